Source: an optimization exercise on an open RTL-to-GDS flow (aim: small area, a short achievable clock period and few clock cycles per item). Production flows keep margins and buffers that such runs may drop.
Where RTL was checked, it was by simulation tests only, not by an equivalence proof against the original.
Order is by start time. A run may have started before the one above it ended, and the first run may already hold edits.
Not every run is shown, and edits may drop behaviour that the tests do not exercise.
The RTL of runs 2 to 14, 24, 32, 33 and 37 was laid out without a check of its function.

### run.sh
#!/bin/bash
# synth_recipe.tcl (not shown) runs the flow's synth.tcl, then flattens the netlist and writes it again
# the make line also repeats each setting of config.mk as NAME=value (left out here)
make -C /OpenROAD-flow-scripts/flow DESIGN_CONFIG=/design/flow/config.mk WORK_HOME=/design/flow/orfs CLKGATE_MAP_FILE= SYNTH_SCRIPT=/design/flow/synth_recipe.tcl finish
### config.mk
export PLATFORM = sky130hd
export DESIGN_NAME = gcd_coprocessor
export DESIGN_NICKNAME = gcd_coprocessor
export VERILOG_FILES = /design/flow/design.v
export SDC_FILE = /design/flow/constraint.sdc
export NUM_CORES = 4
export LEC_CHECK = 0
export CAP_MARGIN = 20
export CELL_PAD_IN_SITES_DETAIL_PLACEMENT = 1
export CELL_PAD_IN_SITES_GLOBAL_PLACEMENT = 2
export CORE_AREA = 10 10 170 170
export DIE_AREA = 0 0 180 180
export PLACE_DENSITY = 0.5
export SLEW_MARGIN = 20
### constraint.sdc
create_clock -name core_clock -period 5.0 [get_ports {clk}]
set_input_delay 1.0000 -clock core_clock [delete_from_list [all_inputs] [get_ports {clk}]]
set_output_delay 1.0000 -clock core_clock [all_outputs]
set_load 0.01 [all_outputs]
### design.v
module fifo #(parameter WIDTH = 8, parameter LOGDEPTH = 3) (
    input clk,
    input reset,
    input enq_val,
    input [WIDTH-1:0] enq_data,
    output enq_rdy,
    output deq_val,
    output [WIDTH-1:0] deq_data,
    input deq_rdy
);
localparam DEPTH = (1 << LOGDEPTH);
reg [WIDTH-1:0] buffer [0:DEPTH-1];
reg [LOGDEPTH-1:0] rptr, wptr;
reg full;
wire enq_fire;
wire deq_fire;
assign enq_fire = enq_val & enq_rdy;
assign deq_fire = deq_val & deq_rdy;
assign enq_rdy  = !full;
assign deq_val  = (rptr != wptr) || full;
assign deq_data = buffer[rptr];
always @(posedge clk or posedge reset) begin
  if (reset) begin
    rptr <= 0;
    wptr <= 0;
    full <= 1'b0;
  end else begin
    if (enq_fire) begin
      buffer[wptr] <= enq_data;
      wptr <= wptr + 1'b1;
    end
    if (deq_fire) begin
      rptr <= rptr + 1'b1;
    end
    if (enq_fire && !deq_fire) begin
      full <= ((wptr + 1'b1) == rptr);
    end else if (deq_fire && !enq_fire) begin
      full <= 1'b0;
    end
  end
end
endmodule
module gcd_datapath #( parameter W = 16 )
( 
	input [W-1:0] operands_bits_A,
	input [W-1:0] operands_bits_B,
	output [W-1:0] result_bits_data,
	input clk, reset,
	input B_mux_sel, A_en, B_en,
	input [1:0] A_mux_sel,
	output B_zero,
	output A_lt_B
);
reg [W-1:0] A_reg;
reg [W-1:0] B_reg;
wire [W-1:0] A_next;
wire [W-1:0] B_next;
wire [W-1:0] sub_out;
assign A_next
	= A_mux_sel == 0 ? operands_bits_A
	: A_mux_sel == 1 ? B_reg
	: A_mux_sel == 2 ? sub_out
	: {W{1'bx}};
assign B_next
	= B_mux_sel == 0 ? operands_bits_B
	: B_mux_sel == 1 ? A_reg
	: {W{1'bx}};
assign sub_out = A_reg - B_reg;
assign B_zero = (B_reg == 0) ? 1'b1 : 1'b0;
assign A_lt_B = (A_reg < B_reg) ? 1'b1 : 1'b0;
assign result_bits_data = A_reg;
always @ (posedge clk or posedge reset) begin
	if(reset) begin
		A_reg <= 0;
		B_reg <= 0;
	end else begin
		if (A_en) A_reg <= A_next;
		if (B_en) B_reg <= B_next;
	end
end
endmodule
module gcd_control
( 
	input clk, reset, operands_val, result_rdy,
	input B_zero, A_lt_B,
	output reg result_val, operands_rdy,
	output reg [1:0] A_mux_sel,
	output reg B_mux_sel, A_en, B_en
);
parameter CALC = 2'b00;
parameter IDLE = 2'b10;
parameter DONE = 2'b11;
reg [1:0] state;
reg [1:0] nextstate;
always @* begin
	nextstate = state; 
	A_en = 0;
	B_en = 0;
	result_val = 0;
	operands_rdy = 0;
	B_mux_sel = 0;
	A_mux_sel = 0;
	case (state)
		IDLE : begin
			operands_rdy = 1;
			if(operands_val == 1'b1) begin
				nextstate = CALC;
				A_en = 1;
				B_en = 1;
			end else begin
				nextstate = IDLE;
			end
		end
		CALC : begin
			if(A_lt_B == 1'b1) begin
				B_mux_sel = 1;
				A_mux_sel = 1;
				A_en = 1;
				B_en = 1;
				nextstate = CALC;
			end else if (B_zero == 1'b0) begin
				A_mux_sel = 2;
				A_en = 1;
				nextstate = CALC;
			end else begin
				nextstate = DONE;
			end
		end
		DONE : begin
      result_val = 1;
			if (result_rdy == 1'b1) begin
				nextstate = IDLE;
			end else begin
				nextstate = DONE;
			end
		end
	endcase
end
always @(posedge clk) begin
	if(reset)
		state <= IDLE;
	else
		state <= nextstate;
end
endmodule
module gcd_coprocessor #( parameter W = 16 ) (
  input clk,
  input reset,
  input operands_val,
  input [W-1:0] operands_bits_A,
  input [W-1:0] operands_bits_B,
  output operands_rdy,
  output result_val,
  output [W-1:0] result_bits,
  input result_rdy
);
  wire             req_deq_val, req_deq_rdy;
  wire [2*W-1:0]   req_deq_bits;
  wire             resp_deq_val;
  wire [W-1:0]     resp_deq_bits;
  wire [W-1:0] gcd_A, gcd_B;
  wire [W-1:0] gcd_result_bits;
  wire         B_zero, A_lt_B;
  wire [1:0]   A_mux_sel;
  wire         B_mux_sel, A_en, B_en;
  wire         gcd_result_val, gcd_result_rdy;
  fifo #( .WIDTH(2*W), .LOGDEPTH(2) ) req_fifo (
    .clk(clk),
    .reset(reset),
    .enq_val(operands_val),
    .enq_data({operands_bits_A, operands_bits_B}),
    .enq_rdy(operands_rdy),
    .deq_val(req_deq_val),
    .deq_data(req_deq_bits),
    .deq_rdy(req_deq_rdy)
  );
  assign gcd_A = req_deq_bits[2*W-1:W];
  assign gcd_B = req_deq_bits[W-1:0];
  gcd_datapath #( .W(W) ) datapath (
    .operands_bits_A(gcd_A),
    .operands_bits_B(gcd_B),
    .result_bits_data(gcd_result_bits),
    .clk(clk),
    .reset(reset),
    .B_mux_sel(B_mux_sel),
    .A_en(A_en),
    .B_en(B_en),
    .A_mux_sel(A_mux_sel),
    .B_zero(B_zero),
    .A_lt_B(A_lt_B)
  );
  gcd_control control (
    .clk(clk),
    .reset(reset),
    .operands_val(req_deq_val),
    .result_rdy(gcd_result_rdy),
    .B_zero(B_zero),
    .A_lt_B(A_lt_B),
    .result_val(gcd_result_val),
    .operands_rdy(req_deq_rdy),
    .A_mux_sel(A_mux_sel),
    .B_mux_sel(B_mux_sel),
    .A_en(A_en),
    .B_en(B_en)
  );
  fifo #( .WIDTH(W), .LOGDEPTH(2) ) resp_fifo (
    .clk(clk),
    .reset(reset),
    .enq_val(gcd_result_val),
    .enq_data(gcd_result_bits),
    .enq_rdy(gcd_result_rdy),
    .deq_val(result_val),
    .deq_data(result_bits),
    .deq_rdy(result_rdy)
  );
endmodule
==> flow_metrics.tcl, run 1 <==
set metrics [dict create \
    fin_ws_ns 1.161 \
    rows 58 \
    globalplace.congestion 0.8192 \
    initial_utilization 0.4095 \
    fillers 2503 \
    worst_clock_skew_ns 0.01253 \
    grt_use_total 0.1514 \
    critPathLaunchType "register" \
    reg2reg_slack_ns 1.97 \
    die_x_um 180 \
    gr-usage-met3 0.02570 \
    fin_crit_ns 3.839 \
    path_max_fanout 16 \
    largest_reg_flops 128 \
    synth_area_leader_cell "edfxtp_1" \
    cts-root-buf "clkbuf_16" \
    syn-instance-count 761 \
    drc 0 \
    fin_setup_tns_ns 0 \
    largest_registers "req_fifo.buffer (128), resp_fifo.buffer (64)" \
    max_freq_mhz 260.5 \
    dr.pass1.iters 6 \
    regMostFlops "req_fifo.buffer" \
    clk_latency_ns 0.53 \
    syn2layout_area_growth_pct 15.94 \
    antenna_cells 0 \
    worst_ep_arrival_time_ns 2.84 \
    tightest_slew_ns 1.016 \
    worstHoldPathType "reg -> reg" \
    critical_path_class "reg -> out" \
    rsz0062_at_grt "false" \
    mappedNetlistNets 836 \
    synthTopCellsByArea "edfxtp_1, dfrtp_1, a222oi_1" \
    synth_cell_types 63 \
    grt_pass1_vias 6894 \
    dpl.hpwl_mm 16.78 \
    hold_viol_final 0 \
    slew_headroom 0.3227 \
    synthArstFlopShare 0.1780 \
    grtUsageMet1 0.1958 \
    cts_sinks 236 \
    h-tree-depth 1 \
    placed_cells 1117 \
    drv_cap 0 \
    final_cells 1162 \
    yosys-top-cells-count "edfxtp_1, nor2_1, a21oi_1" \
    drt-initial-drc-count 601 \
    yosys_warnings 6 \
    synth_area_um2 10310 \
    cts_resized 0 \
    postCtsHoldBufs 0 \
    grt_max_degree 43 \
    setup_viol 0 \
    drive_gt1_frac 0.07572 \
    drt_wl_total_mm 25.31 \
    syn_area_per_cell_um2 13.55 \
    post-route-period-util 0.7678 \
    io_pins 54 \
    vias 6396 \
    antenna_found_initial 0 \
    die_y_um 180 \
    die_area_um2 32400 \
    synth.yosys.seq_area_share 0.6649 \
    viasPerCell 5.504 \
    clkTransAtPathRegs_ns 0.06 \
    cts_buffer_depth 3 \
    cts_buffers 26 \
    met2_usage 0.2612 \
    coreArea_um2 25180 \
    place_ws_ns 1.621 \
    port-buffer-count 53 \
    grt_pass1_wl_mm 39.99 \
    status "finished clean" \
    routedWlPerCell_um 21.78 \
    synth_edf_count 192 \
    cts_tree "built" \
    worstPathRequired_ns 4.00 \
    layout.nets 890 \
    crit_path_end_kind "output pin" \
    slew_violations 0 \
    grt_overflow 0 \
    post_cts_buffers 0 \
    ys_ff_latch 236 \
    grt_busiest_layer "met2" \
    synth_most_common_cell "edfxtp_1" \
    drt.antenna.violating_nets 0 \
    synth_top_area_share 0.5591 \
    synth-main-ff-cell "edfxtp_1" \
]
==> kinds of logic after synthesis <==
| logic type | share of synthesized area |
|---|---|
| muxes | 0.02960 |
| and+or+nand+nor | 0.06625 |
| xor gates and xnor gates | 0.01784 |
| buffers and inverters | 0.03434 |
| AOI/OAI and AO/OA | 0.1390 |
| adders and majority gates | 0.04805 |
| DFF | 0.6649 |
==> per-layer routing <==
metal	wire length (um)	up-vias
met5	0	-
met4	314	0
met3	1063	23
met2	12450	129
met1	11480	3202
li1	-	3042
==> placed cells by master, fill, tap and decap left out, types with 4 or more instances in the layout <==
cell / instances
o21a_1: 4
nand3_1: 8
xnor2_1: 14
nor2b_1: 4
a31oi_1: 4
clkbuf_16: 27
clkinv_1: 5
inv_1: 47
mux2_2: 4
a21oi_1: 72
clkdlybuf4s50_1: 53
buf_4: 12
a211oi_1: 6
and3_1: 11
nand2_1: 27
clkbuf_1: 6
nor4_1: 5
o21ai_0: 25
edfxtp_1: 192
clkinv_2: 5
mux2i_1: 26
a221o_1: 5
dfrtp_1: 42
a222oi_1: 48
xor2_1: 7
o22ai_1: 6
nor2_1: 76
ha_1: 37
nand2b_1: 5
==> through the flow <==
stage / hold WS (ns) / utilization / area [um^2]
CTS: 0.5435 / 0.4748 / 11960
detailed placement: 0.5288 / 0.4439 / 11180
global placement: 0.4982 / 0.4439 / 11180
floorplan: 0.4793 / - / 10310
finish: 0.5294 / 0.4748 / 11960
global route: 0.5705 / 0.4748 / 11960
==> cell type report <==
type / instances / area [um^2] / share of cell area
flip-flops and latches: 236 / 6857 / 0.5735
multi-input cells: 438 / 3107 / 0.2598
clock buffers: 33 / 698.2 / 0.05839
repair buffers: 65 / 620.6 / 0.05190
well taps: 330 / 412.9 / 0.03453
inverters: 48 / 180.2 / 0.01507
clock inverters: 12 / 81.33 / 0.006802
==> final timing paths <==
kind                                            to              start  cells after the start
worst max-delay path                result_bits[0]  resp_fifo.rptr[0]                      4
worst min register to register       req_fifo.full      req_fifo.full                      2
worst min-delay path                 req_fifo.full      req_fifo.full                      2
min in group asynchronous            req_fifo.full              reset                      2
max in group asynchronous       datapath.B_reg[12]              reset                      3
worst max register to register  datapath.A_reg[15]  datapath.A_reg[0]                      9
==> worst max-delay path: stages, from the launching register on <==
cell,delay [ns]
dfrtp_1,0.46
inv_1,0.11
ha_1,0.83
mux2i_1,0.32
clkdlybuf4s50_1,0.59
Testbench counts, summed over its fixed seeds: cycles 62,215, items 512.
Power of run 1 is not shown: the default activity estimate is doubtful for this run.
==> run 2, diff against run 1 <==
==> design.v (replaced) <==
module gcd_coprocessor #( parameter W = 16, parameter S = 2 ) (
  input clk,
  input reset,
  input operands_val,
  input [W-1:0] operands_bits_A,
  input [W-1:0] operands_bits_B,
  output operands_rdy,
  output result_val,
  output [W-1:0] result_bits,
  input result_rdy
);
  reg [W-1:0] A, B;
  reg [3:0]   k;       
  reg         busy;
  wire eq   = (A == B);
  wire kz   = (k == 4'd0);
  wire bz   = (B == {W{1'b0}});
  wire done = busy & eq & kz;
  assign result_val   = done;
  assign result_bits  = A;
  assign operands_rdy = ~busy | (done & result_rdy);
  wire load = operands_val & operands_rdy;
  wire [W:0] d1 = {1'b0, A} - {1'b0, B};
  wire [W:0] d2 = {1'b0, B} - {1'b0, A};
  wire agtb = ~d1[W];
  wire [W-1:0] dabs = agtb ? d1[W-1:0] : d2[W-1:0];
  function [W-1:0] shr_tz(input [W-1:0] x);
    integer i;
    reg stop;
    begin
      shr_tz = x;
      stop = 1'b0;
      for (i = 0; i < S; i = i + 1) begin
        if (!stop && !shr_tz[0]) shr_tz = shr_tz >> 1;
        else stop = 1'b1;
      end
    end
  endfunction
  wire both_even = ~A[0] & ~B[0];
  wire sub_step  = B[0] | bz;
  wire swap      = agtb | ~A[0];
  always @(posedge clk or posedge reset) begin
    if (reset) begin
      busy <= 1'b0;
    end else if (load) begin
      busy <= 1'b1;
    end else if (done & result_rdy) begin
      busy <= 1'b0;
    end
  end
  always @(posedge clk) begin
    if (load) begin
      A <= operands_bits_A;
      B <= operands_bits_B;
      k <= 4'd0;
    end else if (busy) begin
      if (eq) begin
        if (!kz) begin
          A <= A << 1;
          B <= B << 1;
          k <= k - 4'd1;
        end
      end else if (both_even) begin
        A <= A >> 1;
        B <= B >> 1;
        k <= k + 4'd1;
      end else if (sub_step) begin
        if (swap) A <= B;
        B <= shr_tz(dabs);
      end else begin
        B <= shr_tz(B);
      end
    end
  end
endmodule
--- a/config.mk
+++ b/config.mk
@@ -8,7 +8,7 @@
 export CAP_MARGIN = 20
 export CELL_PAD_IN_SITES_DETAIL_PLACEMENT = 1
 export CELL_PAD_IN_SITES_GLOBAL_PLACEMENT = 2
-export CORE_AREA = 10 10 170 170
-export DIE_AREA = 0 0 180 180
-export PLACE_DENSITY = 0.5
+export CORE_AREA = 5 5 65 65
+export DIE_AREA = 0 0 70 70
+export PLACE_DENSITY = 0.6
 export SLEW_MARGIN = 20
==> run 2 against run 1 <==
Net effect: the run now fails in global placement without I/O (3_1_place_gp_skip_io); synthesized cell count is 27% lower; area after synthesis shrank 57%.
==> flow_metrics.tcl, run 2 <==
set metrics [dict create \
    status "aborted with a tool error" \
    haltStage "global placement without I/O (3_1_place_gp_skip_io)" \
    tool.error "[ERROR GPL-0301] Utilization 240.917 % exceeds 100%." \
    synth_area_leader_cell "edfxtp_1" \
    initial_utilization 1.286 \
    yosys_warnings 1 \
    die_y_um 70 \
    synthTopCellsByArea "edfxtp_1, ha_1, nand2_1" \
    yosys-top-cells-count "nand2_1, a21oi_1, inv_1" \
    synthArstFlopShare 0.02703 \
    syn-instance-count 558 \
    mappedNetlistNets 631 \
    die_x_um 70 \
    synth-main-ff-cell "edfxtp_1" \
    synth_edf_count 32 \
    synth_most_common_cell "nand2_1" \
    synth_top_area_share 0.2187 \
    synth_cell_types 64 \
    synth_area_um2 4394 \
    ys_ff_latch 37 \
    rows 21 \
    synth.yosys.seq_area_share 0.2426 \
    syn_area_per_cell_um2 7.875 \
]
==> run 2: changes by cell type after synthesis, moves of 21 or more <==
cell	before	now
a222oi_1	48	0
nor2_1	76	26
o21ai_1	1	34
dfrtp_1	42	1
o211ai_1	3	24
a21oi_1	72	45
nand2_1	28	72
edfxtp_1	192	32
==> run 2: kinds of logic after synthesis <==
| kind of cell | share of synthesized area |
|---|---|
| muxes | 0.05125 |
| buffers and inverters | 0.08229 |
| DFF | 0.2426 |
| adders and majority gates | 0.1105 |
| xor gates and xnor gates | 0.03388 |
| AOI/OAI and AO/OA | 0.2981 |
| and+or+nand+nor | 0.1814 |
==> run 3, diff against run 2 <==
==> config.mk (replaced) <==
export PLATFORM = sky130hd
export DESIGN_NAME = gcd_coprocessor
export DESIGN_NICKNAME = gcd_coprocessor
export VERILOG_FILES = /design/flow/design.v
export SDC_FILE = /design/flow/constraint.sdc
export NUM_CORES = 4
export LEC_CHECK = 0
export CAP_MARGIN = 20
export CELL_PAD_IN_SITES_DETAIL_PLACEMENT = 0
export CELL_PAD_IN_SITES_GLOBAL_PLACEMENT = 0
export CORE_AREA = 5 5 95 95
export DIE_AREA = 0 0 100 100
export PLACE_DENSITY = 0.6
export SLEW_MARGIN = 20
==> run 3 against run 2 <==
Net effect: the run now finishes clean; area after synthesis is the same; synthesized cell count unchanged.
==> flow_metrics.tcl, run 3 <==
set metrics [dict create \
    clkTransAtPathRegs_ns 0.07 \
    die_x_um 100 \
    hold_viol_final 0 \
    cts_sinks 37 \
    syn2layout_area_growth_pct 14.12 \
    worst_ep_arrival_time_ns 3.17 \
    synthTopCellsByArea "edfxtp_1, ha_1, nand2_1" \
    grt_busiest_layer "met2" \
    slew_violations 0 \
    endpoint "operands_rdy" \
    h-tree-depth 2 \
    synth_area_um2 4394 \
    synth_most_common_cell "nand2_1" \
    cts_tree "built" \
    synth-main-ff-cell "edfxtp_1" \
    grt_overflow 0 \
    synth_area_leader_cell "edfxtp_1" \
    status "finished clean" \
    final_cell_mix "nand2_1, clkdlybuf4s50_1, a21oi_1" \
    drt.antenna.violating_nets 0 \
    met2_usage 0.4423 \
    synth_edf_count 32 \
    dpl.hpwl_mm 11.34 \
    r2r_cells 11 \
    critPathLaunchType "register" \
    tightest_slew_ns 0.7737 \
    coreArea_um2 7807 \
    mappedNetlistNets 631 \
    crit_path_end_kind "output pin" \
    r2r_start "B[0]" \
    drc 0 \
    clk_latency_ns 0.28 \
    final_cells 688 \
    synth_cell_types 64 \
    gr-usage-met3 0.03753 \
    path_max_fanout 15 \
    routedWlPerCell_um 21.09 \
    cts_resized 0 \
    syn_area_per_cell_um2 7.875 \
    yosys-top-cells-count "nand2_1, a21oi_1, inv_1" \
    postCtsHoldBufs 0 \
    critPathLaunch "B[0]" \
    worst_clock_skew_ns 0.005987 \
    drt-initial-drc-count 640 \
    rows 32 \
    fin_setup_tns_ns 0 \
    antenna_found_initial 0 \
    grtUsageMet1 0.4317 \
    post_cts_buffers 0 \
    synth.yosys.seq_area_share 0.2426 \
    viasPerCell 6.528 \
    drv_cap 0 \
    layout_commonest_cell "nand2_1" \
    antenna_cells 0 \
    synthArstFlopShare 0.02703 \
    setup_viol 0 \
    port-buffer-count 53 \
    slew_headroom 0.4823 \
    synth_top_area_share 0.2187 \
    cts_buffer_depth 2 \
    reg2reg_slack_ns 1.13 \
    rsz0062_at_grt "false" \
    rr_endpoint "A[10]" \
    io_pins 54 \
    die_area_um2 10000 \
    worstHoldPathType "reg -> reg" \
    ys_ff_latch 37 \
    grt_max_degree 44 \
    largest_registers "A (16), B (16), k (4)" \
    critical_path_class "reg -> out" \
    fin_crit_ns 4.168 \
    layout.nets 658 \
    cts_buffers 5 \
    vias 4491 \
    dr.pass1.iters 7 \
    grt_pass1_wl_mm 22.76 \
    yosys_warnings 1 \
    drive_gt1_frac 0.05802 \
    grt_pass1_vias 4084 \
    post-route-period-util 0.8335 \
    worstPathRequired_ns 4.00 \
    fillers 684 \
    max_freq_mhz 240.0 \
    syn-instance-count 558 \
    grt_use_total 0.2872 \
    initial_utilization 0.5628 \
    globalplace.congestion 0.9827 \
    cts-root-buf "clkbuf_8" \
    drt_wl_total_mm 14.51 \
    placed_cells 680 \
    die_y_um 100 \
]
==> run 3: cell counts after synthesis <==
Identical to the previous run, type by type.
==> run 3: worst min-delay path by stage <==
stage | startpoint | to | depth (start not counted)
2_1_floorplan | k[3] | k[3] | 2
3_3_place_gp | k[3] | k[3] | 2
3_5_place_dp | k[3] | k[3] | 2
4_1_cts | k[3] | k[3] | 2
5_1_grt | k[3] | k[3] | 2
6_report | k[3] | k[3] | 2
==> run 3: critical path, cell delays in order, from the launching register on <==
cell	delay, ns
edfxtp_1	0.55
inv_1	0.19
ha_1	0.53
inv_2	0.15
nand2_1	0.18
nor4_4	0.30
buf_4	0.22
a31o_2	0.21
clkdlybuf4s50_1	0.54
==> run 3: routing by layer <==
metal / share of wire / vias to the layer above
li1: - / 2105
met1: 0.44 / 2090
met2: 0.44 / 266
met3: 0.10 / 30
met4: 0.015 / 0
met5: 0 / -
==> run 3: final cells by class <==
| class | instances | area, um^2 | area share |
|---|---|---|---|
| inverter | 41 | 153.9 | 0.03069 |
| multi-input combinational | 438 | 2968 | 0.5918 |
| clock buffer | 7 | 96.34 | 0.01921 |
| timing repair buffer | 62 | 598.1 | 0.1193 |
| sequential | 37 | 1066 | 0.2126 |
| clock inverter | 1 | 5.005 | 0.0009980 |
| tap | 102 | 127.6 | 0.02545 |
==> run 3: stage by stage <==
stage | worst slack (ns) | utilization | cell area, um^2 | hold WS, ns
2_1_floorplan | 1.221 | - | 4394 | 0.4583
3_3_place_gp | 1.177 | 0.6293 | 4913 | 0.4824
3_5_place_dp | 1.169 | 0.6293 | 4913 | 0.5024
4_1_cts | 0.8549 | 0.6423 | 5015 | 0.5164
5_1_grt | 0.6327 | 0.6423 | 5015 | 0.5797
6_report | 0.8325 | 0.6423 | 5015 | 0.5267
==> run 3: logic make-up (layout without fill, tap and decap cells) <==
group                      after synthesis  in the layout  share of synthesized area
AOI/OAI and AO/OA                      199            199                     0.2981
xor gates and xnor gates                17             17                    0.03388
adders and majority gates               37             37                     0.1105
buffers and inverters                   83            111                    0.08229
DFF                                     37             37                     0.2426
muxes                                   22             22                    0.05125
and+or+nand+nor                        163            163                     0.1814
Power of run 3 is not shown: default switching activity piles up to over one toggle a cycle in this logic, so the estimate is an artifact.
==> run 4, diff against run 3 <==
--- a/config.mk
+++ b/config.mk
@@ -5,6 +5,7 @@
 export SDC_FILE = /design/flow/constraint.sdc
 export NUM_CORES = 4
 export LEC_CHECK = 0
+export ABC_AREA = 1
 export CAP_MARGIN = 20
 export CELL_PAD_IN_SITES_DETAIL_PLACEMENT = 0
 export CELL_PAD_IN_SITES_GLOBAL_PLACEMENT = 0
==> run 4 against run 3 <==
Net effect: core utilization is 8.4 points higher; synthesized cell count increased by 49%; design area grew 13%; via count is 32% higher; still clean on timing, DRC and antenna; sequential share of layout area decreased by 2.5 points.
==> flow_metrics.tcl, run 4 <==
set metrics [dict create \
    status "finished clean" \
    yosys-top-cells-count "nand2_1, inv_1, nand3_1" \
    crit_buf_inv 2 \
    mappedNetlistNets 902 \
    met2_usage 0.5962 \
    io_pins 54 \
    globalplace.congestion 1.025 \
    die_x_um 100 \
    critPathLaunchType "register" \
    worstPathRequired_ns 4.00 \
    syn2layout_area_growth_pct 12.48 \
    tightest_slew_ns 0.8355 \
    coreArea_um2 7807 \
    rr_endpoint "A[12]" \
    clkTransAtPathRegs_ns 0.09 \
    worst_clock_skew_ns 0.01106 \
    synth_area_um2 5045 \
    yosys_warnings 1 \
    synth.yosys.seq_area_share 0.2113 \
    grt_overflow 0 \
    post_cts_buffers 0 \
    antenna_found_initial 0 \
    rows 32 \
    vias 5930 \
    whs_ns 0.5480 \
    setup_viol 0 \
    final_cell_mix "nand2_1, inv_1, nand3_1" \
    critPathTopFamily "buffers and inverters" \
    layout.nets 932 \
    grtUsageMet1 0.4832 \
    synth_edf_count 32 \
    synth_top_area_share 0.2031 \
    drt-initial-drc-count 686 \
    syn_area_per_cell_um2 6.085 \
    syn-instance-count 829 \
    drc 0 \
    slew_violations 0 \
    worstHoldPathType "reg -> reg" \
    synth_area_leader_cell "nand2_1" \
    max_stage_delay_ns 0.60 \
    drv_cap 0 \
    cts_sinks 37 \
    dr.pass1.iters 6 \
    cts_resized 0 \
    drive_gt1_frac 0.04651 \
    drt.antenna.violating_nets 0 \
    cts_buffers 5 \
    cpMostUsedCell "nand3_2" \
    grt_busiest_layer "met2" \
    initial_utilization 0.6462 \
    ys_ff_latch 37 \
    postCtsHoldBufs 0 \
    endpoint "operands_rdy" \
    cts-root-buf "clkbuf_8" \
    port-buffer-count 53 \
    critPathLaunch "B[0]" \
    crit_path_end_kind "output pin" \
    die_y_um 100 \
    worst_ep_arrival_time_ns 3.31 \
    fin_setup_tns_ns 0 \
    slew_headroom 0.4409 \
    routedWlPerCell_um 18.88 \
    final_cells 962 \
    largest_registers "A (16), B (16), k (4)" \
    grt_use_total 0.3633 \
    critical_path_class "reg -> out" \
    grt_max_degree 40 \
    hold_viol_final 0 \
    grt_pass1_vias 5607 \
    crit_chain "inv_1, ha_1, nor2_2, nand3_2, nor2_4, nand3_2, o21ai_4, clkdlybuf4s50_1" \
    synth_most_common_cell "nand2_1" \
    gr-usage-met3 0.06185 \
    fillers 658 \
    synth_cell_types 42 \
    post-route-period-util 0.8622 \
    synth-main-ff-cell "edfxtp_1" \
    r2r_start "B[0]" \
    path_max_fanout 16 \
    worstHoldStart "k[0]" \
    dpl.hpwl_mm 14.33 \
    die_area_um2 10000 \
    synthTopCellsByArea "nand2_1, edfxtp_1, nand3_1" \
    layout_commonest_cell "nand2_1" \
    placed_cells 954 \
    critical_path_depth 8 \
    antenna_cells 0 \
    fin_crit_ns 4.311 \
    cts_buffer_depth 2 \
    clk_latency_ns 0.30 \
    grt_pass1_wl_mm 28.77 \
    h-tree-depth 2 \
    viasPerCell 6.164 \
    drt_wl_total_mm 18.16 \
    reg2reg_slack_ns 1.20 \
    cts_tree "built" \
    synthArstFlopShare 0.02703 \
    r2r_cells 9 \
    crit_slowest_cell "ha_1" \
    rsz0062_at_grt "false" \
    max_freq_mhz 232.0 \
]
==> run 4: cell count changes after synthesis, sizes merged, moves of 10 or more <==
cell / change
a21o: -12
a31oi: +10
inv: +85
mux2i: -21
nand2: +206
nand3: +82
nor2: +19
o21ai: -31
==> run 4: how the worst min path moves through the flow <==
stage	slack (ns)	cells past startpoint	endpoint
CTS	0.55	1	k[0]
global route	0.59	2	k[3]
floorplan	0.48	1	k[0]
global placement	0.50	1	k[0]
detailed placement	0.53	1	k[0]
finish	0.55	1	k[0]
==> run 4: layer usage <==
metal  wire, um  up-vias
met5          0        -
met4        783        0
met3       2219       78
met2       8182      413
met1       6973     2672
li1           -     2767
==> run 4: per-stage QoR <==
stage | instance area (um^2) | utilization | setup WS [ns]
after floorplan | 5045 | - | 1.567
after global placement | 5567 | 0.7130 | 1.205
after detailed placement | 5567 | 0.7130 | 1.108
after CTS | 5674 | 0.7268 | 0.7663
after global routing | 5674 | 0.7268 | 0.5138
final | 5674 | 0.7268 | 0.6892
==> run 4: final cells by class <==
cell class / instances / area (um^2) / share of cell area
clock buffers: 6 / 93.84 / 0.01654
multi-input cells: 628 / 3312 / 0.5837
inverters: 128 / 485.5 / 0.08556
repair buffers: 59 / 575.6 / 0.1014
well taps: 102 / 127.6 / 0.02249
flip-flops and latches: 37 / 1066 / 0.1879
clock inverters: 2 / 13.76 / 0.002426
==> run 4: kinds of logic after synthesis <==
group,after synthesis,synth area share
and+or+nand+nor,455,0.3899
buffers and inverters,164,0.1322
AOI/OAI and AO/OA,120,0.1426
DFF,37,0.2113
adders and majority gates,37,0.09623
xor gates and xnor gates,16,0.02778
Power of run 4 is left out for the same reason.
==> run 5, diff against run 4 <==
--- a/config.mk
+++ b/config.mk
@@ -5,11 +5,12 @@
 export SDC_FILE = /design/flow/constraint.sdc
 export NUM_CORES = 4
 export LEC_CHECK = 0
-export ABC_AREA = 1
+export ABC_CLOCK_PERIOD_IN_PS = 2500
 export CAP_MARGIN = 20
 export CELL_PAD_IN_SITES_DETAIL_PLACEMENT = 0
 export CELL_PAD_IN_SITES_GLOBAL_PLACEMENT = 0
 export CORE_AREA = 5 5 95 95
 export DIE_AREA = 0 0 100 100
 export PLACE_DENSITY = 0.6
+export SETUP_SLACK_MARGIN = 2.5
 export SLEW_MARGIN = 20
==> run 5 against run 4 <==
Net effect: design area is 18% higher; die area stayed put; cell count is 18% lower; area after synthesis is 13% lower; register-to-register slack better by 0.31 ns; sequential cell count stayed put; clock-buffer cell count is 1 higher; critical path type is now reg -> reg.
==> flow_metrics.tcl, run 5 <==
set metrics [dict create \
    cts_tree "built" \
    dpl.hpwl_mm 10.80 \
    max_stage_delay_ns 0.78 \
    critPathTopFamily "compound AO/OA/AOI/OAI gates" \
    crit_chain "inv_2, ha_4, buf_4, a21oi_1, o21ai_2, a221oi_4, buf_12, nand2_4, o211ai_1, o31ai_2, xnor2_1, a221oi_2, a22oi_1" \
    largest_registers "A (16), B (16), k (4)" \
    layout.nets 761 \
    coreArea_um2 7807 \
    cts_buffer_depth 2 \
    die_area_um2 10000 \
    hold_depth 2 \
    viasPerCell 7.268 \
    drive_gt1_frac 0.3367 \
    synth-main-ff-cell "edfxtp_1" \
    status "finished clean" \
    hold_viol_final 0 \
    critPathLaunchType "register" \
    worst_clock_skew_ns 0.01019 \
    drt.antenna.violating_nets 0 \
    die_y_um 100 \
    port-buffer-count 53 \
    synth.yosys.seq_area_share 0.2426 \
    grt_max_degree 44 \
    synth_area_leader_cell "edfxtp_1" \
    syn_area_per_cell_um2 7.875 \
    mappedNetlistNets 631 \
    post-route-period-util 0.6979 \
    drt_wl_total_mm 21.47 \
    reg2reg_slack_ns 1.51 \
    grt_pass1_vias 4987 \
    drt-initial-drc-count 1004 \
    synthArstFlopShare 0.02703 \
    worstHoldPathType "reg -> reg" \
    die_x_um 100 \
    syn2layout_area_growth_pct 52.93 \
    dr.pass1.iters 12 \
    path_max_fanout 8 \
    yosys-top-cells-count "nand2_1, a21oi_1, inv_1" \
    slew_violations 0 \
    final_cell_mix "buf_4, nand2_1, clkdlybuf4s50_1" \
    cts-root-buf "clkbuf_8" \
    synth_cell_types 64 \
    h-tree-depth 2 \
    worstPathRequired_ns 5.15 \
    antenna_cells 0 \
    grt_use_total 0.3589 \
    critical_path_class "reg -> reg" \
    rows 32 \
    crit_slowest_cell "xnor2_1" \
    slew_headroom 0.3410 \
    globalplace.congestion 1.061 \
    rsz0062_at_grt "true" \
    clk_latency_ns 0.31 \
    crit_buf_inv 3 \
    max_freq_mhz 286.6 \
    fin_setup_tns_ns 0 \
    worst_ep_arrival_time_ns 3.64 \
    synthTopCellsByArea "edfxtp_1, ha_1, nand2_1" \
    clkTransAtPathRegs_ns 0.09 \
    synth_area_um2 4394 \
    fin_area_um2 6720 \
    setup_viol 0 \
    antenna_found_initial 0 \
    io_pins 54 \
    vias 5749 \
    grt_overflow 0 \
    initial_utilization 0.5628 \
    drc 0 \
    r2r_cells 13 \
    ys_ff_latch 37 \
    yosys_warnings 1 \
    drv_cap 0 \
    synth_edf_count 32 \
    tightest_slew_ns 0.9815 \
    dpl_cell_area_um2 4927 \
    critical_path_depth 13 \
    fin_crit_ns 3.490 \
    crit_path_end_kind "register" \
    layout_commonest_cell "buf_4" \
    routedWlPerCell_um 27.15 \
    synth_top_area_share 0.2187 \
    cts_sinks 37 \
    grt_pass1_wl_mm 27.75 \
    syn-instance-count 558 \
    synth_most_common_cell "nand2_1" \
    fillers 407 \
    cts_buffers 5 \
]
[run 5: per-layer routing]
metal / share of wire / global-route usage / vias up
met1: 0.34 / 0.4734 / 2554
met2: 0.42 / 0.5541 / 626
met3: 0.14 / 0.06880 / 245
met5: 0 / 0 / -
li1: - / - / 2324
met4: 0.099 / 0.1948 / 0
[run 5: worst min-delay path, stage by stage (launching register included)]
cell,delay [ns]
dfxtp_1,0.33
o21ai_0,0.07
a21oi_1,0.06
[run 5: area by class of cell]
cell class,instances,area (um^2),area share
clock buffer,7,96.34,0.01434
clock inverter,1,8.758,0.001303
inverter,41,163.9,0.02439
multi-input combinational,442,3665,0.5453
sequential,37,1066,0.1586
tap,102,127.6,0.01899
timing repair buffer,161,1593,0.2370
[run 5: final timing paths]
check,from,to
worst min register to register,k[3],k[3]
worst min-delay path,k[3],k[3]
worst max-delay path,B[9],B[8]
max in group asynchronous,reset,busy
worst max register to register,B[9],B[8]
min in group asynchronous,reset,busy
[run 5: stage by stage]
step	hold slack (ns)	util	instances	setup WS, ns
2_1_floorplan	0.4557	-	558	2.007
3_3_place_gp	0.4779	0.6311	677	1.216
3_5_place_dp	0.4883	0.6311	677	1.125
4_1_cts	0.4974	0.7936	757	1.898
5_1_grt	0.5285	0.8607	791	1.560
6_report	0.4942	0.8607	791	1.511
[run 5: cell families after synthesis]
| logic type | after synthesis | share of synthesized area |
|---|---|---|
| simple gates | 163 | 0.1814 |
| fa+ha+maj | 37 | 0.1105 |
| buf+inv | 83 | 0.08229 |
| compound gates | 199 | 0.2981 |
| flops | 37 | 0.2426 |
| mux | 22 | 0.05125 |
| xor+xnor | 17 | 0.03388 |
[run 5: repair_timing]
action,4_1_cts,5_1_grt
gates cloned,7,1
gates resized for setup,112,54
endpoints found under the setup margin,71,72
buffers inserted,65,33
pin swaps,36,40
hold buffers,0,0
Power of run 5 is left out for the same reason.
==> run 6, diff against run 5 <==
--- a/config.mk
+++ b/config.mk
@@ -5,12 +5,12 @@
 export SDC_FILE = /design/flow/constraint.sdc
 export NUM_CORES = 4
 export LEC_CHECK = 0
-export ABC_CLOCK_PERIOD_IN_PS = 2500
+export ABC_CLOCK_PERIOD_IN_PS = 3500
 export CAP_MARGIN = 20
 export CELL_PAD_IN_SITES_DETAIL_PLACEMENT = 0
 export CELL_PAD_IN_SITES_GLOBAL_PLACEMENT = 0
 export CORE_AREA = 5 5 95 95
 export DIE_AREA = 0 0 100 100
 export PLACE_DENSITY = 0.6
-export SETUP_SLACK_MARGIN = 2.5
+export SETUP_SLACK_MARGIN = 1.5
 export SLEW_MARGIN = 20
==> run 6 against run 5 <==
Net effect: first-iteration DRC count decreased by 34%; critical path depth decreased by 1; sequential cell count is the same; via count shrank 18%; clock-buffer cell count down 2.
==> flow_metrics.tcl, run 6 <==
set metrics [dict create \
    critPathLaunchType "register" \
    synth-main-ff-cell "edfxtp_1" \
    fillers 609 \
    drt-initial-drc-count 661 \
    synth.yosys.seq_area_share 0.2426 \
    grt_pass1_vias 4427 \
    grt_overflow 0 \
    drc 0 \
    syn-instance-count 558 \
    mappedNetlistNets 631 \
    grt_max_degree 36 \
    vias 4727 \
    die_x_um 100 \
    grt_use_total 0.3083 \
    dr.pass1.iters 6 \
    placed_cells 679 \
    tightest_slew_ns 0.8845 \
    drv_cap 0 \
    worst_ep_arrival_time_ns 3.47 \
    h-tree-depth 2 \
    worstHoldPathType "reg -> reg" \
    routedWlPerCell_um 21.76 \
    layout_commonest_cell "nand2_1" \
    crit_slowest_cell "edfxtp_1" \
    cts_buffer_depth 2 \
    port-buffer-count 53 \
    cts_sinks 37 \
    synth_area_leader_cell "edfxtp_1" \
    clkTransAtPathRegs_ns 0.08 \
    globalplace.congestion 0.9394 \
    largest_registers "A (16), B (16), k (4)" \
    crit_path_end_kind "register" \
    slew_headroom 0.4103 \
    grt_pass1_wl_mm 24.07 \
    clk_latency_ns 0.29 \
    synth_area_um2 4394 \
    status "finished clean" \
    initial_utilization 0.5628 \
    post-route-period-util 0.6906 \
    worstPathRequired_ns 5.01 \
    path_max_fanout 18 \
    slew_violations 0 \
    cts_tree "built" \
    cts-root-buf "clkbuf_8" \
    coreArea_um2 7807 \
    synthTopCellsByArea "edfxtp_1, ha_1, nand2_1" \
    fin_crit_ns 3.453 \
    max_freq_mhz 289.6 \
    syn_area_per_cell_um2 7.875 \
    drive_gt1_frac 0.1853 \
    rsz0062_at_grt "true" \
    postCtsHoldBufs 0 \
    synth_most_common_cell "nand2_1" \
    drt_wl_total_mm 15.84 \
    drt.antenna.violating_nets 0 \
    io_pins 54 \
    worst_clock_skew_ns 0.004316 \
    viasPerCell 6.493 \
    yosys_warnings 1 \
    setup_viol 0 \
    hold_viol_final 0 \
    critical_path_class "reg -> reg" \
    synth_cell_types 64 \
    crit_chain "buf_4, ha_1, fa_1, nand3b_1, a21oi_4, o21bai_4, nand2_8, mux2i_1, xor2_2, o22ai_1, o221ai_1, o311ai_1" \
    die_area_um2 10000 \
    final_cell_mix "nand2_1, clkdlybuf4s50_1, buf_4" \
    layout.nets 698 \
    antenna_cells 0 \
    post-route-util 0.7215 \
    synth_edf_count 32 \
    dpl.hpwl_mm 11.31 \
    ys_ff_latch 37 \
    cts_buffers 5 \
    final_cells 728 \
    max_stage_delay_ns 0.44 \
    die_y_um 100 \
    antenna_found_initial 0 \
    synthArstFlopShare 0.02703 \
    yosys-top-cells-count "nand2_1, a21oi_1, inv_1" \
    synth_top_area_share 0.2187 \
    fin_setup_tns_ns 0 \
    rows 32 \
    syn2layout_area_growth_pct 28.19 \
]
## run 6: path summary, 6_finish.rpt
path / slack [ns] / to / start / depth (start not counted)
setup / recovery: 1.55 / B[2] / B[0] / 12
hold / removal: 0.51 / k[3] / k[3] / 2
setup reg to reg: 1.55 / B[2] / B[0] / 12
hold reg to reg: 0.51 / k[3] / k[3] / 2
max in group asynchronous: 4.07 / busy / reset / 2
min in group asynchronous: 0.84 / busy / reset / 2
## run 6: timing repair
action,in CTS,in global routing
setup endpoints to repair,45,29
cloned,0,0
pin swaps,4,5
gates resized for setup,32,30
buffers inserted,25,16
## run 6: through the flow
step                setup slack [ns]  cell area, um^2  hold WS [ns]
global route                   1.419             5633        0.5598
CTS                            1.357             5348        0.5129
floorplan                      1.546             4398        0.4583
detailed placement             1.133             4910        0.5012
global placement               1.237             4910        0.4797
finish                         1.547             5633        0.5145
## run 6: kinds of logic (layout without fill, tap and decap cells)
family	count (synthesis)	count (layout)	share of synthesized area
DFF	37	37	0.2426
and+or+nand+nor	163	163	0.1814
buffers and inverters	83	151	0.08229
xor gates and xnor gates	17	17	0.03388
adders and majority gates	37	37	0.1105
muxes	22	22	0.05125
AOI/OAI and AO/OA	199	199	0.2981
## run 6: routing by layer
layer / global-route usage / vias to the layer above / routed length, um
li1: - / 2179 / -
met1: 0.4578 / 2218 / 6972
met2: 0.4767 / 298 / 7048
met3: 0.04448 / 32 / 1530
met4: 0.06632 / 0 / 293
met5: 0 / - / 0
## run 6: worst max-delay path: cells and delay by family (launching register included)
kind / cells / cell delay (ns)
buffers and inverters: 1 / 0.20
muxes: 1 / 0.30
and+or+nand+nor: 2 / 0.46
xor gates and xnor gates: 1 / 0.28
AOI/OAI and AO/OA: 5 / 0.79
adders and majority gates: 2 / 0.68
DFF: 1 / 0.44
## run 6: layout make-up
cell class                 instances  area [um^2]  area share
clock buffer                       5        68.82     0.01222
sequential                        37         1066      0.1892
clock inverter                     3        17.52    0.003110
timing repair buffer             102        903.4      0.1604
tap                              102        127.6     0.02266
multi-input combinational        438         3296      0.5851
inverter                          41        153.9     0.02732
Power of run 6 is left out for the same reason.
==> run 7, diff against run 6 <==
==> design.v (replaced) <==
module gcd_coprocessor #( parameter W = 16 ) (
  input clk,
  input reset,
  input operands_val,
  input [W-1:0] operands_bits_A,
  input [W-1:0] operands_bits_B,
  output operands_rdy,
  output result_val,
  output [W-1:0] result_bits,
  input result_rdy
);
  reg [W-1:0] A, B;
  reg [3:0]   k;       
  reg         busy;
  wire [W-1:0] xab = A ^ B;
  wire eq   = ~|xab;
  wire kz   = (k == 4'd0);
  wire done = busy & eq & kz;
  assign result_val   = done;
  assign result_bits  = A;
  assign operands_rdy = ~busy | (done & result_rdy);
  wire load = operands_val & operands_rdy;
  wire both_even = ~A[0] & ~B[0];
  wire [W-1:0] X = B[0] ? A : {W{1'b0}};
  wire [W-1:0] y = B[0] ? xab : B;        
  wire [W:0]   d = {1'b0, X} - {1'b0, B};
  wire         neg = d[W];
  function [3:0] ctz(input [W-1:0] v);
    integer i;
    begin
      ctz = 4'd0;
      for (i = W - 1; i >= 0; i = i - 1)
        if (v[i]) ctz = i;
    end
  endfunction
  wire [3:0]   s = ctz(y);
  wire [W-1:0] f = d[W-1:0] ^ {W{neg}};   
  wire [W-1:0] bodd = (f >> s) | {{(W-1){1'b0}}, 1'b1};
  wire swap = B[0] & (~A[0] | ~neg);
  always @(posedge clk or posedge reset) begin
    if (reset) begin
      busy <= 1'b0;
    end else if (load) begin
      busy <= 1'b1;
    end else if (done & result_rdy) begin
      busy <= 1'b0;
    end
  end
  always @(posedge clk) begin
    if (load) begin
      A <= operands_bits_A;
      B <= (operands_bits_B == {W{1'b0}}) ? operands_bits_A : operands_bits_B;
      k <= 4'd0;
    end else if (busy) begin
      if (eq) begin
        if (!kz) begin
          A <= A << 1;
          B <= B << 1;
          k <= k - 4'd1;
        end
      end else if (both_even) begin
        A <= A >> 1;
        B <= B >> 1;
        k <= k + 4'd1;
      end else begin
        if (swap) A <= B;
        B <= bodd;
      end
    end
  end
endmodule
==> config.mk (replaced) <==
export PLATFORM = sky130hd
export DESIGN_NAME = gcd_coprocessor
export DESIGN_NICKNAME = gcd_coprocessor
export VERILOG_FILES = /design/flow/design.v
export SDC_FILE = /design/flow/constraint.sdc
export NUM_CORES = 4
export LEC_CHECK = 0
export CAP_MARGIN = 20
export CELL_PAD_IN_SITES_DETAIL_PLACEMENT = 1
export CELL_PAD_IN_SITES_GLOBAL_PLACEMENT = 2
export CORE_AREA = 5 5 95 95
export DIE_AREA = 0 0 100 100
export PLACE_DENSITY = 0.5
export SETUP_SLACK_MARGIN = 1.5
export SLEW_MARGIN = 20
==> run 7 against run 6 <==
Net effect: the flow now stops in global placement without I/O (3_1_place_gp_skip_io); area after synthesis grew 15%; synthesized cell count rose by 14%.
==> flow_metrics.tcl, run 7 <==
set metrics [dict create \
    die_x_um 100 \
    rows 32 \
    tool.error "[ERROR GPL-0301] Utilization 121.619 % exceeds 100%." \
    yosys_warnings 1 \
    synth_edf_count 32 \
    die_y_um 100 \
    synth_top_area_share 0.1903 \
    synth_most_common_cell "nand2_1" \
    synthTopCellsByArea "edfxtp_1, xnor2_1, mux2i_1" \
    yosys-top-cells-count "nand2_1, nor2_1, o21ai_0" \
    synth_area_leader_cell "edfxtp_1" \
    initial_utilization 0.6466 \
    synth.yosys.seq_area_share 0.2112 \
    synth_area_um2 5049 \
    synth-main-ff-cell "edfxtp_1" \
    status "aborted with a tool error" \
    mappedNetlistNets 694 \
    syn_area_per_cell_um2 7.926 \
    haltStage "global placement without I/O (3_1_place_gp_skip_io)" \
    syn-instance-count 637 \
    synthArstFlopShare 0.02703 \
    synth_cell_types 78 \
    ys_ff_latch 37 \
]
## run 7: cells by family after synthesis
kind of cell / Yosys count / synth area share
fa+ha+maj: 21 / 0.05502
flops: 37 / 0.2112
mux: 37 / 0.08005
xor+xnor: 52 / 0.09021
buf+inv: 84 / 0.07608
simple gates: 205 / 0.2047
compound gates: 201 / 0.2828
==> run 8, diff against run 7 <==
--- a/design.v
+++ b/design.v
@@ -21,10 +21,9 @@
   assign operands_rdy = ~busy | (done & result_rdy);
   wire load = operands_val & operands_rdy;
   wire both_even = ~A[0] & ~B[0];
-  wire [W-1:0] X = B[0] ? A : {W{1'b0}};
+  wire [W:0]   d = {1'b0, A} - {1'b0, B};
+  wire         neg = d[W];
   wire [W-1:0] y = B[0] ? xab : B;        
-  wire [W:0]   d = {1'b0, X} - {1'b0, B};
-  wire         neg = d[W];
   function [3:0] ctz(input [W-1:0] v);
     integer i;
     begin
@@ -35,7 +34,8 @@
   endfunction
   wire [3:0]   s = ctz(y);
   wire [W-1:0] f = d[W-1:0] ^ {W{neg}};   
-  wire [W-1:0] bodd = (f >> s) | {{(W-1){1'b0}}, 1'b1};
+  wire [W-1:0] g = B[0] ? f : B;
+  wire [W-1:0] bodd = (g >> s) | {{(W-1){1'b0}}, 1'b1};
   wire swap = B[0] & (~A[0] | ~neg);
   always @(posedge clk or posedge reset) begin
     if (reset) begin
==> config.mk (replaced) <==
export PLATFORM = sky130hd
export DESIGN_NAME = gcd_coprocessor
export DESIGN_NICKNAME = gcd_coprocessor
export VERILOG_FILES = /design/flow/design.v
export SDC_FILE = /design/flow/constraint.sdc
export NUM_CORES = 4
export LEC_CHECK = 0
export CAP_MARGIN = 20
export CELL_PAD_IN_SITES_DETAIL_PLACEMENT = 0
export CELL_PAD_IN_SITES_GLOBAL_PLACEMENT = 1
export CORE_AREA = 5 5 115 115
export DIE_AREA = 0 0 120 120
export PLACE_DENSITY = 0.5
export SETUP_SLACK_MARGIN = 1.5
export SLEW_MARGIN = 20
==> run 8 against run 7 <==
Net effect: the run now finishes clean; area after synthesis is 4.4% lower; synthesized cell count up 0.63%.
==> flow_metrics.tcl, run 8 <==
set metrics [dict create \
    clk_latency_ns 0.29 \
    syn_area_per_cell_um2 7.527 \
    cts_tree "built" \
    synth_top_area_share 0.1992 \
    setup_viol 0 \
    globalplace.congestion 0.9136 \
    grt_use_total 0.2704 \
    grt_busiest_layer "met2" \
    layout.nets 798 \
    regMostFlops "A" \
    syn2layout_area_growth_pct 40.92 \
    critical_path_class "reg -> reg" \
    drt.antenna.violating_nets 0 \
    vias 5592 \
    grt_pass1_vias 5225 \
    synth_area_um2 4825 \
    r2r_cells 11 \
    grt_max_degree 54 \
    met2_usage 0.4268 \
    rr_endpoint "B[6]" \
    crit_path_end_kind "register" \
    synth_edf_count 32 \
    min_to "k[3]" \
    fin_setup_tns_ns 0 \
    drt_wl_total_mm 20.37 \
    crit_slowest_cell "mux4_2" \
    coreArea_um2 11960 \
    grtUsageMet1 0.3667 \
    reg2reg_slack_ns 1.48 \
    hold_viol_final 0 \
    critPathTopFamily "compound AO/OA/AOI/OAI gates" \
    worstHoldPathType "reg -> reg" \
    fin_crit_ns 3.524 \
    grt_overflow 0 \
    drv_cap 0 \
    rows 40 \
    drt-initial-drc-count 547 \
    io_pins 54 \
    synthXorXnorAreaFrac 0.04305 \
    max_stage_delay_ns 0.57 \
    synthArstFlopShare 0.02703 \
    r2r_start "A[8]" \
    synth_area_leader_cell "edfxtp_1" \
    critPathLaunchType "register" \
    crit_chain "ha_4, buf_4, o2111ai_1, a31o_2, a211oi_4, or2_4, mux4_2, nand3_1, o2111ai_1, a221oi_1, a21oi_1" \
    viasPerCell 6.290 \
    yosys_warnings 1 \
    port-buffer-count 53 \
    largest_reg_flops 16 \
    h-tree-depth 2 \
    synthAdderAreaFrac 0.05757 \
    multi_input_area_um2 4056 \
    routedWlPerCell_um 22.91 \
    fillers 1122 \
    synth.yosys.seq_area_share 0.2210 \
    die_y_um 120 \
    initial_utilization 0.4033 \
    post-route-period-util 0.7048 \
    critical_path_depth 11 \
    cts_buffers 5 \
    synth_most_common_cell "a21oi_1" \
    cts_buffer_depth 2 \
    yosys-top-cells-count "a21oi_1, nor2_1, nand2_1" \
    final_cell_mix "a21oi_1, buf_4, nor2_1" \
    grt_pass1_wl_mm 30.25 \
    largest_registers "A (16), B (15), k (4)" \
    slew_headroom 0.5471 \
    gr-usage-met3 0.04383 \
    syn-instance-count 641 \
    cts-root-buf "clkbuf_16" \
    antenna_found_initial 0 \
    cpMostUsedCell "o2111ai_1" \
    worst_clock_skew_ns 0.006387 \
    worstHoldStart "k[3]" \
    worst_ep_arrival_time_ns 3.53 \
    ys_ff_latch 37 \
    seqCellArea_um2 1066 \
    worstPathRequired_ns 5.01 \
    synth_cell_types 79 \
    synth_top_family_by_area "compound AO/OA/AOI/OAI gates" \
    tightest_slew_ns 0.6722 \
    rsz0062_at_grt "true" \
    mappedNetlistNets 698 \
    antenna_cells 0 \
    synthMuxAreaShare 0.07287 \
    dr.pass1.iters 5 \
    die_x_um 120 \
    die_area_um2 14400 \
    slew_violations 0 \
    synth_compound_area_frac 0.3278 \
    drc 0 \
    path_max_fanout 6 \
    dpl.hpwl_mm 14.41 \
    hold_depth 2 \
    synth-main-ff-cell "edfxtp_1" \
    drive_gt1_frac 0.2668 \
    crit_buf_inv 1 \
    synth_simple_gate_area_frac 0.2160 \
    max_freq_mhz 283.8 \
    cts_sinks 37 \
    clkTransAtPathRegs_ns 0.06 \
    status "finished clean" \
    synthTopCellsByArea "edfxtp_1, a21oi_1, mux2i_1" \
]
==> run 8: cell types whose count changed after synthesis, moves of 7 or more <==
cell | before | now
xnor2_1 | 40 | 11
and2_1 | 16 | 5
a21oi_1 | 36 | 79
o22ai_1 | 10 | 3
clkbuf_1 | 38 | 29
nor2_1 | 47 | 61
==> run 8: cell type report <==
class | count | area share
clock buffer | 6 | 0.01895
clock inverter | 2 | 0.004969
inverter | 30 | 0.01711
multi-input combinational | 531 | 0.5966
sequential | 37 | 0.1568
tap | 147 | 0.02705
timing repair buffer | 136 | 0.1785
==> run 8: metal layers <==
layer / wire (um) / vias up
li1: - / 2613
met1: 8932 / 2704
met2: 9289 / 232
met3: 1407 / 43
met4: 740 / 0
met5: 0 / -
==> run 8: how the worst max path moves through the flow <==
stage,endpoint,start,slack [ns]
2_1_floorplan,A[0],B[13],1.51
6_report,B[6],A[8],1.48
3_3_place_gp,B[12],B[12],0.83
4_1_cts,register,A[8],1.38
3_5_place_dp,B[12],B[12],0.79
5_1_grt,B[6],B[0],1.40
==> run 8: metrics by stage <==
step | hold slack [ns] | util | area [um^2] | setup WS (ns) | instances
2_1_floorplan | 0.4578 | - | 4853 | 1.507 | 641
3_3_place_gp | 0.4822 | 0.4581 | 5479 | 0.8346 | 810
3_5_place_dp | 0.4871 | 0.4581 | 5479 | 0.7913 | 810
4_1_cts | 0.4957 | 0.5280 | 6316 | 1.378 | 861
5_1_grt | 0.5183 | 0.5684 | 6799 | 1.399 | 889
6_report | 0.4908 | 0.5684 | 6799 | 1.476 | 889
==> run 8: repair_timing <==
action | 4_1_cts | 5_1_grt
gates cloned | 0 | 1
hold buffers | 0 | 0
endpoints found under the setup margin | 50 | 48
hold endpoints to repair | 0 | 0
pin swaps | 12 | 47
gates resized for setup | 75 | 70
buffers inserted | 43 | 27
==> run 8: tightest hold or removal path: stages (launching register included) <==
cell	delay (ns)
dfxtp_1	0.32
o21ai_0	0.07
a21oi_1	0.06
==> run 8: kinds of logic after synthesis <==
kind of cell               Yosys count
AOI/OAI and AO/OA                  240
xor gates and xnor gates            22
adders and majority gates           21
buffers and inverters               74
DFF                                 37
muxes                               30
and+or+nand+nor                    217
Power of run 8 is left out for the same reason.
==> run 9, diff against run 8 <==
--- a/config.mk
+++ b/config.mk
@@ -11,5 +11,6 @@
 export CORE_AREA = 5 5 115 115
 export DIE_AREA = 0 0 120 120
 export PLACE_DENSITY = 0.5
-export SETUP_SLACK_MARGIN = 1.5
+export SETUP_SLACK_MARGIN = 1.0
 export SLEW_MARGIN = 20
+export TNS_END_PERCENT = 5
==> run 9 against run 8 <==
Net effect: still clean on timing, DRC and antenna; clock skew shrank 0.0026 ns; worst hold slack lost 0.0013 ns; area after synthesis is the same; synthesized cell count is the same; cell count shrank 6.2%; first-iteration DRC count grew 15%; critical path depth shrank 2; clock-buffer cell count is the same; critical endpoint is now operands_rdy; highest routed layer unchanged.
==> flow_metrics.tcl, run 9 <==
set metrics [dict create \
    status "finished clean" \
    slew_headroom 0.5066 \
    final_cell_mix "a21oi_1, nor2_1, nand2_1" \
    r2r_start "A[0]" \
    regMostFlops "A" \
    grt_pass1_vias 4970 \
    drt.antenna.violating_nets 0 \
    viasPerCell 6.312 \
    slew_violations 0 \
    synth_cell_types 79 \
    grt_overflow 0 \
    rows 40 \
    layout_commonest_cell "a21oi_1" \
    worst_ep_arrival_time_ns 2.88 \
    yosys_warnings 1 \
    synth_area_um2 4825 \
    vias 5264 \
    die_area_um2 14400 \
    die_x_um 120 \
    cpMostUsedCell "nand3_1" \
    rsz0062_at_grt "true" \
    worst_clock_skew_ns 0.003790 \
    coreArea_um2 11960 \
    synth-main-ff-cell "edfxtp_1" \
    dr.pass1.iters 5 \
    path_max_fanout 15 \
    synth_area_leader_cell "edfxtp_1" \
    layout.nets 743 \
    crit_buf_inv 3 \
    initial_utilization 0.4033 \
    max_stage_delay_ns 0.55 \
    largest_registers "A (16), B (15), k (4)" \
    cts_tree "built" \
    clkTransAtPathRegs_ns 0.06 \
    drive_gt1_frac 0.1194 \
    worstPathRequired_ns 4.00 \
    synth_most_common_cell "a21oi_1" \
    post-route-period-util 0.7754 \
    critPathLaunchType "register" \
    antenna_cells 0 \
    drv_cap 0 \
    drc 0 \
    synth_top_area_share 0.1992 \
    yosys-top-cells-count "a21oi_1, nor2_1, nand2_1" \
    ys_ff_latch 37 \
    grt_pass1_wl_mm 28.62 \
    fin_setup_tns_ns 0 \
    cts_buffers 5 \
    synthArstFlopShare 0.02703 \
    syn_area_per_cell_um2 7.527 \
    largest_reg_flops 16 \
    critPathTopFamily "buffers and inverters" \
    fin_crit_ns 3.877 \
    antenna_found_initial 0 \
    die_y_um 120 \
    syn2layout_area_growth_pct 21.86 \
    synthTopCellsByArea "edfxtp_1, a21oi_1, mux2i_1" \
    hold_viol_final 0 \
    syn-instance-count 641 \
    grt_max_degree 54 \
    h-tree-depth 2 \
    synth_edf_count 32 \
    crit_slowest_cell "clkdlybuf4s50_1" \
    cts_sinks 37 \
    routedWlPerCell_um 22.83 \
    clk_latency_ns 0.28 \
    cts_buffer_depth 2 \
    cts-root-buf "clkbuf_16" \
    synth.yosys.seq_area_share 0.2210 \
    io_pins 54 \
    dpl.hpwl_mm 14.64 \
    crit_path_end_kind "output pin" \
    drt_wl_total_mm 19.04 \
    worstHoldPathType "reg -> reg" \
    max_freq_mhz 257.9 \
    globalplace.congestion 0.8796 \
    mappedNetlistNets 698 \
    grt_use_total 0.2550 \
    port-buffer-count 53 \
    drt-initial-drc-count 631 \
    tightest_slew_ns 0.7401 \
    setup_viol 0 \
    worstHoldStart "k[3]" \
    postCtsHoldBufs 0 \
    critPathLaunch "A[9]" \
    critical_path_class "reg -> out" \
    crit_chain "ha_2, nand4_1, nor2_2, nand3_1, buf_4, inv_2, nand3_1, nand2_1, clkdlybuf4s50_1" \
]
## run 9: cell counts after synthesis
No cell type changed its count.
## run 9: logic make-up (layout without fill, tap and decap cells)
kind of cell,Yosys count,after routing,share of synthesized area
adder cells (fa/ha/maj),21,21,0.05757
AND/OR/NAND/NOR,217,217,0.2160
multiplexers,30,30,0.07287
XOR/XNOR,22,22,0.04305
buffers and inverters,74,120,0.06172
flip-flops,37,37,0.2210
AO/OA/AOI/OAI,240,240,0.3278
## run 9: repair_timing
action / CTS / global route
pin swaps: 2 / 2
setup endpoints to repair: 14 / 25
gates cloned: 0 / 0
setup buffers: 5 / 9
gates resized for setup: 11 / 26
## run 9: final cells by class
| class | instances | area (um^2) |
|---|---|---|
| timing repair buffer | 82 | 764.5 |
| inverter | 30 | 112.6 |
| clock inverter | 2 | 10.01 |
| fill | 1206 | 6082 |
| sequential | 37 | 1066 |
| tap | 147 | 183.9 |
| multi-input combinational | 530 | 3613 |
| clock buffer | 6 | 128.9 |
## run 9: final timing paths
kind / to / depth (start not counted) / slack, ns
max: operands_rdy / 9 / 1.12
min: k[3] / 2 / 0.49
min in group asynchronous: busy / 2 / 0.86
max in group asynchronous: busy / 2 / 4.05
min reg2reg: k[3] / 2 / 0.49
max reg2reg: register / 12 / 1.15
## run 9: worst min-delay path: cells and delay by family (launching register included)
| kind | cells | cell delay [ns] |
|---|---|---|
| DFF | 1 | 0.31 |
| AOI/OAI and AO/OA | 2 | 0.13 |
## run 9: per-stage QoR
stage	setup WS [ns]	instance area (um^2)	hold slack (ns)	utilization	std cells
floorplan	1.005	4825	0.4578	-	641
global route	0.9693	5879	0.5280	0.4915	834
CTS	0.9641	5688	0.4910	0.4755	825
global placement	0.7793	5466	0.4754	0.4570	812
finish	1.123	5879	0.4895	0.4915	834
detailed placement	0.6536	5466	0.4830	0.4570	812
## run 9: routing by layer
metal / up-vias / track usage / share of wire
met2: 214 / 0.4067 / 0.45
li1: 2506 / - / -
met1: 2503 / 0.3424 / 0.44
met3: 41 / 0.03817 / 0.068
met4: 0 / 0.1095 / 0.039
met5: - / 0 / 0
Power of run 9 is left out for the same reason.
==> run 10, diff against run 9 <==
--- a/config.mk
+++ b/config.mk
@@ -11,6 +11,6 @@
 export CORE_AREA = 5 5 115 115
 export DIE_AREA = 0 0 120 120
 export PLACE_DENSITY = 0.5
-export SETUP_SLACK_MARGIN = 1.0
+export SETUP_SLACK_MARGIN = 1.5
 export SLEW_MARGIN = 20
 export TNS_END_PERCENT = 5
==> run 10 against run 9 <==
Net effect: still clean; cell count up 3.8%; critical path depth is 3 higher; wire length up 4.3%; via count up 5.0%; global-route usage up 1.5 points; register-to-register slack gained 0.26 ns; critical path type is now reg -> reg; critical endpoint is now B[3]; highest routed layer unchanged.
==> flow_metrics.tcl, run 10 <==
set metrics [dict create \
    status "finished clean" \
    grt_pass1_vias 5303 \
    clkTransAtPathRegs_ns 0.05 \
    max_freq_mhz 278.4 \
    fin_setup_tns_ns 0 \
    h-tree-depth 2 \
    regMostFlops "A" \
    layout.nets 775 \
    cts_buffers 5 \
    fillers 1155 \
    hold_viol_final 0 \
    yosys-top-cells-count "a21oi_1, nor2_1, nand2_1" \
    cts-root-buf "clkbuf_16" \
    cts_buffer_depth 2 \
    synth.yosys.seq_area_share 0.2210 \
    syn2layout_area_growth_pct 32.96 \
    worstPathRequired_ns 5.01 \
    drt_wl_total_mm 19.85 \
    coreArea_um2 11960 \
    die_area_um2 14400 \
    drc 0 \
    synth_top_area_share 0.1992 \
    routedWlPerCell_um 22.93 \
    synth_area_um2 4825 \
    die_x_um 120 \
    tightest_slew_ns 0.6716 \
    synth_most_common_cell "a21oi_1" \
    grt_max_degree 54 \
    crit_path_end_kind "register" \
    viasPerCell 6.381 \
    clk_latency_ns 0.29 \
    critical_path_class "reg -> reg" \
    largest_reg_flops 16 \
    mappedNetlistNets 698 \
    dr.pass1.iters 5 \
    drt-initial-drc-count 529 \
    antenna_found_initial 0 \
    ys_ff_latch 37 \
    dpl.hpwl_mm 14.36 \
    grt_overflow 0 \
    synthTopCellsByArea "edfxtp_1, a21oi_1, mux2i_1" \
    yosys_warnings 1 \
    layout_commonest_cell "a21oi_1" \
    drv_cap 0 \
    slew_headroom 0.5518 \
    post-route-period-util 0.7184 \
    path_max_fanout 4 \
    globalplace.congestion 0.9044 \
    vias 5526 \
    antenna_cells 0 \
    initial_utilization 0.4033 \
    worst_clock_skew_ns 0.008658 \
    drt.antenna.violating_nets 0 \
    synthArstFlopShare 0.02703 \
    cts_tree "built" \
    largest_registers "A (16), B (15), k (4)" \
    worstHoldPathType "reg -> reg" \
    port-buffer-count 53 \
    setup_viol 0 \
    synth_area_leader_cell "edfxtp_1" \
    syn-instance-count 641 \
    synth-main-ff-cell "edfxtp_1" \
    grt_pass1_wl_mm 30.23 \
    rows 40 \
    critPathLaunchType "register" \
    slew_violations 0 \
    synth_edf_count 32 \
    io_pins 54 \
    die_y_um 120 \
    synth_cell_types 79 \
    cts_sinks 37 \
    grt_use_total 0.2702 \
    final_cell_mix "a21oi_1, nor2_1, buf_4" \
    rsz0062_at_grt "true" \
    worst_ep_arrival_time_ns 3.60 \
    drive_gt1_frac 0.1975 \
    fin_crit_ns 3.592 \
    syn_area_per_cell_um2 7.527 \
]
[run 10: cell count changes in the layout (fill, tap and decap cells not counted), sizes merged]
cell	delta
bufbuf	+1
clkinvlp	+1
buf	+31
dlygate4sd2	+2
inv	-1
clkdlybuf4s50	-2
[run 10: final cells by class]
| cell class | count | area, um^2 | area share |
|---|---|---|---|
| clock inverters | 2 | 8.758 | 0.001365 |
| inverters | 30 | 116.4 | 0.01814 |
| well taps | 147 | 183.9 | 0.02867 |
| clock buffers | 6 | 138.9 | 0.02165 |
| repair buffers | 114 | 1047 | 0.1633 |
| multi-input cells | 530 | 3854 | 0.6007 |
| flip-flops and latches | 37 | 1066 | 0.1662 |
[run 10: cells by family (layout without fill, tap and decap cells)]
logic type / after synthesis / after routing / share of synthesized area
and+or+nand+nor: 217 / 217 / 0.2160
muxes: 30 / 30 / 0.07287
AOI/OAI and AO/OA: 240 / 240 / 0.3278
DFF: 37 / 37 / 0.2210
adders and majority gates: 21 / 21 / 0.05757
buffers and inverters: 74 / 152 / 0.06172
xor gates and xnor gates: 22 / 22 / 0.04305
[run 10: layer usage]
metal / global-route usage / wire [um] / up-vias
li1: - / - / 2573
met1: 0.3556 / 8391 / 2643
met2: 0.4373 / 9052 / 254
met3: 0.04901 / 1561 / 56
met4: 0.1081 / 849 / 0
met5: 0 / 0 / -
[run 10: worst max-delay path, cell delays in order, from the launching register on]
cell and delay [ns]:
edfxtp_1 0.46, ha_2 0.27, fa_2 0.36, nand2b_4 0.17, a21oi_4 0.22, o221ai_1 0.23
nand3_1 0.20, xor2_2 0.27, mux4_2 0.30, nor2_1 0.05, nor4_1 0.46, or2_2 0.23
a32oi_1 0.10
[run 10: path summary, 6_finish.rpt]
path,slack (ns),cells after the start,to,start
max,1.41,12,B[3],B[0]
max reg2reg,1.41,12,B[3],B[0]
max in group asynchronous,4.06,2,busy,reset
min,0.50,2,k[3],k[3]
min reg2reg,0.50,2,k[3],k[3]
min in group asynchronous,0.85,2,busy,reset
[run 10: repair_timing]
action                                  4_1_cts  5_1_grt
pin swaps                                     8        8
endpoints found under the setup margin       50       49
resized for setup                            61       26
hold buffers                                  0        0
hold endpoints to repair                      0        0
cloned                                        1        0
setup buffers                                33       16
[run 10: per-stage QoR]
step	area (um^2)	hold WS (ns)	setup slack, ns	utilization	cells
final	6415	0.5040	1.408	0.5363	866
after global routing	6415	0.5399	1.273	0.5363	866
after CTS	6162	0.5032	1.403	0.5152	850
after detailed placement	5451	0.4918	0.7349	0.4558	808
after global placement	5451	0.4724	0.7921	0.4558	808
after floorplan	4840	0.4578	1.344	-	641
Power of run 10 is left out for the same reason.
==> run 11, diff against run 10 <==
--- a/config.mk
+++ b/config.mk
@@ -11,6 +11,6 @@
 export CORE_AREA = 5 5 115 115
 export DIE_AREA = 0 0 120 120
 export PLACE_DENSITY = 0.5
-export SETUP_SLACK_MARGIN = 1.5
+export SETUP_SLACK_MARGIN = 0.5
 export SLEW_MARGIN = 20
 export TNS_END_PERCENT = 5
==> run 11 against run 10 <==
Net effect: core utilization is 6.7 points lower; first-iteration DRC count increased by 9.3%; setup slack got worse by 0.64 ns; area after synthesis did not move; highest routed layer unchanged.
==> flow_metrics.tcl, run 11 <==
set metrics [dict create \
    hold_viol_final 0 \
    dr.pass1.iters 5 \
    rsz0062_at_grt "false" \
    drc 0 \
    cts_resized 0 \
    cts-root-buf "clkbuf_16" \
    synthArstFlopShare 0.02703 \
    largest_reg_flops 16 \
    mappedNetlistNets 698 \
    worst_ep_arrival_time_ns 4.37 \
    layout_commonest_cell "a21oi_1" \
    synthMuxAreaShare 0.07287 \
    status "finished clean" \
    synth-main-ff-cell "edfxtp_1" \
    slew_violations 0 \
    antenna_cells 0 \
    clkTransAtPathRegs_ns 0.06 \
    drt_wl_total_mm 18.81 \
    worst_clock_skew_ns 0.003404 \
    cts_tree "built" \
    coreArea_um2 11960 \
    syn2layout_area_growth_pct 16.36 \
    post_cts_buffers 0 \
    viasPerCell 6.368 \
    yosys-top-cells-count "a21oi_1, nor2_1, nand2_1" \
    cts_sinks 37 \
    setup_viol 0 \
    die_y_um 120 \
    synth_cell_types 79 \
    synth_simple_gate_area_frac 0.2160 \
    synthXorXnorAreaFrac 0.04305 \
    grt_overflow 0 \
    reg2reg_slack_ns 0.76 \
    synth_area_leader_cell "edfxtp_1" \
    die_area_um2 14400 \
    worstPathRequired_ns 5.13 \
    drt-initial-drc-count 578 \
    grt_max_degree 54 \
    final_cell_mix "a21oi_1, nor2_1, nand2_1" \
    rows 40 \
    grt_pass1_wl_mm 28.44 \
    post-route-period-util 0.8473 \
    antenna_found_initial 0 \
    path_max_fanout 10 \
    clk_latency_ns 0.28 \
    crit_path_end_kind "register" \
    syn-instance-count 641 \
    drv_cap 0 \
    grt_pass1_vias 4929 \
    slew_headroom 0.4950 \
    ys_ff_latch 37 \
    postCtsHoldBufs 0 \
    synthAdderAreaFrac 0.05757 \
    max_freq_mhz 236.0 \
    routedWlPerCell_um 22.94 \
    drive_gt1_frac 0.07132 \
    critPathLaunchType "register" \
    drt.antenna.violating_nets 0 \
    synthTopCellsByArea "edfxtp_1, a21oi_1, mux2i_1" \
    syn_area_per_cell_um2 7.527 \
    cts_buffers 5 \
    largest_registers "A (16), B (15), k (4)" \
    io_pins 54 \
    tightest_slew_ns 0.7557 \
    initial_utilization 0.4033 \
    synth_area_um2 4825 \
    die_x_um 120 \
    synth_most_common_cell "a21oi_1" \
    regMostFlops "A" \
    fin_crit_ns 4.237 \
    synth_top_family_by_area "compound AO/OA/AOI/OAI gates" \
    layout.nets 729 \
    whs_ns 0.4896 \
    globalplace.congestion 0.8796 \
    yosys_warnings 1 \
    fin_setup_tns_ns 0 \
    critical_path_class "reg -> reg" \
    worstHoldPathType "reg -> reg" \
    cts_buffer_depth 2 \
    synth_compound_area_frac 0.3278 \
    synth_top_area_share 0.1992 \
    synth.yosys.seq_area_share 0.2210 \
    grt_use_total 0.2531 \
    dpl.hpwl_mm 14.64 \
    synth_edf_count 32 \
    vias 5222 \
    port-buffer-count 53 \
    h-tree-depth 2 \
]
==> run 11: cell counts after synthesis <==
Identical to the previous run, type by type.
==> run 11: per-stage QoR <==
step / util / setup WS (ns) / cell area (um^2) / cells
after detailed placement: 0.4570 / 0.6536 / 5466 / 812
after global routing: 0.4694 / 0.5567 / 5614 / 820
final: 0.4694 / 0.7635 / 5614 / 820
after global placement: 0.4570 / 0.7793 / 5466 / 812
after CTS: 0.4686 / 0.6254 / 5605 / 820
after floorplan: - / 1.005 / 4825 / 641
==> run 11: layer usage <==
| layer | share of wire | wire length [um] | GRT usage | vias to the layer above |
|---|---|---|---|---|
| li1 | - | - | - | 2473 |
| met1 | 0.45 | 8439 | 0.3427 | 2496 |
| met2 | 0.45 | 8472 | 0.4057 | 208 |
| met3 | 0.059 | 1102 | 0.03063 | 45 |
| met4 | 0.042 | 792 | 0.1088 | 0 |
| met5 | 0 | 0 | 0 | - |
==> run 11: critical path, cell delays in order (launching register included) <==
cell	delay, ns
edfxtp_1	0.57
inv_1	0.11
ha_1	0.48
nand4_1	0.33
a21oi_1	0.32
o21ai_4	0.16
a31oi_4	0.41
xor3_1	0.43
mux4_2	0.54
a221o_1	0.37
o211a_1	0.25
o22ai_2	0.10
==> run 11: final timing paths <==
kind	from	end	depth (start not counted)
max in group asynchronous	reset	busy	2
worst min-delay path	k[3]	k[3]	2
worst max-delay path	B[10]	register	11
worst max register to register	B[10]	register	11
min in group asynchronous	reset	busy	2
worst min register to register	k[3]	k[3]	2
==> run 11: final cells by class <==
class,count,area [um^2]
fillers,1230,6347
flip-flops and latches,37,1066
multi-input cells,530,3470
inverters,30,112.6
well taps,147,183.9
clock buffers,6,128.9
repair buffers,68,643.1
clock inverters,2,10.01
==> run 11: cells by family after synthesis <==
group / count (synthesis)
adders and majority gates: 21
DFF: 37
AOI/OAI and AO/OA: 240
xor gates and xnor gates: 22
buffers and inverters: 74
and+or+nand+nor: 217
muxes: 30
Power of run 11 is left out for the same reason.
==> run 12, diff against run 11 <==
--- a/design.v
+++ b/design.v
@@ -32,11 +32,14 @@
         if (v[i]) ctz = i;
     end
   endfunction
-  wire [3:0]   s = ctz(y);
+  wire [3:0]   tz = ctz(y);
+  wire         big = tz[3];
+  wire [2:0]   s = big ? 3'd7 : tz[2:0];
   wire [W-1:0] f = d[W-1:0] ^ {W{neg}};   
   wire [W-1:0] g = B[0] ? f : B;
-  wire [W-1:0] bodd = (g >> s) | {{(W-1){1'b0}}, 1'b1};
-  wire swap = B[0] & (~A[0] | ~neg);
+  wire [W-1:0] bodd = (g >> s) | {{(W-1){1'b0}}, B[0] & neg};
+  wire         flip = B[0] & A[0] & neg & big;
+  wire swap = B[0] & (~A[0] | ~neg | big);
   always @(posedge clk or posedge reset) begin
     if (reset) begin
       busy <= 1'b0;
@@ -64,7 +67,7 @@
         k <= k + 4'd1;
       end else begin
         if (swap) A <= B;
-        B <= bodd;
+        B <= flip ? A : bodd;
       end
     end
   end
--- a/config.mk
+++ b/config.mk
@@ -11,6 +11,6 @@
 export CORE_AREA = 5 5 115 115
 export DIE_AREA = 0 0 120 120
 export PLACE_DENSITY = 0.5
-export SETUP_SLACK_MARGIN = 0.5
+export SETUP_SLACK_MARGIN = 1.0
 export SLEW_MARGIN = 20
 export TNS_END_PERCENT = 5
==> run 12 against run 11 <==
Net effect: still clean; sequential cell count is the same; sequential share of layout area decreased by 0.90 points; critical path depth decreased by 4; largest cell class unchanged.
==> flow_metrics.tcl, run 12 <==
set metrics [dict create \
    viasPerCell 6.747 \
    worst_ep_arrival_time_ns 2.94 \
    die_area_um2 14400 \
    crit_path_end_kind "output pin" \
    yosys_warnings 1 \
    post-route-util 0.4927 \
    critical_path_class "reg -> out" \
    dr.pass1.iters 5 \
    critPathLaunchType "register" \
    drt-initial-drc-count 740 \
    cts_sinks 37 \
    synth_most_common_cell "nand2_1" \
    slew_headroom 0.4554 \
    grt_use_total 0.2877 \
    grt_max_degree 32 \
    final_cell_mix "nand2_1, clkdlybuf4s50_1, nor2_1" \
    tightest_slew_ns 0.8169 \
    hold_viol_final 0 \
    vias 5627 \
    port-buffer-count 53 \
    cts-root-buf "clkbuf_16" \
    coreArea_um2 11960 \
    r2r_cells 14 \
    synth_edf_count 32 \
    synth_cell_types 79 \
    fin_setup_tns_ns 0 \
    slew_violations 0 \
    h-tree-depth 2 \
    synthArstFlopShare 0.02703 \
    hold_depth 2 \
    synth-main-ff-cell "edfxtp_1" \
    crit_slowest_cell "clkdlybuf4s50_1" \
    grt_overflow 0 \
    post-route-period-util 0.7871 \
    worstPathRequired_ns 4.00 \
    routedWlPerCell_um 25.19 \
    largest_registers "A (16), B (16), k (4)" \
    rr_endpoint "B[6]" \
    clkTransAtPathRegs_ns 0.06 \
    dpl_cell_area_um2 5590 \
    dpl.hpwl_mm 16.04 \
    syn_area_per_cell_um2 7.596 \
    layout_commonest_cell "nand2_1" \
    cpMostUsedCell "and3_1" \
    synthTopCellsByArea "edfxtp_1, ha_1, nand2_1" \
    synth.yosys.seq_area_share 0.2162 \
    r2r_start "A[0]" \
    critPathLaunch "B[8]" \
    drc 0 \
    antenna_found_initial 0 \
    postCtsHoldBufs 0 \
    reg2reg_slack_ns 1.07 \
    syn2layout_area_growth_pct 19.54 \
    die_x_um 120 \
    cts_tree "built" \
    die_y_um 120 \
    worst_clock_skew_ns 0.008332 \
    clk_latency_ns 0.30 \
    crit_chain "inv_1, ha_1, and4_1, and2_1, and3_1, and3_1, clkdlybuf4s50_1" \
    drv_cap 0 \
    grt_pass1_wl_mm 31.77 \
    setup_viol 0 \
    synth_top_area_share 0.1949 \
    ys_ff_latch 37 \
    io_pins 54 \
    fin_ws_ns 1.064 \
    cts_buffer_depth 2 \
    fin_crit_ns 3.936 \
    drive_gt1_frac 0.09753 \
    drt_wl_total_mm 21.01 \
    drt.antenna.violating_nets 0 \
    synth_area_um2 4930 \
    max_freq_mhz 254.1 \
    mappedNetlistNets 708 \
    endpoint "result_val" \
    layout.nets 745 \
    path_max_fanout 10 \
    syn-instance-count 649 \
    grt_pass1_vias 5276 \
    fin_area_um2 5893 \
    worstHoldPathType "reg -> reg" \
    max_stage_delay_ns 0.53 \
    rsz0062_at_grt "true" \
    rows 40 \
    yosys-top-cells-count "nand2_1, nor2_1, a21oi_1" \
    globalplace.congestion 0.9760 \
    cts_buffers 5 \
    antenna_cells 0 \
    status "finished clean" \
    place_ws_ns 0.8966 \
    synth_area_leader_cell "edfxtp_1" \
    initial_utilization 0.4121 \
]
run 12: cell count changes after synthesis, sizes merged, moves of 7 or more:
cell and delta:
a21o -9, nand3 +12, nand2 +13, a221o +11, clkbuf +7, or2 -8
mux2i -13, nand2b -7, o211ai +10, a21oi -33, nor2 -14, a211oi +7
run 12: cell type report:
class / instances / area, um^2
flip-flops and latches: 37 / 1066
clock buffers: 5 / 125.1
multi-input cells: 528 / 3617
fillers: 1187 / 6068
repair buffers: 79 / 725.7
inverters: 35 / 131.4
well taps: 147 / 183.9
clock inverters: 3 / 43.79
run 12: stage by stage:
| step | hold slack [ns] | cells |
|---|---|---|
| 2_1_floorplan | 0.4804 | 649 |
| 3_3_place_gp | 0.4997 | 817 |
| 5_1_grt | 0.5601 | 834 |
| 4_1_cts | 0.5368 | 825 |
| 3_5_place_dp | 0.5177 | 817 |
| 6_report | 0.5358 | 834 |
run 12: logic make-up after synthesis:
logic type / after synthesis / synth area share
compound gates: 244 / 0.3556
simple gates: 224 / 0.2236
mux: 17 / 0.04036
xor+xnor: 20 / 0.03553
fa+ha+maj: 23 / 0.06142
buf+inv: 84 / 0.06726
flops: 37 / 0.2162
run 12: per-layer routing:
layer	share of wire	track usage	routed length [um]	vias up
li1	-	-	-	2576
met1	0.43	0.3990	9073	2676
met2	0.44	0.4338	9314	327
met3	0.094	0.06362	1985	48
met4	0.030	0.1110	632	0
met5	0	0	0	-
run 12: worst max-delay path, delay by kind of cell (launching register included):
family / cells / cell delay, ns
simple gates: 4 / 1.00
buf+inv: 2 / 0.65
fa+ha+maj: 1 / 0.52
flops: 1 / 0.47
run 12: timing repair:
item | CTS | global route
gates resized for setup | 3 | 12
setup endpoints to repair | 9 | 33
setup buffers | 0 | 9
pin swaps | 0 | 2
hold endpoints to repair | 0 | 0
run 12: how the worst min path moves through the flow:
stage,end,startpoint,slack [ns]
4_1_cts,k[3],k[3],0.54
5_1_grt,k[1],k[1],0.56
3_5_place_dp,k[3],k[3],0.52
2_1_floorplan,k[3],k[3],0.48
3_3_place_gp,k[3],k[3],0.50
6_report,k[3],k[3],0.54
Power of run 12 is left out for the same reason.
==> run 13, diff against run 12 <==
==> design.v (replaced) <==
module gcd_coprocessor #( parameter W = 16 ) (
  input clk,
  input reset,
  input operands_val,
  input [W-1:0] operands_bits_A,
  input [W-1:0] operands_bits_B,
  output operands_rdy,
  output result_val,
  output [W-1:0] result_bits,
  input result_rdy
);
  function [3:0] ctz(input [W-1:0] v);
    integer i;
    begin
      ctz = 4'd0;
      for (i = W - 1; i >= 0; i = i - 1)
        if (v[i]) ctz = i;
    end
  endfunction
  reg [W-1:0] A, B;
  reg [3:0]   k;       
  reg         fin;     
  reg         busy;
  wire [W-1:0] xab = A ^ B;
  wire eq   = ~|xab;
  wire bz   = ~|B;
  wire kz   = (k == 4'd0);
  wire stop = eq | fin;
  wire done = busy & stop & kz;
  assign result_val   = done;
  assign result_bits  = A;
  assign operands_rdy = ~busy | (done & result_rdy);
  wire load = operands_val & operands_rdy;
  wire both_even = ~A[0] & ~B[0];
  wire         sub = B[0] | bz;
  wire [W:0]   d = {1'b0, A} - {1'b0, B};
  wire         neg = d[W];
  wire [W-1:0] y = sub ? xab : B;         
  wire [3:0]   s = both_even ? 4'd1 : ctz(y);
  wire [W-1:0] f = d[W-1:0] ^ {W{neg}};   
  wire [W-1:0] g = sub ? f : B;
  wire [W-1:0] bnext = (g >> s) | {{(W-1){1'b0}}, sub & neg};
  wire swap = B[0] & (~A[0] | ~neg);
  always @(posedge clk or posedge reset) begin
    if (reset) begin
      busy <= 1'b0;
    end else if (load) begin
      busy <= 1'b1;
    end else if (done & result_rdy) begin
      busy <= 1'b0;
    end
  end
  always @(posedge clk) begin
    if (load) begin
      A   <= operands_bits_A;
      B   <= operands_bits_B;
      k   <= 4'd0;
      fin <= 1'b0;
    end else if (busy) begin
      if (stop) begin
        if (!kz) begin
          A   <= A << 1;
          k   <= k - 4'd1;
          fin <= 1'b1;
        end
      end else begin
        if (both_even) begin
          A <= A >> 1;
          k <= k + 4'd1;
        end else if (swap) begin
          A <= B;
        end
        B <= bnext;
      end
    end
  end
endmodule
==> run 13 against run 12 <==
Net effect: critical endpoint is now B[3]; area after synthesis is 6.1% lower; setup slack worse by 0.00097 ns; worst hold slack worse by 0.015 ns; still clean on timing, DRC and antenna; via count down 13%; design area is 2.7% lower; maximum frequency hardly changed; global-route usage shrank 5.6 points; cell count shrank 3.8%; core utilization decreased by 1.3 points; non-clock buffer count is 11 higher; clock-buffer cell count increased by 3; largest cell class unchanged.
==> flow_metrics.tcl, run 13 <==
set metrics [dict create \
    status "finished clean" \
    hold_viol_final 0 \
    cts-root-buf "clkbuf_16" \
    synth_top_area_share 0.2075 \
    drc 0 \
    viasPerCell 6.136 \
    fin_setup_tns_ns 0 \
    worstHoldPathType "reg -> reg" \
    yosys_warnings 1 \
    slew_violations 0 \
    critPathLaunchType "register" \
    synth_cell_types 86 \
    crit_chain "ha_1, fa_1, nor2b_2, o31a_1, buf_4, o211a_1, nor2_4, buf_4, xnor2_1, a211oi_1, nor3_1, a311oi_1, a21o_1, o311a_1" \
    clkTransAtPathRegs_ns 0.06 \
    synth.yosys.seq_area_share 0.2345 \
    fillers 1230 \
    worst_ep_arrival_time_ns 4.07 \
    cts_buffers 5 \
    crit_path_end_kind "register" \
    largest_registers "A (16), B (16), k (4)" \
    critPathTopFamily "compound AO/OA/AOI/OAI gates" \
    vias 4921 \
    fin_crit_ns 3.936 \
    synth_area_leader_cell "edfxtp_1" \
    drt.antenna.violating_nets 0 \
    synthArstFlopShare 0.02632 \
    final_cell_mix "nand2_1, nor2_1, o21ai_0" \
    postCtsHoldBufs 0 \
    io_pins 54 \
    cts_sinks 38 \
    drv_cap 0 \
    layout_commonest_cell "nand2_1" \
    yosys-top-cells-count "nand2_1, nor2_1, o21ai_0" \
    worst_clock_skew_ns 0.006502 \
    max_stage_delay_ns 0.50 \
    synth_most_common_cell "nand2_1" \
    mappedNetlistNets 653 \
    cpMostUsedCell "buf_4" \
    globalplace.congestion 0.9317 \
    die_area_um2 14400 \
    layout.nets 711 \
    ys_ff_latch 38 \
    syn_area_per_cell_um2 7.770 \
    syn2layout_area_growth_pct 23.86 \
    drt-initial-drc-count 414 \
    slew_headroom 0.6117 \
    rows 40 \
    coreArea_um2 11960 \
    dr_wl_met2_mm 7.805 \
    clk_latency_ns 0.29 \
    setup_viol 0 \
    rsz0062_at_grt "true" \
    crit_buf_inv 2 \
    grt_overflow 0 \
    wl_met1_mm 7.771 \
    dpl.hpwl_mm 12.99 \
    cts_tree "built" \
    initial_utilization 0.3871 \
    die_x_um 120 \
    routedWlPerCell_um 21.33 \
    grt_pass1_vias 4713 \
    synth_edf_count 32 \
    antenna_cells 0 \
    syn-instance-count 596 \
    port-buffer-count 53 \
    drive_gt1_frac 0.1466 \
    met3WireLength_mm 1.089 \
    path_max_fanout 6 \
    cts_buffer_depth 2 \
    synth_area_um2 4631 \
    h-tree-depth 2 \
    worstPathRequired_ns 5.13 \
    grt_max_degree 38 \
    post-route-period-util 0.7873 \
    critical_path_class "reg -> reg" \
    crit_slowest_cell "edfxtp_1" \
    routed.top_layer "met4" \
    max_freq_mhz 254.0 \
    dr.pass1.iters 5 \
    tightest_slew_ns 0.5774 \
    synth-main-ff-cell "edfxtp_1" \
    synthTopCellsByArea "edfxtp_1, o21ai_0, nand2_1" \
    drt_wl_total_mm 17.11 \
    antenna_found_initial 0 \
    grt_pass1_wl_mm 26.41 \
    die_y_um 120 \
    grt_use_total 0.2320 \
]
run 13: through the flow:
stage	std cells	instance area, um^2	util	hold slack [ns]	setup WS, ns
detailed placement	764	5218	0.4362	0.5084	0.5454
finish	802	5736	0.4795	0.5206	1.064
CTS	774	5416	0.4528	0.5268	0.9602
global route	802	5736	0.4795	0.5763	0.9295
global placement	764	5218	0.4362	0.5022	0.4567
floorplan	596	4631	-	0.4707	1.484
run 13: per-layer routing:
metal / track usage / vias to the layer above
met1: 0.3195 / 2340
met5: 0 / -
li1: - / 2359
met2: 0.3656 / 189
met4: 0.07516 / 0
met3: 0.04383 / 33
run 13: area by class of cell:
cell class / instances / area [um^2] / area share
multi-input combinational: 487 / 3369 / 0.5875
inverter: 32 / 120.1 / 0.02094
clock buffer: 8 / 167.7 / 0.02923
timing repair buffer: 90 / 808.3 / 0.1409
sequential: 38 / 1086 / 0.1894
tap: 147 / 183.9 / 0.03207
run 13: final timing paths:
path / startpoint / end / slack, ns / depth (start not counted)
worst min-delay path: k[3] / k[3] / 0.52 / 2
max in group asynchronous: reset / busy / 4.07 / 2
min in group asynchronous: reset / busy / 0.84 / 2
worst min register to register: k[3] / k[3] / 0.52 / 2
worst max-delay path: B[0] / B[3] / 1.06 / 14
worst max register to register: B[0] / B[3] / 1.06 / 14
run 13: worst min-delay path: stages (launching register included):
cell     delay (ns)
dfxtp_1        0.34
xor2_1         0.07
nor2_1         0.07
run 13: cell families after synthesis:
group,synth area share
simple gates,0.2245
xor+xnor,0.03972
compound gates,0.3350
fa+ha+maj,0.05998
flops,0.2345
buf+inv,0.06836
mux,0.03783
run 13: what timing repair did:
item,CTS,global route
hold endpoints to repair,0,0
gates cloned,0,1
resized for setup,6,23
endpoints found under the setup margin,18,16
setup buffers,2,27
pin swaps,0,5
Power of run 13 is left out for the same reason.
==> run 14, diff against run 13 <==
==> flow/run.sh (new file) <==
#!/bin/bash
# The standard layout (standard.sh on all ORFS steps), with the port
# buffers that global placement inserts made the smallest buffer cell
# (sky130_fd_sc_hd__buf_1) instead of the delay buffer buffer_ports picks by
# itself. Every input and output port still gets its own buffer.
set -euo pipefail
export BUFFER_PORTS_ARGS="-buffer_cell sky130_fd_sc_hd__buf_1"
bash standard.sh > run_standard.log 2>&1
==> standard.sh (new file) <==
#!/bin/bash
# synth_recipe.tcl (not shown) runs the flow's synth.tcl, then flattens the netlist and writes it again
# the make line also repeats each setting of config.mk as NAME=value (left out here)
make -C /OpenROAD-flow-scripts/flow DESIGN_CONFIG=/design/flow/config.mk WORK_HOME=/design/flow/orfs CLKGATE_MAP_FILE= SYNTH_SCRIPT=/design/flow/synth_recipe.tcl "${@:-finish}"
removed: run.sh
==> run 14 against run 13 <==
Net effect: clock-buffer cell count decreased by 1; global-route usage decreased by 0.37 points; register-to-register slack improved by 0.04 ns; clock skew increased by 0.0056 ns; non-clock buffer count decreased by 19; critical endpoint is now B[6]; largest cell class unchanged.
==> flow_metrics.tcl, run 14 <==
set metrics [dict create \
    routedWlPerCell_um 21.42 \
    syn-instance-count 596 \
    synth_most_common_cell "nand2_1" \
    syn_area_per_cell_um2 7.770 \
    synth-main-ff-cell "edfxtp_1" \
    drv_cap 0 \
    port-buffer-count 53 \
    vias 4798 \
    r2r_start "B[14]" \
    initial_utilization 0.3871 \
    reg2reg_slack_ns 1.11 \
    viasPerCell 6.136 \
    clkTransAtPathRegs_ns 0.06 \
    h-tree-depth 2 \
    fin_setup_tns_ns 0 \
    grt_max_degree 52 \
    die_y_um 120 \
    largest_registers "A (16), B (16), k (4)" \
    drt.antenna.violating_nets 0 \
    grt_pass1_wl_mm 25.65 \
    synth_edf_count 32 \
    dpl_cell_area_um2 4893 \
    max_freq_mhz 256.9 \
    yosys-top-cells-count "nand2_1, nor2_1, o21ai_0" \
    slew_violations 0 \
    worstPathRequired_ns 5.13 \
    die_x_um 120 \
    critPathLaunchType "register" \
    post-route-period-util 0.7785 \
    placed_cells 765 \
    io_pins 54 \
    place_ws_ns 0.4806 \
    layout_commonest_cell "nand2_1" \
    cts_tree "built" \
    worstHoldPathType "in -> async" \
    synth_top_area_share 0.2075 \
    clk_latency_ns 0.30 \
    critPathLaunch "B[14]" \
    die_area_um2 14400 \
    worst_clock_skew_ns 0.01209 \
    worst_ep_arrival_time_ns 4.02 \
    rr_endpoint "B[6]" \
    synth.yosys.seq_area_share 0.2345 \
    syn2layout_area_growth_pct 11.32 \
    globalplace.congestion 0.9254 \
    crit_chain "inv_1, ha_1, nand2b_1, a311oi_1, o221ai_1, a211oi_2, nand2b_4, nand2_1, o221a_2, o21ai_0, a221oi_1, o31ai_1" \
    antenna_cells 0 \
    cts-root-buf "clkbuf_16" \
    mappedNetlistNets 653 \
    rows 40 \
    grt_use_total 0.2283 \
    critical_path_class "reg -> reg" \
    antenna_found_initial 0 \
    crit_path_end_kind "register" \
    rsz0062_at_grt "true" \
    path_max_fanout 19 \
    fin_area_um2 5155 \
    drive_gt1_frac 0.1008 \
    synth_cell_types 86 \
    drt_wl_total_mm 16.75 \
    drc 0 \
    final_cell_mix "nand2_1, nor2_1, o21ai_0" \
    status "finished clean" \
    r2r_cells 12 \
    crit_slowest_cell "ha_1" \
    synthTopCellsByArea "edfxtp_1, o21ai_0, nand2_1" \
    drt-initial-drc-count 508 \
    cts_buffer_depth 2 \
    coreArea_um2 11960 \
    cts_sinks 38 \
    cts_buffers 5 \
    tightest_slew_ns 0.8776 \
    postCtsHoldBufs 0 \
    yosys_warnings 1 \
    fin_crit_ns 3.893 \
    layout.nets 691 \
    hold_viol_final 0 \
    ys_ff_latch 38 \
    dr.pass1.iters 5 \
    slew_headroom 0.4149 \
    final_cells 782 \
    synth_area_um2 4631 \
    max_stage_delay_ns 0.52 \
    synth_area_leader_cell "edfxtp_1" \
    grt_overflow 0 \
    grt_pass1_vias 4419 \
    synthArstFlopShare 0.02632 \
    dpl.hpwl_mm 12.87 \
    fin_ws_ns 1.107 \
    setup_viol 0 \
]
[run 14: cell count changes in the layout (fill, tap and decap cells not counted), moves of 2 or more]
| cell | previous run | this run |
|---|---|---|
| o31a_1 | 3 | 1 |
| mux2i_2 | 2 | 0 |
| nor3_1 | 17 | 19 |
| mux2i_1 | 11 | 13 |
| buf_1 | 0 | 53 |
| ha_2 | 4 | 1 |
| buf_4 | 37 | 18 |
| and4_1 | 1 | 3 |
| ha_1 | 11 | 17 |
| nor3_2 | 2 | 0 |
| ha_4 | 4 | 1 |
| and4_2 | 2 | 0 |
| clkdlybuf4s50_1 | 53 | 0 |
[run 14: area by class of cell]
class	instances	area, um^2
Fill cell	1259	6807
Multi-Input combinational cell	486	3283
Sequential cell	38	1086
Timing Repair Buffer	71	334.1
Tap cell	147	183.9
Clock buffer	7	142.6
Inverter	32	120.1
Clock inverter	1	5.005
[run 14: kinds of logic (layout without fill, tap and decap cells)]
family	Yosys count	in the layout	share of synthesized area
compound gates	217	217	0.3350
simple gates	211	211	0.2245
buf+inv	72	111	0.06836
flops	38	38	0.2345
fa+ha+maj	21	21	0.05998
xor+xnor	21	21	0.03972
mux	16	16	0.03783
[run 14: worst max-delay path by stage]
stage | cells past startpoint | slack [ns] | to
2_1_floorplan | 9 | 1.48 | A[0]
3_3_place_gp | 12 | 0.36 | B[5]
3_5_place_dp | 12 | 0.48 | B[5]
4_1_cts | 12 | 1.04 | B[0]
5_1_grt | 12 | 0.94 | B[8]
6_report | 12 | 1.11 | B[6]
[run 14: what timing repair did]
item	4_1_cts	5_1_grt
resized for setup	4	8
cloned	0	0
setup buffers	0	9
pin swaps	0	2
endpoints found under the setup margin	16	10
[run 14: stage by stage]
stage                     utilization  hold WS [ns]
after floorplan                     -        0.4707
after global placement         0.4091        0.5022
after detailed placement       0.4091        0.5115
after CTS                      0.4230        0.4879
after global routing           0.4310        0.4953
final                          0.4310        0.4940
[run 14: metal layers]
metal | global-route usage | share of wire | vias to the layer above | wire, um
li1 | - | - | 2319 | -
met1 | 0.3144 | 0.46 | 2254 | 7658
met2 | 0.3678 | 0.46 | 200 | 7658
met3 | 0.03582 | 0.060 | 25 | 1012
met4 | 0.06872 | 0.025 | 0 | 422
met5 | 0 | 0 | - | 0
[run 14: worst max-delay path: cells and delay by family (launching register included)]
family                   cells  cell delay (ns)
flip-flops                   1             0.44
AO/OA/AOI/OAI                7             2.01
buffers and inverters        1             0.15
AND/OR/NAND/NOR              3             0.60
adder cells (fa/ha/maj)      1             0.52
Power of run 14 is left out for the same reason.
==> run 15, diff against run 14 <==
--- a/design.v
+++ b/design.v
@@ -50,27 +50,30 @@
       busy <= 1'b0;
     end
   end
+  wire a_load = load;
+  wire a_shl  = ~load & busy & stop & ~kz;
+  wire a_shr  = ~load & busy & ~stop & both_even;
+  wire a_swp  = ~load & busy & ~stop & ~both_even & swap;
+  wire a_hold = ~(a_load | a_shl | a_shr | a_swp);
+  wire b_new  = ~load & busy & ~stop;
+  wire b_hold = ~(load | b_new);
+  wire [W-1:0] anext = ({W{a_load}} & operands_bits_A) | ({W{a_shl}} & (A << 1))
+                     | ({W{a_shr}} & (A >> 1)) | ({W{a_swp}} & B) | ({W{a_hold}} & A);
+  wire [W-1:0] bnext2 = ({W{load}} & operands_bits_B) | ({W{b_new}} & bnext) | ({W{b_hold}} & B);
   always @(posedge clk) begin
+    A <= anext;
+    B <= bnext2;
     if (load) begin
-      A   <= operands_bits_A;
-      B   <= operands_bits_B;
       k   <= 4'd0;
       fin <= 1'b0;
     end else if (busy) begin
       if (stop) begin
         if (!kz) begin
-          A   <= A << 1;
           k   <= k - 4'd1;
           fin <= 1'b1;
         end
-      end else begin
-        if (both_even) begin
-          A <= A >> 1;
-          k <= k + 4'd1;
-        end else if (swap) begin
-          A <= B;
-        end
-        B <= bnext;
+      end else if (both_even) begin
+        k <= k + 4'd1;
       end
     end
   end
==> run.sh (new file) <==
#!/bin/bash
# synth_recipe.tcl (not shown) runs the flow's synth.tcl, then flattens the netlist and writes it again
# the make line also repeats each setting of config.mk as NAME=value (left out here)
make -C /OpenROAD-flow-scripts/flow DESIGN_CONFIG=/design/flow/config.mk WORK_HOME=/design/flow/orfs CLKGATE_MAP_FILE= SYNTH_SCRIPT=/design/flow/synth_recipe.tcl finish
removed: flow/run.sh
removed: standard.sh
==> run 15 against run 14 <==
Net effect: maximum frequency barely moved; clock-buffer cell count fell by 1; synthesized cell count fell by 5.4%; non-clock buffer count rose by 5; clock skew fell by 0.0091 ns; critical path depth fell by 4; design area rose by 0.63%.
==> flow_metrics.tcl, run 15 <==
set metrics [dict create \
    mappedNetlistNets 621 \
    die_x_um 120 \
    synth_area_um2 4285 \
    largest_registers "A (16), B (16), k (4)" \
    grt_use_total 0.2381 \
    synth_area_leader_cell "dfxtp_1" \
    drt_wl_total_mm 16.90 \
    io_pins 54 \
    drive_gt1_frac 0.1080 \
    slew_violations 0 \
    fin_crit_ns 3.895 \
    synthTopCellsByArea "dfxtp_1, nand2_1, mux2i_1" \
    layout.nets 667 \
    placed_cells 747 \
    antenna_found_initial 0 \
    hold_viol_final 0 \
    synth_most_common_cell "nand2_1" \
    h-tree-depth 2 \
    ys_ff_latch 38 \
    rows 40 \
    drc 0 \
    drv_cap 0 \
    worstPathRequired_ns 4.00 \
    dpl.hpwl_mm 13.32 \
    max_freq_mhz 256.8 \
    postCtsHoldBufs 0 \
    vias 4691 \
    grt_pass1_vias 4581 \
    clk_latency_ns 0.30 \
    synth_cell_types 79 \
    crit_path_end_kind "output pin" \
    final_cell_mix "nand2_1, clkdlybuf4s50_1, dfxtp_1" \
    post-route-period-util 0.7789 \
    grt_pass1_wl_mm 26.79 \
    critical_path_class "reg -> out" \
    syn_area_per_cell_um2 7.598 \
    synthArstFlopShare 0.02632 \
    synth-main-ff-cell "dfxtp_1" \
    grt_overflow 0 \
    port-buffer-count 53 \
    setup_viol 0 \
    routedWlPerCell_um 22.29 \
    coreArea_um2 11960 \
    synth_top_area_share 0.1728 \
    die_y_um 120 \
    grt_max_degree 26 \
    clkTransAtPathRegs_ns 0.06 \
    fillers 1247 \
    yosys-top-cells-count "nand2_1, dfxtp_1, a21oi_1" \
    status "finished clean" \
    synth.yosys.seq_area_share 0.1787 \
    initial_utilization 0.3583 \
    die_area_um2 14400 \
    drt-initial-drc-count 454 \
    slew_headroom 0.3656 \
    worstHoldPathType "reg -> reg" \
    tightest_slew_ns 0.9444 \
    synth_edf_count 0 \
    cts_buffers 5 \
    fin_setup_tns_ns 0 \
    worst_clock_skew_ns 0.003026 \
    dr.pass1.iters 5 \
    critPathLaunchType "register" \
    yosys_warnings 1 \
    cts_tree "built" \
    path_max_fanout 8 \
    worst_ep_arrival_time_ns 2.89 \
    globalplace.congestion 0.9021 \
    syn-instance-count 564 \
    final_cells 758 \
    rsz0062_at_grt "true" \
    syn2layout_area_growth_pct 21.05 \
    cts_sinks 38 \
    cts-root-buf "clkbuf_16" \
    viasPerCell 6.189 \
    cts_buffer_depth 2 \
    drt.antenna.violating_nets 0 \
    antenna_cells 0 \
    layout_commonest_cell "nand2_1" \
]
## run 15: cell count changes in the layout (fill, tap and decap cells not counted), moves of 13 or more
| cell | previous run | this run |
|---|---|---|
| a222oi_1 | 0 | 15 |
| and3_1 | 1 | 16 |
| buf_1 | 53 | 0 |
| clkdlybuf4s50_1 | 0 | 53 |
| dfxtp_1 | 5 | 32 |
| edfxtp_1 | 32 | 0 |
| nand3_1 | 9 | 25 |
| nor2_1 | 59 | 29 |
| o211ai_1 | 21 | 8 |
| o21ai_0 | 58 | 24 |
## run 15: cell type report
cell class / instances / area, um^2 / share of cell area
multi-input cells: 460 / 3262 / 0.6288
flip-flops and latches: 38 / 774.5 / 0.1493
repair buffers: 76 / 703.2 / 0.1356
well taps: 147 / 183.9 / 0.03546
clock buffers: 6 / 138.9 / 0.02677
inverters: 29 / 112.6 / 0.02171
clock inverters: 2 / 12.51 / 0.002412
## run 15: per-stage QoR
| step | hold slack [ns] | setup slack (ns) | cell area, um^2 | utilization |
|---|---|---|---|---|
| floorplan | 0.4578 | 1.712 | 4285 | - |
| global placement | 0.4756 | 0.8600 | 4972 | 0.4157 |
| detailed placement | 0.4847 | 0.7537 | 4972 | 0.4157 |
| CTS | 0.4934 | 1.001 | 5161 | 0.4315 |
| global route | 0.5169 | 0.9393 | 5187 | 0.4337 |
| finish | 0.4886 | 1.105 | 5187 | 0.4337 |
## run 15: what timing repair did
item | 4_1_cts | 5_1_grt
pin swaps | 3 | 2
endpoints found under the setup margin | 4 | 31
setup buffers | 3 | 0
resized for setup | 3 | 11
## run 15: worst paths after layout
kind,from,endpoint,slack (ns),depth (start not counted)
max,B[8],operands_rdy,1.11,8
min,k[3],k[3],0.49,2
max reg2reg,B[15],B[8],1.17,12
min reg2reg,k[3],k[3],0.49,2
max in group asynchronous,reset,busy,4.07,2
min in group asynchronous,reset,busy,0.84,2
## run 15: worst max-delay path: stages, from the launching register on
cell and delay [ns]:
dfxtp_1 0.59, inv_1 0.09, ha_1 0.45, nand4_1 0.13, buf_4 0.18, o41ai_4 0.38, nand3_1 0.12, nand2_1 0.11
clkdlybuf4s50_1 0.54
## run 15: kinds of logic (layout without fill, tap and decap cells)
group / count (synthesis) / after routing / share of synthesized area
AO/OA/AOI/OAI: 174 / 174 / 0.3092
buffers and inverters: 66 / 113 / 0.07241
adder cells (fa/ha/maj): 21 / 21 / 0.06482
XOR/XNOR: 22 / 22 / 0.04496
multiplexers: 31 / 31 / 0.07533
flip-flops: 38 / 38 / 0.1787
AND/OR/NAND/NOR: 212 / 212 / 0.2546
## run 15: metal layers
metal | share of wire | wire length [um] | up-vias | GRT usage
met5 | 0 | 0 | - | 0
met1 | 0.46 | 7772 | 2231 | 0.3305
met2 | 0.45 | 7655 | 177 | 0.3692
li1 | - | - | 2257 | -
met3 | 0.055 | 935 | 26 | 0.04100
met4 | 0.032 | 533 | 0 | 0.08518
Testbench counts for the RTL of run 15, summed over its fixed seeds: cycles 6,282, items 512.
Power of run 15 is not shown: the default activity estimate is doubtful for this run.
==> run 16, diff against run 15 <==
==> flow/run.sh (new file) <==
#!/bin/bash
# The standard layout (standard.sh on all ORFS steps), with the port
# buffers that global placement inserts made the smallest buffer cell
# (sky130_fd_sc_hd__buf_1) instead of the delay buffer buffer_ports picks by
# itself. Every input and output port still gets its own buffer.
set -euo pipefail
export BUFFER_PORTS_ARGS="-buffer_cell sky130_fd_sc_hd__buf_1"
export RECOVER_POWER=100
bash standard.sh > run_standard.log 2>&1
==> standard.sh (new file) <==
#!/bin/bash
# synth_recipe.tcl (not shown) runs the flow's synth.tcl, then flattens the netlist and writes it again
# the make line also repeats each setting of config.mk as NAME=value (left out here)
make -C /OpenROAD-flow-scripts/flow DESIGN_CONFIG=/design/flow/config.mk WORK_HOME=/design/flow/orfs CLKGATE_MAP_FILE= SYNTH_SCRIPT=/design/flow/synth_recipe.tcl "${@:-finish}"
removed: run.sh
==> run 16 against run 15 <==
Net effect: core utilization shrank 2.5 points; clock-buffer cell count rose by 1; global-route usage fell by 0.96 points; clock skew grew 0.0081 ns; worst hold slack about the same; first-iteration DRC count is 14% higher; largest cell class unchanged; highest routed layer unchanged.
==> flow_metrics.tcl, run 16 <==
set metrics [dict create \
    largest_registers "A (16), B (16), k (4)" \
    grt_pass1_vias 4510 \
    drt.antenna.violating_nets 0 \
    r2r_cells 12 \
    whs_ns 0.4884 \
    synth_cell_types 79 \
    critPathLaunchType "register" \
    synth_edf_count 0 \
    fin_ws_ns 0.6445 \
    grt_max_degree 26 \
    coreArea_um2 11960 \
    drv_cap 0 \
    cts_buffers 5 \
    tightest_slew_ns 0.8533 \
    h-tree-depth 2 \
    layout_commonest_cell "nand2_1" \
    synthArstFlopShare 0.02632 \
    path_max_fanout 15 \
    ys_ff_latch 38 \
    port-buffer-count 53 \
    cts-root-buf "clkbuf_16" \
    grt_pass1_wl_mm 25.94 \
    critical_path_class "reg -> out" \
    max_stage_delay_ns 0.71 \
    syn-instance-count 564 \
    synth_most_common_cell "nand2_1" \
    yosys-top-cells-count "nand2_1, dfxtp_1, a21oi_1" \
    synthMuxAreaShare 0.07533 \
    die_area_um2 14400 \
    crit_chain "clkinv_1, ha_1, nand4b_1, o41ai_1, nand3_1, nand2_1, buf_1" \
    placed_cells 747 \
    setup_viol 0 \
    grt_use_total 0.2284 \
    drive_gt1_frac 0.09724 \
    synthAdderAreaFrac 0.06482 \
    endpoint "operands_rdy" \
    r2r_start "B[0]" \
    rows 40 \
    status "finished clean" \
    clkTransAtPathRegs_ns 0.06 \
    drt_wl_total_mm 16.73 \
    clk_latency_ns 0.30 \
    globalplace.congestion 0.9009 \
    drt-initial-drc-count 518 \
    place_ws_ns 0.7118 \
    antenna_cells 0 \
    fillers 1285 \
    rsz0062_at_grt "true" \
    synth.yosys.seq_area_share 0.1787 \
    die_x_um 120 \
    synth_compound_area_frac 0.3092 \
    viasPerCell 6.187 \
    final_cell_mix "nand2_1, buf_1, dfxtp_1" \
    worstPathRequired_ns 4.00 \
    fin_crit_ns 4.356 \
    synth_top_family_by_area "compound AO/OA/AOI/OAI gates" \
    fin_setup_tns_ns 0 \
    synth_area_um2 4285 \
    final_cells 764 \
    synth-main-ff-cell "dfxtp_1" \
    crit_slowest_cell "dfxtp_1" \
    antenna_found_initial 0 \
    yosys_warnings 1 \
    critPathLaunch "B[0]" \
    vias 4727 \
    synth_area_leader_cell "dfxtp_1" \
    io_pins 54 \
    grt_overflow 0 \
    mappedNetlistNets 621 \
    post-route-period-util 0.8711 \
    syn_area_per_cell_um2 7.598 \
    dr.pass1.iters 7 \
    synth_top_area_share 0.1728 \
    cts_buffer_depth 2 \
    layout.nets 673 \
    die_y_um 120 \
    synthXorXnorAreaFrac 0.04496 \
    synthTopCellsByArea "dfxtp_1, nand2_1, mux2i_1" \
    dpl.hpwl_mm 13.04 \
    hold_viol_final 0 \
    worst_ep_arrival_time_ns 3.36 \
    routedWlPerCell_um 21.89 \
    initial_utilization 0.3583 \
    synth_simple_gate_area_frac 0.2546 \
    drc 0 \
    worstHoldPathType "reg -> reg" \
    worst_clock_skew_ns 0.01112 \
    syn2layout_area_growth_pct 14.19 \
    cts_tree "built" \
    cts_sinks 38 \
    slew_headroom 0.4312 \
    slew_violations 0 \
    rr_endpoint "B[3]" \
    crit_path_end_kind "output pin" \
    reg2reg_slack_ns 0.79 \
    max_freq_mhz 229.6 \
]
[run 16: area by class of cell]
cell class | instances | area, um^2 | area share
Sequential cell | 38 | 765.7 | 0.1565
Clock inverter | 1 | 30.03 | 0.006137
Tap cell | 147 | 183.9 | 0.03759
Inverter | 29 | 108.9 | 0.02224
Multi-Input combinational cell | 461 | 3257 | 0.6656
Timing Repair Buffer | 81 | 405.4 | 0.08284
Clock buffer | 7 | 142.6 | 0.02915
[run 16: through the flow]
| stage | cell area, um^2 | utilization |
|---|---|---|
| floorplan | 4285 | - |
| global route | 4893 | 0.4091 |
| detailed placement | 4648 | 0.3886 |
| finish | 4893 | 0.4091 |
| global placement | 4648 | 0.3886 |
| CTS | 4850 | 0.4054 |
[run 16: per-layer routing]
| layer | GRT usage | share of wire | up-vias |
|---|---|---|---|
| met5 | 0 | 0 | - |
| met4 | 0.07373 | 0.025 | 0 |
| met3 | 0.04477 | 0.061 | 34 |
| met2 | 0.3509 | 0.45 | 180 |
| met1 | 0.3196 | 0.47 | 2247 |
| li1 | - | - | 2266 |
[run 16: cell families (layout without fill, tap and decap cells)]
kind of cell / after synthesis / count (layout)
simple gates: 212 / 213
compound gates: 174 / 174
buf+inv: 66 / 118
flops: 38 / 38
mux: 31 / 31
xor+xnor: 22 / 22
fa+ha+maj: 21 / 21
[run 16: what timing repair did]
item                                    in CTS  in global routing
gates cloned                                 0                  1
hold buffers                                 0                  0
buffers inserted                             1                  7
pin swaps                                    1                  3
endpoints found under the setup margin      28                 13
gates resized for setup                      3                  6
[run 16: how the worst min path moves through the flow]
stage	startpoint	cells past startpoint	slack (ns)	to
global route	reset	2	0.51	busy
finish	fin	2	0.49	fin
floorplan	k[3]	2	0.46	k[3]
detailed placement	k[3]	2	0.49	k[3]
CTS	reset	2	0.50	busy
global placement	k[3]	2	0.48	k[3]
[run 16: worst max-delay path: cells and delay by family, from the launching register on]
kind	cells	cell delay, ns
AOI/OAI and AO/OA	1	0.64
adders and majority gates	1	0.49
buffers and inverters	2	0.58
DFF	1	0.71
and+or+nand+nor	3	0.63
Power of run 16 is not shown: the default activity estimate is doubtful for this run.
==> run 17, diff against run 16 <==
--- a/flow/run.sh
+++ b/flow/run.sh
@@ -5,5 +5,4 @@
 # itself. Every input and output port still gets its own buffer.
 set -euo pipefail
 export BUFFER_PORTS_ARGS="-buffer_cell sky130_fd_sc_hd__buf_1"
-export RECOVER_POWER=100
 bash standard.sh > run_standard.log 2>&1
==> run 17 against run 16 <==
Net effect: still clean; die area stayed put; design area is 0.77% higher; clock skew is 0.0014 ns lower; synthesized cell count stayed put; critical path type unchanged.
==> flow_metrics.tcl, run 17 <==
set metrics [dict create \
    r2r_cells 13 \
    layout_commonest_cell "nand2_1" \
    setup_viol 0 \
    worst_clock_skew_ns 0.009743 \
    critical_path_class "reg -> out" \
    rsz0062_at_grt "true" \
    die_x_um 120 \
    tightest_slew_ns 0.8276 \
    slew_violations 0 \
    synth-main-ff-cell "dfxtp_1" \
    cts_buffers 5 \
    grt_overflow 0 \
    synth_most_common_cell "nand2_1" \
    cts-root-buf "clkbuf_16" \
    yosys-top-cells-count "nand2_1, dfxtp_1, a21oi_1" \
    viasPerCell 6.194 \
    synth_area_um2 4285 \
    crit_path_end_kind "output pin" \
    synthArstFlopShare 0.02632 \
    largest_registers "A (16), B (16), k (4)" \
    path_max_fanout 15 \
    drt_wl_total_mm 16.67 \
    synthTopCellsByArea "dfxtp_1, nand2_1, mux2i_1" \
    clkTransAtPathRegs_ns 0.06 \
    drv_cap 0 \
    port-buffer-count 53 \
    initial_utilization 0.3583 \
    routedWlPerCell_um 21.82 \
    antenna_found_initial 0 \
    cts_buffer_depth 2 \
    postCtsHoldBufs 0 \
    mappedNetlistNets 621 \
    grt_max_degree 26 \
    die_area_um2 14400 \
    syn2layout_area_growth_pct 15.07 \
    vias 4732 \
    coreArea_um2 11960 \
    rows 40 \
    synth_edf_count 0 \
    layout.nets 673 \
    synth_cell_types 79 \
    dr.pass1.iters 6 \
    drive_gt1_frac 0.1086 \
    die_y_um 120 \
    worst_ep_arrival_time_ns 2.92 \
    syn_area_per_cell_um2 7.598 \
    yosys_warnings 1 \
    synth_area_leader_cell "dfxtp_1" \
    final_cell_mix "nand2_1, buf_1, dfxtp_1" \
    drt.antenna.violating_nets 0 \
    globalplace.congestion 0.9009 \
    cts_sinks 38 \
    drt-initial-drc-count 468 \
    grt_pass1_vias 4510 \
    worstPathRequired_ns 4.00 \
    fin_crit_ns 3.916 \
    synth_top_area_share 0.1728 \
    worstHoldPathType "in -> async" \
    grt_pass1_wl_mm 25.94 \
    hold_viol_final 0 \
    clk_latency_ns 0.30 \
    synth.yosys.seq_area_share 0.1787 \
    io_pins 54 \
    max_freq_mhz 255.3 \
    antenna_cells 0 \
    dpl.hpwl_mm 13.04 \
    fin_setup_tns_ns 0 \
    cts_tree "built" \
    h-tree-depth 2 \
    slew_headroom 0.4413 \
    ys_ff_latch 38 \
    status "finished clean" \
    syn-instance-count 564 \
    drc 0 \
    critPathLaunchType "register" \
    post-route-period-util 0.7833 \
    grt_use_total 0.2284 \
]
==> run 17: cell counts after synthesis <==
Identical to the previous run, type by type.
==> run 17: final timing paths <==
check,start,end,slack [ns]
hold reg to reg,k[3],k[3],0.50
hold / removal,reset,busy,0.50
setup / recovery,B[0],operands_rdy,1.08
setup reg to reg,B[0],B[3],1.13
max in group asynchronous,reset,busy,4.41
min in group core_clock,k[3],k[3],0.50
==> run 17: metrics by stage <==
stage	worst slack, ns	instances	hold WS (ns)	cell area, um^2	utilization
2_1_floorplan	1.712	564	0.4578	4285	-
3_3_place_gp	0.7314	747	0.4782	4648	0.3886
3_5_place_dp	0.7118	747	0.4928	4648	0.3886
4_1_cts	0.9996	756	0.4958	4850	0.4054
5_1_grt	0.9608	764	0.5053	4931	0.4122
6_report	1.084	764	0.4986	4931	0.4122
==> run 17: cell type report <==
cell class	count	area [um^2]
Clock buffer	7	142.6
Clock inverter	1	30.03
Fill cell	1278	7030
Inverter	29	108.9
Multi-Input combinational cell	461	3289
Sequential cell	38	767.0
Tap cell	147	183.9
Timing Repair Buffer	81	409.1
==> run 17: cell families after synthesis <==
kind of cell | count (synthesis) | synth area share
muxes | 31 | 0.07533
and+or+nand+nor | 212 | 0.2546
xor gates and xnor gates | 22 | 0.04496
buffers and inverters | 66 | 0.07241
AOI/OAI and AO/OA | 174 | 0.3092
DFF | 38 | 0.1787
adders and majority gates | 21 | 0.06482
==> run 17: worst max-delay path, cell delays in order, from the launching register on <==
cell and delay (ns):
dfxtp_2 0.52, clkinv_1 0.33, ha_1 0.47, nand4b_1 0.42, o41ai_4 0.50, nand3_1 0.11
nand2_1 0.11, buf_1 0.15
==> run 17: layer usage <==
metal | global-route usage | share of wire | vias up
li1 | - | - | 2268
met1 | 0.3196 | 0.46 | 2264
met2 | 0.3509 | 0.45 | 176
met3 | 0.04477 | 0.065 | 24
met4 | 0.07373 | 0.022 | 0
met5 | 0 | 0 | -
==> run 17: what timing repair did <==
| action | in CTS | in global routing |
|---|---|---|
| endpoints found under the setup margin | 28 | 13 |
| buffers inserted | 1 | 7 |
| pin swaps | 1 | 3 |
| gates cloned | 0 | 1 |
| resized for setup | 3 | 6 |
| endpoints found under the hold margin | 0 | 0 |
Power of run 17 is not shown: the default activity estimate is doubtful for this run.
==> run 18, diff against run 17 <==
--- a/config.mk
+++ b/config.mk
@@ -11,6 +11,6 @@
 export CORE_AREA = 5 5 115 115
 export DIE_AREA = 0 0 120 120
 export PLACE_DENSITY = 0.5
-export SETUP_SLACK_MARGIN = 1.0
+export SETUP_SLACK_MARGIN = 1.3
 export SLEW_MARGIN = 20
 export TNS_END_PERCENT = 5
==> run 18 against run 17 <==
Net effect: first-iteration DRC count up 12%; synthesized cell count did not move; sequential cell count unchanged; largest cell class unchanged; wire length rose by 0.74%; die area is the same; critical path type is now reg -> reg; setup slack better by 0.13 ns; worst hold slack better by 0.0021 ns; still clean on timing, DRC and antenna.
==> flow_metrics.tcl, run 18 <==
set metrics [dict create \
    tightest_slew_ns 0.8260 \
    rsz0062_at_grt "true" \
    grt_use_total 0.2315 \
    critical_path_class "reg -> reg" \
    worstPathRequired_ns 5.16 \
    final_cell_mix "nand2_1, buf_1, dfxtp_1" \
    r2r_start "B[3]" \
    vias 4808 \
    coreArea_um2 11960 \
    rows 40 \
    layout_commonest_cell "nand2_1" \
    routed.top_layer "met4" \
    worst_clock_skew_ns 0.01183 \
    cts_tree "built" \
    viasPerCell 6.285 \
    fin_crit_ns 3.789 \
    drv_cap 0 \
    status "finished clean" \
    place_ws_ns 0.7118 \
    drt_wl_total_mm 16.80 \
    synth_area_leader_cell "dfxtp_1" \
    slew_headroom 0.4424 \
    synth.yosys.seq_area_share 0.1787 \
    grt_pass1_vias 4561 \
    r2r_cells 12 \
    die_x_um 120 \
    synth_compound_area_frac 0.3092 \
    grt_pass1_wl_mm 26.28 \
    synth_top_family_by_area "compound AO/OA/AOI/OAI gates" \
    reg2reg_slack_ns 1.21 \
    syn2layout_area_growth_pct 15.47 \
    drt-initial-drc-count 522 \
    layout.nets 674 \
    io_pins 54 \
    max_freq_mhz 263.9 \
    die_y_um 120 \
    met3WireLength_mm 1.069 \
    synth_most_common_cell "nand2_1" \
    cts_buffer_depth 2 \
    synthTopCellsByArea "dfxtp_1, nand2_1, mux2i_1" \
    synthMuxAreaShare 0.07533 \
    slew_violations 0 \
    fin_ws_ns 1.211 \
    grt_overflow 0 \
    ys_ff_latch 38 \
    antenna_found_initial 0 \
    drc 0 \
    globalplace.congestion 0.9009 \
    syn_area_per_cell_um2 7.598 \
    rr_endpoint "B[8]" \
    multi_input_area_um2 3296 \
    clk_latency_ns 0.30 \
    seqCellArea_um2 769.5 \
    endpoint "B[8]" \
    hold_viol_final 0 \
    yosys_warnings 1 \
    synth_simple_gate_area_frac 0.2546 \
    critPathLaunch "B[3]" \
    critPathLaunchType "register" \
    drive_gt1_frac 0.1133 \
    post-route-period-util 0.7578 \
    drt.antenna.violating_nets 0 \
    grt_max_degree 26 \
    clkTransAtPathRegs_ns 0.06 \
    yosys-top-cells-count "nand2_1, dfxtp_1, a21oi_1" \
    mappedNetlistNets 621 \
    setup_viol 0 \
    final_cells 765 \
    initial_utilization 0.3583 \
    worstHoldPathType "in -> async" \
    crit_path_end_kind "register" \
    wl_met1_mm 7.719 \
    cts-root-buf "clkbuf_16" \
    synth_top_area_share 0.1728 \
    h-tree-depth 2 \
    synth_edf_count 0 \
    fin_setup_tns_ns 0 \
    synth_cell_types 79 \
    syn-instance-count 564 \
    dpl.hpwl_mm 13.04 \
    path_max_fanout 9 \
    synthArstFlopShare 0.02632 \
    fillers 1278 \
    worst_ep_arrival_time_ns 3.95 \
    dr.pass1.iters 5 \
    routedWlPerCell_um 21.96 \
    cts_buffers 5 \
    placed_cells 747 \
    largest_registers "A (16), B (16), k (4)" \
    whs_ns 0.5007 \
    synthAdderAreaFrac 0.06482 \
    antenna_cells 0 \
    cts_sinks 38 \
    dr_wl_met2_mm 7.463 \
    synth-main-ff-cell "dfxtp_1" \
    die_area_um2 14400 \
    synth_area_um2 4285 \
    synthXorXnorAreaFrac 0.04496 \
    port-buffer-count 53 \
]
## run 18: cells by family after synthesis
group / after synthesis
and+or+nand+nor: 212
AOI/OAI and AO/OA: 174
buffers and inverters: 66
DFF: 38
muxes: 31
xor gates and xnor gates: 22
adders and majority gates: 21
## run 18: final cells by class
cell class,count,area share
Multi-Input combinational cell,461,0.6660
Sequential cell,38,0.1555
Timing Repair Buffer,82,0.08420
Tap cell,147,0.03717
Clock buffer,7,0.02882
Inverter,29,0.02225
Clock inverter,1,0.006068
## run 18: routing by layer
metal / up-vias / GRT usage
met5: - / 0
met2: 201 / 0.3498
met1: 2300 / 0.3222
met4: 0 / 0.08590
met3: 28 / 0.04854
li1: 2279 / -
## run 18: through the flow
stage / instance area [um^2] / utilization
floorplan: 4285 / -
global placement: 4648 / 0.3886
detailed placement: 4648 / 0.3886
CTS: 4913 / 0.4108
global route: 4949 / 0.4137
finish: 4949 / 0.4137
## run 18: timing repair
item / in CTS / in global routing
pin swaps: 4 / 1
hold buffers: 0 / 0
setup buffers: 5 / 4
endpoints found under the setup margin: 38 / 32
gates cloned: 1 / 0
gates resized for setup: 12 / 1
## run 18: worst min-delay path by stage
stage | slack [ns] | to | cells past startpoint
6_report | 0.50 | busy | 2
5_1_grt | 0.50 | busy | 2
4_1_cts | 0.50 | busy | 2
3_5_place_dp | 0.49 | k[3] | 2
3_3_place_gp | 0.48 | k[3] | 2
2_1_floorplan | 0.46 | k[3] | 2
## run 18: worst max-delay path, cell delays in order, from the launching register on
cell	delay (ns)
dfxtp_1	0.51
inv_1	0.16
ha_1	0.48
and3_1	0.26
a221oi_4	0.11
a211o_2	0.39
a41oi_1	0.23
or3b_2	0.48
nand3_1	0.09
a21boi_1	0.30
o21ai_0	0.17
mux2i_1	0.30
o221ai_1	0.17
Power of run 18 is not shown: the default activity estimate is doubtful for this run.
==> run 19, diff against run 18 <==
--- a/config.mk
+++ b/config.mk
@@ -11,6 +11,6 @@
 export CORE_AREA = 5 5 115 115
 export DIE_AREA = 0 0 120 120
 export PLACE_DENSITY = 0.5
-export SETUP_SLACK_MARGIN = 1.3
+export SETUP_SLACK_MARGIN = 0.8
 export SLEW_MARGIN = 20
 export TNS_END_PERCENT = 5
==> run 19 against run 18 <==
Net effect: still clean; register-to-register slack got worse by 0.24 ns; synthesized cell count unchanged; sequential cell count unchanged; setup slack got worse by 0.24 ns; cell count decreased by 1.3%; first-iteration DRC count decreased by 7.3%; largest cell class unchanged.
==> flow_metrics.tcl, run 19 <==
set metrics [dict create \
    cts_resized 2 \
    worst_clock_skew_ns 0.01374 \
    postCtsHoldBufs 0 \
    drt-initial-drc-count 484 \
    synthArstFlopShare 0.02632 \
    initial_utilization 0.3583 \
    tightest_slew_ns 1.049 \
    antenna_found_initial 0 \
    critPathLaunchType "register" \
    layout_commonest_cell "nand2_1" \
    cts_tree "built" \
    post_cts_buffers 0 \
    drt.antenna.violating_nets 0 \
    grt_use_total 0.2280 \
    routedWlPerCell_um 21.97 \
    coreArea_um2 11960 \
    vias 4715 \
    syn_area_per_cell_um2 7.598 \
    die_x_um 120 \
    largest_registers "A (16), B (16), k (4)" \
    fin_crit_ns 4.031 \
    globalplace.congestion 0.9009 \
    final_cell_mix "nand2_1, buf_1, dfxtp_1" \
    die_area_um2 14400 \
    synthTopCellsByArea "dfxtp_1, nand2_1, mux2i_1" \
    clkTransAtPathRegs_ns 0.06 \
    crit_path_end_kind "register" \
    cts-root-buf "clkbuf_16" \
    synth_top_area_share 0.1728 \
    whs_ns 0.5000 \
    worst_ep_arrival_time_ns 4.20 \
    yosys_warnings 1 \
    post-route-period-util 0.8062 \
    io_pins 54 \
    hold_viol_final 0 \
    synth_cell_types 79 \
    die_y_um 120 \
    post-route-util 0.4048 \
    slew_headroom 0.2956 \
    clk_latency_ns 0.30 \
    antenna_cells 0 \
    max_stage_delay_ns 0.74 \
    drt_wl_total_mm 16.59 \
    max_freq_mhz 248.1 \
    layout.nets 664 \
    dpl.hpwl_mm 13.04 \
    port-buffer-count 53 \
    synth-main-ff-cell "dfxtp_1" \
    cts_sinks 38 \
    crit_slowest_cell "o41ai_4" \
    cts_buffer_depth 2 \
    h-tree-depth 2 \
    synth_edf_count 0 \
    worstPathRequired_ns 5.17 \
    yosys-top-cells-count "nand2_1, dfxtp_1, a21oi_1" \
    syn-instance-count 564 \
    critical_path_class "reg -> reg" \
    grt_max_degree 26 \
    worstHoldPathType "in -> async" \
    viasPerCell 6.245 \
    dr.pass1.iters 6 \
    drv_cap 0 \
    synth_most_common_cell "nand2_1" \
    grt_pass1_vias 4512 \
    crit_chain "clkinv_1, ha_1, nand4b_1, o41ai_4, nand3b_1, and3_1, a21oi_1, o21ai_0, a221o_1" \
    grt_overflow 0 \
    setup_viol 0 \
    rows 40 \
    slew_violations 0 \
    cts_buffers 5 \
    r2r_cells 9 \
    mappedNetlistNets 621 \
    fin_setup_tns_ns 0 \
    rsz0062_at_grt "false" \
    synth_area_um2 4285 \
    drc 0 \
    grt_pass1_wl_mm 25.92 \
    drive_gt1_frac 0.08882 \
    ys_ff_latch 38 \
    path_max_fanout 15 \
    syn2layout_area_growth_pct 12.99 \
    synth_area_leader_cell "dfxtp_1" \
    synth.yosys.seq_area_share 0.1787 \
    status "finished clean" \
]
[run 19: cell type report]
class	instances	area [um^2]
fillers	1285	7119
flip-flops and latches	38	767.0
clock inverters	1	30.03
inverters	29	108.9
clock buffers	7	142.6
multi-input cells	460	3261
repair buffers	73	349.1
well taps	147	183.9
[run 19: stage by stage]
stage	instances	setup slack, ns	area, um^2
after floorplan	564	1.712	4285
after global placement	747	0.7314	4648
after detailed placement	747	0.7118	4648
after CTS	755	0.9041	4833
after global routing	755	0.8112	4842
final	755	0.9692	4842
[run 19: routing by layer]
layer | part of all wire | up-vias | track usage
met5 | 0 | - | 0
li1 | - | 2248 | -
met2 | 0.44 | 182 | 0.3488
met1 | 0.46 | 2250 | 0.3185
met4 | 0.031 | 0 | 0.07588
met3 | 0.064 | 35 | 0.04618
[run 19: path summary, 6_finish.rpt]
kind | slack [ns] | to | start
min in group core_clock | 0.51 | k[3] | k[3]
setup reg to reg | 0.97 | B[7] | B[0]
setup / recovery | 0.97 | B[7] | B[0]
hold reg to reg | 0.51 | k[3] | k[3]
hold / removal | 0.50 | busy | reset
max in group asynchronous | 4.41 | busy | reset
[run 19: logic make-up after synthesis]
logic type,share of synthesized area
multiplexers,0.07533
buffers and inverters,0.07241
AND/OR/NAND/NOR,0.2546
XOR/XNOR,0.04496
adder cells (fa/ha/maj),0.06482
AO/OA/AOI/OAI,0.3092
flip-flops,0.1787
[run 19: worst max-delay path: cells and delay by family (launching register included)]
family	cells	cell delay [ns]
AND/OR/NAND/NOR	3	1.33
adder cells (fa/ha/maj)	1	0.48
flip-flops	1	0.52
buffers and inverters	1	0.33
AO/OA/AOI/OAI	4	1.24
Power of run 19 is not shown: the default activity estimate is doubtful for this run.
==> run 20, diff against run 19 <==
--- a/config.mk
+++ b/config.mk
@@ -11,6 +11,6 @@
 export CORE_AREA = 5 5 115 115
 export DIE_AREA = 0 0 120 120
 export PLACE_DENSITY = 0.5
-export SETUP_SLACK_MARGIN = 0.8
+export SETUP_SLACK_MARGIN = 1.7
 export SLEW_MARGIN = 20
 export TNS_END_PERCENT = 5
==> run 20 against run 19 <==
Net effect: non-clock buffer count up 47; global-route usage up 1.4 points; clock skew down 0.0031 ns; area after synthesis unchanged; critical endpoint is now operands_rdy; still clean; core utilization up 7.1 points; register-to-register slack better by 0.67 ns.
==> flow_metrics.tcl, run 20 <==
set metrics [dict create \
    status "finished clean" \
    fin_ws_ns 1.628 \
    largest_registers "A (16), B (16), k (4)" \
    antenna_found_initial 0 \
    fin_area_um2 5694 \
    yosys_warnings 1 \
    initial_utilization 0.3583 \
    synthArstFlopShare 0.02632 \
    worst_clock_skew_ns 0.01067 \
    die_area_um2 14400 \
    max_freq_mhz 296.6 \
    port-buffer-count 53 \
    grt_use_total 0.2418 \
    synth_cell_types 79 \
    cts-root-buf "clkbuf_16" \
    grt_pass1_vias 4711 \
    synth_compound_area_frac 0.3092 \
    synth.yosys.seq_area_share 0.1787 \
    ys_ff_latch 38 \
    synthMuxAreaShare 0.07533 \
    clk_latency_ns 0.30 \
    cts_buffer_depth 2 \
    fin_crit_ns 3.372 \
    worstPathRequired_ns 4.00 \
    syn2layout_area_growth_pct 32.88 \
    routedWlPerCell_um 22.38 \
    synthAdderAreaFrac 0.06482 \
    fin_setup_tns_ns 0 \
    worst_ep_arrival_time_ns 2.37 \
    final_cell_mix "nand2_1, buf_4, buf_1" \
    antenna_cells 0 \
    place_ws_ns 0.7118 \
    viasPerCell 6.231 \
    rsz0062_at_grt "true" \
    drv_cap 0 \
    synthTopCellsByArea "dfxtp_1, nand2_1, mux2i_1" \
    grt_overflow 0 \
    synth_top_family_by_area "compound AO/OA/AOI/OAI gates" \
    final_cells 804 \
    critPathLaunchType "register" \
    io_pins 54 \
    globalplace.congestion 0.9009 \
    slew_headroom 0.5083 \
    mappedNetlistNets 621 \
    synth-main-ff-cell "dfxtp_1" \
    syn-instance-count 564 \
    die_y_um 120 \
    synth_edf_count 0 \
    clkTransAtPathRegs_ns 0.06 \
    crit_path_end_kind "output pin" \
    rows 40 \
    critical_path_class "reg -> out" \
    post-route-period-util 0.6743 \
    setup_viol 0 \
    slew_violations 0 \
    synth_most_common_cell "nand2_1" \
    hold_viol_final 0 \
    cts_tree "built" \
    drc 0 \
    synth_area_um2 4285 \
    worstHoldPathType "in -> async" \
    drive_gt1_frac 0.2664 \
    placed_cells 747 \
    cts_buffers 5 \
    dpl.hpwl_mm 13.04 \
    synth_top_area_share 0.1728 \
    drt.antenna.violating_nets 0 \
    syn_area_per_cell_um2 7.598 \
    synthXorXnorAreaFrac 0.04496 \
    reg2reg_slack_ns 1.64 \
    yosys-top-cells-count "nand2_1, dfxtp_1, a21oi_1" \
    grt_max_degree 26 \
    drt_wl_total_mm 17.99 \
    synth_area_leader_cell "dfxtp_1" \
    layout_commonest_cell "nand2_1" \
    grt_pass1_wl_mm 27.32 \
    drt-initial-drc-count 410 \
    vias 5010 \
    layout.nets 713 \
    cts_sinks 38 \
    dr.pass1.iters 6 \
    path_max_fanout 6 \
    die_x_um 120 \
    h-tree-depth 2 \
    dpl_cell_area_um2 4648 \
    coreArea_um2 11960 \
    tightest_slew_ns 0.7309 \
    synth_simple_gate_area_frac 0.2546 \
]
run 20: changes by cell type in the layout (fill, tap and decap cells not counted), moves of 4 or more:
cell     before  now
ha_2          0    5
a21oi_1      31   24
dfxtp_2       1    5
o21ai_0      24   18
o21ai_1       0    4
ha_1         19    6
buf_4        20   65
ha_4          0    8
dfxtp_4       0    8
a21oi_4       0    4
dfxtp_1      36   24
run 20: worst max-delay path, stage by stage, from the launching register on:
cell	delay (ns)
dfxtp_4	0.39
clkinv_2	0.15
ha_2	0.37
nand4b_1	0.34
o41ai_4	0.45
nand3_1	0.11
nand2_1	0.11
buf_1	0.15
run 20: timing repair:
item / CTS / global route
cloned: 2 / 0
hold buffers: 0 / 0
buffers inserted: 23 / 24
pin swaps: 17 / 20
resized for setup: 75 / 46
setup endpoints to repair: 39 / 34
run 20: routing by layer:
metal  up-vias  GRT usage  part of all wire
met5         -          0                 0
met4         0    0.09950             0.037
met3        44    0.04995             0.071
met2       211     0.3709              0.45
met1      2403     0.3289              0.44
li1       2352          -                 -
run 20: logic make-up after synthesis:
logic type,count (synthesis)
xor gates and xnor gates,22
and+or+nand+nor,212
DFF,38
muxes,31
AOI/OAI and AO/OA,174
adders and majority gates,21
buffers and inverters,66
run 20: final cells by class:
class	count	area (um^2)
timing repair buffer	120	709.4
inverter	29	116.4
clock buffer	7	142.6
multi-input combinational	462	3710
fill	1241	6267
clock inverter	1	30.03
tap	147	183.9
sequential	38	802.0
run 20: path summary, 6_finish.rpt:
path / startpoint / end / depth (start not counted)
max: B[0] / operands_rdy / 7
min: reset / busy / 2
max reg2reg: A[0] / B[3] / 14
max in group asynchronous: reset / busy / 2
min in group core_clock: k[3] / k[3] / 2
min reg2reg: k[3] / k[3] / 2
run 20: metrics by stage:
step | utilization | hold slack (ns)
6_report | 0.4760 | 0.5004
5_1_grt | 0.4760 | 0.5036
4_1_cts | 0.4427 | 0.4959
3_5_place_dp | 0.3886 | 0.4928
3_3_place_gp | 0.3886 | 0.4782
2_1_floorplan | - | 0.4578
Power of run 20 is not shown: the default activity estimate is doubtful for this run.
==> run 21, diff against run 20 <==
--- a/config.mk
+++ b/config.mk
@@ -5,12 +5,13 @@
 export SDC_FILE = /design/flow/constraint.sdc
 export NUM_CORES = 4
 export LEC_CHECK = 0
+export ABC_AREA = 1
 export CAP_MARGIN = 20
 export CELL_PAD_IN_SITES_DETAIL_PLACEMENT = 0
 export CELL_PAD_IN_SITES_GLOBAL_PLACEMENT = 1
 export CORE_AREA = 5 5 115 115
 export DIE_AREA = 0 0 120 120
 export PLACE_DENSITY = 0.5
-export SETUP_SLACK_MARGIN = 1.7
+export SETUP_SLACK_MARGIN = 2.0
 export SLEW_MARGIN = 20
 export TNS_END_PERCENT = 5
==> run 21 against run 20 <==
Net effect: clock skew down 0.0035 ns; synthesized cell count grew 13%; sequential cell count stayed put; critical path type unchanged; critical endpoint unchanged.
==> flow_metrics.tcl, run 21 <==
set metrics [dict create \
    cts_tree "built" \
    fin_ws_ns 1.874 \
    ys_ff_latch 38 \
    dr.pass1.iters 5 \
    layout.nets 785 \
    grt_pass1_vias 4464 \
    rows 40 \
    critPathTopFamily "simple AND/OR/NAND/NOR gates" \
    synthTopCellsByArea "dfxtp_1, nand2_1, nand3_1" \
    syn-instance-count 639 \
    fin_area_um2 5314 \
    cts_buffer_depth 2 \
    dpl.hpwl_mm 12.58 \
    viasPerCell 5.393 \
    postCtsHoldBufs 0 \
    reg2reg_slack_ns 1.90 \
    post-route-period-util 0.6253 \
    path_max_fanout 4 \
    max_stage_delay_ns 0.35 \
    fin_crit_ns 3.126 \
    min_to "k[3]" \
    worstPathRequired_ns 4.00 \
    synth_most_common_cell "nand2_1" \
    crit_chain "inv_4, ha_4, inv_4, nor3_4, inv_2, nor2_4, nand3_4, o21ai_4, nand2_2, nor2_4, nand2_2, nand2_4, buf_6" \
    fillers 1283 \
    slew_headroom 0.6382 \
    critical_path_depth 13 \
    coreArea_um2 11960 \
    worstHoldStart "k[3]" \
    tightest_slew_ns 0.5378 \
    drt-initial-drc-count 431 \
    dpl_cell_area_um2 4193 \
    largest_registers "A (16), B (16), k (4)" \
    synth_area_um2 3896 \
    drt_wl_total_mm 16.47 \
    antenna_cells 0 \
    grt_max_degree 37 \
    initial_utilization 0.3257 \
    die_x_um 120 \
    rsz0062_at_grt "true" \
    synth-main-ff-cell "dfxtp_1" \
    r2r_start "A[13]" \
    crit_slowest_cell "dfxtp_2" \
    io_pins 54 \
    clkTransAtPathRegs_ns 0.06 \
    crit_path_end_kind "output pin" \
    crit_buf_inv 4 \
    hold_depth 1 \
    globalplace.congestion 0.9438 \
    syn2layout_area_growth_pct 36.38 \
    synthArstFlopShare 0.02632 \
    seqCellArea_um2 799.5 \
    antenna_found_initial 0 \
    port-buffer-count 53 \
    slew_violations 0 \
    h-tree-depth 2 \
    worstHoldPathType "reg -> reg" \
    setup_viol 0 \
    cts_buffers 5 \
    max_freq_mhz 319.9 \
    drc 0 \
    final_cell_mix "nand2_1, inv_1, nand3_1" \
    synth_area_leader_cell "dfxtp_1" \
    rr_endpoint "B[6]" \
    vias 4719 \
    critPathLaunchType "register" \
    synth_edf_count 0 \
    place_ws_ns 1.107 \
    mappedNetlistNets 696 \
    synth_cell_types 50 \
    die_y_um 120 \
    routedWlPerCell_um 18.82 \
    status "finished clean" \
    grt_overflow 0 \
    layout_commonest_cell "nand2_1" \
    yosys_warnings 1 \
    fin_setup_tns_ns 0 \
    yosys-top-cells-count "nand2_1, inv_1, nand3_1" \
    worst_ep_arrival_time_ns 2.13 \
    critical_path_class "reg -> out" \
    synth.yosys.seq_area_share 0.1965 \
    synth_top_area_share 0.1901 \
    cts-root-buf "clkbuf_16" \
    clk_latency_ns 0.28 \
    drive_gt1_frac 0.2775 \
    worst_clock_skew_ns 0.007210 \
    grt_pass1_wl_mm 24.74 \
    syn_area_per_cell_um2 6.097 \
    die_area_um2 14400 \
    critPathLaunch "B[14]" \
    r2r_cells 18 \
    drt.antenna.violating_nets 0 \
    cts_sinks 38 \
    grt_use_total 0.2194 \
    hold_viol_final 0 \
    drv_cap 0 \
    multi_input_area_um2 3306 \
]
run 21: through the flow:
stage / cells / util / hold WS, ns
finish: 875 / 0.4442 / 0.4680
global route: 875 / 0.4442 / 0.5084
CTS: 852 / 0.4007 / 0.4701
detailed placement: 825 / 0.3505 / 0.4606
global placement: 825 / 0.3505 / 0.4526
floorplan: 639 / - / 0.4231
run 21: cells by family (layout without fill, tap and decap cells):
group,after synthesis,in the layout,synth area share
AOI/OAI and AO/OA,138,138,0.2203
xor gates and xnor gates,19,19,0.04271
adders and majority gates,21,21,0.07129
buffers and inverters,100,183,0.1092
DFF,38,38,0.1965
and+or+nand+nor,323,329,0.3600
run 21: layer usage:
layer  vias up  GRT usage  wire length, um
met3        25    0.02969              896
met4         0    0.06013              363
met2       146     0.3544             7616
met5         -          0                0
met1      2232     0.3054             7594
li1       2316          -                -
run 21: what timing repair did:
item,in CTS,in global routing
hold endpoints to repair,0,0
resized for setup,82,93
setup buffers,19,18
cloned,1,5
setup endpoints to repair,35,35
pin swaps,19,34
run 21: worst reg2reg max path: stages (launching register included):
cell and delay, ns:
dfxtp_4 0.38, ha_4 0.25, buf_4 0.15, a21oi_1 0.12
inv_1 0.07, a31oi_1 0.12, o21ai_0 0.13, a21oi_2 0.24
nand2_4 0.14, buf_4 0.16, xor2_1 0.14, xor2_1 0.17
a21boi_2 0.24, nand2_2 0.10, nand2_1 0.11, nand3_2 0.13
a21oi_2 0.19, o21ai_1 0.12, nand3_1 0.08
run 21: layout make-up:
class                      instances  area share
multi-input combinational        507      0.6221
sequential                        38      0.1505
inverter                          83     0.06664
timing repair buffer              93     0.09936
tap                              147     0.03461
clock buffer                       7     0.02684
run 21: how the worst max path moves through the flow:
stage | to | slack (ns)
after floorplan | B[0] | 2.09
after global placement | B[14] | 1.01
after detailed placement | A[6] | 1.11
after CTS | operands_rdy | 1.77
after global routing | B[0] | 1.76
final | operands_rdy | 1.87
Power of run 21 is left out: the tool's default activity adds up to more than one toggle a clock period on the data nets, which glitch-free logic cannot reach.
==> run 22, diff against run 21 <==
--- a/config.mk
+++ b/config.mk
@@ -12,6 +12,6 @@
 export CORE_AREA = 5 5 115 115
 export DIE_AREA = 0 0 120 120
 export PLACE_DENSITY = 0.5
-export SETUP_SLACK_MARGIN = 2.0
+export SETUP_SLACK_MARGIN = 1.6
 export SLEW_MARGIN = 20
 export TNS_END_PERCENT = 5
==> run 22 against run 21 <==
Net effect: sequential share of layout area up 1.2 points; core utilization down 4.7 points; clock-buffer cell count unchanged; global-route usage down 0.73 points; maximum frequency down 4.7%; critical path type unchanged.
==> flow_metrics.tcl, run 22 <==
set metrics [dict create \
    status "finished clean" \
    crit_buf_inv 4 \
    io_pins 54 \
    h-tree-depth 2 \
    synth_top_area_share 0.1901 \
    synthArstFlopShare 0.02632 \
    syn_area_per_cell_um2 6.097 \
    crit_chain "inv_1, ha_4, inv_2, nor3_2, inv_1, nor2_4, nand3_4, o21ai_4, nand2_2, nor2_4, nand2_1, nand2_2, clkbuf_2" \
    fin_setup_tns_ns 0 \
    syn2layout_area_growth_pct 21.93 \
    largest_registers "A (16), B (16), k (4)" \
    mappedNetlistNets 696 \
    path_max_fanout 5 \
    drt_wl_total_mm 15.68 \
    initial_utilization 0.3257 \
    worstHoldPathType "reg -> reg" \
    drt.antenna.violating_nets 0 \
    final_cell_mix "nand2_1, inv_1, nand3_1" \
    post-route-period-util 0.6559 \
    synth-main-ff-cell "dfxtp_1" \
    worst_clock_skew_ns 0.007309 \
    critical_path_class "reg -> out" \
    grt_max_degree 37 \
    vias 4508 \
    antenna_cells 0 \
    routedWlPerCell_um 18.45 \
    cts-root-buf "clkbuf_16" \
    grt_busiest_layer "met2" \
    synthTopCellsByArea "dfxtp_1, nand2_1, nand3_1" \
    antenna_found_initial 0 \
    synth_edf_count 0 \
    slew_headroom 0.6393 \
    critPathTopFamily "simple AND/OR/NAND/NOR gates" \
    coreArea_um2 11960 \
    die_y_um 120 \
    drv_cap 0 \
    fillers 1351 \
    clk_latency_ns 0.28 \
    rows 40 \
    grtUsageMet1 0.2951 \
    yosys_warnings 1 \
    slew_violations 0 \
    max_stage_delay_ns 0.33 \
    grt_pass1_wl_mm 23.87 \
    layout_commonest_cell "nand2_1" \
    rsz0062_at_grt "true" \
    drive_gt1_frac 0.1550 \
    worstPathRequired_ns 4.00 \
    viasPerCell 5.304 \
    crit_slowest_cell "dfxtp_1" \
    yosys-top-cells-count "nand2_1, inv_1, nand3_1" \
    grt_overflow 0 \
    hold_viol_final 0 \
    crit_path_end_kind "output pin" \
    gr-usage-met3 0.03110 \
    drc 0 \
    layout.nets 760 \
    synth_area_leader_cell "dfxtp_1" \
    port-buffer-count 53 \
    die_x_um 120 \
    drt-initial-drc-count 316 \
    dr.pass1.iters 5 \
    critPathLaunchType "register" \
    synth_area_um2 3896 \
    clkTransAtPathRegs_ns 0.06 \
    ys_ff_latch 38 \
    globalplace.congestion 0.9438 \
    syn-instance-count 639 \
    grt_use_total 0.2121 \
    cts_sinks 38 \
    grt_pass1_vias 4333 \
    synth.yosys.seq_area_share 0.1965 \
    fin_crit_ns 3.280 \
    die_area_um2 14400 \
    worst_ep_arrival_time_ns 2.28 \
    synth_cell_types 50 \
    tightest_slew_ns 0.5361 \
    dpl.hpwl_mm 12.58 \
    cts_buffers 5 \
    cts_buffer_depth 2 \
    synth_most_common_cell "nand2_1" \
    met2_usage 0.3397 \
    setup_viol 0 \
    cts_tree "built" \
    max_freq_mhz 304.9 \
]
run 22: cell counts after synthesis:
No cell type changed its count.
run 22: cell families (layout without fill, tap and decap cells):
logic type,after synthesis,count (layout),share of synthesized area
AND/OR/NAND/NOR,323,325,0.3600
XOR/XNOR,19,19,0.04271
buffers and inverters,100,162,0.1092
flip-flops,38,38,0.1965
adder cells (fa/ha/maj),21,21,0.07129
AO/OA/AOI/OAI,138,138,0.2203
run 22: worst paths after layout:
| check | startpoint | to | slack [ns] | cells past startpoint |
|---|---|---|---|---|
| min reg2reg | k[3] | k[3] | 0.47 | 1 |
| max reg2reg | B[2] | B[5] | 1.72 | 22 |
| max | B[14] | operands_rdy | 1.72 | 13 |
| max in group asynchronous | reset | busy | 4.40 | 2 |
| min in group asynchronous | reset | busy | 0.52 | 2 |
| min | k[3] | k[3] | 0.47 | 1 |
run 22: area by class of cell:
type,instances,area [um^2],area share
timing repair buffer,72,342.8,0.07216
inverter,83,337.8,0.07111
multi-input combinational,503,2973,0.6258
clock buffer,7,142.6,0.03002
sequential,38,770.7,0.1622
tap,147,183.9,0.03871
run 22: layer usage:
layer / vias to the layer above / routed length [um]
met5: - / 0
met4: 0 / 298
met3: 17 / 720
met2: 126 / 7180
met1: 2110 / 7483
li1: 2255 / -
run 22: per-stage QoR:
stage / instance area, um^2 / setup slack (ns) / hold slack [ns] / util / cells
finish: 4751 / 1.720 / 0.4657 / 0.3972 / 850
floorplan: 3896 / 2.090 / 0.4231 / - / 639
global route: 4751 / 1.546 / 0.5084 / 0.3972 / 850
detailed placement: 4193 / 1.107 / 0.4606 / 0.3505 / 825
global placement: 4193 / 1.012 / 0.4526 / 0.3505 / 825
CTS: 4451 / 1.541 / 0.4700 / 0.3721 / 839
run 22: timing repair:
item | CTS | global route
hold buffers | 0 | 0
cloned | 0 | 2
buffers inserted | 7 | 9
setup endpoints to repair | 34 | 31
pin swaps | 5 | 14
resized for setup | 20 | 53
hold endpoints to repair | 0 | 0
Power of run 22 is left out for the same reason.
==> run 23, diff against run 22 <==
--- a/config.mk
+++ b/config.mk
@@ -12,6 +12,6 @@
 export CORE_AREA = 5 5 115 115
 export DIE_AREA = 0 0 120 120
 export PLACE_DENSITY = 0.5
-export SETUP_SLACK_MARGIN = 1.6
+export SETUP_SLACK_MARGIN = 1.3
 export SLEW_MARGIN = 20
 export TNS_END_PERCENT = 5
==> run 23 against run 22 <==
Net effect: still clean on timing, DRC and antenna; via count down 1.9%; design area fell by 6.3%; first-iteration DRC count up 24%; clock-buffer cell count is the same; synthesized cell count stayed put; worst hold slack better by 0.0025 ns; critical path type is now reg -> reg.
==> flow_metrics.tcl, run 23 <==
set metrics [dict create \
    viasPerCell 5.277 \
    die_x_um 120 \
    syn_area_per_cell_um2 6.097 \
    cts_buffer_depth 2 \
    routedWlPerCell_um 18.08 \
    synth.yosys.seq_area_share 0.1965 \
    grt_pass1_vias 4293 \
    grt_use_total 0.2102 \
    port-buffer-count 53 \
    critical_path_class "reg -> reg" \
    synth_cell_types 50 \
    synth_top_area_share 0.1901 \
    grt_max_degree 37 \
    synth-main-ff-cell "dfxtp_1" \
    synthArstFlopShare 0.02632 \
    drt-initial-drc-count 392 \
    initial_utilization 0.3257 \
    worst_ep_arrival_time_ns 3.69 \
    layout_commonest_cell "nand2_1" \
    die_area_um2 14400 \
    drv_cap 0 \
    fin_crit_ns 3.530 \
    die_y_um 120 \
    status "finished clean" \
    worstHoldPathType "reg -> reg" \
    setup_viol 0 \
    cts_sinks 38 \
    dr.pass1.iters 5 \
    synth_edf_count 0 \
    antenna_found_initial 0 \
    max_freq_mhz 283.3 \
    yosys_warnings 1 \
    io_pins 54 \
    final_cell_mix "nand2_1, inv_1, nand3_1" \
    worst_clock_skew_ns 0.006732 \
    largest_registers "A (16), B (16), k (4)" \
    mappedNetlistNets 696 \
    cts_tree "built" \
    layout.nets 748 \
    syn-instance-count 639 \
    drc 0 \
    rsz0062_at_grt "true" \
    worstPathRequired_ns 5.16 \
    synth_area_um2 3896 \
    coreArea_um2 11960 \
    h-tree-depth 2 \
    clkTransAtPathRegs_ns 0.06 \
    fin_setup_tns_ns 0 \
    synth_area_leader_cell "dfxtp_1" \
    critPathLaunchType "register" \
    yosys-top-cells-count "nand2_1, inv_1, nand3_1" \
    rows 40 \
    post-route-period-util 0.7059 \
    drive_gt1_frac 0.08973 \
    drt.antenna.violating_nets 0 \
    synth_most_common_cell "nand2_1" \
    hold_viol_final 0 \
    cts-root-buf "clkbuf_16" \
    slew_violations 0 \
    dpl.hpwl_mm 12.58 \
    path_max_fanout 36 \
    clk_latency_ns 0.28 \
    vias 4422 \
    cts_buffers 5 \
    grt_pass1_wl_mm 23.67 \
    syn2layout_area_growth_pct 14.26 \
    drt_wl_total_mm 15.15 \
    antenna_cells 0 \
    ys_ff_latch 38 \
    tightest_slew_ns 0.7450 \
    crit_path_end_kind "register" \
    slew_headroom 0.5015 \
    grt_overflow 0 \
    synthTopCellsByArea "dfxtp_1, nand2_1, nand3_1" \
    globalplace.congestion 0.9438 \
    reg2reg_slack_ns 1.47 \
]
[run 23: cell types whose count changed in the layout (fill, tap and decap cells not counted), moves of 3 or more]
cell,delta
a21oi_2,-4
buf_4,-10
nor2_4,-3
o21ai_2,-3
nand2_2,-7
nor2_1,+3
nand2_1,+7
inv_2,-3
ha_1,+9
a21oi_1,+4
ha_4,-8
[run 23: final cells by class]
type,instances,area (um^2)
Clock buffer,7,142.6
Fill cell,1359,7510
Inverter,83,334.1
Multi-Input combinational cell,501,2756
Sequential cell,38,768.2
Tap cell,147,183.9
Timing Repair Buffer,62,266.5
[run 23: logic make-up after synthesis]
family / share of synthesized area
AO/OA/AOI/OAI: 0.2203
XOR/XNOR: 0.04271
adder cells (fa/ha/maj): 0.07129
buffers and inverters: 0.1092
flip-flops: 0.1965
AND/OR/NAND/NOR: 0.3600
[run 23: final timing paths]
path,startpoint,to,cells past startpoint
worst max-delay path,B[10],A[6],22
worst min-delay path,k[3],k[3],1
worst max register to register,B[10],A[6],22
worst min register to register,k[3],k[3],1
max in group asynchronous,reset,busy,2
min in group asynchronous,reset,busy,2
[run 23: layer usage]
layer | track usage | up-vias | wire length [um]
met1 | 0.2931 | 2035 | 7170
met4 | 0.06228 | 0 | 360
met2 | 0.3347 | 139 | 6804
met3 | 0.03110 | 20 | 813
li1 | - | 2228 | -
met5 | 0 | - | 0
[run 23: worst max-delay path, stage by stage, from the launching register on]
cell and delay, ns:
dfxtp_2 0.38, inv_1 0.08, ha_1 0.38, nand2_1 0.12, nor2_1 0.04, inv_1 0.08
nor2_2 0.07, nand3_2 0.10, o21ai_4 0.09, nand2_2 0.07, nor2_2 0.04, nand2_1 0.06
nand2_2 0.07, nand2_4 0.14, inv_8 0.11, nor3_4 0.30, inv_4 0.13, a2111oi_4 0.48
inv_4 0.16, nand4_4 0.13, inv_4 0.10, a21oi_1 0.18, nand3_1 0.08
[run 23: through the flow]
step                      instances  hold WS [ns]  cell area, um^2  worst slack [ns]  utilization
final                           838        0.4682             4452             1.470       0.3722
after global routing            838        0.5084             4452             1.208       0.3722
after CTS                       832        0.4699             4345             1.127       0.3633
after detailed placement        825        0.4606             4193             1.107       0.3505
after global placement          825        0.4526             4193             1.012       0.3505
after floorplan                 639        0.4231             3896             2.090            -
[run 23: what timing repair did]
item                       4_1_cts  5_1_grt
setup endpoints to repair       29       33
pin swaps                        0        6
resized for setup                3       22
buffers inserted                 0        6
hold buffers                     0        0
Power of run 23 is left out for the same reason.
==> run 24, diff against run 23 <==
--- a/design.v
+++ b/design.v
@@ -36,11 +36,14 @@
   wire [W:0]   d = {1'b0, A} - {1'b0, B};
   wire         neg = d[W];
   wire [W-1:0] y = sub ? xab : B;         
-  wire [3:0]   s = both_even ? 4'd1 : ctz(y);
+  wire [3:0]   tz = ctz(y);
+  wire         big = tz[3];               
+  wire [2:0]   s = both_even ? 3'd1 : (big ? 3'd7 : tz[2:0]);
   wire [W-1:0] f = d[W-1:0] ^ {W{neg}};   
   wire [W-1:0] g = sub ? f : B;
   wire [W-1:0] bnext = (g >> s) | {{(W-1){1'b0}}, sub & neg};
-  wire swap = B[0] & (~A[0] | ~neg);
+  wire flip = sub & neg & big;
+  wire swap = B[0] & (~A[0] | ~neg | big);
   always @(posedge clk or posedge reset) begin
     if (reset) begin
       busy <= 1'b0;
@@ -59,22 +62,17 @@
   wire b_hold = ~(load | b_new);
   wire [W-1:0] anext = ({W{a_load}} & operands_bits_A) | ({W{a_shl}} & (A << 1))
                      | ({W{a_shr}} & (A >> 1)) | ({W{a_swp}} & B) | ({W{a_hold}} & A);
-  wire [W-1:0] bnext2 = ({W{load}} & operands_bits_B) | ({W{b_new}} & bnext) | ({W{b_hold}} & B);
+  wire [W-1:0] bnext2 = ({W{load}} & operands_bits_B) | ({W{b_new & ~flip}} & bnext)
+                      | ({W{b_new & flip}} & A) | ({W{b_hold}} & B);
+  wire k_dec = a_shl;
+  wire k_inc = a_shr;
+  wire [3:0] knext = ({4{k_dec}} & (k - 4'd1)) | ({4{k_inc}} & (k + 4'd1))
+                   | ({4{~load & ~k_dec & ~k_inc}} & k);
+  wire finnext = ~load & (fin | a_shl);
   always @(posedge clk) begin
     A <= anext;
     B <= bnext2;
-    if (load) begin
-      k   <= 4'd0;
-      fin <= 1'b0;
-    end else if (busy) begin
-      if (stop) begin
-        if (!kz) begin
-          k   <= k - 4'd1;
-          fin <= 1'b1;
-        end
-      end else if (both_even) begin
-        k <= k + 4'd1;
-      end
-    end
+    k   <= knext;
+    fin <= finnext;
   end
 endmodule
==> run 24 against run 23 <==
Net effect: non-clock buffer count unchanged; maximum frequency decreased by 2.4%; sequential share of layout area increased by 0.41 points; die area unchanged; setup slack got worse by 0.086 ns; clock-buffer cell count decreased by 1; highest routed layer unchanged; clock skew about the same; still clean; worst hold slack improved by 0.040 ns; critical path depth decreased by 5; sequential cell count unchanged.
==> flow_metrics.tcl, run 24 <==
set metrics [dict create \
    grt_pass1_vias 4110 \
    die_area_um2 14400 \
    yosys_warnings 1 \
    syn-instance-count 578 \
    synth_area_leader_cell "dfxtp_1" \
    vias 4313 \
    crit_chain "inv_1, ha_1, inv_1, fa_1, a221o_1, a21oi_4, or2_1, nand2_2, nor2_4, clkinvlp_4, buf_4, o21ai_0, a21oi_1, o21ai_1, nand2_1, nand3_1, nand3_1" \
    seqCellArea_um2 768.2 \
    multi_input_area_um2 2644 \
    synth_cell_types 45 \
    rsz0062_at_grt "true" \
    r2r_start "A[0]" \
    yosys-top-cells-count "nand2_1, nand3_1, inv_1" \
    syn2layout_area_growth_pct 16.68 \
    max_stage_delay_ns 0.43 \
    post-route-period-util 0.7232 \
    critical_path_class "reg -> reg" \
    dpl.hpwl_mm 12.62 \
    final_cell_mix "nand2_1, nand3_1, inv_1" \
    port-buffer-count 53 \
    routedWlPerCell_um 20.01 \
    postCtsHoldBufs 0 \
    crit_slowest_cell "a221o_1" \
    worstPathRequired_ns 5.17 \
    fillers 1337 \
    coreArea_um2 11960 \
    mappedNetlistNets 634 \
    clk_latency_ns 0.29 \
    path_max_fanout 5 \
    drc 0 \
    synth_top_area_share 0.1987 \
    setup_viol 0 \
    synth_edf_count 0 \
    synth_most_common_cell "nand2_1" \
    synth-main-ff-cell "dfxtp_1" \
    drv_cap 0 \
    hold_viol_final 0 \
    viasPerCell 5.551 \
    critPathLaunch "A[0]" \
    clkTransAtPathRegs_ns 0.06 \
    tightest_slew_ns 0.8557 \
    dr.pass1.iters 5 \
    grt_pass1_wl_mm 23.81 \
    drive_gt1_frac 0.1048 \
    synthArstFlopShare 0.02632 \
    die_x_um 120 \
    drt_wl_total_mm 15.55 \
    cts-root-buf "clkbuf_16" \
    cts_buffers 5 \
    initial_utilization 0.3116 \
    antenna_found_initial 0 \
    antenna_cells 0 \
    grt_overflow 0 \
    crit_path_end_kind "register" \
    max_freq_mhz 276.6 \
    reg2reg_slack_ns 1.38 \
    worst_ep_arrival_time_ns 3.79 \
    cts_sinks 38 \
    layout_commonest_cell "nand2_1" \
    synth_area_um2 3727 \
    status "finished clean" \
    synthTopCellsByArea "dfxtp_1, nand2_1, nand3_1" \
    drt.antenna.violating_nets 0 \
    slew_violations 0 \
    ys_ff_latch 38 \
    drt-initial-drc-count 311 \
    fin_crit_ns 3.616 \
    fin_setup_tns_ns 0 \
    io_pins 54 \
    worst_clock_skew_ns 0.006398 \
    cts_buffer_depth 2 \
    h-tree-depth 2 \
    slew_headroom 0.4274 \
    die_y_um 120 \
    layout.nets 685 \
    grt_max_degree 30 \
    globalplace.congestion 0.9233 \
    grt_use_total 0.2143 \
    rows 40 \
    critPathLaunchType "register" \
    synth.yosys.seq_area_share 0.2054 \
    largest_registers "A (16), B (16), k (4)" \
    worstHoldPathType "in -> async" \
    r2r_cells 17 \
    rr_endpoint "B[7]" \
    cts_tree "built" \
    syn_area_per_cell_um2 6.449 \
]
-- run 24: cell types whose count changed after synthesis, moves of 11 or more --
cell | previous run | this run
o21ai_0 | 35 | 11
a221oi_1 | 1 | 14
nand2_1 | 190 | 122
nor2_1 | 42 | 56
inv_1 | 71 | 59
o211ai_1 | 19 | 8
-- run 24: logic make-up after synthesis --
| family | synth area share |
|---|---|
| buffers and inverters | 0.1084 |
| XOR/XNOR | 0.04465 |
| flip-flops | 0.2054 |
| AO/OA/AOI/OAI | 0.2461 |
| AND/OR/NAND/NOR | 0.3263 |
| adder cells (fa/ha/maj) | 0.06915 |
-- run 24: what timing repair did --
action / CTS / global route
endpoints found under the setup margin: 34 / 34
resized for setup: 4 / 17
pin swaps: 3 / 3
setup buffers: 2 / 3
-- run 24: layer usage --
layer / wire length (um) / share of wire / global-route usage
met1: 7612 / 0.49 / 0.3205
met2: 6531 / 0.42 / 0.3045
met3: 1055 / 0.068 / 0.04100
met4: 347 / 0.022 / 0.06943
met5: 0 / 0 / 0
-- run 24: worst max path at each step --
stage | end | slack (ns) | cells past startpoint
2_1_floorplan | B[0] | 2.03 | 19
3_3_place_gp | A[3] | 0.86 | 17
3_5_place_dp | A[2] | 1.00 | 17
4_1_cts | operands_rdy | 1.18 | 11
5_1_grt | operands_rdy | 1.23 | 10
6_report | B[7] | 1.38 | 17
-- run 24: critical path: cells and delay by family (launching register included) --
kind	cells	cell delay (ns)
flops	1	0.39
compound gates	5	1.20
buf+inv	4	0.56
fa+ha+maj	2	0.58
simple gates	6	0.76
-- run 24: cell type report --
cell class,count,area share
inverters,75,0.06617
flip-flops and latches,38,0.1766
clock inverters,2,0.01381
well taps,147,0.04229
multi-input cells,447,0.6079
clock buffers,6,0.03193
repair buffers,62,0.06128
-- run 24: stage by stage --
step                setup WS, ns  hold WS, ns  std cells  instance area [um^2]    util
global route               1.229       0.5109        777                  4349  0.3636
detailed placement         1.003       0.5000        764                  4018  0.3359
CTS                        1.185       0.5029        774                  4250  0.3553
global placement          0.8640       0.5033        764                  4018  0.3359
floorplan                  2.031       0.4283        578                  3727       -
finish                     1.384       0.5085        777                  4349  0.3636
Power of run 24 is left out for the same reason.
==> run 25, diff against run 24 <==
--- a/design.v
+++ b/design.v
@@ -36,14 +36,11 @@
   wire [W:0]   d = {1'b0, A} - {1'b0, B};
   wire         neg = d[W];
   wire [W-1:0] y = sub ? xab : B;         
-  wire [3:0]   tz = ctz(y);
-  wire         big = tz[3];               
-  wire [2:0]   s = both_even ? 3'd1 : (big ? 3'd7 : tz[2:0]);
+  wire [3:0]   s = both_even ? 4'd1 : ctz(y);
   wire [W-1:0] f = d[W-1:0] ^ {W{neg}};   
   wire [W-1:0] g = sub ? f : B;
   wire [W-1:0] bnext = (g >> s) | {{(W-1){1'b0}}, sub & neg};
-  wire flip = sub & neg & big;
-  wire swap = B[0] & (~A[0] | ~neg | big);
+  wire swap = B[0] & (~A[0] | ~neg);
   always @(posedge clk or posedge reset) begin
     if (reset) begin
       busy <= 1'b0;
@@ -62,8 +59,7 @@
   wire b_hold = ~(load | b_new);
   wire [W-1:0] anext = ({W{a_load}} & operands_bits_A) | ({W{a_shl}} & (A << 1))
                      | ({W{a_shr}} & (A >> 1)) | ({W{a_swp}} & B) | ({W{a_hold}} & A);
-  wire [W-1:0] bnext2 = ({W{load}} & operands_bits_B) | ({W{b_new & ~flip}} & bnext)
-                      | ({W{b_new & flip}} & A) | ({W{b_hold}} & B);
+  wire [W-1:0] bnext2 = ({W{load}} & operands_bits_B) | ({W{b_new}} & bnext) | ({W{b_hold}} & B);
   wire k_dec = a_shl;
   wire k_inc = a_shr;
   wire [3:0] knext = ({4{k_dec}} & (k - 4'd1)) | ({4{k_inc}} & (k + 4'd1))
==> run 25 against run 24 <==
Net effect: setup slack better by 0.15 ns; critical path depth is 6 lower; sequential cell count stayed put; area after synthesis is 3.6% higher; critical path type is now reg -> out; critical endpoint is now operands_rdy; highest routed layer unchanged.
==> flow_metrics.tcl, run 25 <==
set metrics [dict create \
    status "finished clean" \
    yosys-top-cells-count "nand2_1, inv_1, nand3_1" \
    antenna_cells 0 \
    layout.nets 733 \
    rsz0062_at_grt "true" \
    gr-usage-met3 0.02922 \
    placed_cells 817 \
    post_cts_buffers 0 \
    rr_endpoint "B[2]" \
    synth_edf_count 0 \
    final_cell_mix "nand2_1, inv_1, nand3_1" \
    syn-instance-count 634 \
    clk_latency_ns 0.28 \
    antenna_found_initial 0 \
    worstHoldPathType "reg -> reg" \
    drt-initial-drc-count 301 \
    io_pins 54 \
    hold_depth 2 \
    max_freq_mhz 288.7 \
    synth_most_common_cell "nand2_1" \
    tightest_slew_ns 0.7474 \
    largest_registers "A (16), B (16), k (4)" \
    grt_pass1_wl_mm 23.45 \
    grt_busiest_layer "met2" \
    critPathLaunch "B[2]" \
    synth_area_um2 3861 \
    slew_violations 0 \
    reg2reg_slack_ns 1.55 \
    dpl.hpwl_mm 12.67 \
    grtUsageMet1 0.2833 \
    r2r_cells 19 \
    worst_ep_arrival_time_ns 2.46 \
    cts_tree "built" \
    fin_crit_ns 3.464 \
    synth_area_leader_cell "dfxtp_1" \
    worstPathRequired_ns 4.00 \
    syn_area_per_cell_um2 6.090 \
    met2_usage 0.3302 \
    viasPerCell 5.336 \
    grt_overflow 0 \
    drc 0 \
    grt_use_total 0.2105 \
    worstHoldStart "fin" \
    critical_path_class "reg -> out" \
    coreArea_um2 11960 \
    r2r_start "B[9]" \
    final_cells 825 \
    ys_ff_latch 38 \
    hold_viol_final 0 \
    layout_commonest_cell "nand2_1" \
    initial_utilization 0.3228 \
    critPathLaunchType "register" \
    synthArstFlopShare 0.02632 \
    endpoint "operands_rdy" \
    crit_buf_inv 3 \
    drt_wl_total_mm 15.35 \
    grt_max_degree 26 \
    grt_pass1_vias 4235 \
    yosys_warnings 1 \
    drive_gt1_frac 0.07670 \
    cpMostUsedCell "nand2_1" \
    drt.antenna.violating_nets 0 \
    mappedNetlistNets 690 \
    port-buffer-count 53 \
    cts_sinks 38 \
    setup_viol 0 \
    globalplace.congestion 0.8921 \
    path_max_fanout 6 \
    synth_top_area_share 0.1918 \
    crit_chain "inv_1, ha_1, nand2_1, nor4_1, nand2_1, nand2_1, nand2_1, nor2_1, a21oi_1, inv_1, buf_1" \
    critPathTopFamily "simple AND/OR/NAND/NOR gates" \
    drv_cap 0 \
    h-tree-depth 2 \
    cts_buffer_depth 2 \
    synth.yosys.seq_area_share 0.1983 \
    synthTopCellsByArea "dfxtp_1, nand2_1, nand3_1" \
    crit_slowest_cell "dfxtp_1" \
    synth_cell_types 44 \
    syn2layout_area_growth_pct 12.93 \
    worst_clock_skew_ns 0.005248 \
    routedWlPerCell_um 18.61 \
    cts_buffers 5 \
    max_stage_delay_ns 0.46 \
    post-route-period-util 0.6928 \
    rows 40 \
    synth-main-ff-cell "dfxtp_1" \
    critical_path_depth 11 \
    fin_ws_ns 1.536 \
    die_y_um 120 \
    dr.pass1.iters 5 \
    vias 4402 \
    crit_path_end_kind "output pin" \
    place_ws_ns 0.9872 \
    die_area_um2 14400 \
    fin_setup_tns_ns 0 \
    cts-root-buf "clkbuf_16" \
    die_x_um 120 \
    fillers 1391 \
    slew_headroom 0.5018 \
    clkTransAtPathRegs_ns 0.06 \
]
## run 25: repair_timing
action / in CTS / in global routing
hold buffers: 0 / 0
gates resized for setup: 2 / 13
cloned: 0 / 0
setup endpoints to repair: 16 / 34
## run 25: cell type report
cell class | instances | area, um^2 | area share
clock buffer | 5 | 125.1 | 0.02869
clock inverter | 3 | 40.04 | 0.009182
inverter | 90 | 340.3 | 0.07805
multi-input combinational | 488 | 2696 | 0.6184
sequential | 38 | 768.2 | 0.1762
tap | 147 | 183.9 | 0.04218
timing repair buffer | 54 | 206.4 | 0.04735
## run 25: how the worst min path moves through the flow
stage	to	slack, ns
global route	fin	0.48
floorplan	fin	0.43
CTS	fin	0.46
detailed placement	fin	0.45
global placement	fin	0.44
finish	fin	0.45
## run 25: logic make-up (layout without fill, tap and decap cells)
kind of cell,Yosys count,count (layout),synth area share
buffers and inverters,108,152,0.1160
AND/OR/NAND/NOR,319,319,0.3587
AO/OA/AOI/OAI,131,131,0.2194
adder cells (fa/ha/maj),20,20,0.06675
flip-flops,38,38,0.1983
XOR/XNOR,18,18,0.04083
## run 25: per-layer routing
layer	vias up	share of wire
met4	0	0.045
met5	-	0
li1	2213	-
met3	32	0.039
met2	130	0.43
met1	2027	0.48
## run 25: per-stage QoR
step                      area (um^2)  utilization  hold slack (ns)
after detailed placement         4146       0.3467           0.4530
after global routing             4360       0.3645           0.4759
after global placement           4146       0.3467           0.4429
final                            4360       0.3645           0.4550
after CTS                        4317       0.3609           0.4611
after floorplan                  3861            -           0.4318
## run 25: worst register-to-register path, stage by stage (launching register included)
cell	delay [ns]
dfxtp_1	0.33
inv_1	0.12
ha_1	0.40
a21oi_1	0.19
nor2_1	0.06
a211oi_1	0.24
o21ai_0	0.12
a21oi_1	0.16
nand2_1	0.19
nand2_2	0.16
clkinv_1	0.23
nand2_1	0.14
o211ai_1	0.12
nand3b_1	0.20
and2_1	0.18
o21ai_1	0.21
inv_1	0.07
nand2_1	0.08
nand3_1	0.09
nand3b_1	0.10
Testbench counts for the RTL of run 25, summed over its fixed seeds: cycles 6,282, items 512.
Power of run 25 is left out for the same reason.
==> run 26, diff against run 25 <==
--- a/config.mk
+++ b/config.mk
@@ -9,9 +9,9 @@
 export CAP_MARGIN = 20
 export CELL_PAD_IN_SITES_DETAIL_PLACEMENT = 0
 export CELL_PAD_IN_SITES_GLOBAL_PLACEMENT = 1
-export CORE_AREA = 5 5 115 115
-export DIE_AREA = 0 0 120 120
-export PLACE_DENSITY = 0.5
+export CORE_AREA = 5 5 85 85
+export DIE_AREA = 0 0 90 90
+export PLACE_DENSITY = 0.65
 export SETUP_SLACK_MARGIN = 1.3
 export SLEW_MARGIN = 20
 export TNS_END_PERCENT = 5
==> run 26 against run 25 <==
Net effect: the flow now stops in global placement without I/O (3_1_place_gp_skip_io); synthesized cell count is the same; area after synthesis is the same.
==> flow_metrics.tcl, run 26 <==
set metrics [dict create \
    status "aborted with a tool error" \
    haltStage "global placement without I/O (3_1_place_gp_skip_io)" \
    tool.error "[ERROR GPL-0301] Utilization 100.578 % exceeds 100%." \
    mappedNetlistNets 690 \
    synth.yosys.seq_area_share 0.1983 \
    ys_ff_latch 38 \
    syn-instance-count 634 \
    synth_area_um2 3861 \
    synth_cell_types 44 \
    synthTopCellsByArea "dfxtp_1, nand2_1, nand3_1" \
    yosys_warnings 1 \
    rows 29 \
    synth_area_leader_cell "dfxtp_1" \
    die_y_um 90 \
    synth-main-ff-cell "dfxtp_1" \
    syn_area_per_cell_um2 6.090 \
    synth_top_area_share 0.1918 \
    synthArstFlopShare 0.02632 \
    die_x_um 90 \
    synth_edf_count 0 \
    yosys-top-cells-count "nand2_1, inv_1, nand3_1" \
    initial_utilization 0.6151 \
    synth_most_common_cell "nand2_1" \
]
[run 26: cells by family after synthesis]
logic type | share of synthesized area
AOI/OAI and AO/OA | 0.2194
xor gates and xnor gates | 0.04083
adders and majority gates | 0.06675
buffers and inverters | 0.1160
DFF | 0.1983
and+or+nand+nor | 0.3587
==> run 27, diff against run 26 <==
--- a/config.mk
+++ b/config.mk
@@ -9,9 +9,9 @@
 export CAP_MARGIN = 20
 export CELL_PAD_IN_SITES_DETAIL_PLACEMENT = 0
 export CELL_PAD_IN_SITES_GLOBAL_PLACEMENT = 1
-export CORE_AREA = 5 5 85 85
-export DIE_AREA = 0 0 90 90
-export PLACE_DENSITY = 0.65
-export SETUP_SLACK_MARGIN = 1.3
+export CORE_AREA = 5 5 115 115
+export DIE_AREA = 0 0 120 120
+export PLACE_DENSITY = 0.5
+export SETUP_SLACK_MARGIN = 1.5
 export SLEW_MARGIN = 20
 export TNS_END_PERCENT = 5
==> run 27 against run 26 <==
Net effect: now clean on timing, DRC and antenna; area after synthesis unchanged; synthesized cell count unchanged.
==> flow_metrics.tcl, run 27 <==
set metrics [dict create \
    status "finished clean" \
    cts_tree "built" \
    worstHoldPathType "reg -> reg" \
    fillers 1388 \
    fin_setup_tns_ns 0 \
    final_cell_mix "nand2_1, inv_1, nand3_1" \
    syn_area_per_cell_um2 6.090 \
    critPathLaunch "B[13]" \
    synth_most_common_cell "nand2_1" \
    drt.antenna.violating_nets 0 \
    slew_headroom 0.5584 \
    dr.pass1.iters 5 \
    drt_wl_total_mm 15.42 \
    max_freq_mhz 293.5 \
    coreArea_um2 11960 \
    io_pins 54 \
    syn2layout_area_growth_pct 16.14 \
    cts_sinks 38 \
    grt_pass1_wl_mm 23.45 \
    drv_cap 0 \
    drive_gt1_frac 0.1098 \
    initial_utilization 0.3228 \
    antenna_found_initial 0 \
    ys_ff_latch 38 \
    cts_buffer_depth 2 \
    grt_overflow 0 \
    die_area_um2 14400 \
    cts_buffers 5 \
    grt_max_degree 26 \
    synth_area_leader_cell "dfxtp_1" \
    drc 0 \
    fin_crit_ns 3.407 \
    routedWlPerCell_um 18.57 \
    layout_commonest_cell "nand2_1" \
    die_y_um 120 \
    vias 4416 \
    layout.nets 738 \
    setup_viol 0 \
    synth_edf_count 0 \
    grt_pass1_vias 4233 \
    h-tree-depth 2 \
    synth.yosys.seq_area_share 0.1983 \
    worstPathRequired_ns 4.00 \
    rows 40 \
    antenna_cells 0 \
    post-route-period-util 0.6813 \
    synth_top_area_share 0.1918 \
    hold_viol_final 0 \
    critPathLaunchType "register" \
    synthTopCellsByArea "dfxtp_1, nand2_1, nand3_1" \
    cts-root-buf "clkbuf_16" \
    synth-main-ff-cell "dfxtp_1" \
    worst_ep_arrival_time_ns 2.41 \
    dpl.hpwl_mm 12.67 \
    yosys-top-cells-count "nand2_1, inv_1, nand3_1" \
    mappedNetlistNets 690 \
    path_max_fanout 7 \
    synth_area_um2 3861 \
    rsz0062_at_grt "true" \
    viasPerCell 5.320 \
    die_x_um 120 \
    largest_registers "A (16), B (16), k (4)" \
    syn-instance-count 634 \
    drt-initial-drc-count 299 \
    tightest_slew_ns 0.6605 \
    clkTransAtPathRegs_ns 0.06 \
    slew_violations 0 \
    synthArstFlopShare 0.02632 \
    r2r_start "B[2]" \
    globalplace.congestion 0.8921 \
    clk_latency_ns 0.29 \
    port-buffer-count 53 \
    crit_path_end_kind "output pin" \
    synth_cell_types 44 \
    critical_path_class "reg -> out" \
    worstHoldStart "fin" \
    yosys_warnings 1 \
    worst_clock_skew_ns 0.006934 \
    grt_use_total 0.2108 \
]
-- run 27: cell counts after synthesis --
No cell type changed its count.
-- run 27: worst max-delay path, cell delays in order (launching register included) --
cell and delay (ns):
dfxtp_1 0.37, inv_1 0.15, ha_2 0.42, nand2_1 0.07, nor2_1 0.10, inv_1 0.06, nor2_2 0.14, nand2_1 0.15
nand2_2 0.12, nand2_1 0.05, nor2_1 0.11, a21oi_1 0.13, inv_1 0.09, buf_1 0.15
-- run 27: worst paths after layout --
path                       slack, ns  cells past startpoint            to
setup / recovery                1.59                     13  operands_rdy
hold / removal                  0.47                      2           fin
setup reg to reg                1.70                     19          B[2]
hold reg to reg                 0.47                      2           fin
max in group asynchronous       4.40                      2          busy
min in group asynchronous       0.51                      2          busy
-- run 27: cell type report --
class	count	area [um^2]	share of cell area
clock buffer	5	125.1	0.02790
inverter	90	347.8	0.07757
sequential	38	774.5	0.1727
timing repair buffer	59	244.0	0.05441
multi-input combinational	488	2769	0.6175
clock inverter	3	40.04	0.008929
tap	147	183.9	0.04102
-- run 27: routing by layer --
| metal | vias up | global-route usage | routed length, um |
|---|---|---|---|
| met2 | 118 | 0.3302 | 6597 |
| met4 | 0 | 0.1024 | 775 |
| met1 | 2044 | 0.2836 | 7446 |
| met5 | - | 0 | 0 |
| met3 | 34 | 0.02922 | 597 |
| li1 | 2220 | - | - |
-- run 27: timing repair --
item | 4_1_cts | 5_1_grt
setup buffers | 0 | 5
gates cloned | 0 | 0
gates resized for setup | 7 | 29
hold buffers | 0 | 0
pin swaps | 0 | 1
setup endpoints to repair | 28 | 34
-- run 27: kinds of logic (layout without fill, tap and decap cells) --
kind of cell,after synthesis,after routing,synth area share
compound gates,131,131,0.2194
xor+xnor,18,18,0.04083
fa+ha+maj,20,20,0.06675
buf+inv,108,157,0.1160
flops,38,38,0.1983
simple gates,319,319,0.3587
-- run 27: metrics by stage --
stage	setup WS, ns	util	area (um^2)	cells	hold slack (ns)
after global placement	0.9719	0.3467	4146	817	0.4429
after global routing	1.413	0.3749	4484	830	0.4951
after CTS	1.516	0.3615	4324	825	0.4611
after detailed placement	0.9872	0.3467	4146	817	0.4530
after floorplan	2.195	-	3861	634	0.4318
final	1.593	0.3749	4484	830	0.4737
Power of run 27 is left out for the same reason.
==> run 28, diff against run 27 <==
--- a/config.mk
+++ b/config.mk
@@ -9,9 +9,9 @@
 export CAP_MARGIN = 20
 export CELL_PAD_IN_SITES_DETAIL_PLACEMENT = 0
 export CELL_PAD_IN_SITES_GLOBAL_PLACEMENT = 1
-export CORE_AREA = 5 5 115 115
-export DIE_AREA = 0 0 120 120
-export PLACE_DENSITY = 0.5
+export CORE_AREA = 5 5 95 95
+export DIE_AREA = 0 0 100 100
+export PLACE_DENSITY = 0.85
 export SETUP_SLACK_MARGIN = 1.5
 export SLEW_MARGIN = 20
 export TNS_END_PERCENT = 5
==> run 28 against run 27 <==
Net effect: register-to-register slack about the same; sequential cell count unchanged; area after synthesis unchanged.
==> flow_metrics.tcl, run 28 <==
set metrics [dict create \
    die_x_um 100 \
    fin_crit_ns 3.375 \
    whs_ns 0.4742 \
    yosys-top-cells-count "nand2_1, inv_1, nand3_1" \
    grt_use_total 0.2711 \
    synth_edf_count 0 \
    clk_latency_ns 0.29 \
    postCtsHoldBufs 0 \
    placed_cells 772 \
    cpMostUsedCell "nand2_1" \
    rsz0062_at_grt "true" \
    h-tree-depth 2 \
    viasPerCell 5.745 \
    crit_buf_inv 4 \
    multi_input_area_um2 2756 \
    max_stage_delay_ns 0.41 \
    globalplace.congestion 0.9663 \
    tightest_slew_ns 0.6573 \
    drc 0 \
    synth_area_um2 3861 \
    io_pins 54 \
    layout_commonest_cell "nand2_1" \
    fin_setup_tns_ns 0 \
    status "finished clean" \
    worstHoldPathType "reg -> reg" \
    drt-initial-drc-count 386 \
    cts_buffer_depth 2 \
    syn-instance-count 634 \
    critPathLaunchType "register" \
    grt_overflow 0 \
    final_cells 788 \
    initial_utilization 0.4946 \
    cts_buffers 5 \
    crit_slowest_cell "ha_2" \
    synth-main-ff-cell "dfxtp_1" \
    max_freq_mhz 296.3 \
    final_cell_mix "nand2_1, inv_1, nand3_1" \
    port-buffer-count 53 \
    crit_path_end_kind "output pin" \
    yosys_warnings 1 \
    grt_pass1_vias 4162 \
    crit_chain "inv_1, ha_2, nand2_1, nor2_1, inv_1, nor2_2, nand2_1, nand2_1, nand2_1, nor2_1, a21oi_1, inv_1, buf_1" \
    worstPathRequired_ns 4.00 \
    synth_area_leader_cell "dfxtp_1" \
    cts_tree "built" \
    worst_clock_skew_ns 0.005952 \
    ys_ff_latch 38 \
    slew_violations 0 \
    drv_cap 0 \
    synth.yosys.seq_area_share 0.1983 \
    layout.nets 741 \
    slew_headroom 0.5606 \
    drt_wl_total_mm 13.80 \
    antenna_cells 0 \
    worst_ep_arrival_time_ns 2.37 \
    synth_cell_types 44 \
    die_area_um2 10000 \
    dr.pass1.iters 5 \
    largest_registers "A (16), B (16), k (4)" \
    critPathTopFamily "simple AND/OR/NAND/NOR gates" \
    routedWlPerCell_um 17.52 \
    fillers 808 \
    mappedNetlistNets 690 \
    vias 4527 \
    path_max_fanout 7 \
    synth_most_common_cell "nand2_1" \
    cts-root-buf "clkbuf_8" \
    drive_gt1_frac 0.1064 \
    grt_max_degree 28 \
    syn2layout_area_growth_pct 13.03 \
    setup_viol 0 \
    synthTopCellsByArea "dfxtp_1, nand2_1, nand3_1" \
    synth_top_area_share 0.1918 \
    cts_sinks 38 \
    coreArea_um2 7807 \
    post-route-period-util 0.6749 \
    dpl.hpwl_mm 11.05 \
    hold_viol_final 0 \
    antenna_found_initial 0 \
    synthArstFlopShare 0.02632 \
    drt.antenna.violating_nets 0 \
    die_y_um 100 \
    seqCellArea_um2 775.7 \
    rows 32 \
    clkTransAtPathRegs_ns 0.08 \
    critical_path_class "reg -> out" \
    syn_area_per_cell_um2 6.090 \
    grt_pass1_wl_mm 21.46 \
]
## run 28: cell counts after synthesis
No cell type changed its count.
## run 28: worst min-delay path: cells and delay by family, from the launching register on
family / cells / cell delay [ns]
DFF: 1 / 0.30
AOI/OAI and AO/OA: 1 / 0.06
buffers and inverters: 1 / 0.07
## run 28: per-stage QoR
| step | utilization | worst slack (ns) | instance area [um^2] |
|---|---|---|---|
| after floorplan | - | 2.195 | 3861 |
| after global placement | 0.5239 | 1.115 | 4090 |
| after detailed placement | 0.5239 | 1.198 | 4090 |
| after CTS | 0.5354 | 1.506 | 4180 |
| after global routing | 0.5590 | 1.345 | 4364 |
| final | 0.5590 | 1.625 | 4364 |
## run 28: logic make-up (layout without fill, tap and decap cells)
| logic type | after synthesis | in the layout | synth area share |
|---|---|---|---|
| adder cells (fa/ha/maj) | 20 | 20 | 0.06675 |
| flip-flops | 38 | 38 | 0.1983 |
| AND/OR/NAND/NOR | 319 | 319 | 0.3587 |
| AO/OA/AOI/OAI | 131 | 131 | 0.2194 |
| buffers and inverters | 108 | 160 | 0.1160 |
| XOR/XNOR | 18 | 18 | 0.04083 |
## run 28: worst paths after layout
check	start	cells after the start	slack [ns]	to
worst max register to register	B[2]	19	1.70	B[2]
worst max-delay path	B[13]	13	1.63	operands_rdy
worst min register to register	fin	2	0.47	fin
worst min-delay path	fin	2	0.47	fin
max in group asynchronous	reset	2	4.41	busy
min in group asynchronous	reset	2	0.50	busy
## run 28: repair_timing
item                                    CTS  global route
setup buffers                             0             8
pin swaps                                 0             1
gates resized for setup                   3            30
endpoints found under the setup margin   20            29
## run 28: final cells by class
class,count,share of cell area
tap,102,0.02924
sequential,38,0.1778
timing repair buffer,62,0.06107
clock inverter,1,0.001720
clock buffer,7,0.01749
multi-input combinational,488,0.6316
inverter,90,0.08114
## run 28: per-layer routing
metal,share of wire,routed length (um),track usage,up-vias
li1,-,-,-,2231
met1,0.44,6058,0.3742,2042
met2,0.46,6332,0.4382,227
met3,0.074,1018,0.03544,27
met4,0.028,393,0.08808,0
met5,0,0,0,-
Power of run 28 is left out for the same reason.
==> run 29, diff against run 28 <==
--- a/config.mk
+++ b/config.mk
@@ -9,9 +9,8 @@
 export CAP_MARGIN = 20
 export CELL_PAD_IN_SITES_DETAIL_PLACEMENT = 0
 export CELL_PAD_IN_SITES_GLOBAL_PLACEMENT = 1
-export CORE_AREA = 5 5 95 95
-export DIE_AREA = 0 0 100 100
-export PLACE_DENSITY = 0.85
+export CORE_AREA = 5 5 115 115
+export DIE_AREA = 0 0 120 120
+export PLACE_DENSITY = 0.5
 export SETUP_SLACK_MARGIN = 1.5
 export SLEW_MARGIN = 20
-export TNS_END_PERCENT = 5
==> run 29 against run 28 <==
Net effect: design area increased by 3.7%; first-iteration DRC count decreased by 16%; global-route usage decreased by 6.0 points; clock skew increased by 0.0011 ns; critical path depth unchanged; wire length increased by 12%; worst hold slack about the same; sequential share of layout area decreased by 0.67 points; non-clock buffer count decreased by 3; core utilization decreased by 18 points.
==> flow_metrics.tcl, run 29 <==
set metrics [dict create \
    largest_registers "A (16), B (16), k (4)" \
    reg2reg_slack_ns 1.70 \
    path_max_fanout 7 \
    cts-root-buf "clkbuf_16" \
    die_area_um2 14400 \
    synth_area_um2 3861 \
    worst_ep_arrival_time_ns 2.35 \
    drt.antenna.violating_nets 0 \
    port-buffer-count 53 \
    worst_clock_skew_ns 0.007062 \
    critical_path_class "reg -> out" \
    multi_input_area_um2 2811 \
    synth_area_leader_cell "dfxtp_1" \
    tightest_slew_ns 0.6833 \
    postCtsHoldBufs 0 \
    worstPathRequired_ns 4.00 \
    status "finished clean" \
    layout.nets 738 \
    max_stage_delay_ns 0.42 \
    drc 0 \
    worstHoldStart "fin" \
    grt_pass1_wl_mm 23.45 \
    hold_viol_final 0 \
    io_pins 54 \
    rr_endpoint "B[2]" \
    synth_edf_count 0 \
    slew_headroom 0.5432 \
    fin_crit_ns 3.346 \
    setup_viol 0 \
    vias 4437 \
    r2r_start "A[0]" \
    post-route-period-util 0.6692 \
    fin_setup_tns_ns 0 \
    ys_ff_latch 38 \
    crit_slowest_cell "ha_2" \
    r2r_cells 19 \
    clk_latency_ns 0.29 \
    initial_utilization 0.3228 \
    max_freq_mhz 298.9 \
    fillers 1385 \
    synthArstFlopShare 0.02632 \
    cts_buffers 5 \
    slew_violations 0 \
    synth-main-ff-cell "dfxtp_1" \
    seqCellArea_um2 774.5 \
    synth_cell_types 44 \
    routedWlPerCell_um 18.64 \
    worstHoldPathType "reg -> reg" \
    yosys-top-cells-count "nand2_1, inv_1, nand3_1" \
    globalplace.congestion 0.8921 \
    rsz0062_at_grt "true" \
    antenna_found_initial 0 \
    rows 40 \
    mappedNetlistNets 690 \
    crit_path_end_kind "output pin" \
    dr.pass1.iters 5 \
    drt-initial-drc-count 326 \
    yosys_warnings 1 \
    critPathLaunchType "register" \
    hold_depth 2 \
    layout_commonest_cell "nand2_1" \
    cpMostUsedCell "inv_1" \
    drive_gt1_frac 0.1171 \
    cts_sinks 38 \
    min_to "fin" \
    synthTopCellsByArea "dfxtp_1, nand2_1, nand3_1" \
    antenna_cells 0 \
    syn-instance-count 634 \
    synth.yosys.seq_area_share 0.1983 \
    drt_wl_total_mm 15.47 \
    drv_cap 0 \
    grt_overflow 0 \
    clkTransAtPathRegs_ns 0.06 \
    dpl.hpwl_mm 12.67 \
    viasPerCell 5.346 \
    cts_tree "built" \
    die_x_um 120 \
    grt_pass1_vias 4233 \
    syn2layout_area_growth_pct 17.24 \
    grt_max_degree 26 \
    h-tree-depth 2 \
    synth_most_common_cell "nand2_1" \
    syn_area_per_cell_um2 6.090 \
    die_y_um 120 \
    coreArea_um2 11960 \
    crit_chain "inv_1, ha_2, nand2_1, nor2_1, inv_1, nor2_2, nand2_2, nand2_2, nand2_1, nor2_1, a21oi_1, inv_1, buf_1" \
    cts_buffer_depth 2 \
    grt_use_total 0.2108 \
    synth_top_area_share 0.1918 \
    final_cell_mix "nand2_1, inv_1, nand3_1" \
]
run 29: metal layers:
metal  wire [um]  GRT usage  vias to the layer above
met2        6711     0.3302                      130
li1            -          -                     2226
met3         608    0.02922                       32
met5           0          0                        -
met1        7463     0.2836                     2049
met4         689     0.1024                        0
run 29: kinds of logic after synthesis:
group	count (synthesis)	share of synthesized area
xor+xnor	18	0.04083
flops	38	0.1983
fa+ha+maj	20	0.06675
buf+inv	108	0.1160
compound gates	131	0.2194
simple gates	319	0.3587
run 29: area by class of cell:
class / instances / area share
Sequential cell: 38 / 0.1711
Clock inverter: 3 / 0.008845
Inverter: 90 / 0.07684
Timing Repair Buffer: 59 / 0.05390
Clock buffer: 5 / 0.02764
Tap cell: 147 / 0.04063
Multi-Input combinational cell: 488 / 0.6211
run 29: worst max-delay path by stage:
stage               startpoint            to  slack, ns  cells past startpoint
finish                   B[13]  operands_rdy       1.65                     13
global route              B[4]          B[0]       1.46                     30
CTS                       B[5]  operands_rdy       1.52                     11
detailed placement       B[10]          A[9]       0.99                     18
global placement         B[10]          A[4]       0.97                     18
floorplan                 A[0]          B[0]       2.20                     21
run 29: critical path: cells and delay by family (launching register included):
kind                       cells  cell delay (ns)
DFF                            1             0.37
adders and majority gates      1             0.42
buffers and inverters          4             0.45
and+or+nand+nor                7             0.69
AOI/OAI and AO/OA              1             0.13
run 29: per-stage QoR:
step / instances / util / hold WS (ns) / area (um^2) / setup slack [ns]
final: 830 / 0.3785 / 0.4737 / 4527 / 1.654
after detailed placement: 817 / 0.3467 / 0.4530 / 4146 / 0.9872
after global routing: 830 / 0.3785 / 0.4951 / 4527 / 1.458
after CTS: 825 / 0.3615 / 0.4611 / 4324 / 1.516
after floorplan: 634 / - / 0.4318 / 3861 / 2.195
after global placement: 817 / 0.3467 / 0.4429 / 4146 / 0.9719
run 29: what timing repair did:
| action | 4_1_cts | 5_1_grt |
|---|---|---|
| resized for setup | 7 | 37 |
| buffers inserted | 0 | 5 |
| setup endpoints to repair | 28 | 34 |
| pin swaps | 0 | 1 |
Power of run 29 is left out for the same reason.
==> run 30, diff against run 29 <==
--- a/config.mk
+++ b/config.mk
@@ -9,8 +9,9 @@
 export CAP_MARGIN = 20
 export CELL_PAD_IN_SITES_DETAIL_PLACEMENT = 0
 export CELL_PAD_IN_SITES_GLOBAL_PLACEMENT = 1
-export CORE_AREA = 5 5 115 115
-export DIE_AREA = 0 0 120 120
-export PLACE_DENSITY = 0.5
-export SETUP_SLACK_MARGIN = 1.5
+export CORE_AREA = 5 5 95 95
+export DIE_AREA = 0 0 100 100
+export PLACE_DENSITY = 0.85
+export SETUP_SLACK_MARGIN = 1.7
 export SLEW_MARGIN = 20
+export TNS_END_PERCENT = 5
==> run 30 against run 29 <==
Net effect: critical path type unchanged; first-iteration DRC count increased by 21%; sequential share of layout area decreased by 0.24 points; largest cell class unchanged; setup slack improved by 0.075 ns; design area increased by 2.1%.
==> flow_metrics.tcl, run 30 <==
set metrics [dict create \
    ys_ff_latch 38 \
    slew_violations 0 \
    drv_cap 0 \
    fin_crit_ns 3.271 \
    slew_headroom 0.5616 \
    viasPerCell 5.835 \
    largest_registers "A (16), B (16), k (4)" \
    dpl.hpwl_mm 11.05 \
    drt-initial-drc-count 394 \
    hold_viol_final 0 \
    synth_simple_gate_area_frac 0.3587 \
    antenna_found_initial 0 \
    vias 4674 \
    synth_area_leader_cell "dfxtp_1" \
    worst_clock_skew_ns 0.008206 \
    critical_path_class "reg -> out" \
    synthTopCellsByArea "dfxtp_1, nand2_1, nand3_1" \
    synth_most_common_cell "nand2_1" \
    cts_buffer_depth 2 \
    routedWlPerCell_um 17.82 \
    synth_cell_types 44 \
    setup_viol 0 \
    worstPathRequired_ns 4.00 \
    clk_latency_ns 0.30 \
    cts_sinks 38 \
    drive_gt1_frac 0.1574 \
    die_area_um2 10000 \
    grt_overflow 0 \
    synth.yosys.seq_area_share 0.1983 \
    synth_edf_count 0 \
    die_x_um 100 \
    drt_wl_total_mm 14.28 \
    r2r_start "B[5]" \
    layout.nets 754 \
    cts_buffers 5 \
    critPathLaunchType "register" \
    crit_path_end_kind "output pin" \
    post-route-period-util 0.6543 \
    grt_max_degree 28 \
    max_freq_mhz 305.7 \
    grt_pass1_vias 4190 \
    tightest_slew_ns 0.6557 \
    synth_area_um2 3861 \
    synthArstFlopShare 0.02632 \
    initial_utilization 0.4946 \
    status "finished clean" \
    critPathLaunch "B[2]" \
    synth_top_area_share 0.1918 \
    grt_pass1_wl_mm 21.60 \
    syn-instance-count 634 \
    path_max_fanout 6 \
    mappedNetlistNets 690 \
    cts_tree "built" \
    cts-root-buf "clkbuf_8" \
    fin_setup_tns_ns 0 \
    yosys-top-cells-count "nand2_1, inv_1, nand3_1" \
    syn2layout_area_growth_pct 19.70 \
    synthXorXnorAreaFrac 0.04083 \
    globalplace.congestion 0.9663 \
    worstHoldPathType "reg -> reg" \
    syn_area_per_cell_um2 6.090 \
    antenna_cells 0 \
    synthMuxAreaShare 0 \
    h-tree-depth 2 \
    grt_use_total 0.2726 \
    synth_compound_area_frac 0.2194 \
    synth-main-ff-cell "dfxtp_1" \
    rows 32 \
    worst_ep_arrival_time_ns 2.27 \
    yosys_warnings 1 \
    layout_commonest_cell "nand2_1" \
    drc 0 \
    port-buffer-count 53 \
    synth_top_family_by_area "simple AND/OR/NAND/NOR gates" \
    synthAdderAreaFrac 0.06675 \
    coreArea_um2 7807 \
    dr.pass1.iters 5 \
    worstHoldStart "fin" \
    clkTransAtPathRegs_ns 0.08 \
    final_cell_mix "nand2_1, inv_1, nand3_1" \
    fillers 784 \
    rsz0062_at_grt "true" \
    die_y_um 100 \
    postCtsHoldBufs 0 \
    drt.antenna.violating_nets 0 \
    io_pins 54 \
]
## run 30: layout make-up
type / instances / area [um^2] / area share
clock buffers: 7 / 76.32 / 0.01651
clock inverters: 1 / 7.507 / 0.001624
inverters: 90 / 351.6 / 0.07607
multi-input cells: 490 / 2929 / 0.6337
flip-flops and latches: 38 / 779.5 / 0.1687
well taps: 102 / 127.6 / 0.02761
repair buffers: 73 / 350.3 / 0.07580
## run 30: timing repair
item,in CTS,in global routing
setup endpoints to repair,35,34
pin swaps,0,9
setup buffers,0,19
gates resized for setup,13,53
gates cloned,0,2
## run 30: routing by layer
layer / up-vias / routed length (um) / track usage
li1: 2263 / - / -
met1: 2165 / 6152 / 0.3725
met2: 218 / 6605 / 0.4423
met3: 28 / 1072 / 0.03961
met4: 0 / 446 / 0.08808
met5: - / 0 / 0
## run 30: logic make-up (layout without fill, tap and decap cells)
family,after synthesis,count (layout)
AOI/OAI and AO/OA,131,131
xor gates and xnor gates,18,18
adders and majority gates,20,20
buffers and inverters,108,171
DFF,38,38
and+or+nand+nor,319,321
## run 30: stage by stage
| stage | cells | hold WS [ns] | worst slack (ns) | util | cell area, um^2 |
|---|---|---|---|---|---|
| final | 801 | 0.4871 | 1.729 | 0.5920 | 4622 |
| after CTS | 780 | 0.4731 | 1.612 | 0.5410 | 4224 |
| after global routing | 801 | 0.5067 | 1.614 | 0.5920 | 4622 |
| after detailed placement | 772 | 0.4601 | 1.198 | 0.5239 | 4090 |
| after global placement | 772 | 0.4566 | 1.115 | 0.5239 | 4090 |
| after floorplan | 634 | 0.4318 | 2.195 | - | 3861 |
## run 30: worst paths after layout
kind / end / slack [ns] / depth (start not counted)
min reg2reg: fin / 0.49 / 2
min in group asynchronous: busy / 0.50 / 2
max: operands_rdy / 1.73 / 11
max in group asynchronous: busy / 4.41 / 2
max reg2reg: B[1] / 1.77 / 18
min: fin / 0.49 / 2
## run 30: worst max-delay path, cell delays in order (launching register included)
cell,delay (ns)
dfxtp_2,0.41
inv_1,0.08
ha_2,0.39
nand2_1,0.13
nor4_4,0.25
nand2_2,0.12
nand2_2,0.11
nand2_1,0.07
nor2_2,0.14
a21oi_2,0.08
inv_1,0.07
buf_2,0.13
Power of run 30 is left out for the same reason.
==> run 31, diff against run 30 <==
--- a/config.mk
+++ b/config.mk
@@ -12,6 +12,5 @@
 export CORE_AREA = 5 5 95 95
 export DIE_AREA = 0 0 100 100
 export PLACE_DENSITY = 0.85
-export SETUP_SLACK_MARGIN = 1.7
+export SETUP_SLACK_MARGIN = 1.5
 export SLEW_MARGIN = 20
-export TNS_END_PERCENT = 5
==> run 31 against run 30 <==
Net effect: sequential cell count stayed put; sequential share of layout area is 0.78 points higher; clock-buffer cell count stayed put; synthesized cell count stayed put; maximum frequency is 1.3% lower; still clean.
==> flow_metrics.tcl, run 31 <==
set metrics [dict create \
    status "finished clean" \
    die_area_um2 10000 \
    synthArstFlopShare 0.02632 \
    ys_ff_latch 38 \
    synth_top_family_by_area "simple AND/OR/NAND/NOR gates" \
    worstPathRequired_ns 4.00 \
    synth_edf_count 0 \
    clk_latency_ns 0.29 \
    layout_commonest_cell "nand2_1" \
    drt.antenna.violating_nets 0 \
    drv_cap 0 \
    antenna_cells 0 \
    slew_headroom 0.5683 \
    yosys-top-cells-count "nand2_1, inv_1, nand3_1" \
    max_freq_mhz 301.7 \
    crit_buf_inv 4 \
    synthMuxAreaShare 0 \
    grt_overflow 0 \
    viasPerCell 5.796 \
    syn_area_per_cell_um2 6.090 \
    synth_area_um2 3861 \
    drt-initial-drc-count 336 \
    io_pins 54 \
    cts_sinks 38 \
    synth.yosys.seq_area_share 0.1983 \
    globalplace.congestion 0.9663 \
    worstHoldPathType "reg -> reg" \
    mappedNetlistNets 690 \
    vias 4573 \
    grt_use_total 0.2711 \
    antenna_found_initial 0 \
    hold_viol_final 0 \
    fillers 806 \
    critical_path_class "reg -> out" \
    drive_gt1_frac 0.1150 \
    grt_pass1_vias 4162 \
    rows 32 \
    routedWlPerCell_um 17.49 \
    cts_tree "built" \
    fin_setup_tns_ns 0 \
    yosys_warnings 1 \
    clkTransAtPathRegs_ns 0.08 \
    dr.pass1.iters 7 \
    cts_buffers 5 \
    largest_registers "A (16), B (16), k (4)" \
    synthAdderAreaFrac 0.06675 \
    synth_compound_area_frac 0.2194 \
    synthXorXnorAreaFrac 0.04083 \
    synth-main-ff-cell "dfxtp_1" \
    path_max_fanout 6 \
    grt_pass1_wl_mm 21.46 \
    setup_viol 0 \
    worst_clock_skew_ns 0.006395 \
    h-tree-depth 2 \
    synth_top_area_share 0.1918 \
    drt_wl_total_mm 13.80 \
    worst_ep_arrival_time_ns 2.31 \
    crit_slowest_cell "dfxtp_4" \
    rsz0062_at_grt "false" \
    port-buffer-count 53 \
    max_stage_delay_ns 0.42 \
    synth_simple_gate_area_frac 0.3587 \
    grt_max_degree 28 \
    synthTopCellsByArea "dfxtp_1, nand2_1, nand3_1" \
    syn2layout_area_growth_pct 13.84 \
    layout.nets 742 \
    synth_cell_types 44 \
    dpl.hpwl_mm 11.05 \
    post-route-period-util 0.6630 \
    final_cell_mix "nand2_1, inv_1, nand3_1" \
    syn-instance-count 634 \
    die_y_um 100 \
    initial_utilization 0.4946 \
    crit_chain "inv_1, ha_2, nand2_1, nor2_1, inv_1, nor2_2, nand2_1, nand2_2, nand2_1, nor2_1, a21oi_1, inv_1, buf_1" \
    coreArea_um2 7807 \
    tightest_slew_ns 0.6458 \
    cts_buffer_depth 2 \
    critPathLaunchType "register" \
    drc 0 \
    post-route-util 0.5630 \
    synth_area_leader_cell "dfxtp_1" \
    critPathTopFamily "simple AND/OR/NAND/NOR gates" \
    cts-root-buf "clkbuf_8" \
    die_x_um 100 \
    slew_violations 0 \
    synth_most_common_cell "nand2_1" \
    crit_path_end_kind "output pin" \
    postCtsHoldBufs 0 \
    fin_crit_ns 3.315 \
]
## run 31: cell count changes in the layout (fill, tap and decap cells not counted), moves of 3 or more
cell	change
nand2_1	+3
dfxtp_2	-3
nor2_4	-3
dfxtp_1	+3
buf_4	-10
ha_1	+4
ha_4	-5
## run 31: through the flow
step | setup WS (ns) | cell area (um^2) | cells | hold slack (ns)
after floorplan | 2.195 | 3861 | 634 | 0.4318
after CTS | 1.506 | 4180 | 780 | 0.4731
after global routing | 1.348 | 4395 | 789 | 0.5093
final | 1.685 | 4395 | 789 | 0.4900
after global placement | 1.115 | 4090 | 772 | 0.4566
after detailed placement | 1.198 | 4090 | 772 | 0.4601
## run 31: kinds of logic after synthesis
| kind of cell | count (synthesis) |
|---|---|
| flops | 38 |
| simple gates | 319 |
| fa+ha+maj | 20 |
| buf+inv | 108 |
| xor+xnor | 18 |
| compound gates | 131 |
## run 31: cell type report
| class | count | area [um^2] | share of cell area |
|---|---|---|---|
| Clock inverter | 1 | 7.507 | 0.001708 |
| Multi-Input combinational cell | 488 | 2780 | 0.6325 |
| Inverter | 90 | 354.1 | 0.08056 |
| Tap cell | 102 | 127.6 | 0.02903 |
| Clock buffer | 7 | 76.32 | 0.01736 |
| Sequential cell | 38 | 775.7 | 0.1765 |
| Timing Repair Buffer | 63 | 274.0 | 0.06234 |
## run 31: worst min-delay path, cell delays in order (launching register included)
cell,delay [ns]
dfxtp_1,0.30
inv_1,0.08
a21oi_1,0.06
## run 31: layer usage
metal / part of all wire / GRT usage
met5: 0 / 0
met4: 0.028 / 0.08808
met3: 0.069 / 0.03544
met2: 0.46 / 0.4382
met1: 0.45 / 0.3742
## run 31: worst paths after layout
path | from | to | slack [ns] | cells past startpoint
worst min register to register | fin | fin | 0.49 | 2
max in group asynchronous | reset | busy | 4.41 | 2
min in group asynchronous | reset | busy | 0.51 | 2
worst max register to register | B[5] | B[6] | 1.72 | 17
worst max-delay path | B[10] | operands_rdy | 1.69 | 13
worst min-delay path | fin | fin | 0.49 | 2
## run 31: repair_timing
item                       CTS  global route
buffers inserted             0             9
setup endpoints to repair   20            29
pin swaps                    0             2
resized for setup            3            36
Power of run 31 is left out for the same reason.
==> run 32, diff against run 31 <==
--- a/design.v
+++ b/design.v
@@ -36,11 +36,14 @@
   wire [W:0]   d = {1'b0, A} - {1'b0, B};
   wire         neg = d[W];
   wire [W-1:0] y = sub ? xab : B;         
-  wire [3:0]   s = both_even ? 4'd1 : ctz(y);
+  wire [3:0]   tz = ctz(y);
+  wire         big = tz[3];               
+  wire [2:0]   s = both_even ? 3'd1 : (big ? 3'd7 : tz[2:0]);
   wire [W-1:0] f = d[W-1:0] ^ {W{neg}};   
   wire [W-1:0] g = sub ? f : B;
   wire [W-1:0] bnext = (g >> s) | {{(W-1){1'b0}}, sub & neg};
-  wire swap = B[0] & (~A[0] | ~neg);
+  wire flip = sub & neg & big;
+  wire swap = B[0] & (~A[0] | ~neg | big);
   always @(posedge clk or posedge reset) begin
     if (reset) begin
       busy <= 1'b0;
@@ -59,7 +62,8 @@
   wire b_hold = ~(load | b_new);
   wire [W-1:0] anext = ({W{a_load}} & operands_bits_A) | ({W{a_shl}} & (A << 1))
                      | ({W{a_shr}} & (A >> 1)) | ({W{a_swp}} & B) | ({W{a_hold}} & A);
-  wire [W-1:0] bnext2 = ({W{load}} & operands_bits_B) | ({W{b_new}} & bnext) | ({W{b_hold}} & B);
+  wire [W-1:0] bnext2 = ({W{load}} & operands_bits_B) | ({W{b_new & ~flip}} & bnext)
+                      | ({W{b_new & flip}} & A) | ({W{b_hold}} & B);
   wire k_dec = a_shl;
   wire k_inc = a_shr;
   wire [3:0] knext = ({4{k_dec}} & (k - 4'd1)) | ({4{k_inc}} & (k + 4'd1))
==> run 32 against run 31 <==
Net effect: design area is 0.46% lower; non-clock buffer count up 1; critical path depth decreased by 2; cell count fell by 7.0%; clock-buffer cell count is 1 lower; first-iteration DRC count increased by 34%; maximum frequency down 1.7%; via count decreased by 1.5%; clock skew grew 0.0089 ns; global-route usage down 0.22 points; still clean on timing, DRC and antenna; critical path type unchanged; sequential share of layout area grew 0.14 points; critical endpoint unchanged; worst hold slack better by 0.0032 ns.
==> flow_metrics.tcl, run 32 <==
set metrics [dict create \
    dr.pass1.iters 5 \
    synth_edf_count 0 \
    dpl.hpwl_mm 10.74 \
    layout.nets 687 \
    drt_wl_total_mm 13.75 \
    slew_violations 0 \
    worst_ep_arrival_time_ns 2.37 \
    cpMostUsedCell "inv_1" \
    synth-main-ff-cell "dfxtp_1" \
    max_stage_delay_ns 0.38 \
    worstPathRequired_ns 4.00 \
    fin_crit_ns 3.373 \
    globalplace.congestion 1.108 \
    hold_viol_final 0 \
    max_freq_mhz 296.5 \
    rsz0062_at_grt "true" \
    ys_ff_latch 38 \
    synthArstFlopShare 0.02632 \
    viasPerCell 6.136 \
    h-tree-depth 2 \
    grt_pass1_wl_mm 21.58 \
    synthTopCellsByArea "dfxtp_1, nand2_1, nand3_1" \
    syn-instance-count 578 \
    cts_buffer_depth 2 \
    synth.yosys.seq_area_share 0.2054 \
    drive_gt1_frac 0.1424 \
    cts_tree "built" \
    crit_chain "inv_1, ha_4, nand2_2, nor3_4, nand4_1, o21ai_4, nand2_1, nor2_2, a21oi_1, inv_1, clkbuf_2" \
    fillers 790 \
    synth_cell_types 45 \
    cts_sinks 38 \
    die_y_um 100 \
    syn_area_per_cell_um2 6.449 \
    rows 32 \
    cts-root-buf "clkbuf_8" \
    mappedNetlistNets 634 \
    drv_cap 0 \
    port-buffer-count 53 \
    clkTransAtPathRegs_ns 0.08 \
    critical_path_class "reg -> out" \
    synth_area_leader_cell "dfxtp_1" \
    crit_path_end_kind "output pin" \
    synth_most_common_cell "nand2_1" \
    drt.antenna.violating_nets 0 \
    whs_ns 0.4932 \
    tightest_slew_ns 0.6253 \
    grt_use_total 0.2689 \
    slew_headroom 0.5820 \
    setup_viol 0 \
    grt_pass1_vias 4266 \
    vias 4504 \
    worst_clock_skew_ns 0.01532 \
    status "finished clean" \
    path_max_fanout 5 \
    cts_buffers 5 \
    layout_commonest_cell "nand2_1" \
    crit_buf_inv 3 \
    critPathLaunchType "register" \
    reg2reg_slack_ns 1.66 \
    die_x_um 100 \
    post-route-period-util 0.6746 \
    drt-initial-drc-count 450 \
    clk_latency_ns 0.31 \
    crit_slowest_cell "dfxtp_2" \
    die_area_um2 10000 \
    drc 0 \
    routedWlPerCell_um 18.74 \
    grt_max_degree 30 \
    synth_top_area_share 0.1987 \
    largest_registers "A (16), B (16), k (4)" \
    yosys_warnings 1 \
    yosys-top-cells-count "nand2_1, nand3_1, inv_1" \
    antenna_cells 0 \
    postCtsHoldBufs 0 \
    synth_area_um2 3727 \
    grt_overflow 0 \
    antenna_found_initial 0 \
    syn2layout_area_growth_pct 17.39 \
    initial_utilization 0.4774 \
    coreArea_um2 7807 \
    final_cell_mix "nand2_1, nand3_1, inv_1" \
    worstHoldPathType "in -> async" \
    fin_setup_tns_ns 0 \
    critPathTopFamily "simple AND/OR/NAND/NOR gates" \
    io_pins 54 \
]
run 32: changes by cell type in the layout (fill, tap and decap cells not counted), moves of 10 or more:
cell | previous run | this run
a21oi_1 | 26 | 36
inv_1 | 79 | 56
inv_2 | 6 | 17
nand2_1 | 169 | 121
nor2_1 | 42 | 52
o21ai_0 | 30 | 9
o22ai_1 | 4 | 14
run 32: timing repair:
action                                  4_1_cts  5_1_grt
pin swaps                                     0        6
buffers inserted                              1        8
gates resized for setup                       4       47
endpoints found under the setup margin       31       36
run 32: final timing paths:
path / from / end / depth (start not counted)
setup / recovery: B[7] / operands_rdy / 11
hold / removal: reset / busy / 2
setup reg to reg: A[0] / B[0] / 18
hold reg to reg: B[11] / A[11] / 1
max in group asynchronous: reset / busy / 2
min in group core_clock: B[11] / A[11] / 1
run 32: logic make-up (layout without fill, tap and decap cells):
kind of cell,Yosys count,in the layout,share of synthesized area
compound gates,134,134,0.2461
buf+inv,93,147,0.1084
simple gates,274,274,0.3263
fa+ha+maj,20,20,0.06915
xor+xnor,19,19,0.04465
flops,38,38,0.2054
run 32: final cells by class:
class,instances,area (um^2),area share
inverters,75,287.8,0.06577
clock buffers,6,82.58,0.01887
multi-input cells,447,2756,0.6300
well taps,102,127.6,0.02917
flip-flops and latches,38,778.2,0.1779
clock inverters,2,60.06,0.01373
repair buffers,64,282.8,0.06463
run 32: metrics by stage:
step / util / std cells / setup slack, ns / cell area [um^2]
2_1_floorplan: - / 578 / 2.031 / 3727
3_3_place_gp: 0.5054 / 717 / 1.201 / 3946
3_5_place_dp: 0.5054 / 717 / 1.313 / 3946
4_1_cts: 0.5261 / 726 / 1.455 / 4108
5_1_grt: 0.5604 / 734 / 1.464 / 4375
6_report: 0.5604 / 734 / 1.627 / 4375
run 32: routing by layer:
| metal | GRT usage | vias up | wire, um |
|---|---|---|---|
| met5 | 0 | - | 0 |
| li1 | - | 2104 | - |
| met1 | 0.3848 | 2094 | 6146 |
| met2 | 0.4146 | 275 | 6101 |
| met3 | 0.03961 | 31 | 1230 |
| met4 | 0.08705 | 0 | 274 |
run 32: worst reg2reg max path, delay by kind of cell, from the launching register on:
family / cells / cell delay, ns
buf+inv: 4 / 0.53
flops: 1 / 0.35
simple gates: 9 / 0.84
compound gates: 3 / 0.99
fa+ha+maj: 2 / 0.57
Power of run 32 is left out for the same reason.
==> run 33, diff against run 32 <==
--- a/design.v
+++ b/design.v
@@ -37,8 +37,8 @@
   wire         neg = d[W];
   wire [W-1:0] y = sub ? xab : B;         
   wire [3:0]   tz = ctz(y);
-  wire         big = tz[3];               
-  wire [2:0]   s = both_even ? 3'd1 : (big ? 3'd7 : tz[2:0]);
+  wire         big = |tz[3:2];            
+  wire [1:0]   s = both_even ? 2'd1 : (big ? 2'd3 : tz[1:0]);
   wire [W-1:0] f = d[W-1:0] ^ {W{neg}};   
   wire [W-1:0] g = sub ? f : B;
   wire [W-1:0] bnext = (g >> s) | {{(W-1){1'b0}}, sub & neg};
==> run 33 against run 32 <==
Net effect: core utilization down 3.4 points; global-route usage down 3.0 points; wire length down 11%; clock skew down 0.0079 ns; setup slack better by 0.031 ns; area after synthesis down 2.7%; first-iteration DRC count down 26%; design area down 6.1%; non-clock buffer count down 8; critical endpoint unchanged; largest cell class unchanged.
==> flow_metrics.tcl, run 33 <==
set metrics [dict create \
    drc 0 \
    crit_slowest_cell "dfxtp_1" \
    synthTopCellsByArea "dfxtp_1, nand2_1, nand3_1" \
    status "finished clean" \
    worst_clock_skew_ns 0.007444 \
    path_max_fanout 5 \
    critical_path_class "reg -> out" \
    initial_utilization 0.4644 \
    drt_wl_total_mm 12.27 \
    synth_cell_types 39 \
    postCtsHoldBufs 0 \
    crit_path_end_kind "output pin" \
    h-tree-depth 2 \
    max_freq_mhz 299.2 \
    die_x_um 100 \
    dr_wl_met2_mm 5.535 \
    grt_overflow 0 \
    slew_violations 0 \
    ys_ff_latch 38 \
    grt_pass1_vias 3632 \
    crit_buf_inv 3 \
    critPathTopFamily "simple AND/OR/NAND/NOR gates" \
    grt_max_degree 27 \
    cts_tree "built" \
    fin_setup_tns_ns 0 \
    cts_buffers 5 \
    drive_gt1_frac 0.1152 \
    synth.yosys.seq_area_share 0.2112 \
    vias 3975 \
    drv_cap 0 \
    rows 32 \
    synth_area_leader_cell "dfxtp_1" \
    io_pins 54 \
    drt-initial-drc-count 334 \
    max_stage_delay_ns 0.35 \
    globalplace.congestion 0.8849 \
    cts_buffer_depth 2 \
    grt_pass1_wl_mm 19.02 \
    final_cell_mix "nand2_1, inv_1, buf_1" \
    tightest_slew_ns 0.5850 \
    syn_area_per_cell_um2 6.545 \
    worst_ep_arrival_time_ns 2.34 \
    grt_use_total 0.2387 \
    mappedNetlistNets 610 \
    clk_latency_ns 0.29 \
    dr.pass1.iters 6 \
    rsz0062_at_grt "true" \
    routedWlPerCell_um 17.50 \
    viasPerCell 5.670 \
    syn2layout_area_growth_pct 13.29 \
    yosys_warnings 1 \
    setup_viol 0 \
    fillers 835 \
    port-buffer-count 53 \
    largest_registers "A (16), B (16), k (4)" \
    die_area_um2 10000 \
    hold_viol_final 0 \
    synth_edf_count 0 \
    cts-root-buf "clkbuf_8" \
    synth_top_area_share 0.2043 \
    met3WireLength_um 967 \
    drt.antenna.violating_nets 0 \
    worstHoldPathType "in -> async" \
    fin_crit_ns 3.342 \
    yosys-top-cells-count "nand2_1, inv_1, nand3_1" \
    dpl.hpwl_mm 9.614 \
    antenna_cells 0 \
    cts_sinks 38 \
    clkTransAtPathRegs_ns 0.08 \
    synthArstFlopShare 0.02632 \
    die_y_um 100 \
    worstPathRequired_ns 4.00 \
    wl_met1_mm 5.603 \
    routed.top_layer "met4" \
    coreArea_um2 7807 \
    crit_chain "inv_1, ha_4, nand2_1, nor3_2, nand4_1, o21ai_2, nand2_1, nor2_1, a21oi_1, inv_1, buf_1" \
    slew_headroom 0.6089 \
    synth-main-ff-cell "dfxtp_1" \
    syn-instance-count 554 \
    synth_most_common_cell "nand2_1" \
    layout_commonest_cell "nand2_1" \
    antenna_found_initial 0 \
    layout.nets 655 \
    post-route-period-util 0.6685 \
    critPathLaunchType "register" \
    synth_area_um2 3626 \
]
run 33: cells by family (layout without fill, tap and decap cells):
logic type / Yosys count / count (layout) / synth area share
simple gates: 264 / 264 / 0.3161
compound gates: 108 / 108 / 0.2170
xor+xnor: 30 / 30 / 0.07246
buf+inv: 94 / 139 / 0.1121
flops: 38 / 38 / 0.2112
fa+ha+maj: 20 / 20 / 0.07108
run 33: metal layers:
layer	vias to the layer above	global-route usage
met3	16	0.03683
met1	1828	0.3531
met2	169	0.3576
met5	-	0
met4	0	0.06736
li1	1962	-
run 33: worst paths after layout:
kind                             from           end  slack, ns  cells past startpoint
worst max-delay path             B[6]  operands_rdy       1.66                     11
worst min-delay path            reset          busy       0.50                      2
worst max register to register   A[0]          A[1]       1.75                     17
worst min register to register    fin           fin       0.51                      2
max in group asynchronous       reset          busy       4.41                      2
min in group core_clock           fin           fin       0.51                      2
run 33: cell type report:
cell class              count  area, um^2  share of cell area
inverters                  76       287.8             0.07006
flip-flops and latches     38       768.2              0.1870
multi-input cells         422        2623              0.6384
repair buffers             56       225.2             0.05483
clock buffers               7       76.32             0.01858
well taps                 102       127.6             0.03107
run 33: repair_timing:
action | 4_1_cts | 5_1_grt
gates resized for setup | 3 | 32
setup buffers | 0 | 1
setup endpoints to repair | 30 | 33
hold endpoints to repair | 0 | 0
pin swaps | 0 | 3
run 33: stage by stage:
stage | cells | util | cell area [um^2] | hold slack, ns | setup slack, ns
after floorplan | 554 | - | 3626 | 0.4283 | 2.160
after global placement | 693 | 0.4926 | 3846 | 0.4391 | 1.242
after detailed placement | 693 | 0.4926 | 3846 | 0.4625 | 1.226
after CTS | 700 | 0.5035 | 3931 | 0.4954 | 1.505
after global routing | 701 | 0.5261 | 4108 | 0.4982 | 1.449
final | 701 | 0.5261 | 4108 | 0.5045 | 1.658
Power of run 33 is not shown: the default activity estimate is doubtful for this run.
==> run 34, diff against run 33 <==
--- a/design.v
+++ b/design.v
@@ -36,14 +36,11 @@
   wire [W:0]   d = {1'b0, A} - {1'b0, B};
   wire         neg = d[W];
   wire [W-1:0] y = sub ? xab : B;         
-  wire [3:0]   tz = ctz(y);
-  wire         big = |tz[3:2];            
-  wire [1:0]   s = both_even ? 2'd1 : (big ? 2'd3 : tz[1:0]);
+  wire [3:0]   s = both_even ? 4'd1 : ctz(y);
   wire [W-1:0] f = d[W-1:0] ^ {W{neg}};   
   wire [W-1:0] g = sub ? f : B;
   wire [W-1:0] bnext = (g >> s) | {{(W-1){1'b0}}, sub & neg};
-  wire flip = sub & neg & big;
-  wire swap = B[0] & (~A[0] | ~neg | big);
+  wire swap = B[0] & (~A[0] | ~neg);
   always @(posedge clk or posedge reset) begin
     if (reset) begin
       busy <= 1'b0;
@@ -62,8 +59,7 @@
   wire b_hold = ~(load | b_new);
   wire [W-1:0] anext = ({W{a_load}} & operands_bits_A) | ({W{a_shl}} & (A << 1))
                      | ({W{a_shr}} & (A >> 1)) | ({W{a_swp}} & B) | ({W{a_hold}} & A);
-  wire [W-1:0] bnext2 = ({W{load}} & operands_bits_B) | ({W{b_new & ~flip}} & bnext)
-                      | ({W{b_new & flip}} & A) | ({W{b_hold}} & B);
+  wire [W-1:0] bnext2 = ({W{load}} & operands_bits_B) | ({W{b_new}} & bnext) | ({W{b_hold}} & B);
   wire k_dec = a_shl;
   wire k_inc = a_shr;
   wire [3:0] knext = ({4{k_dec}} & (k - 4'd1)) | ({4{k_inc}} & (k + 4'd1))
--- a/config.mk
+++ b/config.mk
@@ -9,8 +9,8 @@
 export CAP_MARGIN = 20
 export CELL_PAD_IN_SITES_DETAIL_PLACEMENT = 0
 export CELL_PAD_IN_SITES_GLOBAL_PLACEMENT = 1
-export CORE_AREA = 5 5 95 95
-export DIE_AREA = 0 0 100 100
-export PLACE_DENSITY = 0.85
+export CORE_AREA = 4 4 88 88
+export DIE_AREA = 0 0 92 92
+export PLACE_DENSITY = 0.9
 export SETUP_SLACK_MARGIN = 1.5
 export SLEW_MARGIN = 20
==> run 34 against run 33 <==
Net effect: still clean on timing, DRC and antenna; first-iteration DRC count grew 36%; setup slack better by 0.012 ns; critical path depth rose by 4; sequential share of layout area fell by 0.93 points; highest routed layer unchanged.
==> flow_metrics.tcl, run 34 <==
set metrics [dict create \
    worst_ep_arrival_time_ns 3.54 \
    cts-root-buf "clkbuf_8" \
    viasPerCell 5.795 \
    die_y_um 92 \
    clk_latency_ns 0.30 \
    synth_top_family_by_area "simple AND/OR/NAND/NOR gates" \
    h-tree-depth 2 \
    layout_commonest_cell "nand2_1" \
    synthArstFlopShare 0.02632 \
    drv_cap 0 \
    setup_viol 0 \
    cts_buffers 5 \
    vias 4491 \
    synthAdderAreaFrac 0.06675 \
    initial_utilization 0.5652 \
    critical_path_class "reg -> reg" \
    tightest_slew_ns 0.6390 \
    crit_buf_inv 5 \
    crit_path_end_kind "register" \
    synth_area_leader_cell "dfxtp_1" \
    routedWlPerCell_um 17.05 \
    path_max_fanout 13 \
    crit_chain "inv_1, ha_1, inv_1, fa_1, a21oi_1, o21ai_2, nand2_1, nand2_2, inv_1, nand2_1, nand2_1, clkinvlp_4, nor2_2, inv_2, o21ai_0" \
    synth_area_um2 3861 \
    crit_slowest_cell "fa_1" \
    drive_gt1_frac 0.09720 \
    max_freq_mhz 300.3 \
    grt_max_degree 26 \
    rows 30 \
    ys_ff_latch 38 \
    syn-instance-count 634 \
    drt_wl_total_mm 13.21 \
    synth_edf_count 0 \
    synth.yosys.seq_area_share 0.1983 \
    io_pins 54 \
    yosys-top-cells-count "nand2_1, inv_1, nand3_1" \
    hold_viol_final 0 \
    dpl.hpwl_mm 10.46 \
    critPathLaunch "A[0]" \
    slew_violations 0 \
    seqCellArea_um2 772.0 \
    antenna_cells 0 \
    synth_compound_area_frac 0.2194 \
    status "finished clean" \
    synth_most_common_cell "nand2_1" \
    synthXorXnorAreaFrac 0.04083 \
    cts_sinks 38 \
    worstPathRequired_ns 5.21 \
    post-route-period-util 0.6661 \
    syn2layout_area_growth_pct 12.51 \
    r2r_start "A[0]" \
    rsz0062_at_grt "false" \
    worst_clock_skew_ns 0.007717 \
    fin_setup_tns_ns 0 \
    grt_use_total 0.3071 \
    synth_cell_types 44 \
    layout.nets 734 \
    fin_crit_ns 3.330 \
    port-buffer-count 53 \
    antenna_found_initial 0 \
    drt.antenna.violating_nets 0 \
    drt-initial-drc-count 453 \
    cts_buffer_depth 2 \
    max_stage_delay_ns 0.44 \
    grt_pass1_wl_mm 20.70 \
    worstHoldPathType "reg -> reg" \
    globalplace.congestion 1.015 \
    synth_simple_gate_area_frac 0.3587 \
    fillers 707 \
    worstHoldStart "fin" \
    yosys_warnings 1 \
    coreArea_um2 6832 \
    final_cell_mix "nand2_1, inv_1, nand3_1" \
    synthMuxAreaShare 0 \
    die_x_um 92 \
    critPathLaunchType "register" \
    grt_overflow 0 \
    multi_input_area_um2 2800 \
    mappedNetlistNets 690 \
    grt_pass1_vias 4147 \
    critPathTopFamily "simple AND/OR/NAND/NOR gates" \
    die_area_um2 8464 \
    synth-main-ff-cell "dfxtp_1" \
    synth_top_area_share 0.1918 \
    dr.pass1.iters 8 \
    synthTopCellsByArea "dfxtp_1, nand2_1, nand3_1" \
    cts_tree "built" \
    clkTransAtPathRegs_ns 0.08 \
    slew_headroom 0.5695 \
    syn_area_per_cell_um2 6.090 \
    drc 0 \
    largest_registers "A (16), B (16), k (4)" \
]
run 34: cell types whose count changed after synthesis, sizes merged, moves of 5 or more:
cell    delta
nand2     +33
o21ai     +23
nand3     +15
inv       +13
o211ai    +11
a221oi     -9
xor2       -7
o22ai      -6
xnor2      -5
run 34: metal layers:
metal  global-route usage  routed length, um  up-vias
li1                     -                  -     2212
met1               0.4106               5719     2029
met2               0.4970               6097      219
met3              0.04594                967       31
met4               0.1188                426        0
met5                    0                  0        -
run 34: worst min-delay path: cells and delay by family, from the launching register on:
kind / cells / cell delay (ns)
AO/OA/AOI/OAI: 1 / 0.06
buffers and inverters: 1 / 0.06
flip-flops: 1 / 0.30
run 34: per-stage QoR:
stage / util / cells / area, um^2 / hold WS [ns] / setup slack, ns
final: 0.6359 / 775 / 4344 / 0.4625 / 1.670
after global routing: 0.6359 / 775 / 4344 / 0.4875 / 1.480
after CTS: 0.6104 / 774 / 4170 / 0.4659 / 1.547
after detailed placement: 0.5976 / 766 / 4083 / 0.4549 / 1.294
after global placement: 0.5976 / 766 / 4083 / 0.4424 / 1.243
after floorplan: - / 634 / 3861 / 0.4318 / 2.195
run 34: path summary, 6_finish.rpt:
check	to	slack, ns	cells past startpoint
worst min-delay path	fin	0.46	2
worst min register to register	fin	0.46	2
max in group asynchronous	busy	4.43	2
worst max-delay path	A[2]	1.67	15
min in group asynchronous	busy	0.49	2
worst max register to register	A[2]	1.67	15
run 34: area by class of cell:
cell class                 count  share of cell area
inverter                      90             0.08151
timing repair buffer          55             0.04925
multi-input combinational    488              0.6446
sequential                    38              0.1777
clock inverter                 1            0.001728
clock buffer                   7             0.01757
tap                           96             0.02765
run 34: kinds of logic (layout without fill, tap and decap cells):
kind of cell / count (synthesis) / after routing
simple gates: 319 / 319
xor+xnor: 18 / 18
fa+ha+maj: 20 / 20
buf+inv: 108 / 153
flops: 38 / 38
compound gates: 131 / 131
run 34: timing repair:
action,CTS,global route
pin swaps,0,2
resized for setup,3,34
endpoints found under the setup margin,14,33
setup buffers,0,1
cloned,0,0
hold buffers,0,0
Testbench counts for the RTL of run 34, summed over its fixed seeds: cycles 6,282, items 512.
Power of run 34 is not shown: default switching activity piles up to over one toggle a cycle in this logic, so the estimate is an artifact.
==> run 35, diff against run 34 <==
--- a/config.mk
+++ b/config.mk
@@ -9,8 +9,8 @@
 export CAP_MARGIN = 20
 export CELL_PAD_IN_SITES_DETAIL_PLACEMENT = 0
 export CELL_PAD_IN_SITES_GLOBAL_PLACEMENT = 1
-export CORE_AREA = 4 4 88 88
-export DIE_AREA = 0 0 92 92
-export PLACE_DENSITY = 0.9
-export SETUP_SLACK_MARGIN = 1.5
+export CORE_AREA = 5 5 95 95
+export DIE_AREA = 0 0 100 100
+export PLACE_DENSITY = 0.85
+export SETUP_SLACK_MARGIN = 1.6
 export SLEW_MARGIN = 20
==> run 35 against run 34 <==
Net effect: still clean; sequential cell count did not move; non-clock buffer count rose by 15; cell count rose by 3.0%; via count grew 2.9%; worst hold slack improved by 0.026 ns; synthesized cell count did not move; core utilization decreased by 5.8 points; area after synthesis unchanged; global-route usage decreased by 3.6 points; critical path depth increased by 3; setup slack better by 0.056 ns; critical path type unchanged.
==> flow_metrics.tcl, run 35 <==
set metrics [dict create \
    syn_area_per_cell_um2 6.090 \
    layout.nets 751 \
    antenna_cells 0 \
    min_to "fin" \
    rows 32 \
    met2_usage 0.4397 \
    slew_headroom 0.5635 \
    setup_viol 0 \
    max_freq_mhz 305.4 \
    worstHoldStart "fin" \
    synth_top_area_share 0.1918 \
    r2r_start "B[3]" \
    clk_latency_ns 0.29 \
    routedWlPerCell_um 17.67 \
    critical_path_class "reg -> reg" \
    h-tree-depth 2 \
    final_cell_mix "nand2_1, inv_1, nand3_1" \
    r2r_cells 18 \
    hold_viol_final 0 \
    gr-usage-met3 0.03544 \
    critPathLaunch "B[3]" \
    largest_registers "A (16), B (16), k (4)" \
    yosys_warnings 1 \
    synthMuxAreaShare 0 \
    drive_gt1_frac 0.1379 \
    vias 4620 \
    port-buffer-count 53 \
    path_max_fanout 13 \
    fin_crit_ns 3.274 \
    syn-instance-count 634 \
    synth_area_leader_cell "dfxtp_1" \
    initial_utilization 0.4946 \
    fillers 797 \
    critPathTopFamily "simple AND/OR/NAND/NOR gates" \
    globalplace.congestion 0.9663 \
    post-route-period-util 0.6548 \
    ys_ff_latch 38 \
    crit_path_end_kind "register" \
    reg2reg_slack_ns 1.73 \
    fin_area_um2 4513 \
    die_y_um 100 \
    cts_sinks 38 \
    max_stage_delay_ns 0.42 \
    synth_top_family_by_area "simple AND/OR/NAND/NOR gates" \
    whs_ns 0.4885 \
    worstPathRequired_ns 5.23 \
    synth.yosys.seq_area_share 0.1983 \
    crit_buf_inv 3 \
    grt_use_total 0.2714 \
    synth-main-ff-cell "dfxtp_1" \
    postCtsHoldBufs 0 \
    drv_cap 0 \
    grt_max_degree 28 \
    fin_setup_tns_ns 0 \
    hold_depth 2 \
    synthTopCellsByArea "dfxtp_1, nand2_1, nand3_1" \
    synth_most_common_cell "nand2_1" \
    die_x_um 100 \
    cts_buffer_depth 2 \
    synth_cell_types 44 \
    synth_edf_count 0 \
    viasPerCell 5.789 \
    grt_busiest_layer "met2" \
    synthXorXnorAreaFrac 0.04083 \
    cts_tree "built" \
    die_area_um2 10000 \
    cpMostUsedCell "nand3_1" \
    syn2layout_area_growth_pct 16.88 \
    crit_chain "inv_1, ha_1, a21oi_1, o21ai_1, a21oi_2, o21ai_2, nand2_1, nand2_2, nor2_2, inv_2, nor2_1, nor3_1, inv_1, o211ai_1, nand3_1, nand3_1, nand3_1, nand2_1" \
    drt_wl_total_mm 14.10 \
    crit_slowest_cell "dfxtp_1" \
    synth_area_um2 3861 \
    critPathLaunchType "register" \
    grt_overflow 0 \
    worstHoldPathType "reg -> reg" \
    mappedNetlistNets 690 \
    drt-initial-drc-count 309 \
    synth_simple_gate_area_frac 0.3587 \
    worst_ep_arrival_time_ns 3.51 \
    rr_endpoint "B[1]" \
    io_pins 54 \
    layout_commonest_cell "nand2_1" \
    dr.pass1.iters 6 \
    slew_violations 0 \
    grt_pass1_wl_mm 21.49 \
    status "finished clean" \
    dpl_cell_area_um2 4090 \
    synthArstFlopShare 0.02632 \
    cts_buffers 5 \
    synth_compound_area_frac 0.2194 \
    worst_clock_skew_ns 0.007428 \
    synthAdderAreaFrac 0.06675 \
    grtUsageMet1 0.3737 \
    grt_pass1_vias 4166 \
    antenna_found_initial 0 \
    coreArea_um2 7807 \
    rsz0062_at_grt "false" \
    clkTransAtPathRegs_ns 0.08 \
    tightest_slew_ns 0.6529 \
    drt.antenna.violating_nets 0 \
    cts-root-buf "clkbuf_8" \
    yosys-top-cells-count "nand2_1, inv_1, nand3_1" \
    dpl.hpwl_mm 11.05 \
    drc 0 \
]
==> run 35: cell counts after synthesis <==
No cell type changed its count.
==> run 35: per-layer routing <==
layer	part of all wire	vias to the layer above	wire, um
met3	0.067	30	948
met4	0.031	0	432
met1	0.45	2136	6277
li1	-	2254	-
met2	0.46	200	6442
met5	0	-	0
==> run 35: final cells by class <==
type                    count  area (um^2)  share of cell area
clock buffers               7        76.32             0.01691
clock inverters             1        7.507            0.001663
inverters                  90        354.1             0.07846
multi-input cells         489         2836              0.6285
flip-flops and latches     38        778.2              0.1724
well taps                 102        127.6             0.02828
repair buffers             70        327.8             0.07264
repair inverters            1        5.005            0.001109
==> run 35: worst reg2reg max path, cell delays in order, from the launching register on <==
cell	delay [ns]
dfxtp_1	0.42
inv_1	0.07
ha_1	0.37
a21oi_1	0.12
o21ai_1	0.20
a21oi_2	0.07
o21ai_2	0.20
nand2_1	0.09
nand2_2	0.17
nor2_2	0.08
inv_2	0.19
nor2_1	0.07
nor3_1	0.38
inv_1	0.12
o211ai_1	0.24
nand3_1	0.14
nand3_1	0.10
nand3_1	0.10
nand2_1	0.09
==> run 35: how the worst max path moves through the flow <==
| stage | to | slack, ns | cells after the start |
|---|---|---|---|
| global route | B[0] | 1.52 | 21 |
| detailed placement | A[4] | 1.20 | 18 |
| CTS | operands_rdy | 1.61 | 11 |
| finish | B[1] | 1.73 | 18 |
| floorplan | B[0] | 2.20 | 21 |
| global placement | A[4] | 1.12 | 18 |
==> run 35: cell families (layout without fill, tap and decap cells) <==
logic type               count (synthesis)  after routing
XOR/XNOR                                18             18
buffers and inverters                  108            169
adder cells (fa/ha/maj)                 20             20
AND/OR/NAND/NOR                        319            320
flip-flops                              38             38
AO/OA/AOI/OAI                          131            131
==> run 35: metrics by stage <==
step,setup slack [ns],cells,util
floorplan,2.195,634,-
CTS,1.606,780,0.5386
finish,1.726,798,0.5780
global placement,1.115,772,0.5239
global route,1.518,798,0.5780
detailed placement,1.198,772,0.5239
==> run 35: repair_timing <==
item / in CTS / in global routing
gates cloned: 0 / 2
resized for setup: 10 / 39
pin swaps: 0 / 7
endpoints found under the setup margin: 31 / 33
buffers inserted: 0 / 16
Power of run 35 is left out for the same reason.
==> run 36, diff against run 35 <==
--- a/config.mk
+++ b/config.mk
@@ -12,5 +12,5 @@
 export CORE_AREA = 5 5 95 95
 export DIE_AREA = 0 0 100 100
 export PLACE_DENSITY = 0.85
-export SETUP_SLACK_MARGIN = 1.6
+export SETUP_SLACK_MARGIN = 1.4
 export SLEW_MARGIN = 20
==> run 36 against run 35 <==
Net effect: global-route usage about the same; cell count down 1.6%; sequential share of layout area up 0.77 points; synthesized cell count unchanged; clock skew up 0.00071 ns; non-clock buffer count down 12; critical path depth down 1; wire length down 3.1%; setup slack worse by 0.17 ns.
==> flow_metrics.tcl, run 36 <==
set metrics [dict create \
    max_freq_mhz 290.6 \
    crit_buf_inv 1 \
    grt_pass1_wl_mm 21.46 \
    syn_area_per_cell_um2 6.090 \
    drt.antenna.violating_nets 0 \
    dpl_cell_area_um2 4090 \
    synth.yosys.seq_area_share 0.1983 \
    worst_clock_skew_ns 0.008138 \
    drt-initial-drc-count 335 \
    layout.nets 738 \
    syn2layout_area_growth_pct 11.02 \
    fin_area_um2 4287 \
    max_stage_delay_ns 0.40 \
    placed_cells 772 \
    post-route-util 0.5490 \
    coreArea_um2 7807 \
    drt_wl_total_mm 13.67 \
    worst_ep_arrival_time_ns 3.68 \
    routedWlPerCell_um 17.41 \
    globalplace.congestion 0.9663 \
    die_y_um 100 \
    layout_commonest_cell "nand2_1" \
    tightest_slew_ns 0.6406 \
    synth_top_area_share 0.1918 \
    drc 0 \
    grt_pass1_vias 4162 \
    critPathLaunchType "register" \
    antenna_found_initial 0 \
    status "finished clean" \
    io_pins 54 \
    slew_violations 0 \
    worstPathRequired_ns 5.24 \
    cts-root-buf "clkbuf_8" \
    yosys-top-cells-count "nand2_1, inv_1, nand3_1" \
    cts_tree "built" \
    cpMostUsedCell "nand2_1" \
    synthTopCellsByArea "dfxtp_1, nand2_1, nand3_1" \
    critical_path_class "reg -> reg" \
    grt_use_total 0.2711 \
    h-tree-depth 2 \
    cts_buffers 5 \
    crit_slowest_cell "a21boi_0" \
    critPathTopFamily "compound AO/OA/AOI/OAI gates" \
    crit_chain "inv_1, ha_1, a21oi_1, nor2_1, a211oi_1, o21ai_0, a21oi_1, nand2_2, xor2_1, xnor2_1, a21boi_0, nand2_1, nand2_1, nand3_1, o21ai_0, nand2_1, nand2_1" \
    synthArstFlopShare 0.02632 \
    synth-main-ff-cell "dfxtp_1" \
    yosys_warnings 1 \
    grt_max_degree 28 \
    postCtsHoldBufs 0 \
    synth_most_common_cell "nand2_1" \
    syn-instance-count 634 \
    grt_overflow 0 \
    fin_setup_tns_ns 0 \
    rsz0062_at_grt "true" \
    synth_area_um2 3861 \
    worstHoldPathType "reg -> reg" \
    post-route-period-util 0.6883 \
    port-buffer-count 53 \
    dr.pass1.iters 7 \
    viasPerCell 5.744 \
    crit_path_end_kind "register" \
    final_cells 785 \
    die_area_um2 10000 \
    initial_utilization 0.4946 \
    ys_ff_latch 38 \
    dpl.hpwl_mm 11.05 \
    die_x_um 100 \
    rows 32 \
    largest_registers "A (16), B (16), k (4)" \
    mappedNetlistNets 690 \
    synth_cell_types 44 \
    vias 4509 \
    fin_crit_ns 3.442 \
    final_cell_mix "nand2_1, inv_1, nand3_1" \
    slew_headroom 0.5718 \
    path_max_fanout 5 \
    cts_buffer_depth 2 \
    cts_sinks 38 \
    drv_cap 0 \
    clk_latency_ns 0.29 \
    clkTransAtPathRegs_ns 0.08 \
    hold_viol_final 0 \
    antenna_cells 0 \
    setup_viol 0 \
    drive_gt1_frac 0.08785 \
    synth_area_leader_cell "dfxtp_1" \
    synth_edf_count 0 \
]
run 36: tightest hold or removal path, cell delays in order (launching register included):
cell     delay [ns]
dfxtp_1        0.31
inv_1          0.06
a21oi_1        0.06
run 36: path summary, 6_finish.rpt:
check                      slack [ns]  cells after the start  endpoint  start
max                              1.56                     17      B[6]   B[9]
min                              0.47                      2       fin    fin
max reg2reg                      1.56                     17      B[6]   B[9]
min reg2reg                      0.47                      2       fin    fin
max in group asynchronous        4.41                      2      busy  reset
min in group asynchronous        0.50                      2      busy  reset
run 36: per-stage QoR:
stage	setup slack (ns)	hold slack [ns]
detailed placement	1.198	0.4601
CTS	1.506	0.4731
floorplan	2.195	0.4318
global route	1.307	0.5062
finish	1.558	0.4738
global placement	1.115	0.4566
run 36: what timing repair did:
| item | in CTS | in global routing |
|---|---|---|
| pin swaps | 0 | 1 |
| gates cloned | 0 | 1 |
| setup endpoints to repair | 13 | 28 |
| resized for setup | 3 | 18 |
| buffers inserted | 0 | 4 |
run 36: logic make-up (layout without fill, tap and decap cells):
group	after synthesis	after routing	share of synthesized area
simple gates	319	319	0.3587
compound gates	131	131	0.2194
buf+inv	108	157	0.1160
flops	38	38	0.1983
fa+ha+maj	20	20	0.06675
xor+xnor	18	18	0.04083
run 36: layer usage:
layer,GRT usage,wire length (um),up-vias
met5,0,0,-
met4,0.08808,455,0
met3,0.03544,872,31
met2,0.4382,6182,180
met1,0.3742,6154,2069
li1,-,-,2229
run 36: area by class of cell:
type,instances,area (um^2)
multi-input cells,488,2711
inverters,90,350.3
fillers,826,3521
well taps,102,127.6
clock buffers,7,76.32
flip-flops and latches,38,772.0
clock inverters,1,7.507
repair buffers,58,236.5
repair inverters,1,5.005
Power of run 36 is left out for the same reason.
==> run 37, diff against run 36 <==
--- a/design.v
+++ b/design.v
@@ -51,20 +51,18 @@
     end
   end
   wire a_load = load;
-  wire a_shl  = ~load & busy & stop & ~kz;
-  wire a_shr  = ~load & busy & ~stop & both_even;
-  wire a_swp  = ~load & busy & ~stop & ~both_even & swap;
+  wire a_shl  = ~load & stop & ~kz;
+  wire a_shr  = ~load & ~stop & both_even;
+  wire a_swp  = ~load & ~stop & ~both_even & swap;
   wire a_hold = ~(a_load | a_shl | a_shr | a_swp);
-  wire b_new  = ~load & busy & ~stop;
-  wire b_hold = ~(load | b_new);
   wire [W-1:0] anext = ({W{a_load}} & operands_bits_A) | ({W{a_shl}} & (A << 1))
                      | ({W{a_shr}} & (A >> 1)) | ({W{a_swp}} & B) | ({W{a_hold}} & A);
-  wire [W-1:0] bnext2 = ({W{load}} & operands_bits_B) | ({W{b_new}} & bnext) | ({W{b_hold}} & B);
+  wire [W-1:0] bnext2 = ({W{load}} & operands_bits_B) | ({W{~load}} & bnext);
   wire k_dec = a_shl;
   wire k_inc = a_shr;
   wire [3:0] knext = ({4{k_dec}} & (k - 4'd1)) | ({4{k_inc}} & (k + 4'd1))
                    | ({4{~load & ~k_dec & ~k_inc}} & k);
-  wire finnext = ~load & (fin | a_shl);
+  wire finnext = ~load & stop;
   always @(posedge clk) begin
     A <= anext;
     B <= bnext2;
--- a/config.mk
+++ b/config.mk
@@ -12,5 +12,5 @@
 export CORE_AREA = 5 5 95 95
 export DIE_AREA = 0 0 100 100
 export PLACE_DENSITY = 0.85
-export SETUP_SLACK_MARGIN = 1.4
+export SETUP_SLACK_MARGIN = 1.5
 export SLEW_MARGIN = 20
==> run 37 against run 36 <==
Net effect: sequential cell count stayed put; area after synthesis is 1.1% lower; synthesized cell count is 4.9% lower; wire length is 5.3% lower; clock skew is 0.00089 ns lower; largest cell class unchanged; critical endpoint is now operands_rdy.
==> flow_metrics.tcl, run 37 <==
set metrics [dict create \
    status "finished clean" \
    synth_top_area_share 0.1940 \
    crit_path_end_kind "output pin" \
    clk_latency_ns 0.29 \
    grt_pass1_vias 4009 \
    slew_violations 0 \
    dpl.hpwl_mm 10.06 \
    r2r_start "B[0]" \
    syn-instance-count 603 \
    grt_overflow 0 \
    die_x_um 100 \
    max_stage_delay_ns 0.37 \
    die_y_um 100 \
    path_max_fanout 5 \
    critPathTopFamily "simple AND/OR/NAND/NOR gates" \
    synth.yosys.seq_area_share 0.2006 \
    crit_chain "inv_1, ha_4, inv_2, nor3_4, nand2_1, inv_2, a31oi_2, nor3b_2, nand2_1, nand2_2, buf_1" \
    synthArstFlopShare 0.02632 \
    viasPerCell 5.825 \
    cts_sinks 38 \
    coreArea_um2 7807 \
    syn2layout_area_growth_pct 16.55 \
    yosys-top-cells-count "nand2_1, inv_1, nand3_1" \
    die_area_um2 10000 \
    drive_gt1_frac 0.1542 \
    port-buffer-count 53 \
    hold_viol_final 0 \
    layout_commonest_cell "nand2_1" \
    cts_buffer_depth 2 \
    final_cell_mix "nand2_1, inv_1, nand3_1" \
    fillers 805 \
    max_freq_mhz 302.2 \
    r2r_cells 19 \
    critPathLaunchType "register" \
    synthTopCellsByArea "dfxtp_1, nand2_1, nand3_1" \
    mappedNetlistNets 659 \
    cts_tree "built" \
    fin_setup_tns_ns 0 \
    cts-root-buf "clkbuf_8" \
    dr.pass1.iters 5 \
    rr_endpoint "B[0]" \
    post-route-util 0.5699 \
    grt_use_total 0.2515 \
    ys_ff_latch 38 \
    reg2reg_slack_ns 1.73 \
    largest_registers "A (16), B (16), k (4)" \
    vias 4485 \
    h-tree-depth 2 \
    initial_utilization 0.4889 \
    slew_headroom 0.3027 \
    synth_cell_types 49 \
    tightest_slew_ns 1.046 \
    rsz0062_at_grt "false" \
    drt-initial-drc-count 408 \
    grt_pass1_wl_mm 20.32 \
    dpl_cell_area_um2 4039 \
    syn_area_per_cell_um2 6.331 \
    clkTransAtPathRegs_ns 0.08 \
    synth_area_leader_cell "dfxtp_1" \
    crit_slowest_cell "dfxtp_1" \
    fin_area_um2 4449 \
    rows 32 \
    fin_crit_ns 3.309 \
    antenna_found_initial 0 \
    drc 0 \
    drt_wl_total_mm 12.94 \
    synth_most_common_cell "nand2_1" \
    layout.nets 723 \
    io_pins 54 \
    worstPathRequired_ns 4.00 \
    postCtsHoldBufs 0 \
    routedWlPerCell_um 16.80 \
    critical_path_class "reg -> out" \
    synth_edf_count 0 \
    drv_cap 0 \
    synth-main-ff-cell "dfxtp_1" \
    crit_buf_inv 4 \
    post-route-period-util 0.6618 \
    drt.antenna.violating_nets 0 \
    whs_ns 0.5062 \
    worst_clock_skew_ns 0.007252 \
    antenna_cells 0 \
    worstHoldPathType "in -> async" \
    synth_area_um2 3817 \
    globalplace.congestion 1.011 \
    worst_ep_arrival_time_ns 2.31 \
    yosys_warnings 1 \
    cts_buffers 5 \
    setup_viol 0 \
    grt_max_degree 24 \
]
[run 37: cell types whose count changed in the layout (fill, tap and decap cells not counted), sizes merged, moves of 4 or more]
| cell | delta |
|---|---|
| o22ai | +11 |
| a221oi | -6 |
| buf | +15 |
| o211ai | -4 |
| nand2 | -17 |
| a21oi | +11 |
| o21ai | -16 |
| inv | -5 |
[run 37: worst reg2reg max path, cell delays in order (launching register included)]
cell and delay, ns:
dfxtp_1 0.38, nor2_1 0.13, nand2_1 0.09, nor2_2 0.17
nand2_4 0.12, nand2_8 0.14, buf_4 0.13, buf_4 0.10
nor2_1 0.06, a21oi_2 0.15, nand3_1 0.15, nor2_1 0.22
inv_1 0.08, a21oi_2 0.47, inv_2 0.28, nand3_1 0.23
nand3_1 0.10, nand3_1 0.10, nand2_1 0.06, inv_1 0.05
[run 37: worst max-delay path by stage]
| stage | from | endpoint | slack, ns | depth (start not counted) |
|---|---|---|---|---|
| after floorplan | A[0] | B[0] | 2.05 | 19 |
| after global placement | A[0] | B[0] | 1.36 | 16 |
| after detailed placement | A[0] | B[0] | 1.22 | 16 |
| after CTS | B[13] | A[2] | 1.45 | 11 |
| after global routing | B[0] | B[5] | 1.45 | 30 |
| final | B[14] | operands_rdy | 1.69 | 11 |
[run 37: cells by family after synthesis]
group                      after synthesis  share of synthesized area
DFF                                     38                     0.2006
AOI/OAI and AO/OA                      126                     0.2324
adders and majority gates               20                    0.06752
and+or+nand+nor                        296                     0.3409
xor gates and xnor gates                19                    0.04359
buffers and inverters                  104                     0.1150
[run 37: area by class of cell]
class	count	area (um^2)	share of cell area
repair buffers	73	349.1	0.07846
well taps	102	127.6	0.02868
inverters	86	346.6	0.07790
repair inverters	1	7.507	0.001687
multi-input cells	462	2755	0.6192
clock inverters	1	5.005	0.001125
flip-flops and latches	38	772.0	0.1735
clock buffers	7	86.33	0.01940
[run 37: layer usage]
metal  routed length [um]  global-route usage  share of wire  vias up
met5                    0                   0              0        -
met4                  335             0.08705          0.026        0
met3                 1037             0.04587          0.080       29
met2                 5620              0.3817           0.43      204
met1                 5945              0.3570           0.46     2103
li1                     -                   -              -     2149
[run 37: stage by stage]
stage / instances / setup WS [ns]
5_1_grt: 770 / 1.448
4_1_cts: 749 / 1.449
2_1_floorplan: 603 / 2.052
3_5_place_dp: 741 / 1.220
3_3_place_gp: 741 / 1.361
6_report: 770 / 1.691
[run 37: timing repair]
item	CTS	global route
setup buffers	0	19
pin swaps	0	16
gates cloned	0	2
resized for setup	2	41
hold endpoints to repair	0	0
setup endpoints to repair	13	33
Power of run 37 is left out for the same reason.
==> run 38, diff against run 37 <==
--- a/design.v
+++ b/design.v
@@ -51,18 +51,20 @@
     end
   end
   wire a_load = load;
-  wire a_shl  = ~load & stop & ~kz;
-  wire a_shr  = ~load & ~stop & both_even;
-  wire a_swp  = ~load & ~stop & ~both_even & swap;
+  wire a_shl  = ~load & busy & stop & ~kz;
+  wire a_shr  = ~load & busy & ~stop & both_even;
+  wire a_swp  = ~load & busy & ~stop & ~both_even & swap;
   wire a_hold = ~(a_load | a_shl | a_shr | a_swp);
+  wire b_new  = ~load & busy & ~stop;
+  wire b_hold = ~(load | b_new);
   wire [W-1:0] anext = ({W{a_load}} & operands_bits_A) | ({W{a_shl}} & (A << 1))
                      | ({W{a_shr}} & (A >> 1)) | ({W{a_swp}} & B) | ({W{a_hold}} & A);
-  wire [W-1:0] bnext2 = ({W{load}} & operands_bits_B) | ({W{~load}} & bnext);
+  wire [W-1:0] bnext2 = ({W{load}} & operands_bits_B) | ({W{b_new}} & bnext) | ({W{b_hold}} & B);
   wire k_dec = a_shl;
   wire k_inc = a_shr;
   wire [3:0] knext = ({4{k_dec}} & (k - 4'd1)) | ({4{k_inc}} & (k + 4'd1))
                    | ({4{~load & ~k_dec & ~k_inc}} & k);
-  wire finnext = ~load & stop;
+  wire finnext = ~load & (fin | a_shl);
   always @(posedge clk) begin
     A <= anext;
     B <= bnext2;
--- a/config.mk
+++ b/config.mk
@@ -11,6 +11,7 @@
 export CELL_PAD_IN_SITES_GLOBAL_PLACEMENT = 1
 export CORE_AREA = 5 5 95 95
 export DIE_AREA = 0 0 100 100
+export GPL_TIMING_DRIVEN = 0
 export PLACE_DENSITY = 0.85
 export SETUP_SLACK_MARGIN = 1.5
 export SLEW_MARGIN = 20
==> run 38 against run 37 <==
Net effect: first-iteration DRC count shrank 26%; via count grew 1.9%; sequential share of layout area grew 0.077 points; core utilization shrank 0.16 points; register-to-register slack lost 0.03 ns; critical path type unchanged; setup slack lost 0.012 ns; die area is the same.
==> flow_metrics.tcl, run 38 <==
set metrics [dict create \
    status "finished clean" \
    fin_setup_tns_ns 0 \
    whs_ns 0.4611 \
    crit_buf_inv 3 \
    coreArea_um2 7807 \
    vias 4572 \
    syn_area_per_cell_um2 6.090 \
    hold_viol_final 0 \
    path_max_fanout 5 \
    die_area_um2 10000 \
    yosys_warnings 1 \
    layout.nets 753 \
    grt_use_total 0.2733 \
    synth_top_area_share 0.1918 \
    die_y_um 100 \
    postCtsHoldBufs 0 \
    synthTopCellsByArea "dfxtp_1, nand2_1, nand3_1" \
    io_pins 54 \
    grt_overflow 0 \
    worstHoldStart "fin" \
    final_cell_mix "nand2_1, inv_1, nand3_1" \
    tightest_slew_ns 0.5799 \
    drv_cap 0 \
    slew_headroom 0.6134 \
    worstHoldPathType "reg -> reg" \
    drt-initial-drc-count 300 \
    reg2reg_slack_ns 1.70 \
    synth_most_common_cell "nand2_1" \
    hold_depth 2 \
    cts_buffer_depth 2 \
    drc 0 \
    grt_pass1_wl_mm 21.78 \
    cts-root-buf "clkbuf_8" \
    syn-instance-count 634 \
    ys_ff_latch 38 \
    port-buffer-count 53 \
    clk_latency_ns 0.29 \
    cts_sinks 38 \
    crit_chain "inv_1, ha_2, nand2_1, nor4_2, nand2_1, nand2_1, nand2_1, nor2_1, a21oi_1, inv_1, buf_1" \
    rows 32 \
    post-route-period-util 0.6643 \
    h-tree-depth 2 \
    routedWlPerCell_um 17.05 \
    slew_violations 0 \
    antenna_cells 0 \
    globalplace.congestion 0.9713 \
    drive_gt1_frac 0.1189 \
    layout_commonest_cell "nand2_1" \
    dpl.hpwl_mm 11.18 \
    worst_clock_skew_ns 0.006489 \
    setup_viol 0 \
    rr_endpoint "B[0]" \
    rsz0062_at_grt "false" \
    synth.yosys.seq_area_share 0.1983 \
    min_to "fin" \
    max_stage_delay_ns 0.42 \
    initial_utilization 0.4946 \
    synth_edf_count 0 \
    cpMostUsedCell "nand2_1" \
    crit_slowest_cell "dfxtp_1" \
    yosys-top-cells-count "nand2_1, inv_1, nand3_1" \
    grt_pass1_vias 4203 \
    critPathTopFamily "simple AND/OR/NAND/NOR gates" \
    grt_max_degree 13 \
    synth_area_um2 3861 \
    r2r_start "A[9]" \
    synthArstFlopShare 0.02632 \
    drt_wl_total_mm 13.64 \
    syn2layout_area_growth_pct 14.91 \
    synth_cell_types 44 \
    die_x_um 100 \
    worstPathRequired_ns 4.00 \
    largest_registers "A (16), B (16), k (4)" \
    worst_ep_arrival_time_ns 2.32 \
    critical_path_class "reg -> out" \
    cts_tree "built" \
    dr.pass1.iters 5 \
    drt.antenna.violating_nets 0 \
    viasPerCell 5.715 \
    antenna_found_initial 0 \
    synth-main-ff-cell "dfxtp_1" \
    fin_crit_ns 3.321 \
    synth_area_leader_cell "dfxtp_1" \
    fillers 837 \
    mappedNetlistNets 690 \
    r2r_cells 20 \
    clkTransAtPathRegs_ns 0.08 \
    max_freq_mhz 301.1 \
    crit_path_end_kind "output pin" \
    critPathLaunchType "register" \
    cts_buffers 5 \
]
run 38: kinds of logic (layout without fill, tap and decap cells):
family,Yosys count,after routing,synth area share
buffers and inverters,108,172,0.1160
xor gates and xnor gates,18,18,0.04083
and+or+nand+nor,319,319,0.3587
adders and majority gates,20,20,0.06675
AOI/OAI and AO/OA,131,131,0.2194
DFF,38,38,0.1983
run 38: timing repair:
action | 4_1_cts | 5_1_grt
setup endpoints to repair | 27 | 31
resized for setup | 8 | 32
pin swaps | 0 | 3
hold endpoints to repair | 0 | 0
setup buffers | 0 | 3
run 38: area by class of cell:
cell class / instances / area, um^2 / share of cell area
flip-flops and latches: 38 / 773.2 / 0.1743
plain buffers: 18 / 111.4 / 0.02510
well taps: 102 / 127.6 / 0.02876
repair buffers: 56 / 221.5 / 0.04992
inverters: 90 / 341.6 / 0.07699
clock buffers: 6 / 82.58 / 0.01861
clock inverters: 2 / 12.51 / 0.002820
multi-input cells: 488 / 2766 / 0.6235
run 38: worst register-to-register path, delay by kind of cell, from the launching register on:
family,cells,cell delay [ns]
AOI/OAI and AO/OA,5,0.96
buffers and inverters,3,0.33
DFF,1,0.44
and+or+nand+nor,11,1.09
adders and majority gates,1,0.36
run 38: routing by layer:
metal,vias to the layer above,part of all wire,GRT usage
met2,173,0.45,0.4341
met3,29,0.062,0.03058
li1,2250,-,-
met4,0,0.039,0.1057
met5,-,0,0
met1,2120,0.45,0.3794
run 38: worst max-delay path by stage:
stage,startpoint,endpoint,slack [ns],cells past startpoint
finish,B[5],operands_rdy,1.68,11
floorplan,A[0],B[0],2.20,21
CTS,B[5],B[6],1.50,20
global route,B[9],B[0],1.41,21
global placement,B[10],A[11],1.08,19
detailed placement,B[10],A[10],1.06,19
run 38: through the flow:
stage / std cells / util / setup slack (ns) / area, um^2
finish: 800 / 0.5683 / 1.679 / 4437
floorplan: 634 / - / 2.195 / 3861
global placement: 789 / 0.5364 / 1.084 / 4188
CTS: 797 / 0.5505 / 1.502 / 4298
detailed placement: 789 / 0.5364 / 1.058 / 4188
global route: 800 / 0.5683 / 1.412 / 4437
Testbench counts for the RTL of run 38, summed over its fixed seeds: cycles 6,282, items 512.
Power of run 38 is left out for the same reason.
==> run 39, diff against run 38 <==
--- a/config.mk
+++ b/config.mk
@@ -8,10 +8,9 @@
 export ABC_AREA = 1
 export CAP_MARGIN = 20
 export CELL_PAD_IN_SITES_DETAIL_PLACEMENT = 0
-export CELL_PAD_IN_SITES_GLOBAL_PLACEMENT = 1
+export CELL_PAD_IN_SITES_GLOBAL_PLACEMENT = 0
 export CORE_AREA = 5 5 95 95
 export DIE_AREA = 0 0 100 100
-export GPL_TIMING_DRIVEN = 0
-export PLACE_DENSITY = 0.85
+export PLACE_DENSITY = 0.7
 export SETUP_SLACK_MARGIN = 1.5
 export SLEW_MARGIN = 20
==> run 39 against run 38 <==
Net effect: register-to-register slack gained 0.04 ns; sequential cell count stayed put; first-iteration DRC count grew 14%; sequential share of layout area is 0.12 points higher; global-route usage down 0.51 points; area after synthesis did not move; via count fell by 0.26%; critical path depth unchanged; cell count fell by 2.0%; design area shrank 0.71%; clock skew rose by 0.0015 ns; critical path type unchanged; largest cell class unchanged.
==> flow_metrics.tcl, run 39 <==
set metrics [dict create \
    globalplace.congestion 0.9918 \
    syn2layout_area_growth_pct 14.10 \
    critPathLaunchType "register" \
    synth_edf_count 0 \
    postCtsHoldBufs 0 \
    fin_setup_tns_ns 0 \
    critical_path_depth 11 \
    layout.nets 737 \
    grt_max_degree 26 \
    port-buffer-count 53 \
    cpMostUsedCell "nand2_1" \
    dr.pass1.iters 5 \
    status "finished clean" \
    syn-instance-count 634 \
    cts_tree "built" \
    drt.antenna.violating_nets 0 \
    fin_area_um2 4405 \
    cts_buffers 5 \
    worstPathRequired_ns 4.00 \
    die_area_um2 10000 \
    die_x_um 100 \
    initial_utilization 0.4946 \
    syn_area_per_cell_um2 6.090 \
    drive_gt1_frac 0.1056 \
    fillers 807 \
    antenna_found_initial 0 \
    synth_cell_types 44 \
    max_freq_mhz 298.4 \
    worst_ep_arrival_time_ns 2.35 \
    rsz0062_at_grt "true" \
    synth_area_um2 3861 \
    viasPerCell 5.816 \
    synthArstFlopShare 0.02632 \
    cts_sinks 38 \
    dpl.hpwl_mm 10.85 \
    vias 4560 \
    clkTransAtPathRegs_ns 0.08 \
    drc 0 \
    yosys-top-cells-count "nand2_1, inv_1, nand3_1" \
    critical_path_class "reg -> out" \
    synthTopCellsByArea "dfxtp_1, nand2_1, nand3_1" \
    setup_viol 0 \
    rows 32 \
    coreArea_um2 7807 \
    grt_busiest_layer "met2" \
    met2_usage 0.4202 \
    critPathTopFamily "simple AND/OR/NAND/NOR gates" \
    synth_area_leader_cell "dfxtp_1" \
    drt_wl_total_mm 13.65 \
    slew_headroom 0.5927 \
    max_stage_delay_ns 0.39 \
    crit_chain "inv_1, ha_1, nand2_1, nor4_2, nand2_1, nand2_1, nand2_1, nor2_1, a21oi_1, inv_1, clkbuf_2" \
    worstHoldPathType "reg -> reg" \
    crit_path_end_kind "output pin" \
    grt_use_total 0.2682 \
    tightest_slew_ns 0.6092 \
    h-tree-depth 2 \
    r2r_cells 13 \
    mappedNetlistNets 690 \
    synth_top_area_share 0.1918 \
    crit_slowest_cell "dfxtp_2" \
    path_max_fanout 5 \
    drt-initial-drc-count 342 \
    io_pins 54 \
    layout_commonest_cell "nand2_1" \
    dpl_cell_area_um2 4090 \
    crit_buf_inv 3 \
    hold_viol_final 0 \
    synth.yosys.seq_area_share 0.1983 \
    fin_crit_ns 3.351 \
    slew_violations 0 \
    drv_cap 0 \
    hold_depth 2 \
    yosys_warnings 1 \
    routedWlPerCell_um 17.41 \
    cts-root-buf "clkbuf_8" \
    largest_registers "A (16), B (16), k (4)" \
    ys_ff_latch 38 \
    grtUsageMet1 0.3577 \
    cts_buffer_depth 2 \
    synth_most_common_cell "nand2_1" \
    synth-main-ff-cell "dfxtp_1" \
    gr-usage-met3 0.04239 \
    worst_clock_skew_ns 0.007979 \
    final_cell_mix "nand2_1, inv_1, nand3_1" \
    grt_pass1_vias 4276 \
    post-route-util 0.5643 \
    die_y_um 100 \
    clk_latency_ns 0.30 \
    post-route-period-util 0.6702 \
    antenna_cells 0 \
    grt_overflow 0 \
    grt_pass1_wl_mm 21.31 \
]
-- run 39: cell counts after synthesis --
Identical to the previous run, type by type.
-- run 39: per-layer routing --
metal | share of wire | routed length (um)
met3 | 0.075 | 1025
met1 | 0.42 | 5776
met5 | 0 | 0
met2 | 0.46 | 6243
met4 | 0.044 | 604
-- run 39: what timing repair did --
item                       in CTS  in global routing
setup endpoints to repair      16                 33
buffers inserted                0                  3
resized for setup               7                 31
pin swaps                       0                  1
gates cloned                    0                  1
-- run 39: layout make-up --
| cell class | instances | area, um^2 | share of cell area |
|---|---|---|---|
| clock buffers | 6 | 82.58 | 0.01874 |
| clock inverters | 2 | 60.06 | 0.01363 |
| inverters | 90 | 347.8 | 0.07895 |
| multi-input cells | 489 | 2784 | 0.6319 |
| flip-flops and latches | 38 | 773.2 | 0.1755 |
| well taps | 102 | 127.6 | 0.02897 |
| repair buffers | 57 | 230.2 | 0.05226 |
-- run 39: path summary, 6_finish.rpt --
check	startpoint	slack, ns	endpoint
max	B[5]	1.65	operands_rdy
min	fin	0.47	fin
max reg2reg	B[2]	1.74	B[9]
min reg2reg	fin	0.47	fin
max in group asynchronous	reset	4.41	busy
min in group asynchronous	reset	0.50	busy
-- run 39: stage by stage --
stage / cells / setup slack, ns / hold WS, ns
2_1_floorplan: 634 / 2.195 / 0.4318
3_3_place_gp: 772 / 1.264 / 0.4448
3_5_place_dp: 772 / 1.258 / 0.4737
4_1_cts: 780 / 1.529 / 0.4852
5_1_grt: 784 / 1.430 / 0.5051
6_report: 784 / 1.649 / 0.4710
-- run 39: logic make-up after synthesis --
logic type               share of synthesized area
adder cells (fa/ha/maj)                    0.06675
AO/OA/AOI/OAI                               0.2194
AND/OR/NAND/NOR                             0.3587
buffers and inverters                       0.1160
XOR/XNOR                                   0.04083
flip-flops                                  0.1983
-- run 39: worst reg2reg max path, stage by stage (launching register included) --
cell      delay (ns)
dfxtp_1         0.42
nor2_1          0.10
nand2_1         0.08
nor2_2          0.05
nand2_2         0.16
nand2_4         0.15
o21ai_0         0.50
nand2_1         0.11
nor2_1          0.26
nand3_1         0.40
nand2_1         0.40
inv_1           0.22
nand2_1         0.12
o211ai_1        0.15
Power of run 39 is left out for the same reason.
==> run 40, diff against run 39 <==
--- a/config.mk
+++ b/config.mk
@@ -8,9 +8,11 @@
 export ABC_AREA = 1
 export CAP_MARGIN = 20
 export CELL_PAD_IN_SITES_DETAIL_PLACEMENT = 0
-export CELL_PAD_IN_SITES_GLOBAL_PLACEMENT = 0
+export CELL_PAD_IN_SITES_GLOBAL_PLACEMENT = 1
 export CORE_AREA = 5 5 95 95
+export CTS_CLUSTER_DIAMETER = 100
+export CTS_CLUSTER_SIZE = 40
 export DIE_AREA = 0 0 100 100
-export PLACE_DENSITY = 0.7
+export PLACE_DENSITY = 0.85
 export SETUP_SLACK_MARGIN = 1.5
 export SLEW_MARGIN = 20
==> run 40 against run 39 <==
Net effect: wire length up 1.1%; register-to-register slack got worse by 0.02 ns; clock skew decreased by 0.0016 ns; via count up 0.29%; clock-buffer cell count rose by 1; critical path depth is 2 higher; still clean; critical path type unchanged; setup slack better by 0.036 ns; maximum frequency grew 1.1%.
==> flow_metrics.tcl, run 40 <==
set metrics [dict create \
    status "finished clean" \
    synth_area_um2 3861 \
    synthMuxAreaShare 0 \
    h-tree-depth 2 \
    globalplace.congestion 0.9663 \
    io_pins 54 \
    clk_latency_ns 0.29 \
    whs_ns 0.4900 \
    drv_cap 0 \
    drt_wl_total_mm 13.80 \
    rows 32 \
    postCtsHoldBufs 0 \
    routedWlPerCell_um 17.49 \
    die_x_um 100 \
    worst_clock_skew_ns 0.006395 \
    synthArstFlopShare 0.02632 \
    port-buffer-count 53 \
    synthTopCellsByArea "dfxtp_1, nand2_1, nand3_1" \
    fillers 806 \
    cts_sinks 38 \
    dr_wl_met2_mm 6.306 \
    cts_buffers 5 \
    cts_buffer_depth 2 \
    worst_ep_arrival_time_ns 2.31 \
    worstPathRequired_ns 4.00 \
    drt-initial-drc-count 336 \
    syn2layout_area_growth_pct 13.84 \
    slew_headroom 0.5683 \
    path_max_fanout 6 \
    fin_ws_ns 1.685 \
    slew_violations 0 \
    vias 4573 \
    synthAdderAreaFrac 0.06675 \
    clkTransAtPathRegs_ns 0.08 \
    die_y_um 100 \
    critPathLaunchType "register" \
    crit_path_end_kind "output pin" \
    max_stage_delay_ns 0.42 \
    crit_slowest_cell "dfxtp_4" \
    initial_utilization 0.4946 \
    fin_crit_ns 3.315 \
    cts-root-buf "clkbuf_8" \
    layout.nets 742 \
    layout_commonest_cell "nand2_1" \
    dr.pass1.iters 7 \
    max_freq_mhz 301.7 \
    coreArea_um2 7807 \
    grt_max_degree 28 \
    rsz0062_at_grt "false" \
    syn-instance-count 634 \
    wl_met1_mm 6.150 \
    synth_edf_count 0 \
    synth.yosys.seq_area_share 0.1983 \
    ys_ff_latch 38 \
    syn_area_per_cell_um2 6.090 \
    place_ws_ns 1.198 \
    synth_cell_types 44 \
    grt_overflow 0 \
    hold_viol_final 0 \
    post-route-period-util 0.6630 \
    mappedNetlistNets 690 \
    synth-main-ff-cell "dfxtp_1" \
    synth_compound_area_frac 0.2194 \
    cts_tree "built" \
    synth_area_leader_cell "dfxtp_1" \
    crit_chain "inv_1, ha_2, nand2_1, nor2_1, inv_1, nor2_2, nand2_1, nand2_2, nand2_1, nor2_1, a21oi_1, inv_1, buf_1" \
    grt_pass1_vias 4162 \
    largest_registers "A (16), B (16), k (4)" \
    setup_viol 0 \
    grt_pass1_wl_mm 21.46 \
    yosys_warnings 1 \
    synth_simple_gate_area_frac 0.3587 \
    dpl.hpwl_mm 11.05 \
    synth_top_family_by_area "simple AND/OR/NAND/NOR gates" \
    drc 0 \
    antenna_found_initial 0 \
    post-route-util 0.5630 \
    routed.top_layer "met4" \
    critical_path_class "reg -> out" \
    synthXorXnorAreaFrac 0.04083 \
    yosys-top-cells-count "nand2_1, inv_1, nand3_1" \
    die_area_um2 10000 \
    viasPerCell 5.796 \
    synth_top_area_share 0.1918 \
    drive_gt1_frac 0.1150 \
    synth_most_common_cell "nand2_1" \
    worstHoldPathType "reg -> reg" \
    drt.antenna.violating_nets 0 \
    fin_setup_tns_ns 0 \
    final_cell_mix "nand2_1, inv_1, nand3_1" \
    grt_use_total 0.2711 \
    tightest_slew_ns 0.6458 \
    met3WireLength_um 950 \
    antenna_cells 0 \
]
## run 40: critical path: cells and delay by family, from the launching register on
family                   cells  cell delay, ns
AO/OA/AOI/OAI                1            0.10
flip-flops                   1            0.42
adder cells (fa/ha/maj)      1            0.37
AND/OR/NAND/NOR              7            0.77
buffers and inverters        4            0.35
## run 40: cell families (layout without fill, tap and decap cells)
| logic type | Yosys count | after routing |
|---|---|---|
| AO/OA/AOI/OAI | 131 | 131 |
| XOR/XNOR | 18 | 18 |
| AND/OR/NAND/NOR | 319 | 319 |
| flip-flops | 38 | 38 |
| buffers and inverters | 108 | 161 |
| adder cells (fa/ha/maj) | 20 | 20 |
## run 40: timing repair
action                                  4_1_cts  5_1_grt
endpoints found under the setup margin       20       29
pin swaps                                     0        2
buffers inserted                              0        9
gates cloned                                  0        0
resized for setup                             3       36
## run 40: worst paths after layout
kind / start / to / slack (ns) / depth (start not counted)
max: B[10] / operands_rdy / 1.69 / 13
min: fin / fin / 0.49 / 2
max reg2reg: B[5] / B[6] / 1.72 / 17
min reg2reg: fin / fin / 0.49 / 2
max in group asynchronous: reset / busy / 4.41 / 2
min in group asynchronous: reset / busy / 0.51 / 2
## run 40: layout make-up
class | instances | area [um^2] | share of cell area
clock inverter | 1 | 7.507 | 0.001708
clock buffer | 7 | 76.32 | 0.01736
tap | 102 | 127.6 | 0.02903
inverter | 90 | 354.1 | 0.08056
multi-input combinational | 488 | 2780 | 0.6325
sequential | 38 | 775.7 | 0.1765
timing repair buffer | 63 | 274.0 | 0.06234
## run 40: stage by stage
step	instances	instance area, um^2
after floorplan	634	3861
after global placement	772	4090
after detailed placement	772	4090
after CTS	780	4180
after global routing	789	4395
final	789	4395
## run 40: routing by layer
| metal | up-vias | track usage |
|---|---|---|
| li1 | 2236 | - |
| met4 | 0 | 0.08808 |
| met2 | 208 | 0.4382 |
| met1 | 2104 | 0.3742 |
| met3 | 25 | 0.03544 |
| met5 | - | 0 |
Power of run 40 is left out for the same reason.

-- separate check: timing with driven ports --
How much do the figures lean on ideal ports? The routed layouts below were timed once more, with nothing changed but the port constraints.
Step 1 sets driving cells, clkbuf_16 on the clock port and buf_2 on the other inputs (assumed; they add their load-dependent delay and slew).
Step 2 adds t to the input delays and takes it off the output delays; t is the mean of the earliest and latest rising clock arrival at the registers after step 1. Input paths then give back, and output paths get back, about the clock's delay inside the block.
a / b / c = no drivers / after step 1 / after step 2; a / b = the first two.
| run | shift t [ns] | setup slack, ns | worst setup path after step 2 |
|---|---|---|---|
| run 1 | 0.571 | 1.161 / 1.113 / 1.684 | register to output |
| run 3 | 0.311 | 0.832 / 0.803 / 1.114 | register to output |
| run 4 | 0.324 | 0.689 / 0.660 / 0.984 | register to output |
| run 5 | 0.335 | 1.511 / 1.511 / 1.511 | register to register |
| run 6 | 0.317 | 1.547 / 1.547 / 1.547 | register to register |
| run 8 | 0.315 | 1.476 / 1.476 / 1.476 | register to register |
| run 9 | 0.316 | 1.123 / 1.089 / 1.155 | register to register |
| run 10 | 0.318 | 1.408 / 1.405 / 1.408 | register to register |
| run 11 | 0.316 | 0.763 / 0.736 / 0.763 | register to register |
| run 12 | 0.343 | 1.064 / 1.021 / 1.068 | register to register |
| run 13 | 0.320 | 1.064 / 1.064 / 1.064 | register to register |
| run 14 | 0.333 | 1.107 / 1.107 / 1.107 | register to register |
| run 15 | 0.337 | 1.105 / 1.066 / 1.169 | register to register |
| run 16 | 0.334 | 0.644 / 0.602 / 0.786 | register to register |
| run 17 | 0.335 | 1.084 / 1.041 / 1.126 | register to register |
| run 18 | 0.334 | 1.211 / 1.211 / 1.211 | register to register |
| run 19 | 0.333 | 0.969 / 0.969 / 0.969 | register to register |
| run 20 | 0.332 | 1.628 / 1.589 / 1.641 | register to register |
| run 21 | 0.317 | 1.874 / 1.837 / 1.902 | register to register |
| run 22 | 0.317 | 1.720 / 1.683 / 1.723 | register to register |
| run 23 | 0.317 | 1.470 / 1.470 / 1.470 | register to register |
| run 24 | 0.324 | 1.384 / 1.361 / 1.384 | register to register |
| run 25 | 0.316 | 1.536 / 1.502 / 1.547 | register to register |
| run 27 | 0.318 | 1.593 / 1.560 / 1.700 | register to register |
| run 28 | 0.320 | 1.625 / 1.594 / 1.701 | register to register |
| run 29 | 0.319 | 1.654 / 1.620 / 1.703 | register to register |
| run 30 | 0.323 | 1.729 / 1.697 / 1.766 | register to register |
| run 31 | 0.319 | 1.685 / 1.654 / 1.724 | register to register |
| run 32 | 0.333 | 1.627 / 1.594 / 1.662 | register to register |
| run 33 | 0.318 | 1.658 / 1.627 / 1.753 | register to register |
| run 34 | 0.323 | 1.670 / 1.661 / 1.670 | register to register |
| run 35 | 0.322 | 1.726 / 1.723 / 1.726 | register to register |
| run 36 | 0.321 | 1.558 / 1.558 / 1.558 | register to register |
| run 37 | 0.323 | 1.691 / 1.657 / 1.731 | register to register |
| run 38 | 0.316 | 1.679 / 1.653 / 1.705 | register to register |
| run 39 | 0.324 | 1.649 / 1.620 / 1.738 | register to register |
| run 40 | 0.319 | 1.685 / 1.654 / 1.724 | register to register |
After both steps setup and hold are still met in every run listed.
